Source: an optimization exercise on an open RTL-to-GDS flow (aim: small area and a short achievable clock period). Production flows keep margins and buffers that such runs may drop.
Where RTL was checked, it was by simulation tests only, not by an equivalence proof against the original.
Order is by start time. A run may have started before the one above it ended, and the first run may already hold edits.
Not every run is shown, and edits may drop behaviour that the tests do not exercise.
The RTL of runs 2 to 7, 20, 24 to 26 and 31 was laid out without a check of its function.
Power is estimated from default activity; no workload was simulated.

==> flow/design.v <==
`timescale 1ns/1ns
module fifo(clock,reset,pin,sin,din,pout,dout, TM, SI, S0);
input clock,reset; 
input pin, sin; 
input [8:0] din;
output pout ; 
output [8:0] dout;
output S0;
input TM, SI; 
reg full,empty ;  
reg mem_write, mem_read; 
reg [4:0] full_w,memw,full_r,memr; 
reg pout;
assign S0 = memw[4] ; 
mem32x9 mem (.clock   (clock),
             .waddr (memw), 
             .wdata (din), 
             .write (mem_write),
             .raddr (memr), 
             .rdata (dout)
            );
always @ (*)
begin
  if((memw + 5'd1) == memr)
    full = 1'b1 ;
  else 
    full = 1'b0 ; 
  if(memw == memr)
    empty = 1'b1 ;
  else 
    empty = 1'b0 ; 
  mem_write = pin & !full ;
  mem_read = !sin & !empty;
  if(mem_write) 
    full_w = memw + 1'b1 ; else 
    full_w = memw  ;
  if(mem_read) 
    full_r = memr + 1'b1 ; else 
    full_r = memr  ;
  if(!empty)
    pout = 1'b1;
  else 
    pout = 1'b0;
end
always @ (posedge clock or posedge(reset))
begin
  if(reset) begin
    	memw <= 0;
  end else begin
 	memw <= ( (TM)? ({memw[3:0], memr[4]}): full_w );
  end
end
always @ (posedge clock or posedge(reset))
begin
  if(reset) begin
    	memr <= 0;
  end else begin
   	memr <= ( (TM)? ({memr[3:0], SI}): full_r );
  end
end
endmodule
`timescale 1ns/10ps
module mem32x9(input clock,input [4:0] waddr, 
    input [8:0] wdata, input write,
    input [4:0] raddr, output [8:0] rdata);
reg [8:0] mem[0:31];
reg [8:0] rdataf;
assign rdata = rdataf;
always @(*) begin
  rdataf = mem[raddr];
end
always @(posedge(clock)) begin
  if(write) begin
    mem[waddr]<=wdata;
  end
end
endmodule
==> flow/run.sh <==
#!/bin/bash
# synth_recipe.tcl (not shown) runs the flow's synth.tcl, then flattens the netlist and writes it again
# the make line also repeats each setting of config.mk as NAME=value (left out here)
make -C /OpenROAD-flow-scripts/flow DESIGN_CONFIG=/design/flow/config.mk WORK_HOME=/design/flow/orfs CLKGATE_MAP_FILE= SYNTH_SCRIPT=/design/flow/synth_recipe.tcl finish
==> flow/config.mk <==
export PLATFORM = sky130hd
export DESIGN_NAME = fifo
export DESIGN_NICKNAME = fifo
export VERILOG_FILES = /design/flow/design.v
export SDC_FILE = /design/flow/constraint.sdc
export NUM_CORES = 4
export LEC_CHECK = 0
export CAP_MARGIN = 20
export CORE_MARGIN = 2
export CORE_UTILIZATION = 40
export SETUP_SLACK_MARGIN = 1.0
export SLEW_MARGIN = 20
==> flow/constraint.sdc <==
create_clock -name core_clock -period 3.5 [get_ports {clock}]
set_input_delay 0.7000 -clock core_clock [delete_from_list [all_inputs] [get_ports {clock}]]
set_output_delay 0.7000 -clock core_clock [all_outputs]
set_load 0.01 [all_outputs]
==> results.py, run 1 <==
metrics = {
    "setup_path": {
        "rrSetupSlack_ps": 990,
        "timing.rr.start": "memr[0]$_DFFE_PP0P_",
        "crit_end": "dout[3]",
        "required_ps": 2800,
        "cp_max_fo": 7,
        "r2r-end": "mem.mem[3][5]$_DFFE_PP_",
        "crit_arrival_ps": 2750,
        "crit_path_start_kind": "flop",
        "crit_type": "reg -> out",
        "end_kind": "output port",
        "reg2regPathDepth": 9,
        "cp-startpoint": "memr[0]$_DFFE_PP0P_",
    },
    "detailed_routing": {
        "vias": 6019,
        "ant_nets": 0,
        "drt-total-wl_mm": 26.2,
        "drc": 0,
        "viasPerCell": 5.49,
        "wire_per_inst_um": 23.8,
        "drt_pass1_iterations": 5,
        "drtIter0Drc": 559,
    },
    "pwr": {
        "p_seq_frac": 0.427,
        "p_leak_nw": 4.68,
        "ir_drop_v": 0.000408,
        "clockPowerShare": 0.295,
        "swShare": 0.286,
        "p_int_mw": 7.34,
        "p_switching_mw": 2.94,
        "comb_power_share": 0.278,
        "p_per_area_nw_per_um2": 708,
    },
    "synthesis": {
        "synth_common_cells": "edfxtp_1 (288), mux4_2 (72), nor2_1 (36)",
        "synth.cell_area_um2": 12000,
        "yosys_warnings": 2,
        "yosys.area.top_type_share": 0.722,
        "yosysTopAreaCell": "edfxtp_1",
        "ys.flop_type": "edfxtp_1",
        "synth_edf_count": 288,
        "netlist_instances": 584,
        "synth_area_per_cell_um2": 20.5,
        "ys_ff_latch": 298,
        "yosys-top-cells-area": "edfxtp_1 (72%), mux4_2 (14%), dfrtp_1 (2.1%), mux2_2 (1.8%), mux2i_1 (1.8%)",
        "synthDistinctLibCells": 41,
        "yosysSeqAreaShare": 0.743,
        "async_flop_share": 0.0336,
        "yosysMostFrequentCell": "edfxtp_1",
    },
    "die": {
        "design.core.area_um2": 29600,
        "die_x_um": 177,
        "die_y_um": 177,
        "dieArea_um2": 31400,
        "initial_core_util": 0.405,
        "rows": 63,
        "ios": 26,
    },
    "placed_design": {
        "dp_cells": 1016,
        "globalplace.congestion": 0.780,
        "port_buffers": 25,
        "dp_hpwl_mm": 15.7,
    },
    "finish": {
        "finalNonFillerCells": 1097,
        "fillers": 2391,
        "syn_to_final_growth_pct": 21.2,
        "drive_gt1_frac": 0.371,
        "antenna_cells": 0,
        "regArea_um2": 8910,
        "fin_util": 0.491,
        "final_nets": 703,
        "multiInputGateArea_um2": 3120,
    },
    "grt": {
        "overflow": 0,
        "first_global_vias": 6214,
        "grt_max_degree": 47,
        "grt_usage": 0.168,
        "grt_pass1_wl_mm": 38.6,
        "antenna_found_initial": 0,
    },
    "cts": {
        "clockBufferDepth": 3,
        "htree_levels": 1,
        "cts_tree": "done",
        "clk_pin_slew_ps": 60,
        "clk_latency_ps": 540,
        "clock-sinks": 298,
        "cts-root-buf": "clkbuf_16",
        "numCtsBuffers": 30,
    },
    "timing": {
        "setup_viol": 0,
        "final-max-slew-violation-count": 0,
        "skew_ps": 12.5,
        "fin_crit_ps": 3450,
        "worst_pin_slew_ps": 652,
        "hold_ws_ps": 457,
        "max_freq_mhz": 290,
        "slew_headroom": 0.564,
        "period_share": 0.987,
        "rsz0062_at_grt": "true",
        "hold_violations": 0,
    },
    "status": {
        "status": "no timing/DRC/antenna violations",
    },
    "worst_hold_path": {
        "min_path_type": "in -> async",
    },
    "job": {
        "max_cap_viol_count": 0,
    },
}
[flip-flops by register name (all words and copies together) (netlist names)]
register	cells
mem.mem	288
memr	5
memw	5
[power groups by stage]
stage,combinational (mW),clock (mW),sequential [mW]
floorplan,1.69,0,4.29
global placement,2.37,0,4.44
detailed placement,2.40,0,4.45
CTS,2.74,3.09,4.37
global route,3.02,3.21,4.41
finish,2.86,3.03,4.38
[through the flow]
stage	setup WS (ps)	power [mW]	cell area (um^2)	TNS, ps
final	46.3	10.3	14500	0
after global routing	-19.9	10.6	14500	-19.9
after CTS	35.8	10.2	14400	0
after detailed placement	142	6.85	13000	0
after global placement	147	6.81	13000	0
after floorplan	1000	5.98	12000	0
[what timing repair did]
action	in CTS	in global routing
gates cloned	5	1
setup endpoints to repair	298	166
buffers inserted	14	5
pin swaps	7	6
gates resized for setup	91	14
hold buffers	0	0
[worst max-delay path, stage by stage (launching register included)]
cell and delay [ps]:
dfrtp_4 490, buf_12 160, buf_12 150, buf_16 150, mux4_2 460, mux2i_2 200, o22ai_2 130, a221o_1 320
buf_2 150
[area by class of cell]
cell class / instances / area share
clock buffers: 36 / 0.0547
clock inverters: 20 / 0.0103
inverters: 6 / 0.00155
multi-input cells: 246 / 0.215
flip-flops and latches: 298 / 0.614
well taps: 390 / 0.0336
repair buffers: 101 / 0.0706
[cells in the final DEF (no fill, tap or decap), types with 8 or more instances in the layout]
| master | count |
|---|---|
| clkbuf_16 | 31 |
| nor2_1 | 35 |
| nand2_1 | 14 |
| buf_4 | 57 |
| clkinv_1 | 8 |
| mux2_2 | 14 |
| mux4_2 | 72 |
| buf_2 | 11 |
| clkdlybuf4s50_1 | 14 |
| a221o_1 | 9 |
| mux2i_2 | 8 |
| edfxtp_1 | 288 |
| buf_12 | 8 |
| a21oi_1 | 8 |
[routing by layer]
metal	global-route usage	wire (um)	vias up
met5	0	0	-
met4	0.0355	507	0
met3	0.0262	1320	39
met2	0.291	13400	175
met1	0.226	11000	3187
li1	-	-	2618
[worst min path at each step]
stage                     slack [ps]                 from             endpoint
after floorplan                  540                reset  memr[0]$_DFFE_PP0P_
after global placement           670  memw[1]$_DFFE_PP0P_  memw[2]$_DFFE_PP0P_
after detailed placement         690  memw[1]$_DFFE_PP0P_  memw[2]$_DFFE_PP0P_
after CTS                        450                reset  memw[0]$_DFFE_PP0P_
after global routing             480                reset  memw[0]$_DFFE_PP0P_
final                            460                reset  memw[0]$_DFFE_PP0P_
[kinds of logic after synthesis]
kind of cell             Yosys count  synth area share
XOR/XNOR                           9           0.00658
flip-flops                       298             0.743
AO/OA/AOI/OAI                     43            0.0259
AND/OR/NAND/NOR                   76            0.0306
buffers and inverters             41            0.0182
adder cells (fa/ha/maj)            5           0.00522
multiplexers                     112             0.171
==> run 2, diff against run 1 <==
==> flow/design.v (replaced) <==
`timescale 1ns/1ns
module fifo(clock,reset,pin,sin,din,pout,dout, TM, SI, S0);
input clock,reset;
input pin, sin;
input [8:0] din;
output pout;
output [8:0] dout;
output S0;
input TM, SI;
reg [4:0] memw, memr;    
reg       ne;            
reg       full;          
reg [8:0] dq;            
reg [8:0] mem [0:31];
assign pout = ne;
assign S0   = memw[4];
assign dout = dq;
wire write = pin & ~full;
wire pop   = ~sin & ne;
wire [4:0] w1 = memw + 5'd1;
wire [4:0] r1 = memr + 5'd1;
wire [4:0] wt = {memw[3:0], memr[4]};       
wire one    = (memw == r1);                   
wire thirty = ((memw + 5'd2) == memr);        
wire tne0   = (wt != {memr[3:0], 1'b0});
wire tne1   = (wt != {memr[3:0], 1'b1});
wire tfu0   = ((wt + 5'd1) == {memr[3:0], 1'b0});
wire tfu1   = ((wt + 5'd1) == {memr[3:0], 1'b1});
wire tby0   = (memw == {memr[3:0], 1'b0});
wire tby1   = (memw == {memr[3:0], 1'b1});
wire [4:0] raddr = TM ? {memr[3:0], SI} : r1;
wire [8:0] rd = mem[raddr];
wire byp = write & (TM ? (SI ? tby1 : tby0) : (pop ? one : ~ne));
always @(posedge clock) begin
  if (write) mem[memw] <= din;
  dq <= byp ? din : ((TM | pop) ? rd : dq);
end
always @(posedge clock or posedge reset) begin
  if (reset) begin
    memw <= 5'd0;
    memr <= 5'd0;
    ne   <= 1'b0;
    full <= 1'b0;
  end else if (TM) begin
    memw <= wt;
    memr <= {memr[3:0], SI};
    ne   <= SI ? tne1 : tne0;
    full <= SI ? tfu1 : tfu0;
  end else begin
    memw <= memw + {4'd0, write};
    memr <= memr + {4'd0, pop};
    if (write & ~pop) begin
      ne   <= 1'b1;
      full <= thirty;
    end else if (pop & ~write) begin
      ne   <= ~one;
      full <= 1'b0;
    end
  end
end
endmodule
--- a/flow/config.mk
+++ b/flow/config.mk
@@ -7,6 +7,6 @@
 export LEC_CHECK = 0
 export CAP_MARGIN = 20
 export CORE_MARGIN = 2
-export CORE_UTILIZATION = 40
-export SETUP_SLACK_MARGIN = 1.0
+export CORE_UTILIZATION = 60
+export SETUP_SLACK_MARGIN = 1.7
 export SLEW_MARGIN = 20
==> results.py, run 2 <==
metrics = {
    "status": {
        "status": "no timing/DRC/antenna violations",
    },
    "synthesis": {
        "netlist_instances": 970,
        "yosysSeqAreaShare": 0.634,
        "yosys_warnings": 1,
        "yosysMostFrequentCell": "edfxtp_1",
        "synth_edf_count": 297,
        "synthDistinctLibCells": 70,
        "yosys.area.top_type_share": 0.613,
        "synth.cell_area_um2": 14500,
        "synth_area_per_cell_um2": 15.0,
        "yosysTopAreaCell": "edfxtp_1",
        "ys_ff_latch": 309,
        "synth_common_cells": "edfxtp_1 (297), mux2_2 (86), a22oi_1 (75)",
        "ys.flop_type": "edfxtp_1",
        "yosys-top-cells-area": "edfxtp_1 (61%), mux2_2 (6.7%), a22oi_1 (3.9%), mux4_2 (2.6%), a221oi_1 (2.2%)",
        "async_flop_share": 0.0388,
    },
    "setup_path": {
        "critPathMaxStageDelay_ps": 450,
        "rrSetupSlack_ps": 930,
        "reg2regPathDepth": 8,
        "required_ps": 3810,
        "path_cells": "ha_4 > and2b_4 > buf_8 > a22oi_2 > a21oi_2 > o22ai_2 > mux2_4 > a221oi_4",
        "cp_max_fo": 7,
        "slowest_stage": "dfrtp_2",
        "end_kind": "flop",
        "crit_arrival_ps": 2880,
        "crit_path_start_kind": "flop",
        "crit_type": "reg -> reg",
    },
    "cts": {
        "cts_tree": "done",
        "clk_pin_slew_ps": 60,
        "cts-root-buf": "clkbuf_16",
        "htree_levels": 2,
        "numCtsBuffers": 34,
        "clock-sinks": 309,
        "clk_latency_ps": 510,
        "clockBufferDepth": 3,
    },
    "pwr": {
        "p_leak_nw": 5.89,
        "ir_drop_v": 0.000641,
        "p_per_area_nw_per_um2": 784,
    },
    "worst_hold_path": {
        "whs_path_depth": 1,
        "min_path_type": "reg -> reg",
    },
    "finish": {
        "drive_gt1_frac": 0.354,
        "antenna_cells": 0,
        "top_regs": "mem: 288 flops, dq: 9 flops",
        "regArea_um2": 9240,
        "multiInputGateArea_um2": 5230,
        "largest_register_ff_count": 288,
        "fillers": 1414,
        "layout_commonest_cell": "edfxtp_1",
        "fin_util": 0.752,
        "top_register": "mem",
        "finalNonFillerCells": 1406,
        "layout.cells.most_common_list": "edfxtp_1 (297), mux2_2 (80), a22oi_1 (73), buf_4 (51), clkbuf_16 (41)",
        "syn_to_final_growth_pct": 22.0,
        "final_nets": 1084,
    },
    "placed_design": {
        "dp_hpwl_mm": 22.8,
        "port_buffers": 25,
        "dp_cells": 1276,
        "globalplace.congestion": 0.878,
    },
    "timing": {
        "max_freq_mhz": 390,
        "fin_crit_ps": 2570,
        "worst_pin_slew_ps": 1120,
        "rsz0062_at_grt": "true",
        "hold_ws_ps": 503,
        "hold_violations": 0,
        "setup_viol": 0,
        "period_share": 0.734,
        "slew_headroom": 0.255,
        "fin_setup_tns_ps": 0,
        "final-max-slew-violation-count": 0,
        "skew_ps": 11.4,
    },
    "job": {
        "max_cap_viol_count": 0,
    },
    "detailed_routing": {
        "wire_per_inst_um": 29.2,
        "ant_nets": 0,
        "vias": 9727,
        "viasPerCell": 6.92,
        "drt-total-wl_mm": 41.0,
        "drc": 0,
        "drtIter0Drc": 1295,
        "drt_pass1_iterations": 8,
    },
    "die": {
        "ios": 26,
        "initial_core_util": 0.616,
        "die_x_um": 160,
        "rows": 56,
        "design.core.area_um2": 23600,
        "die_y_um": 160,
        "dieArea_um2": 25500,
    },
    "grt": {
        "overflow": 0,
        "grt_pass1_wl_mm": 59.2,
        "grt_usage": 0.309,
        "grt_max_degree": 103,
        "first_global_vias": 9753,
        "antenna_found_initial": 0,
    },
}
[run 2: worst paths after layout]
kind	from	endpoint
worst max-delay path	memr[0]$_DFF_PP0_	dq[8]$_DFFE_PP_
worst min-delay path	full$_DFFE_PP0P_	full$_DFFE_PP0P_
worst max register to register	memr[0]$_DFF_PP0_	dq[8]$_DFFE_PP_
worst min register to register	full$_DFFE_PP0P_	full$_DFFE_PP0P_
max in group asynchronous	reset	memw[3]$_DFF_PP0_
min in group asynchronous	reset	full$_DFFE_PP0P_
[run 2: kinds of logic (layout without fill, tap and decap cells)]
kind of cell,after synthesis,in the layout,share of synthesized area
flip-flops,309,309,0.634
AO/OA/AOI/OAI,273,273,0.136
AND/OR/NAND/NOR,144,144,0.0471
multiplexers,122,123,0.119
buffers and inverters,91,207,0.0415
XOR/XNOR,24,24,0.0173
adder cells (fa/ha/maj),7,7,0.00602
[run 2: per-stage QoR]
step	power, mW	area (um^2)	setup WS, ps
3_5_place_dp	9.24	15300	492
5_1_grt	14.4	17700	923
6_report	13.9	17700	933
3_3_place_gp	9.15	15300	530
2_1_floorplan	7.92	14800	1120
4_1_cts	13.4	17300	1090
[run 2: what timing repair did]
item                                    CTS  global route
setup buffers                            43            14
cloned                                    4             8
hold buffers                              0             0
pin swaps                                27            26
resized for setup                       113            37
endpoints found under the setup margin  336           173
[run 2: final cells by class]
cell class | instances | area share
Sequential cell | 309 | 0.520
Multi-Input combinational cell | 571 | 0.295
Timing Repair Buffer | 136 | 0.0984
Inverter | 10 | 0.00254
Clock buffer | 40 | 0.0504
Tap cell | 319 | 0.0225
Clock inverter | 21 | 0.0112
[run 2: power breakdown]
part / leakage [nW] / switching (mW) / internal, mW
clock network: 0.534 / 1.40 / 2.12
registers: 2.82 / 0.339 / 4.44
logic: 2.54 / 3.17 / 2.44
total: 5.89 / 4.91 / 9.00
[run 2: layer usage]
metal | global-route usage | vias up | wire (um)
met5 | 0 | - | 0
met4 | 0.127 | 0 | 1520
met3 | 0.0535 | 111 | 3690
met2 | 0.509 | 587 | 20400
met1 | 0.411 | 4916 | 15400
li1 | - | 4113 | -
[run 2: critical path: cells and delay by family, from the launching register on]
| family | cells | cell delay [ps] |
|---|---|---|
| compound gates | 4 | 740 |
| fa+ha+maj | 1 | 360 |
| buf+inv | 1 | 170 |
| flops | 1 | 450 |
| mux | 1 | 340 |
| simple gates | 1 | 300 |
==> run 3, diff against run 2 <==
--- a/flow/config.mk
+++ b/flow/config.mk
@@ -7,6 +7,6 @@
 export LEC_CHECK = 0
 export CAP_MARGIN = 20
 export CORE_MARGIN = 2
-export CORE_UTILIZATION = 60
-export SETUP_SLACK_MARGIN = 1.7
+export CORE_UTILIZATION = 40
+export SETUP_SLACK_MARGIN = 1.0
 export SLEW_MARGIN = 20
==> results.py, run 3 <==
metrics = {
    "synthesis": {
        "yosys-top-cells-area": "edfxtp_1 (61%), mux2_2 (6.7%), a22oi_1 (3.9%), mux4_2 (2.6%), a221oi_1 (2.2%)",
        "yosys_warnings": 1,
        "synthDistinctLibCells": 70,
        "synth_edf_count": 297,
        "yosysSeqAreaShare": 0.634,
        "yosysMostFrequentCell": "edfxtp_1",
        "synth_area_per_cell_um2": 15.0,
        "synth_common_cells": "edfxtp_1 (297), mux2_2 (86), a22oi_1 (75)",
        "yosys.area.top_type_share": 0.613,
        "yosysTopAreaCell": "edfxtp_1",
        "async_flop_share": 0.0388,
        "ys.flop_type": "edfxtp_1",
        "netlist_instances": 970,
        "synth.cell_area_um2": 14500,
        "ys_ff_latch": 309,
    },
    "finish": {
        "fin_util": 0.481,
        "layout.cells.most_common_list": "edfxtp_1 (297), mux2_2 (81), buf_4 (79), a22oi_1 (75), nor2_1 (51)",
        "layout_commonest_cell": "edfxtp_1",
        "finalNonFillerCells": 1542,
        "top_register": "mem",
        "largest_register_ff_count": 288,
        "syn_to_final_growth_pct": 18.0,
        "top_regs": "mem: 288 flops, dq: 9 flops",
        "drive_gt1_frac": 0.284,
        "antenna_cells": 0,
        "final_nets": 1080,
    },
    "detailed_routing": {
        "ant_nets": 0,
        "drt_pass1_iterations": 7,
        "viasPerCell": 6.06,
        "wire_per_inst_um": 25.9,
        "drt-total-wl_mm": 39.9,
        "vias": 9338,
        "drtIter0Drc": 937,
        "drc": 0,
    },
    "die": {
        "dieArea_um2": 37900,
        "rows": 69,
        "die_y_um": 195,
        "die_x_um": 195,
        "ios": 26,
        "design.core.area_um2": 35700,
        "initial_core_util": 0.408,
    },
    "grt": {
        "grt_usage": 0.209,
        "grt.met2_usage": 0.342,
        "antenna_found_initial": 0,
        "globalRouteMet1Util": 0.289,
        "met3_usage": 0.0312,
        "busiest_layer": "met2",
        "overflow": 0,
        "grt_pass1_wl_mm": 59.5,
        "grt_max_degree": 74,
        "first_global_vias": 9235,
    },
    "setup_path": {
        "end_kind": "flop",
        "crit_type": "reg -> reg",
        "cp_max_fo": 7,
        "required_ps": 3760,
        "crit_path_start_kind": "flop",
        "rrSetupSlack_ps": 960,
        "crit_arrival_ps": 2800,
    },
    "timing": {
        "max_freq_mhz": 394,
        "worst_pin_slew_ps": 950,
        "rsz0062_at_grt": "true",
        "setup_viol": 0,
        "hold_violations": 0,
        "period_share": 0.725,
        "fin_crit_ps": 2540,
        "skew_ps": 19.6,
        "final-max-slew-violation-count": 0,
        "hold_ws_ps": 487,
        "fin_setup_tns_ps": 0,
        "slew_headroom": 0.365,
    },
    "cts": {
        "cts-root-buf": "clkbuf_16",
        "clock-sinks": 309,
        "cts_tree": "done",
        "clk_latency_ps": 540,
        "htree_levels": 2,
        "cts_hold_buf": 0,
        "clk_pin_slew_ps": 70,
        "clockBufferDepth": 3,
        "numCtsBuffers": 35,
    },
    "pwr": {
        "p_leak_nw": 5.71,
        "fin_total_pwr_mw": 13.4,
        "ir_drop_v": 0.000446,
        "p_per_area_nw_per_um2": 783,
    },
    "placed_design": {
        "port_buffers": 25,
        "dp_cells": 1449,
        "dp_hpwl_mm": 23.2,
        "globalplace.congestion": 0.813,
    },
    "worst_hold_path": {
        "min_path_type": "reg -> reg",
    },
    "status": {
        "status": "no timing/DRC/antenna violations",
    },
    "job": {
        "max_cap_viol_count": 0,
    },
}
-- run 3: cell counts after synthesis --
Identical to the previous run, type by type.
-- run 3: cells by family after synthesis --
| family | synth area share |
|---|---|
| compound gates | 0.136 |
| xor+xnor | 0.0173 |
| fa+ha+maj | 0.00602 |
| buf+inv | 0.0415 |
| flops | 0.634 |
| mux | 0.119 |
| simple gates | 0.0471 |
-- run 3: cell type report --
class	count	area, um^2
fillers	3051	18500
flip-flops and latches	309	9220
multi-input cells	571	4910
repair buffers	131	1370
clock buffers	44	910
well taps	461	577
clock inverters	16	136
inverters	10	37.5
-- run 3: what timing repair did --
item,4_1_cts,5_1_grt
endpoints found under the setup margin,9,9
pin swaps,16,15
gates resized for setup,32,27
gates cloned,5,3
setup buffers,13,12
-- run 3: layer usage --
layer	share of wire	vias up
met5	0	-
met1	0.42	4780
met3	0.070	70
li1	-	4106
met4	0.025	0
met2	0.48	382
-- run 3: metrics by stage --
step	worst slack [ps]	instance area [um^2]
6_report	963	17200
3_5_place_dp	418	15400
2_1_floorplan	1030	14500
5_1_grt	876	17200
4_1_cts	991	16900
3_3_place_gp	498	15400
-- run 3: worst paths after layout --
kind	startpoint	to	cells after the start
min	full$_DFFE_PP0P_	full$_DFFE_PP0P_	1
min reg2reg	full$_DFFE_PP0P_	full$_DFFE_PP0P_	1
max in group asynchronous	reset	memr[2]$_DFF_PP0_	2
max	memr[0]$_DFF_PP0_	dq[8]$_DFFE_PP_	9
min in group asynchronous	reset	memw[1]$_DFF_PP0_	2
max reg2reg	memr[0]$_DFF_PP0_	dq[8]$_DFFE_PP_	9
-- run 3: critical path, cell delays in order (launching register included) --
cell	delay [ps]
dfrtp_2	430
buf_12	140
nor2_1	70
a21oi_4	250
buf_12	150
clkbuf_16	150
mux4_1	550
a22o_1	260
nor2_2	190
a221oi_2	80
-- run 3: report_power, final --
group	internal, mW	switching (mW)	leakage [nW]
combinational	2.35	2.85	2.39
clock	1.99	1.45	0.501
sequential	4.43	0.376	2.82
==> run 4, diff against run 3 <==
--- a/flow/design.v
+++ b/flow/design.v
@@ -7,17 +7,16 @@
 output [8:0] dout;
 output S0;
 input TM, SI;
-reg [4:0] memw, memr;    
-reg       ne;            
-reg       full;          
-reg [8:0] dq;            
-reg [8:0] mem [0:31];
+reg [4:0]   memw, memr;    
+reg         ne;            
+reg         full;          
+reg [8:0]   dq;            
+reg [287:0] mem;           
 assign pout = ne;
 assign S0   = memw[4];
 assign dout = dq;
 wire write = pin & ~full;
 wire pop   = ~sin & ne;
-wire [4:0] w1 = memw + 5'd1;
 wire [4:0] r1 = memr + 5'd1;
 wire [4:0] wt = {memw[3:0], memr[4]};       
 wire one    = (memw == r1);                   
@@ -28,13 +27,38 @@
 wire tfu1   = ((wt + 5'd1) == {memr[3:0], 1'b1});
 wire tby0   = (memw == {memr[3:0], 1'b0});
 wire tby1   = (memw == {memr[3:0], 1'b1});
-wire [4:0] raddr = TM ? {memr[3:0], SI} : r1;
-wire [8:0] rd = mem[raddr];
+wire [31:0] wdec = 32'd1 << memw;
+integer i;
+always @(posedge clock)
+  for (i = 0; i < 32; i = i + 1)
+    if (write & wdec[i]) mem[9*i +: 9] <= din;
+wire [31:0] rdec  = 32'd1 << memr;
+wire [15:0] rdec4 = 16'd1 << memr[3:0];
+wire [31:0] sel;
+genvar e, b;
+generate
+  for (e = 0; e < 32; e = e + 1) begin : g_sel
+    assign sel[e] = TM ? (rdec4[e >> 1] & (e % 2 ? SI : ~SI)) : rdec[(e + 31) % 32];
+  end
+endgenerate
+wire [8:0] rd;
+generate
+  for (b = 0; b < 9; b = b + 1) begin : g_rd
+    wire [10:0] g;
+    for (e = 0; e < 10; e = e + 1) begin : g_grp
+      fifo_aoi222 u (.a1(sel[3*e]),   .a2(mem[9*(3*e)+b]),
+                     .b1(sel[3*e+1]), .b2(mem[9*(3*e+1)+b]),
+                     .c1(sel[3*e+2]), .c2(mem[9*(3*e+2)+b]),
+                     .y(g[e]));
+    end
+    fifo_aoi22 u10 (.a1(sel[30]), .a2(mem[9*30+b]),
+                    .b1(sel[31]), .b2(mem[9*31+b]), .y(g[10]));
+    assign rd[b] = ~&g;
+  end
+endgenerate
 wire byp = write & (TM ? (SI ? tby1 : tby0) : (pop ? one : ~ne));
-always @(posedge clock) begin
-  if (write) mem[memw] <= din;
-  dq <= byp ? din : ((TM | pop) ? rd : dq);
-end
+always @(posedge clock)
+  if (byp | TM | pop) dq <= byp ? din : rd;
 always @(posedge clock or posedge reset) begin
   if (reset) begin
     memw <= 5'd0;
@@ -59,3 +83,9 @@
   end
 end
 endmodule
+module fifo_aoi222(input a1, a2, b1, b2, c1, c2, output y);
+  assign y = ~((a1 & a2) | (b1 & b2) | (c1 & c2));
+endmodule
+module fifo_aoi22(input a1, a2, b1, b2, output y);
+  assign y = ~((a1 & a2) | (b1 & b2));
+endmodule
--- a/flow/config.mk
+++ b/flow/config.mk
@@ -10,3 +10,4 @@
 export CORE_UTILIZATION = 40
 export SETUP_SLACK_MARGIN = 1.0
 export SLEW_MARGIN = 20
+export SYNTH_HIERARCHICAL = 1
==> results.py, run 4 <==
metrics = {
    "finish": {
        "top_register": "mem",
        "syn_to_final_growth_pct": 27.8,
        "final_area_um2": 15400,
        "top_regs": "mem: 288 flops, dq: 9 flops",
        "antenna_cells": 0,
        "layout_commonest_cell": "edfxtp_1",
        "fin_util": 0.519,
        "final_nets": 916,
        "layout.cells.most_common_list": "edfxtp_1 (297), buf_4 (135), a222oi_1 (90), nor2_1 (46), clkbuf_16 (35)",
        "drive_gt1_frac": 0.317,
        "largest_register_ff_count": 288,
        "finalNonFillerCells": 1302,
    },
    "synthesis": {
        "ys_ff_latch": 309,
        "yosysSeqAreaShare": 0.766,
        "synth.cell_area_um2": 12000,
        "yosysMostFrequentCell": "edfxtp_1",
        "yosys.area.top_type_share": 0.741,
        "ys.flop_type": "edfxtp_1",
        "async_flop_share": 0.0388,
        "yosys_warnings": 7,
        "synth_area_per_cell_um2": 17.1,
        "yosys-top-cells-area": "edfxtp_1 (74%), a222oi_1 (7.5%), dfrtp_1 (2.5%), nor2_1 (1.7%), nand4_1 (1.6%)",
        "yosysTopAreaCell": "edfxtp_1",
        "synthDistinctLibCells": 49,
        "netlist_instances": 705,
        "synth_edf_count": 297,
        "synth_common_cells": "edfxtp_1 (297), a222oi_1 (90), nor2_1 (55)",
    },
    "timing": {
        "hold_ws_ps": 518,
        "max_freq_mhz": 357,
        "fin_ws_ps": 702,
        "setup_viol": 0,
        "fin_setup_tns_ps": 0,
        "worst_pin_slew_ps": 1020,
        "slew_headroom": 0.318,
        "period_share": 0.800,
        "skew_ps": 30.7,
        "hold_violations": 0,
        "rsz0062_at_grt": "true",
        "final-max-slew-violation-count": 0,
        "fin_crit_ps": 2800,
    },
    "setup_path": {
        "crit_path_start_kind": "flop",
        "end_kind": "flop",
        "cp_max_fo": 8,
        "required_ps": 3770,
        "crit_type": "reg -> reg",
        "crit_arrival_ps": 3070,
    },
    "placed_design": {
        "dp_hpwl_mm": 21.6,
        "globalplace.congestion": 0.903,
        "dp_cells": 1218,
        "port_buffers": 25,
        "placed_area_um2": 13700,
        "pre_cts_ws_ps": -226,
    },
    "die": {
        "rows": 63,
        "design.core.area_um2": 29600,
        "die_y_um": 177,
        "initial_core_util": 0.406,
        "die_x_um": 177,
        "ios": 26,
        "dieArea_um2": 31500,
    },
    "cts": {
        "clock-sinks": 309,
        "clk_latency_ps": 520,
        "clk_pin_slew_ps": 60,
        "numCtsBuffers": 34,
        "cts-root-buf": "clkbuf_16",
        "clockBufferDepth": 3,
        "cts_tree": "done",
        "htree_levels": 2,
    },
    "pwr": {
        "fin_total_pwr_mw": 11.0,
        "ir_drop_v": 0.000351,
        "p_switching_mw": 3.24,
        "clockPowerShare": 0.325,
        "p_seq_frac": 0.422,
        "swShare": 0.294,
        "p_per_area_nw_per_um2": 716,
        "p_int_mw": 7.78,
        "p_leak_nw": 5.12,
        "comb_power_share": 0.254,
    },
    "grt": {
        "first_global_vias": 7682,
        "grt_usage": 0.206,
        "overflow": 0,
        "grt_max_degree": 36,
        "grt_pass1_wl_mm": 48.1,
        "antenna_found_initial": 0,
    },
    "detailed_routing": {
        "drc": 0,
        "wire_per_inst_um": 24.8,
        "wl_met1_mm": 13.1,
        "routed.top_layer": "met4",
        "wl_met3_mm": 2.83,
        "drt-total-wl_mm": 32.3,
        "viasPerCell": 5.98,
        "ant_nets": 0,
        "vias": 7792,
        "wl_met2_mm": 15.4,
        "drt_pass1_iterations": 8,
        "drtIter0Drc": 1276,
    },
    "worst_hold_path": {
        "min_path_type": "in -> async",
    },
    "job": {
        "max_cap_viol_count": 0,
    },
    "status": {
        "status": "no timing/DRC/antenna violations",
    },
}
-- run 4: changes by cell type after synthesis, moves of 14 or more --
cell / previous run / this run
a22oi_1: 75 / 2
a221oi_1: 36 / 0
o21ai_0: 45 / 14
a21oi_1: 44 / 8
buf_4: 30 / 2
mux4_2: 17 / 0
buf_2: 18 / 1
a222oi_1: 0 / 90
mux2_2: 86 / 13
nand4_1: 5 / 30
a22o_1: 14 / 0
o22ai_1: 22 / 3
-- run 4: path summary, 6_finish.rpt --
path	slack (ps)	startpoint	cells after the start	endpoint
max	700	memr[2]$_DFF_PP0_	9	dq[1]$_DFFE_PP_
max in group asynchronous	2600	reset	2	memr[2]$_DFF_PP0_
min in group core_clock	660	full$_DFFE_PP0P_	2	full$_DFFE_PP0P_
min reg2reg	660	full$_DFFE_PP0P_	2	full$_DFFE_PP0P_
min	520	reset	2	memw[1]$_DFF_PP0_
max reg2reg	700	memr[2]$_DFF_PP0_	9	dq[1]$_DFFE_PP_
-- run 4: timing repair --
item                       4_1_cts  5_1_grt
setup endpoints to repair       18       19
gates resized for setup         69       26
hold endpoints to repair         0        0
cloned                           3        0
hold buffers                     0        0
pin swaps                       43       43
buffers inserted                14        8
-- run 4: area by class of cell --
class / count / area, um^2
fillers: 2422 / 14300
flip-flops and latches: 309 / 9220
multi-input cells: 363 / 3030
repair buffers: 176 / 1490
clock buffers: 39 / 891
well taps: 390 / 488
clock inverters: 20 / 244
inverters: 5 / 22.5
-- run 4: worst max-delay path, stage by stage, from the launching register on --
cell and delay [ps]:
dfrtp_2 450, clkinvlp_4 190, ha_4 230, buf_4 150, nand2_1 100, o21ai_2 90, buf_4 180, a222oi_1 700
nand4_1 170, mux2_4 300
-- run 4: kinds of logic after synthesis --
group	synth area share
and+or+nand+nor	0.0691
muxes	0.0130
xor gates and xnor gates	0.0181
adders and majority gates	0.0125
AOI/OAI and AO/OA	0.110
DFF	0.766
buffers and inverters	0.0121
-- run 4: power groups by stage --
stage               Combinational (mW)  Sequential (mW)  Clock, mW
finish                            2.79             4.65       3.58
global placement                  2.33             4.69          0
CTS                               2.59             4.64       3.63
global route                      2.97             4.67       3.79
floorplan                         1.45             4.61          0
detailed placement                2.36             4.70          0
-- run 4: per-module statistics from Yosys (local to each module, per instance) --
| module | cells inside | times used | area (um^2) |
|---|---|---|---|
| fifo_aoi222 | 1 | 90 | 10.0 |
| fifo | 606 | 1 | 11000 |
| fifo_aoi22 | 1 | 9 | 12.5 |
-- run 4: metal layers --
metal / track usage / up-vias
met2: 0.329 / 431
li1: - / 3369
met3: 0.0362 / 61
met5: 0 / -
met1: 0.288 / 3931
met4: 0.0683 / 0
==> run 5, diff against run 4 <==
--- a/flow/config.mk
+++ b/flow/config.mk
@@ -7,7 +7,8 @@
 export LEC_CHECK = 0
 export CAP_MARGIN = 20
 export CORE_MARGIN = 2
-export CORE_UTILIZATION = 40
-export SETUP_SLACK_MARGIN = 1.0
+export CORE_UTILIZATION = 55
+export CTS_BUF_LIST = sky130_fd_sc_hd__clkbuf_4 sky130_fd_sc_hd__clkbuf_8
+export SETUP_SLACK_MARGIN = 1.2
 export SLEW_MARGIN = 20
 export SYNTH_HIERARCHICAL = 1
==> results.py, run 5 <==
metrics = {
    "synthesis": {
        "yosysTopAreaCell": "edfxtp_1",
        "yosysSeqAreaShare": 0.766,
        "synth.cell_area_um2": 12000,
        "synth_edf_count": 297,
        "synth_area_per_cell_um2": 17.1,
        "synthDistinctLibCells": 49,
        "yosysMostFrequentCell": "edfxtp_1",
        "yosys-top-cells-area": "edfxtp_1 (74%), a222oi_1 (7.5%), dfrtp_1 (2.5%), nor2_1 (1.7%), nand4_1 (1.6%)",
        "yosys.area.top_type_share": 0.741,
        "netlist_instances": 705,
        "ys_ff_latch": 309,
        "async_flop_share": 0.0388,
        "synth_common_cells": "edfxtp_1 (297), a222oi_1 (90), nor2_1 (55)",
        "yosys_warnings": 7,
        "ys.flop_type": "edfxtp_1",
    },
    "cts": {
        "clockBufferDepth": 3,
        "htree_levels": 2,
        "clk_latency_ps": 570,
        "cts_tree": "done",
        "clk_pin_slew_ps": 60,
        "clock-sinks": 309,
        "cts_hold_buf": 0,
        "cts-root-buf": "clkbuf_8",
        "numCtsBuffers": 48,
    },
    "finish": {
        "final_area_um2": 14800,
        "layout_commonest_cell": "edfxtp_1",
        "fin_util": 0.686,
        "layout.cells.most_common_list": "edfxtp_1 (297), buf_4 (129), a222oi_1 (90), clkbuf_8 (50), nor2_1 (47)",
        "top_regs": "mem: 288 flops, dq: 9 flops",
        "antenna_cells": 0,
        "top_register": "mem",
        "fillers": 1460,
        "largest_register_ff_count": 288,
        "syn_to_final_growth_pct": 23.2,
        "final_nets": 915,
        "drive_gt1_frac": 0.307,
        "finalNonFillerCells": 1205,
    },
    "timing": {
        "worst_pin_slew_ps": 870,
        "final-max-slew-violation-count": 0,
        "fin_ws_ps": 607,
        "max_freq_mhz": 346,
        "fin_setup_tns_ps": 0,
        "hold_violations": 0,
        "period_share": 0.827,
        "skew_ps": 31.7,
        "slew_headroom": 0.418,
        "setup_viol": 0,
        "fin_crit_ps": 2890,
        "rsz0062_at_grt": "true",
    },
    "setup_path": {
        "rrSetupSlack_ps": 610,
        "required_ps": 3790,
        "cp_top_family": "compound AO/OA/AOI/OAI gates",
        "timing.rr.start": "memr[0]$_DFF_PP0_",
        "critPathMaxStageDelay_ps": 440,
        "reg2regPathDepth": 11,
        "slowest_stage": "dfrtp_2",
        "crit_arrival_ps": 3180,
        "cp_num_buf_inv": 3,
        "cp_max_fo": 8,
        "crit_path_start_kind": "flop",
        "path_cells": "buf_4 > ha_4 > a32oi_4 > nor2_4 > a222oi_1 > buf_4 > nand4_1 > buf_6 > nor2_4 > nand4_1 > mux2_4",
        "cp-startpoint": "memr[0]$_DFF_PP0_",
        "crit_type": "reg -> reg",
        "r2r-end": "dq[2]$_DFFE_PP_",
        "end_kind": "flop",
    },
    "pwr": {
        "swShare": 0.303,
        "comb_power_share": 0.268,
        "p_switching_mw": 3.12,
        "ir_drop_v": 0.000512,
        "p_int_mw": 7.17,
        "p_seq_frac": 0.451,
        "p_leak_nw": 4.99,
        "clockPowerShare": 0.281,
        "p_per_area_nw_per_um2": 694,
    },
    "placed_design": {
        "dp_cells": 1101,
        "port_buffers": 25,
        "dp_hpwl_mm": 20.1,
        "pre_cts_ws_ps": -297,
        "globalplace.congestion": 0.914,
        "placed_area_um2": 13500,
    },
    "status": {
        "status": "no timing/DRC/antenna violations",
    },
    "detailed_routing": {
        "vias": 7671,
        "wire_per_inst_um": 25.5,
        "viasPerCell": 6.37,
        "drt_pass1_iterations": 7,
        "drtIter0Drc": 1209,
        "drc": 0,
        "drt-total-wl_mm": 30.8,
        "ant_nets": 0,
    },
    "job": {
        "max_cap_viol_count": 0,
    },
    "die": {
        "design.core.area_um2": 21600,
        "initial_core_util": 0.557,
        "ios": 26,
        "die_x_um": 152,
        "dieArea_um2": 23100,
        "die_y_um": 152,
        "rows": 54,
    },
    "worst_hold_path": {
        "min_path_type": "in -> async",
    },
    "grt": {
        "grt_max_degree": 34,
        "grt_pass1_wl_mm": 46.9,
        "antenna_found_initial": 0,
        "first_global_vias": 7605,
        "overflow": 0,
        "grt_usage": 0.269,
    },
}
==> run 5: cell count changes in the layout (fill, tap and decap cells not counted), moves of 4 or more <==
cell,previous run,this run
buf_6,9,2
clkbuf_16,35,0
clkinv_1,5,15
clkbuf_1,4,0
clkbuf_4,0,15
clkbuf_8,0,50
buf_4,135,129
==> run 5: how the worst max path moves through the flow <==
stage,endpoint,slack [ps],depth (start not counted)
after floorplan,dq[0]$_DFFE_PP_,940,12
after CTS,dq[2]$_DFFE_PP_,620,11
final,dq[2]$_DFFE_PP_,610,11
after detailed placement,dq[2]$_DFFE_PP_,-300,12
after global routing,dq[2]$_DFFE_PP_,500,11
after global placement,dq[5]$_DFFE_PP_,-160,11
==> run 5: what timing repair did <==
item,4_1_cts,5_1_grt
endpoints found under the hold margin,0,0
cloned,2,0
pin swaps,28,16
setup endpoints to repair,19,18
gates resized for setup,53,12
buffers inserted,13,2
==> run 5: stage by stage <==
stage | hold slack (ps) | power [mW]
after global routing | 508 | 10.7
after global placement | 606 | 7.00
after floorplan | 565 | 6.06
after detailed placement | 638 | 7.05
after CTS | 463 | 10.2
final | 470 | 10.3
==> run 5: kinds of logic (layout without fill, tap and decap cells) <==
| logic type | after synthesis | in the layout | share of synthesized area |
|---|---|---|---|
| simple gates | 168 | 168 | 0.0691 |
| fa+ha+maj | 12 | 12 | 0.0125 |
| compound gates | 144 | 145 | 0.110 |
| buf+inv | 34 | 253 | 0.0121 |
| xor+xnor | 24 | 24 | 0.0181 |
| mux | 14 | 14 | 0.0130 |
| flops | 309 | 309 | 0.766 |
==> run 5: Yosys stat by module, one instance, submodules excluded <==
module,flip-flops and latches,cells,copies in the design,area [um^2]
fifo_aoi22,0,1,9,12.5
fifo,309,606,1,11000
fifo_aoi222,0,1,90,10.0
==> run 5: power by group through the flow <==
| stage | registers, mW | clock network [mW] | logic [mW] |
|---|---|---|---|
| global route | 4.67 | 3.10 | 2.94 |
| global placement | 4.69 | 0 | 2.31 |
| floorplan | 4.61 | 0 | 1.45 |
| CTS | 4.63 | 2.95 | 2.67 |
| finish | 4.64 | 2.89 | 2.76 |
| detailed placement | 4.70 | 0 | 2.35 |
==> run 5: metal layers <==
layer  wire length [um]  vias to the layer above  track usage
li1                   -                     3373            -
met1              13200                     3808        0.402
met2              13800                      421        0.405
met3               2650                       69       0.0482
met4               1090                        0       0.0921
met5                  0                        -            0
==> run 5: cell type report <==
class	count	area [um^2]	area share
sequential	309	9220	0.622
multi-input combinational	363	2990	0.202
timing repair buffer	161	1320	0.0890
clock buffer	65	801	0.0540
tap	280	350	0.0236
clock inverter	22	124	0.00835
inverter	5	18.8	0.00127
==> run 6, diff against run 5 <==
==> flow/design.v (replaced) <==
`timescale 1ns/1ns
module fifo(clock,reset,pin,sin,din,pout,dout, TM, SI, S0);
input clock,reset;
input pin, sin;
input [8:0] din;
output pout;
output [8:0] dout;
output S0;
input TM, SI;
reg [4:0]   memw, memr;    
reg         ne;            
reg [8:0]   dq;            
reg [287:0] mem;           
assign pout = ne;
assign S0   = memw[4];
assign dout = dq;
wire full  = ((memw + 5'd1) == memr);
wire write = pin & ~full;
wire pop   = ~sin & ne;
wire [4:0] r1 = memr + 5'd1;
wire [4:0] wt = {memw[3:0], memr[4]};       
wire one    = (memw == r1);                   
wire tne0   = (wt != {memr[3:0], 1'b0});
wire tne1   = (wt != {memr[3:0], 1'b1});
wire tby0   = (memw == {memr[3:0], 1'b0});
wire tby1   = (memw == {memr[3:0], 1'b1});
wire [31:0] wdec = 32'd1 << memw;
integer i;
always @(posedge clock)
  for (i = 0; i < 32; i = i + 1)
    if (write & wdec[i]) mem[9*i +: 9] <= din;
wire [7:0] hn, ht;                   
wire [3:0] ln, lt;                   
genvar e, b;
generate
  for (e = 0; e < 8; e = e + 1) begin : g_hi
    assign hn[e] = (memr[4:2] == e);
    assign ht[e] = (memr[3:1] == e);
  end
  for (e = 0; e < 4; e = e + 1) begin : g_lo
    assign ln[e] = ~TM & (memr[1:0] == e);
    assign lt[e] = TM & ({memr[0], SI} == e);
  end
endgenerate
wire [31:0] sel;
generate
  for (e = 0; e < 32; e = e + 1) begin : g_sel
    fifo_ao22 u (.a1(hn[((e + 31) % 32) / 4]), .a2(ln[(e + 31) % 4]),
                 .b1(ht[e / 4]),               .b2(lt[e % 4]),
                 .x(sel[e]));
  end
endgenerate
wire [8:0] rd;
generate
  for (b = 0; b < 9; b = b + 1) begin : g_rd
    wire [3:0] g;
    for (e = 0; e < 4; e = e + 1) begin : g_grp
      wire [7:0] m;
      genvar k;
      for (k = 0; k < 8; k = k + 1) begin : g_m
        assign m[k] = mem[9*(8*e+k)+b];
      end
      fifo_andor8 u (.s(sel[8*e +: 8]), .m(m), .y(g[e]));
    end
    assign rd[b] = |g;
  end
endgenerate
wire byp = write & (TM ? (SI ? tby1 : tby0) : (pop ? one : ~ne));
always @(posedge clock)
  if (byp | TM | pop) dq <= byp ? din : rd;
always @(posedge clock or posedge reset) begin
  if (reset) begin
    memw <= 5'd0;
    memr <= 5'd0;
    ne   <= 1'b0;
  end else if (TM) begin
    memw <= wt;
    memr <= {memr[3:0], SI};
    ne   <= SI ? tne1 : tne0;
  end else begin
    memw <= memw + {4'd0, write};
    memr <= memr + {4'd0, pop};
    if (write & ~pop)
      ne <= 1'b1;
    else if (pop & ~write)
      ne <= ~one;
  end
end
endmodule
module fifo_ao22(input a1, a2, b1, b2, output x);
  assign x = (a1 & a2) | (b1 & b2);
endmodule
module fifo_andor8(input [7:0] s, input [7:0] m, output y);
  assign y = |(s & m);
endmodule
--- a/flow/config.mk
+++ b/flow/config.mk
@@ -9,6 +9,6 @@
 export CORE_MARGIN = 2
 export CORE_UTILIZATION = 55
 export CTS_BUF_LIST = sky130_fd_sc_hd__clkbuf_4 sky130_fd_sc_hd__clkbuf_8
-export SETUP_SLACK_MARGIN = 1.2
+export SETUP_SLACK_MARGIN = 1.0
 export SLEW_MARGIN = 20
 export SYNTH_HIERARCHICAL = 1
==> results.py, run 6 <==
metrics = {
    "status": {
        "status": "no timing/DRC/antenna violations",
    },
    "setup_path": {
        "cp-startpoint": "memr[4]$_DFF_PP0_",
        "cp_max_fo": 10,
        "timing.rr.start": "memr[4]$_DFF_PP0_",
        "end_kind": "flop",
        "crit_path_start_kind": "flop",
        "crit_arrival_ps": 3200,
        "reg2regPathDepth": 7,
        "r2r-end": "dq[7]$_DFFE_PP_",
        "crit_type": "reg -> reg",
        "rrSetupSlack_ps": 630,
        "required_ps": 3830,
    },
    "synthesis": {
        "synth_common_cells": "edfxtp_1 (297), a22oi_1 (144), nand4_1 (38)",
        "yosysSeqAreaShare": 0.758,
        "yosysTopAreaCell": "edfxtp_1",
        "yosysMostFrequentCell": "edfxtp_1",
        "ys.flop_type": "edfxtp_1",
        "synthDistinctLibCells": 45,
        "ys_ff_latch": 308,
        "yosys-top-cells-area": "edfxtp_1 (74%), a22oi_1 (8.9%), a22o_1 (2.3%), dfrtp_1 (2.3%), nand4_1 (2.0%)",
        "synth_edf_count": 297,
        "async_flop_share": 0.0357,
        "synth_area_per_cell_um2": 16.7,
        "yosys.area.top_type_share": 0.735,
        "netlist_instances": 726,
        "yosys_warnings": 7,
        "synth.cell_area_um2": 12100,
    },
    "finish": {
        "finalNonFillerCells": 1210,
        "drive_gt1_frac": 0.394,
        "top_register": "mem",
        "final_nets": 926,
        "final_area_um2": 15800,
        "top_regs": "mem: 288 flops, dq: 9 flops",
        "fin_util": 0.727,
        "fillers": 1392,
        "layout_commonest_cell": "edfxtp_1",
        "syn_to_final_growth_pct": 30.3,
        "antenna_cells": 0,
        "largest_register_ff_count": 288,
        "layout.cells.most_common_list": "edfxtp_1 (297), a22oi_1 (89), a22oi_2 (55), buf_4 (51), clkbuf_8 (48)",
    },
    "grt": {
        "grt_max_degree": 33,
        "grt_pass1_wl_mm": 53.2,
        "first_global_vias": 7872,
        "overflow": 0,
        "grt_usage": 0.319,
        "antenna_found_initial": 1,
    },
    "detailed_routing": {
        "drt_pass1_iterations": 5,
        "viasPerCell": 6.78,
        "drtIter0Drc": 1162,
        "wire_per_inst_um": 31.3,
        "drt-total-wl_mm": 37.9,
        "vias": 8205,
        "ant_nets": 0,
        "drc": 0,
    },
    "placed_design": {
        "port_buffers": 25,
        "pre_cts_ws_ps": -269,
        "placed_area_um2": 13300,
        "globalplace.congestion": 0.969,
        "dp_cells": 1068,
        "dp_hpwl_mm": 23.5,
    },
    "die": {
        "die_x_um": 153,
        "rows": 54,
        "die_y_um": 153,
        "ios": 26,
        "initial_core_util": 0.558,
        "design.core.area_um2": 21800,
        "dieArea_um2": 23300,
    },
    "pwr": {
        "ir_drop_v": 0.000518,
        "p_int_mw": 7.31,
        "p_switching_mw": 3.46,
        "comb_power_share": 0.301,
        "p_leak_nw": 5.21,
        "p_per_area_nw_per_um2": 681,
        "clockPowerShare": 0.272,
        "p_seq_frac": 0.427,
        "swShare": 0.321,
        "fin_total_pwr_mw": 10.8,
    },
    "timing": {
        "slew_headroom": 0.161,
        "fin_ws_ps": 631,
        "hold_violations": 0,
        "fin_setup_tns_ps": 0,
        "fin_crit_ps": 2870,
        "worst_pin_slew_ps": 1250,
        "hold_ws_ps": 458,
        "setup_viol": 0,
        "final-max-slew-violation-count": 0,
        "max_freq_mhz": 349,
        "period_share": 0.820,
        "skew_ps": 16.2,
        "rsz0062_at_grt": "true",
    },
    "cts": {
        "clk_pin_slew_ps": 60,
        "htree_levels": 2,
        "clock-sinks": 308,
        "clockBufferDepth": 3,
        "numCtsBuffers": 48,
        "cts_tree": "done",
        "cts-root-buf": "clkbuf_8",
        "cts_hold_buf": 0,
        "clk_latency_ps": 580,
    },
    "worst_hold_path": {
        "min_path_type": "in -> async",
    },
    "job": {
        "max_cap_viol_count": 0,
    },
}
==> run 6: metal layers <==
layer,global-route usage,share of wire,vias up
met3,0.0939,0.12,106
met2,0.486,0.47,557
met5,0,0.00042,-
met1,0.441,0.37,4117
met4,0.126,0.041,2
li1,-,-,3423
==> run 6: critical path, stage by stage (launching register included) <==
cell     delay, ps
dfrtp_2        510
inv_1          200
nor2_1         170
a22o_2         420
a22oi_2        330
nand4_1        260
or4_1          450
mux2_2         270
==> run 6: area by class of cell <==
type | count | area, um^2 | area share
Sequential cell | 308 | 9200 | 0.582
Clock buffer | 63 | 773 | 0.0489
Tap cell | 280 | 350 | 0.0222
Clock inverter | 20 | 150 | 0.00950
Inverter | 14 | 62.6 | 0.00396
Timing Repair Buffer | 128 | 1320 | 0.0836
Multi-Input combinational cell | 397 | 3950 | 0.250
==> run 6: power groups by stage <==
stage	clock network, mW	registers [mW]	logic (mW)
detailed placement	0	4.67	2.29
floorplan	0	4.60	1.49
finish	2.93	4.60	3.24
global placement	0	4.67	2.25
global route	3.12	4.62	3.38
CTS	2.94	4.58	2.88
==> run 6: how the worst max path moves through the flow <==
stage                            endpoint  slack, ps  depth (start not counted)
after floorplan           dq[1]$_DFFE_PP_        800                          8
final                     dq[7]$_DFFE_PP_        630                          7
after global placement    dq[1]$_DFFE_PP_       -200                         10
after detailed placement  dq[3]$_DFFE_PP_       -270                         10
after CTS                 dq[3]$_DFFE_PP_        720                          9
after global routing      dq[7]$_DFFE_PP_        580                          7
==> run 6: logic make-up (layout without fill, tap and decap cells) <==
logic type | count (synthesis) | in the layout | share of synthesized area
XOR/XNOR | 20 | 20 | 0.0157
buffers and inverters | 33 | 225 | 0.0119
AND/OR/NAND/NOR | 141 | 143 | 0.0620
AO/OA/AOI/OAI | 195 | 205 | 0.125
multiplexers | 15 | 15 | 0.0136
flip-flops | 308 | 308 | 0.758
adder cells (fa/ha/maj) | 14 | 14 | 0.0144
==> run 6: repair_timing <==
item,4_1_cts,5_1_grt
gates resized for setup,158,85
cloned,16,11
pin swaps,45,25
buffers inserted,26,6
setup endpoints to repair,312,311
==> run 6: per-module statistics from Yosys (local to each module, per instance) <==
| module | flops+latches | cell area [um^2] | copies in the design |
|---|---|---|---|
| fifo | 308 | 10500 | 1 |
| fifo_andor8 | 0 | 36.3 | 36 |
| fifo_ao22 | 0 | 8.76 | 32 |
==> run 7, diff against run 6 <==
--- a/flow/design.v
+++ b/flow/design.v
@@ -9,19 +9,22 @@
 input TM, SI;
 reg [4:0]   memw, memr;    
 reg         ne;            
+reg         full;          
 reg [8:0]   dq;            
 reg [287:0] mem;           
 assign pout = ne;
 assign S0   = memw[4];
 assign dout = dq;
-wire full  = ((memw + 5'd1) == memr);
 wire write = pin & ~full;
 wire pop   = ~sin & ne;
 wire [4:0] r1 = memr + 5'd1;
 wire [4:0] wt = {memw[3:0], memr[4]};       
 wire one    = (memw == r1);                   
+wire thirty = ((memw + 5'd2) == memr);        
 wire tne0   = (wt != {memr[3:0], 1'b0});
 wire tne1   = (wt != {memr[3:0], 1'b1});
+wire tfu0   = ((wt + 5'd1) == {memr[3:0], 1'b0});
+wire tfu1   = ((wt + 5'd1) == {memr[3:0], 1'b1});
 wire tby0   = (memw == {memr[3:0], 1'b0});
 wire tby1   = (memw == {memr[3:0], 1'b1});
 wire [31:0] wdec = 32'd1 << memw;
@@ -73,17 +76,22 @@
     memw <= 5'd0;
     memr <= 5'd0;
     ne   <= 1'b0;
+    full <= 1'b0;
   end else if (TM) begin
     memw <= wt;
     memr <= {memr[3:0], SI};
     ne   <= SI ? tne1 : tne0;
+    full <= SI ? tfu1 : tfu0;
   end else begin
     memw <= memw + {4'd0, write};
     memr <= memr + {4'd0, pop};
-    if (write & ~pop)
-      ne <= 1'b1;
-    else if (pop & ~write)
-      ne <= ~one;
+    if (write & ~pop) begin
+      ne   <= 1'b1;
+      full <= thirty;
+    end else if (pop & ~write) begin
+      ne   <= ~one;
+      full <= 1'b0;
+    end
   end
 end
 endmodule
==> results.py, run 7 <==
metrics = {
    "status": {
        "status": "no timing/DRC/antenna violations",
    },
    "cts": {
        "numCtsBuffers": 49,
        "cts_tree": "done",
        "clk_latency_ps": 590,
        "clk_pin_slew_ps": 60,
        "htree_levels": 2,
        "cts-root-buf": "clkbuf_8",
        "clock-sinks": 309,
        "clockBufferDepth": 3,
    },
    "setup_path": {
        "end_kind": "flop",
        "cp_max_fo": 7,
        "crit_type": "reg -> reg",
        "crit_arrival_ps": 3240,
        "crit_path_start_kind": "flop",
        "required_ps": 3820,
    },
    "grt": {
        "overflow": 0,
        "antenna_found_initial": 2,
        "grt_pass1_wl_mm": 49.3,
        "grt_usage": 0.286,
        "first_global_vias": 7809,
        "grt_max_degree": 34,
    },
    "synthesis": {
        "async_flop_share": 0.0388,
        "ys.flop_type": "edfxtp_1",
        "yosys-top-cells-area": "edfxtp_1 (73%), a22oi_1 (8.9%), dfrtp_1 (2.5%), a22o_1 (2.4%), nand4_1 (2.0%)",
        "ys_ff_latch": 309,
        "synth_edf_count": 297,
        "synthDistinctLibCells": 46,
        "yosys_warnings": 7,
        "synth_common_cells": "edfxtp_1 (297), a22oi_1 (144), nor2_1 (49)",
        "synth.cell_area_um2": 12200,
        "yosysTopAreaCell": "edfxtp_1",
        "netlist_instances": 729,
        "synth_area_per_cell_um2": 16.7,
        "yosysMostFrequentCell": "edfxtp_1",
        "yosysSeqAreaShare": 0.757,
        "yosys.area.top_type_share": 0.732,
    },
    "finish": {
        "fin_util": 0.697,
        "layout.cells.most_common_list": "edfxtp_1 (297), a22oi_1 (103), buf_4 (95), clkbuf_8 (49), nor2_1 (46)",
        "top_register": "mem",
        "largest_register_ff_count": 288,
        "drive_gt1_frac": 0.326,
        "syn_to_final_growth_pct": 24.5,
        "layout_commonest_cell": "edfxtp_1",
        "final_nets": 928,
        "top_regs": "mem: 288 flops, dq: 9 flops",
    },
    "timing": {
        "hold_violations": 0,
        "max_freq_mhz": 343,
        "worst_pin_slew_ps": 1020,
        "skew_ps": 31.1,
        "fin_crit_ps": 2920,
        "rsz0062_at_grt": "true",
        "setup_viol": 0,
        "slew_headroom": 0.315,
        "fin_ws_ps": 583,
        "final-max-slew-violation-count": 0,
        "period_share": 0.833,
    },
    "detailed_routing": {
        "drt-total-wl_mm": 34.1,
        "drt_pass1_iterations": 6,
        "ant_nets": 0,
        "wire_per_inst_um": 27.9,
        "drc": 0,
        "viasPerCell": 6.43,
        "drtIter0Drc": 883,
        "vias": 7865,
    },
    "placed_design": {
        "globalplace.congestion": 0.903,
        "port_buffers": 25,
        "pre_cts_ws_ps": -163,
        "dp_hpwl_mm": 22.3,
    },
    "pwr": {
        "p_seq_frac": 0.467,
        "clockPowerShare": 0.294,
        "p_switching_mw": 2.97,
        "comb_power_share": 0.238,
        "p_leak_nw": 5.17,
        "swShare": 0.299,
        "p_per_area_nw_per_um2": 655,
        "p_int_mw": 6.97,
        "ir_drop_v": 0.000420,
    },
    "die": {
        "rows": 54,
        "die_y_um": 153,
        "design.core.area_um2": 21800,
        "ios": 26,
        "die_x_um": 153,
        "dieArea_um2": 23400,
        "initial_core_util": 0.560,
    },
    "job": {
        "max_cap_viol_count": 0,
    },
    "worst_hold_path": {
        "min_path_type": "in -> async",
    },
}
## run 7: cell count changes after synthesis, sizes merged, moves of 4 or more
| cell | previous run | this run |
|---|---|---|
| nor4 | 8 | 0 |
| inv | 13 | 8 |
| nor2b | 5 | 9 |
| ha | 14 | 10 |
| a21oi | 8 | 1 |
| nor3 | 17 | 4 |
| nand2 | 21 | 15 |
| nand3 | 5 | 10 |
| xnor2 | 13 | 17 |
| nor2 | 28 | 49 |
## run 7: repair_timing
| item | CTS | global route |
|---|---|---|
| gates cloned | 2 | 4 |
| resized for setup | 99 | 26 |
| setup endpoints to repair | 10 | 9 |
| hold buffers | 0 | 0 |
| pin swaps | 36 | 26 |
| setup buffers | 10 | 8 |
## run 7: power by group through the flow
stage               Sequential, mW  Clock, mW  Combinational, mW
global placement              4.69          0               2.02
finish                        4.65       2.93               2.37
CTS                           4.64       2.97               2.26
floorplan                     4.59          0               1.32
detailed placement            4.70          0               2.06
global route                  4.67       3.14               2.51
## run 7: worst paths after layout
check,startpoint,to,slack (ps),cells past startpoint
worst min register to register,full$_DFFE_PP0P_,full$_DFFE_PP0P_,550,1
worst min-delay path,reset,memr[1]$_DFF_PP0_,470,2
worst max-delay path,memr[1]$_DFF_PP0_,dq[4]$_DFFE_PP_,580,9
worst max register to register,memr[1]$_DFF_PP0_,dq[4]$_DFFE_PP_,580,9
max in group asynchronous,reset,memr[0]$_DFF_PP0_,2650,2
min in group core_clock,full$_DFFE_PP0P_,full$_DFFE_PP0P_,550,1
## run 7: kinds of logic after synthesis
logic type,after synthesis,share of synthesized area
AOI/OAI and AO/OA,198,0.127
xor gates and xnor gates,24,0.0194
adders and majority gates,10,0.0103
buffers and inverters,27,0.0110
DFF,309,0.757
muxes,12,0.0114
and+or+nand+nor,149,0.0642
## run 7: critical path, stage by stage (launching register included)
cell     delay, ps
dfrtp_2        500
ha_4           190
nor2b_4        150
buf_6          140
a22o_4         300
buf_6          130
a22oi_2        170
nand4_1        260
or4_1          570
mux2_2         270
## run 7: per-layer routing
layer / track usage / vias up / wire length [um]
met2: 0.463 / 398 / 16200
met5: 0 / - / 8
li1: - / 3411 / -
met1: 0.404 / 3991 / 13900
met4: 0.0842 / 2 / 883
met3: 0.0510 / 63 / 3090
## run 7: per-module statistics from Yosys, one instance, submodules excluded
module / cells inside / area, um^2 / flip-flops and latches
fifo: 517 / 10600 / 309
fifo_andor8: 5 / 36.3 / 0
fifo_ao22: 1 / 8.76 / 0
## run 7: cell type report
cell class,count,area [um^2]
repair buffers,136,1170
diodes,1,2.50
clock inverters,25,145
well taps,280,350
flip-flops and latches,309,9220
inverters,8,35.0
multi-input cells,399,3440
clock buffers,65,795
fillers,1461,6590
## run 7: metrics by stage
| step | hold slack (ps) | instance area (um^2) | cells | setup TNS (ps) | power, mW |
|---|---|---|---|---|---|
| finish | 469 | 15200 | 1223 | 0 | 9.94 |
| floorplan | 474 | 12300 | 729 | 0 | 5.90 |
| global placement | 530 | 13500 | 1108 | -646 | 6.71 |
| global route | 500 | 15200 | 1222 | 0 | 10.3 |
| detailed placement | 540 | 13500 | 1108 | -745 | 6.76 |
| CTS | 470 | 14900 | 1210 | 0 | 9.87 |
==> run 8, diff against run 7 <==
--- a/flow/design.v
+++ b/flow/design.v
@@ -32,17 +32,23 @@
 always @(posedge clock)
   for (i = 0; i < 32; i = i + 1)
     if (write & wdec[i]) mem[9*i +: 9] <= din;
+wire [4:0] rn = ~memr;
+wire       tn = ~TM, sn = ~SI;
 wire [7:0] hn, ht;                   
 wire [3:0] ln, lt;                   
-genvar e, b;
+genvar e, b, k;
 generate
   for (e = 0; e < 8; e = e + 1) begin : g_hi
-    assign hn[e] = (memr[4:2] == e);
-    assign ht[e] = (memr[3:1] == e);
+    fifo_and3 un (.a(e & 4 ? memr[4] : rn[4]), .b(e & 2 ? memr[3] : rn[3]),
+                  .c(e & 1 ? memr[2] : rn[2]), .x(hn[e]));
+    fifo_and3 ut (.a(e & 4 ? memr[3] : rn[3]), .b(e & 2 ? memr[2] : rn[2]),
+                  .c(e & 1 ? memr[1] : rn[1]), .x(ht[e]));
   end
   for (e = 0; e < 4; e = e + 1) begin : g_lo
-    assign ln[e] = ~TM & (memr[1:0] == e);
-    assign lt[e] = TM & ({memr[0], SI} == e);
+    fifo_and3 un (.a(tn), .b(e & 2 ? memr[1] : rn[1]),
+                  .c(e & 1 ? memr[0] : rn[0]), .x(ln[e]));
+    fifo_and3 ut (.a(TM), .b(e & 2 ? memr[0] : rn[0]),
+                  .c(e & 1 ? SI : sn), .x(lt[e]));
   end
 endgenerate
 wire [31:0] sel;
@@ -53,24 +59,29 @@
                  .x(sel[e]));
   end
 endgenerate
-wire [8:0] rd;
+wire byp = write & (TM ? (SI ? tby1 : tby0) : (pop ? one : ~ne));
+wire [8:0] dnext;
+wire nbyp = ~byp;
 generate
   for (b = 0; b < 9; b = b + 1) begin : g_rd
     wire [3:0] g;
+    wire [1:0] t;
+    wire       bd;
     for (e = 0; e < 4; e = e + 1) begin : g_grp
       wire [7:0] m;
-      genvar k;
       for (k = 0; k < 8; k = k + 1) begin : g_m
         assign m[k] = mem[9*(8*e+k)+b];
       end
       fifo_andor8 u (.s(sel[8*e +: 8]), .m(m), .y(g[e]));
     end
-    assign rd[b] = |g;
+    fifo_nor2  u0 (.a(g[0]), .b(g[1]), .y(t[0]));
+    fifo_nor2  u1 (.a(g[2]), .b(g[3]), .y(t[1]));
+    fifo_nor2  u2 (.a(nbyp), .b(din[b]), .y(bd));
+    fifo_a31oi u3 (.a1(nbyp), .a2(t[0]), .a3(t[1]), .b1(bd), .y(dnext[b]));
   end
 endgenerate
-wire byp = write & (TM ? (SI ? tby1 : tby0) : (pop ? one : ~ne));
 always @(posedge clock)
-  if (byp | TM | pop) dq <= byp ? din : rd;
+  if (byp | TM | pop) dq <= dnext;
 always @(posedge clock or posedge reset) begin
   if (reset) begin
     memw <= 5'd0;
@@ -95,6 +106,15 @@
   end
 end
 endmodule
+module fifo_and3(input a, b, c, output x);
+  assign x = a & b & c;
+endmodule
+module fifo_nor2(input a, b, output y);
+  assign y = ~(a | b);
+endmodule
+module fifo_a31oi(input a1, a2, a3, b1, output y);
+  assign y = ~((a1 & a2 & a3) | b1);
+endmodule
 module fifo_ao22(input a1, a2, b1, b2, output x);
   assign x = (a1 & a2) | (b1 & b2);
 endmodule
--- a/flow/config.mk
+++ b/flow/config.mk
@@ -9,6 +9,7 @@
 export CORE_MARGIN = 2
 export CORE_UTILIZATION = 55
 export CTS_BUF_LIST = sky130_fd_sc_hd__clkbuf_4 sky130_fd_sc_hd__clkbuf_8
+export GPL_TIMING_DRIVEN = 0
 export SETUP_SLACK_MARGIN = 1.0
 export SLEW_MARGIN = 20
 export SYNTH_HIERARCHICAL = 1
==> results.py, run 8 <==
metrics = {
    "status": {
        "status": "no timing/DRC/antenna violations",
    },
    "grt": {
        "globalRouteMet1Util": 0.378,
        "grt.met2_usage": 0.370,
        "grt_max_degree": 34,
        "antenna_found_initial": 0,
        "grt_usage": 0.250,
        "met3_usage": 0.0441,
        "overflow": 0,
        "first_global_vias": 7218,
        "grt_pass1_wl_mm": 43.4,
        "busiest_layer": "met1",
    },
    "finish": {
        "syn_to_final_growth_pct": 15.7,
        "layout_commonest_cell": "edfxtp_1",
        "drive_gt1_frac": 0.240,
        "fillers": 1558,
        "layout.cells.most_common_list": "edfxtp_1 (297), a22oi_1 (123), clkbuf_8 (49), nand4_1 (38), nor2_1 (29)",
        "regArea_um2": 9230,
        "top_regs": "mem: 288 flops, dq: 9 flops",
        "top_register": "mem",
        "finalNonFillerCells": 1139,
        "antenna_cells": 0,
        "largest_register_ff_count": 288,
        "multiInputGateArea_um2": 3220,
        "final_nets": 846,
    },
    "synthesis": {
        "yosys-top-cells-area": "edfxtp_1 (73%), a22oi_1 (8.9%), dfrtp_1 (2.5%), a22o_1 (2.3%), nand4_1 (2.0%)",
        "synthDistinctLibCells": 49,
        "synth_area_per_cell_um2": 16.4,
        "yosysMostFrequentCell": "edfxtp_1",
        "yosysSeqAreaShare": 0.758,
        "ys_ff_latch": 309,
        "yosys_warnings": 7,
        "synth.cell_area_um2": 12200,
        "synth_common_cells": "edfxtp_1 (297), a22oi_1 (144), nor2_1 (56)",
        "yosysTopAreaCell": "edfxtp_1",
        "ys.flop_type": "edfxtp_1",
        "netlist_instances": 743,
        "synth_edf_count": 297,
        "yosys.area.top_type_share": 0.733,
        "async_flop_share": 0.0388,
    },
    "pwr": {
        "p_per_area_nw_per_um2": 701,
        "ir_drop_v": 0.000366,
        "p_leak_nw": 4.52,
    },
    "setup_path": {
        "crit_arrival_ps": 2690,
        "slowest_stage": "nor2_1",
        "end_kind": "flop",
        "path_cells": "buf_4 > clkbuf_1 > nand3_1 > nor2_1",
        "crit_path_start_kind": "flop",
        "cp_max_fo": 10,
        "required_ps": 3690,
        "critPathMaxStageDelay_ps": 700,
        "crit_type": "reg -> reg",
    },
    "worst_hold_path": {
        "min_path_type": "in -> async",
    },
    "job": {
        "max_cap_viol_count": 0,
    },
    "detailed_routing": {
        "drt-total-wl_mm": 28.5,
        "ant_nets": 0,
        "vias": 7238,
        "drc": 0,
        "viasPerCell": 6.35,
        "drt_pass1_iterations": 5,
        "wire_per_inst_um": 25.1,
        "drtIter0Drc": 713,
    },
    "placed_design": {
        "dp_cells": 1048,
        "globalplace.congestion": 0.926,
        "port_buffers": 25,
        "dp_hpwl_mm": 18.9,
    },
    "die": {
        "initial_core_util": 0.559,
        "die_x_um": 153,
        "dieArea_um2": 23300,
        "rows": 54,
        "ios": 26,
        "design.core.area_um2": 21800,
        "die_y_um": 153,
    },
    "cts": {
        "cts_hold_buf": 0,
        "htree_levels": 2,
        "clock-sinks": 309,
        "clockBufferDepth": 3,
        "clk_pin_slew_ps": 70,
        "numCtsBuffers": 49,
        "cts_tree": "done",
        "cts-root-buf": "clkbuf_8",
        "clk_latency_ps": 560,
    },
    "timing": {
        "fin_crit_ps": 2500,
        "skew_ps": 22.1,
        "final-max-slew-violation-count": 0,
        "rsz0062_at_grt": "true",
        "max_freq_mhz": 401,
        "slew_headroom": 0.473,
        "setup_viol": 0,
        "period_share": 0.713,
        "hold_violations": 0,
        "hold_ws_ps": 471,
        "fin_setup_tns_ps": 0,
        "worst_pin_slew_ps": 787,
    },
}
-- run 8: cell types whose count changed in the layout (fill, tap and decap cells not counted), sizes merged, moves of 4 or more --
cell           change
clkdlybuf4s50      -9
nor3               +6
a31oi              +9
nand2b             +6
mux2               -8
and3              +22
nor2b             -10
a22o               -6
buf               -86
or4               -10
nor2               +7
clkinvlp           +4
-- run 8: modules after synthesis (local to each module, per instance) --
module       copies in the design  area (um^2)  flip-flops and latches  cells inside
fifo                            1        10300                     309           471
fifo_a31oi                      9         6.26                       0             1
fifo_and3                      24         6.26                       0             1
fifo_andor8                    36         36.3                       0             5
fifo_ao22                      32         8.76                       0             1
fifo_nor2                      27         3.75                       0             1
-- run 8: cell families after synthesis --
| group | synth area share |
|---|---|
| multiplexers | 0.00370 |
| buffers and inverters | 0.00966 |
| adder cells (fa/ha/maj) | 0.00720 |
| AO/OA/AOI/OAI | 0.132 |
| XOR/XNOR | 0.0190 |
| AND/OR/NAND/NOR | 0.0708 |
| flip-flops | 0.758 |
-- run 8: through the flow --
stage	power [mW]	setup WS, ps	utilization	cell area (um^2)
2_1_floorplan	6.03	1050	-	12200
3_3_place_gp	6.84	-637	0.587	12800
3_5_place_dp	6.91	-673	0.586	12800
4_1_cts	9.77	786	0.636	13800
5_1_grt	10.3	857	0.647	14100
6_report	9.86	1000	0.647	14100
-- run 8: final cells by class --
cell class	count	area share
Sequential cell	309	0.655
Multi-Input combinational cell	409	0.229
Clock buffer	63	0.0554
Tap cell	280	0.0249
Timing Repair Buffer	30	0.0182
Clock inverter	23	0.00765
Buffer	15	0.00693
Inverter	10	0.00293
-- run 8: path summary, 6_finish.rpt --
path | start | to | slack [ps] | cells after the start
min | reset | memr[0]$_DFF_PP0_ | 470 | 2
min in group core_clock | full$_DFFE_PP0P_ | full$_DFFE_PP0P_ | 560 | 2
max reg2reg | memw[3]$_DFF_PP0_ | mem[143]$_DFFE_PP_ | 1000 | 4
min reg2reg | full$_DFFE_PP0P_ | full$_DFFE_PP0P_ | 560 | 2
max | memw[3]$_DFF_PP0_ | mem[143]$_DFFE_PP_ | 1000 | 4
max in group asynchronous | reset | memr[4]$_DFF_PP0_ | 2630 | 2
-- run 8: worst max-delay path: cells and delay by family, from the launching register on --
family	cells	cell delay [ps]
flops	1	330
simple gates	2	1100
buf+inv	2	690
-- run 8: routing by layer --
layer | routed length, um | share of wire
met5 | 0 | 0
met4 | 835 | 0.029
met3 | 1910 | 0.067
met2 | 13000 | 0.45
met1 | 12800 | 0.45
-- run 8: power breakdown --
part           switching (mW)  internal, mW
combinational            1.63         0.921
clock                    1.31          1.45
sequential              0.135          4.41
-- run 8: what timing repair did --
action                                  CTS  global route
endpoints found under the setup margin  127           211
buffers inserted                          1             4
pin swaps                                 7            17
gates resized for setup                  66            55
hold endpoints to repair                  0             0
==> run 9, diff against run 8 <==
--- a/flow/config.mk
+++ b/flow/config.mk
@@ -9,7 +9,6 @@
 export CORE_MARGIN = 2
 export CORE_UTILIZATION = 55
 export CTS_BUF_LIST = sky130_fd_sc_hd__clkbuf_4 sky130_fd_sc_hd__clkbuf_8
-export GPL_TIMING_DRIVEN = 0
 export SETUP_SLACK_MARGIN = 1.0
 export SLEW_MARGIN = 20
 export SYNTH_HIERARCHICAL = 1
==> results.py, run 9 <==
metrics = {
    "synthesis": {
        "netlist_instances": 743,
        "yosysSeqAreaShare": 0.758,
        "yosys-top-cells-area": "edfxtp_1 (73%), a22oi_1 (8.9%), dfrtp_1 (2.5%), a22o_1 (2.3%), nand4_1 (2.0%)",
        "synth_common_cells": "edfxtp_1 (297), a22oi_1 (144), nor2_1 (56)",
        "synth.cell_area_um2": 12200,
        "async_flop_share": 0.0388,
        "synth_edf_count": 297,
        "yosys.area.top_type_share": 0.733,
        "ys_ff_latch": 309,
        "yosysTopAreaCell": "edfxtp_1",
        "ys.flop_type": "edfxtp_1",
        "yosysMostFrequentCell": "edfxtp_1",
        "synthDistinctLibCells": 49,
        "synth_area_per_cell_um2": 16.4,
        "yosys_warnings": 7,
    },
    "pwr": {
        "p_leak_nw": 4.72,
        "p_per_area_nw_per_um2": 697,
        "fin_total_pwr_mw": 9.95,
        "ir_drop_v": 0.000593,
    },
    "setup_path": {
        "path_cells": "buf_8 > ha_2 > xnor2_1 > o211ai_2 > a2111oi_4 > o311ai_2 > buf_4 > buf_6 > nor2_1 > a31oi_1",
        "crit_path_start_kind": "flop",
        "end_kind": "flop",
        "crit_arrival_ps": 2700,
        "cp_top_family": "compound AO/OA/AOI/OAI gates",
        "cp_max_fo": 10,
        "crit_type": "reg -> reg",
        "slowest_stage": "dfrtp_2",
        "cp_num_buf_inv": 3,
        "critPathMaxStageDelay_ps": 450,
        "required_ps": 3790,
    },
    "timing": {
        "fin_crit_ps": 2410,
        "final-max-slew-violation-count": 0,
        "slew_headroom": 0.279,
        "setup_viol": 0,
        "fin_setup_tns_ps": 0,
        "worst_pin_slew_ps": 1080,
        "period_share": 0.688,
        "fin_ws_ps": 1090,
        "max_freq_mhz": 415,
        "rsz0062_at_grt": "true",
        "hold_violations": 0,
        "skew_ps": 19.0,
    },
    "detailed_routing": {
        "ant_nets": 0,
        "drt-total-wl_mm": 31.3,
        "drc": 0,
        "drt_pass1_iterations": 5,
        "drtIter0Drc": 937,
        "viasPerCell": 6.49,
        "vias": 7603,
        "wire_per_inst_um": 26.7,
    },
    "worst_hold_path": {
        "min_path_type": "in -> async",
    },
    "grt": {
        "grt_max_degree": 27,
        "antenna_found_initial": 1,
        "grt_usage": 0.267,
        "first_global_vias": 7382,
        "overflow": 0,
        "grt_pass1_wl_mm": 46.1,
    },
    "placed_design": {
        "port_buffers": 25,
        "placed_area_um2": 13100,
        "globalplace.congestion": 0.886,
        "dp_hpwl_mm": 20.4,
        "pre_cts_ws_ps": 119,
    },
    "cts": {
        "clk_latency_ps": 570,
        "cts-root-buf": "clkbuf_8",
        "htree_levels": 2,
        "cts_tree": "done",
        "clk_pin_slew_ps": 60,
        "clock-sinks": 309,
        "numCtsBuffers": 47,
        "clockBufferDepth": 3,
    },
    "finish": {
        "top_register": "mem",
        "largest_register_ff_count": 288,
        "top_regs": "mem: 288 flops, dq: 9 flops",
        "drive_gt1_frac": 0.220,
        "final_area_um2": 14300,
        "layout.cells.most_common_list": "edfxtp_1 (297), a22oi_1 (134), buf_4 (51), nor2_1 (49), clkbuf_8 (49)",
        "layout_commonest_cell": "edfxtp_1",
        "syn_to_final_growth_pct": 17.3,
        "final_nets": 878,
    },
    "die": {
        "ios": 26,
        "die_y_um": 153,
        "design.core.area_um2": 21800,
        "dieArea_um2": 23300,
        "initial_core_util": 0.559,
        "die_x_um": 153,
        "rows": 54,
    },
    "status": {
        "status": "no timing/DRC/antenna violations",
    },
    "job": {
        "max_cap_viol_count": 0,
    },
}
-- run 9: cell counts after synthesis --
Identical to the previous run, type by type.
-- run 9: per-layer routing --
layer	wire length [um]	GRT usage
met1	13700	0.413
met2	14000	0.381
met3	2660	0.0549
met4	924	0.0922
met5	0	0
-- run 9: cell families (layout without fill, tap and decap cells) --
logic type      after synthesis  count (layout)  share of synthesized area
compound gates              209             209                      0.132
simple gates                166             166                     0.0708
fa+ha+maj                     7               7                    0.00720
flops                       309             309                      0.758
mux                           4               4                    0.00370
other cells                   0               2                          0
xor+xnor                     23              23                     0.0190
buf+inv                      25             172                    0.00966
-- run 9: power by group --
group | switching [mW] | internal (mW) | leakage [nW]
clock network | 1.30 | 1.52 | 0.470
logic | 1.49 | 0.937 | 1.42
registers | 0.295 | 4.41 | 2.83
total | 3.09 | 6.86 | 4.72
-- run 9: timing repair --
action / CTS / global route
endpoints found under the setup margin: 10 / 26
buffers inserted: 0 / 4
hold buffers: 0 / 0
gates cloned: 0 / 1
resized for setup: 50 / 36
pin swaps: 10 / 6
hold endpoints to repair: 0 / 0
-- run 9: cell type report --
class                           count  area, um^2
Inverter                           10        37.5
Antenna cell                        2        5.00
Fill cell                        1547        7480
Timing Repair Buffer               79         657
Clock inverter                     20         120
Tap cell                          280         350
Sequential cell                   309        9230
Multi-Input combinational cell    409        3100
Clock buffer                       63         779
-- run 9: per-module statistics from Yosys, one instance, submodules excluded --
module       cell area (um^2)  flip-flops and latches
fifo_a31oi               6.26                       0
fifo_nor2                3.75                       0
fifo_andor8              36.3                       0
fifo_and3                6.26                       0
fifo_ao22                8.76                       0
fifo                    10300                     309
-- run 9: metrics by stage --
step	instances	hold slack, ps	utilization
2_1_floorplan	743	503	-
3_3_place_gp	1082	543	0.601
3_5_place_dp	1082	545	0.600
4_1_cts	1165	483	0.648
5_1_grt	1170	515	0.656
6_report	1172	490	0.656
-- run 9: final timing paths --
| kind | startpoint | cells after the start | slack [ps] | to |
|---|---|---|---|---|
| worst min-delay path | reset | 2 | 490 | full$_DFFE_PP0P_ |
| max in group asynchronous | reset | 2 | 2620 | memr[1]$_DFF_PP0_ |
| worst max register to register | memr[1]$_DFF_PP0_ | 10 | 1090 | dq[6]$_DFFE_PP_ |
| worst max-delay path | memr[1]$_DFF_PP0_ | 10 | 1090 | dq[6]$_DFFE_PP_ |
| worst min register to register | full$_DFFE_PP0P_ | 2 | 560 | full$_DFFE_PP0P_ |
| min in group core_clock | full$_DFFE_PP0P_ | 2 | 560 | full$_DFFE_PP0P_ |
==> run 10, diff against run 9 <==
--- a/flow/design.v
+++ b/flow/design.v
@@ -10,6 +10,7 @@
 reg [4:0]   memw, memr;    
 reg         ne;            
 reg         full;          
+reg         one;           
 reg [8:0]   dq;            
 reg [287:0] mem;           
 assign pout = ne;
@@ -17,10 +18,13 @@
 assign dout = dq;
 wire write = pin & ~full;
 wire pop   = ~sin & ne;
+wire [4:0] w1 = memw + 5'd1;
 wire [4:0] r1 = memr + 5'd1;
 wire [4:0] wt = {memw[3:0], memr[4]};       
-wire one    = (memw == r1);                   
+wire two    = (memw == memr + 5'd2);          
 wire thirty = ((memw + 5'd2) == memr);        
+wire ton0   = (wt == {memr[3:0], 1'b1});
+wire ton1   = (wt == {r1[3:0], 1'b0});
 wire tne0   = (wt != {memr[3:0], 1'b0});
 wire tne1   = (wt != {memr[3:0], 1'b1});
 wire tfu0   = ((wt + 5'd1) == {memr[3:0], 1'b0});
@@ -88,20 +92,24 @@
     memr <= 5'd0;
     ne   <= 1'b0;
     full <= 1'b0;
+    one  <= 1'b0;
   end else if (TM) begin
     memw <= wt;
     memr <= {memr[3:0], SI};
     ne   <= SI ? tne1 : tne0;
     full <= SI ? tfu1 : tfu0;
+    one  <= SI ? ton1 : ton0;
   end else begin
-    memw <= memw + {4'd0, write};
-    memr <= memr + {4'd0, pop};
+    memw <= write ? w1 : memw;
+    memr <= pop ? r1 : memr;
     if (write & ~pop) begin
       ne   <= 1'b1;
       full <= thirty;
+      one  <= ~ne;
     end else if (pop & ~write) begin
       ne   <= ~one;
       full <= 1'b0;
+      one  <= two;
     end
   end
 end
==> flow/flow/run.sh (new file) <==
#!/bin/bash
# Layout flow: the standard ORFS flow (standard.sh), with two changes:
#  - the port buffers are plain buf_2 cells instead of the delay cells
#    buffer_ports picks by default;
#  - the clock tree uses larger sink clusters and no dummy loads.
# make's full output goes to flow.log in the work folder; ORFS keeps each
# step's own log under orfs/logs/.
set -euo pipefail
export BUFFER_PORTS_ARGS="-buffer_cell sky130_fd_sc_hd__buf_2"
export CTS_ARGS="-sink_clustering_enable -repair_clock_nets -dont_use_dummy_load -sink_clustering_size 30 -sink_clustering_max_diameter 80 -buf_list {sky130_fd_sc_hd__clkbuf_8 sky130_fd_sc_hd__clkbuf_16}"
bash standard.sh > flow.log 2>&1
==> flow/standard.sh (new file) <==
#!/bin/bash
# synth_recipe.tcl (not shown) runs the flow's synth.tcl, then flattens the netlist and writes it again
# the make line also repeats each setting of config.mk as NAME=value (left out here)
make -C /OpenROAD-flow-scripts/flow DESIGN_CONFIG=/design/flow/config.mk WORK_HOME=/design/flow/orfs CLKGATE_MAP_FILE= SYNTH_SCRIPT=/design/flow/synth_recipe.tcl "${@:-finish}"
--- a/flow/config.mk
+++ b/flow/config.mk
@@ -8,7 +8,6 @@
 export CAP_MARGIN = 20
 export CORE_MARGIN = 2
 export CORE_UTILIZATION = 55
-export CTS_BUF_LIST = sky130_fd_sc_hd__clkbuf_4 sky130_fd_sc_hd__clkbuf_8
-export SETUP_SLACK_MARGIN = 1.0
+export SETUP_SLACK_MARGIN = 1.6
 export SLEW_MARGIN = 20
 export SYNTH_HIERARCHICAL = 1
removed: flow/run.sh
==> results.py, run 10 <==
metrics = {
    "detailed_routing": {
        "viasPerCell": 6.78,
        "ant_nets": 0,
        "vias": 7531,
        "drc": 0,
        "drt_pass1_iterations": 5,
        "drtIter0Drc": 841,
        "drt-total-wl_mm": 32.3,
        "wire_per_inst_um": 29.1,
    },
    "job": {
        "max_cap_viol_count": 0,
    },
    "pwr": {
        "ir_drop_v": 0.000408,
        "p_per_area_nw_per_um2": 575,
        "p_leak_nw": 4.54,
    },
    "setup_path": {
        "required_ps": 3720,
        "r2r-end": "dq[4]$_DFFE_PP_",
        "crit_arrival_ps": 2460,
        "end_kind": "flop",
        "reg2regPathDepth": 7,
        "cp_max_fo": 5,
        "crit_path_start_kind": "flop",
        "crit_type": "reg -> reg",
        "rrSetupSlack_ps": 1270,
        "timing.rr.start": "memr[4]$_DFFE_PP0P_",
    },
    "timing": {
        "rsz0062_at_grt": "true",
        "fin_crit_ps": 2230,
        "skew_ps": 56.9,
        "fin_setup_tns_ps": 0,
        "setup_viol": 0,
        "hold_violations": 0,
        "worst_pin_slew_ps": 795,
        "fin_ws_ps": 1270,
        "slew_headroom": 0.470,
        "final-max-slew-violation-count": 0,
        "hold_ws_ps": 258,
        "period_share": 0.638,
        "max_freq_mhz": 448,
    },
    "die": {
        "rows": 54,
        "die_x_um": 153,
        "initial_core_util": 0.561,
        "die_y_um": 153,
        "ios": 26,
        "dieArea_um2": 23500,
        "design.core.area_um2": 21800,
    },
    "placed_design": {
        "globalplace.congestion": 0.885,
        "port_buffers": 25,
        "pre_cts_ws_ps": 590,
        "dp_hpwl_mm": 20.7,
        "placed_area_um2": 13000,
    },
    "synthesis": {
        "synth_simple_gate_area_frac": 0.0704,
        "synth_top_family_by_area": "compound AO/OA/AOI/OAI gates",
        "synthMuxAreaShare": 0.00163,
        "ys_ff_latch": 310,
        "synth_common_cells": "edfxtp_1 (297), a22oi_1 (144), nor2_1 (64)",
        "synthDistinctLibCells": 39,
        "async_flop_share": 0.0419,
        "ys.flop_type": "edfxtp_1",
        "yosysTopAreaCell": "edfxtp_1",
        "synthAdderAreaFrac": 0.0102,
        "yosys.area.top_type_share": 0.728,
        "yosysMostFrequentCell": "edfxtp_1",
        "synthXorXnorAreaFrac": 0.0199,
        "synth_edf_count": 297,
        "yosysSeqAreaShare": 0.755,
        "yosys-top-cells-area": "edfxtp_1 (73%), a22oi_1 (8.8%), dfrtp_1 (2.7%), a22o_1 (2.3%), nor2_1 (2.0%)",
        "synth_area_per_cell_um2": 15.9,
        "yosys_warnings": 7,
        "synth_compound_area_frac": 0.133,
        "synth.cell_area_um2": 12200,
        "netlist_instances": 768,
    },
    "finish": {
        "final_area_um2": 14400,
        "syn_to_final_growth_pct": 17.7,
        "top_regs": "mem: 288 flops, dq: 9 flops",
        "final_nets": 857,
        "layout.cells.most_common_list": "edfxtp_1 (297), a22oi_1 (99), a22oi_2 (46), nand4_1 (38), nor2_4 (32)",
        "layout_commonest_cell": "edfxtp_1",
        "antenna_cells": 0,
        "top_register": "mem",
        "fillers": 1491,
        "drive_gt1_frac": 0.284,
        "largest_register_ff_count": 288,
        "fin_util": 0.660,
    },
    "status": {
        "status": "no timing/DRC/antenna violations",
    },
    "grt": {
        "grt_max_degree": 34,
        "overflow": 0,
        "first_global_vias": 7405,
        "grt_usage": 0.275,
        "antenna_found_initial": 0,
        "grt_pass1_wl_mm": 47.2,
    },
    "cts": {
        "cts_hold_buf": 0,
        "clockBufferDepth": 3,
        "htree_levels": 1,
        "clk_latency_ps": 500,
        "cts_tree": "done",
        "numCtsBuffers": 15,
        "clock-sinks": 310,
        "clk_pin_slew_ps": 90,
        "cts-root-buf": "clkbuf_16",
    },
    "worst_hold_path": {
        "min_path_type": "in -> async",
    },
}
## run 10: cell types whose count changed after synthesis, moves of 4 or more
cell	change
nor2_1	+8
nand2_1	+6
mux2_2	-4
xor2_1	+7
a211oi_1	+4
nor3_1	-9
a21oi_1	+7
## run 10: area by class of cell
type                            instances  area (um^2)  share of cell area
Inverter                               13         51.3             0.00356
Sequential cell                       310         9250               0.642
Multi-Input combinational cell        436         3850               0.267
Clock buffer                           15          375              0.0261
Tap cell                              280          350              0.0243
Timing Repair Buffer                   56          524              0.0364
## run 10: timing repair
action | CTS | global route
setup endpoints to repair | 168 | 123
resized for setup | 136 | 16
gates cloned | 4 | 2
pin swaps | 47 | 22
buffers inserted | 17 | 7
endpoints found under the hold margin | 0 | 0
## run 10: metrics by stage
stage / cells / power [mW]
after floorplan: 768 / 5.61
final: 1110 / 8.28
after CTS: 1101 / 8.23
after detailed placement: 1065 / 6.21
after global placement: 1064 / 6.17
after global routing: 1110 / 8.59
## run 10: power by group
| group | switching [mW] | leakage (nW) | internal [mW] |
|---|---|---|---|
| registers | 0.176 | 2.84 | 4.35 |
| logic | 1.28 | 1.52 | 0.673 |
| clock network | 1.03 | 0.185 | 0.774 |
| total | 2.48 | 4.54 | 5.80 |
## run 10: worst max-delay path by stage
stage	start	end	slack [ps]
2_1_floorplan	SI	dq[0]$_DFFE_PP_	1510
3_3_place_gp	TM	dq[8]$_DFFE_PP_	620
3_5_place_dp	TM	dq[8]$_DFFE_PP_	590
4_1_cts	memr[0]$_DFFE_PP0P_	dq[8]$_DFFE_PP_	1370
5_1_grt	memr[4]$_DFFE_PP0P_	dq[4]$_DFFE_PP_	1290
6_report	memr[4]$_DFFE_PP0P_	dq[4]$_DFFE_PP_	1270
## run 10: cell families after synthesis
logic type               after synthesis
multiplexers                           2
XOR/XNOR                              27
buffers and inverters                 28
AO/OA/AOI/OAI                        219
flip-flops                           310
adder cells (fa/ha/maj)               10
AND/OR/NAND/NOR                      172
## run 10: critical path, stage by stage (launching register included)
cell,delay [ps]
dfrtp_2,440
buf_4,170
and3_4,210
a22o_4,310
a22oi_2,240
nand4_1,330
nor2_1,190
a31oi_1,80
## run 10: Yosys stat by module (local to each module, per instance)
module       times used  area (um^2)  cells
fifo                  1        10400    496
fifo_andor8          36         36.3      5
fifo_ao22            32         8.76      1
fifo_a31oi            9         6.26      1
fifo_and3            24         6.26      1
fifo_nor2            27         3.75      1
## run 10: layer usage
metal | vias up | share of wire | global-route usage
met2 | 362 | 0.50 | 0.450
met4 | 0 | 0.025 | 0.0798
met3 | 48 | 0.079 | 0.0417
met1 | 3831 | 0.40 | 0.389
met5 | - | 0 | 0
li1 | 3290 | - | -
==> run 11, diff against run 10 <==
--- a/flow/flow/run.sh
+++ b/flow/flow/run.sh
@@ -7,5 +7,5 @@
 # step's own log under orfs/logs/.
 set -euo pipefail
 export BUFFER_PORTS_ARGS="-buffer_cell sky130_fd_sc_hd__buf_2"
-export CTS_ARGS="-sink_clustering_enable -repair_clock_nets -dont_use_dummy_load -sink_clustering_size 30 -sink_clustering_max_diameter 80 -buf_list {sky130_fd_sc_hd__clkbuf_8 sky130_fd_sc_hd__clkbuf_16}"
+export CTS_ARGS="-sink_clustering_enable -repair_clock_nets -dont_use_dummy_load -sink_clustering_size 20 -sink_clustering_max_diameter 60 -buf_list {sky130_fd_sc_hd__clkbuf_8 sky130_fd_sc_hd__clkbuf_16}"
 bash standard.sh > flow.log 2>&1
--- a/flow/config.mk
+++ b/flow/config.mk
@@ -8,6 +8,6 @@
 export CAP_MARGIN = 20
 export CORE_MARGIN = 2
 export CORE_UTILIZATION = 55
-export SETUP_SLACK_MARGIN = 1.6
+export SETUP_SLACK_MARGIN = 1.8
 export SLEW_MARGIN = 20
 export SYNTH_HIERARCHICAL = 1
==> results.py, run 11 <==
metrics = {
    "synthesis": {
        "yosys_warnings": 7,
        "async_flop_share": 0.0419,
        "yosysMostFrequentCell": "edfxtp_1",
        "synth_edf_count": 297,
        "ys_ff_latch": 310,
        "synth_simple_gate_area_frac": 0.0704,
        "yosysSeqAreaShare": 0.755,
        "yosysTopAreaCell": "edfxtp_1",
        "synth.cell_area_um2": 12200,
        "yosys.area.top_type_share": 0.728,
        "synth_common_cells": "edfxtp_1 (297), a22oi_1 (144), nor2_1 (64)",
        "synthAdderAreaFrac": 0.0102,
        "ys.flop_type": "edfxtp_1",
        "netlist_instances": 768,
        "synth_area_per_cell_um2": 15.9,
        "synthXorXnorAreaFrac": 0.0199,
        "yosys-top-cells-area": "edfxtp_1 (73%), a22oi_1 (8.8%), dfrtp_1 (2.7%), a22o_1 (2.3%), nor2_1 (2.0%)",
        "synth_top_family_by_area": "compound AO/OA/AOI/OAI gates",
        "synth_compound_area_frac": 0.133,
        "synthMuxAreaShare": 0.00163,
        "synthDistinctLibCells": 39,
    },
    "finish": {
        "fillers": 1432,
        "drive_gt1_frac": 0.326,
        "antenna_cells": 0,
        "largest_register_ff_count": 288,
        "final_area_um2": 15100,
        "fin_util": 0.693,
        "layout.cells.most_common_list": "edfxtp_1 (297), a22oi_1 (110), nand4_1 (38), nor2_4 (35), a22oi_2 (35)",
        "top_regs": "mem: 288 flops, dq: 9 flops",
        "layout_commonest_cell": "edfxtp_1",
        "syn_to_final_growth_pct": 23.5,
        "finalNonFillerCells": 1151,
        "final_nets": 898,
        "top_register": "mem",
    },
    "timing": {
        "period_share": 0.652,
        "slew_headroom": 0.494,
        "fin_setup_tns_ps": 0,
        "max_freq_mhz": 438,
        "fin_ws_ps": 1220,
        "rsz0062_at_grt": "true",
        "final-max-slew-violation-count": 0,
        "hold_ws_ps": 236,
        "setup_viol": 0,
        "hold_violations": 0,
        "fin_crit_ps": 2280,
        "worst_pin_slew_ps": 759,
        "skew_ps": 54.3,
    },
    "setup_path": {
        "crit_type": "in -> reg",
        "required_ps": 3720,
        "cp-startpoint": "TM",
        "slowest_stage": "and3_4",
        "path_cells": "buf_2 > buf_4 > and3_4 > a22o_4 > a22oi_1 > nand4_1 > nor2_2 > a31oi_1",
        "crit_arrival_ps": 2500,
        "crit_path_start_kind": "primary input",
        "cp_max_fo": 26,
        "reg2regPathDepth": 7,
        "timing.rr.start": "memr[1]$_DFFE_PP0P_",
        "end_kind": "flop",
        "rrSetupSlack_ps": 1230,
        "critPathMaxStageDelay_ps": 290,
        "r2r-end": "dq[7]$_DFFE_PP_",
    },
    "cts": {
        "clock-sinks": 310,
        "clk_latency_ps": 540,
        "clk_pin_slew_ps": 80,
        "clockBufferDepth": 3,
        "numCtsBuffers": 22,
        "cts-root-buf": "clkbuf_16",
        "cts_tree": "done",
        "htree_levels": 1,
    },
    "grt": {
        "grt.met2_usage": 0.463,
        "overflow": 0,
        "grt_max_degree": 34,
        "globalRouteMet1Util": 0.409,
        "busiest_layer": "met2",
        "met3_usage": 0.0360,
        "grt_pass1_wl_mm": 49.6,
        "grt_usage": 0.285,
        "first_global_vias": 7680,
        "antenna_found_initial": 0,
    },
    "placed_design": {
        "dp_cells": 1063,
        "dp_hpwl_mm": 20.5,
        "port_buffers": 25,
        "placed_area_um2": 13100,
        "globalplace.congestion": 0.835,
        "pre_cts_ws_ps": 531,
    },
    "die": {
        "initial_core_util": 0.561,
        "ios": 26,
        "die_y_um": 153,
        "dieArea_um2": 23500,
        "design.core.area_um2": 21800,
        "die_x_um": 153,
        "rows": 54,
    },
    "pwr": {
        "fin_total_pwr_mw": 9.02,
        "p_leak_nw": 4.87,
        "ir_drop_v": 0.000535,
        "p_per_area_nw_per_um2": 596,
    },
    "detailed_routing": {
        "wire_per_inst_um": 29.2,
        "drtIter0Drc": 747,
        "drt_pass1_iterations": 5,
        "vias": 7793,
        "ant_nets": 0,
        "drc": 0,
        "drt-total-wl_mm": 33.6,
        "viasPerCell": 6.77,
    },
    "worst_hold_path": {
        "min_path_type": "in -> async",
    },
    "status": {
        "status": "no timing/DRC/antenna violations",
    },
    "job": {
        "max_cap_viol_count": 0,
    },
}
## run 11: cell types whose count changed in the layout (fill, tap and decap cells not counted), sizes merged
| cell | before | now |
|---|---|---|
| a22o | 36 | 38 |
| clkbuf | 15 | 22 |
| buf | 56 | 83 |
| nor2 | 64 | 69 |
## run 11: cells by family after synthesis
logic type | Yosys count
buffers and inverters | 28
adder cells (fa/ha/maj) | 10
AND/OR/NAND/NOR | 172
XOR/XNOR | 27
flip-flops | 310
multiplexers | 2
AO/OA/AOI/OAI | 219
## run 11: Yosys stat by module, one instance, submodules excluded
module | cell area, um^2 | cells | flops+latches
fifo | 10400 | 496 | 310
fifo_andor8 | 36.3 | 5 | 0
fifo_ao22 | 8.76 | 1 | 0
fifo_a31oi | 6.26 | 1 | 0
fifo_and3 | 6.26 | 1 | 0
fifo_nor2 | 3.75 | 1 | 0
## run 11: how the worst max path moves through the flow
stage,end,cells past startpoint
floorplan,dq[0]$_DFFE_PP_,8
global placement,dq[5]$_DFFE_PP_,8
detailed placement,dq[5]$_DFFE_PP_,8
CTS,dq[5]$_DFFE_PP_,8
global route,dq[3]$_DFFE_PP_,7
finish,dq[7]$_DFFE_PP_,8
## run 11: cell type report
cell class | instances | area, um^2 | area share
multi-input combinational | 443 | 3970 | 0.263
inverter | 13 | 56.3 | 0.00372
tap | 280 | 350 | 0.0232
clock buffer | 22 | 551 | 0.0364
sequential | 310 | 9250 | 0.612
timing repair buffer | 83 | 943 | 0.0624
## run 11: power by group
part	internal, mW	switching (mW)
registers	4.35	0.149
logic	0.868	1.42
clock network	1.11	1.12
## run 11: timing repair
item	in CTS	in global routing
hold buffers	0	0
buffers inserted	39	14
gates resized for setup	117	32
pin swaps	65	42
endpoints found under the setup margin	320	239
cloned	6	7
## run 11: layer usage
layer	vias up	part of all wire
met3	64	0.056
li1	3385	-
met2	288	0.49
met4	0	0.036
met5	-	0
met1	4056	0.42
## run 11: worst max-delay path, delay by kind of cell
kind	cells	cell delay, ps
and+or+nand+nor	3	800
buffers and inverters	2	370
AOI/OAI and AO/OA	3	620
==> run 12, diff against run 11 <==
--- a/flow/config.mk
+++ b/flow/config.mk
@@ -8,6 +8,6 @@
 export CAP_MARGIN = 20
 export CORE_MARGIN = 2
 export CORE_UTILIZATION = 55
-export SETUP_SLACK_MARGIN = 1.8
+export SETUP_SLACK_MARGIN = 1.4
 export SLEW_MARGIN = 20
 export SYNTH_HIERARCHICAL = 1
==> results.py, run 12 <==
metrics = {
    "detailed_routing": {
        "drt_pass1_iterations": 5,
        "drtIter0Drc": 937,
        "ant_nets": 0,
        "wire_per_inst_um": 30.0,
        "viasPerCell": 6.96,
        "drt-total-wl_mm": 34.7,
        "drc": 0,
        "vias": 8041,
    },
    "die": {
        "initial_core_util": 0.561,
        "ios": 26,
        "rows": 54,
        "die_y_um": 153,
        "die_x_um": 153,
        "dieArea_um2": 23500,
        "design.core.area_um2": 21800,
    },
    "setup_path": {
        "r2r-end": "dq[6]$_DFFE_PP_",
        "required_ps": 3710,
        "critPathMaxStageDelay_ps": 480,
        "crit_path_start_kind": "flop",
        "reg2regPathDepth": 7,
        "path_cells": "buf_6 > and3_4 > a22o_4 > a22oi_2 > nand4_1 > nor2_2 > a31oi_1",
        "rrSetupSlack_ps": 1170,
        "timing.rr.start": "memr[1]$_DFFE_PP0P_",
        "end_kind": "flop",
        "crit_arrival_ps": 2540,
        "slowest_stage": "dfrtp_2",
        "cp_max_fo": 6,
        "crit_type": "reg -> reg",
    },
    "synthesis": {
        "yosysTopAreaCell": "edfxtp_1",
        "yosysSeqAreaShare": 0.755,
        "yosysMostFrequentCell": "edfxtp_1",
        "yosys_warnings": 7,
        "synth_edf_count": 297,
        "yosys.area.top_type_share": 0.728,
        "netlist_instances": 768,
        "ys.flop_type": "edfxtp_1",
        "ys_ff_latch": 310,
        "async_flop_share": 0.0419,
        "synth.cell_area_um2": 12200,
        "yosys-top-cells-area": "edfxtp_1 (73%), a22oi_1 (8.8%), dfrtp_1 (2.7%), a22o_1 (2.3%), nor2_1 (2.0%)",
        "synthDistinctLibCells": 39,
        "synth_common_cells": "edfxtp_1 (297), a22oi_1 (144), nor2_1 (64)",
        "synth_area_per_cell_um2": 15.9,
    },
    "pwr": {
        "ir_drop_v": 0.000441,
        "p_per_area_nw_per_um2": 592,
        "p_leak_nw": 4.85,
    },
    "cts": {
        "htree_levels": 1,
        "cts-root-buf": "clkbuf_16",
        "clockBufferDepth": 3,
        "cts_hold_buf": 0,
        "clock-sinks": 310,
        "clk_pin_slew_ps": 80,
        "numCtsBuffers": 21,
        "clk_latency_ps": 520,
        "cts_tree": "done",
    },
    "grt": {
        "grt_pass1_wl_mm": 49.4,
        "grt_max_degree": 34,
        "overflow": 0,
        "grt_usage": 0.285,
        "first_global_vias": 7504,
        "antenna_found_initial": 0,
    },
    "timing": {
        "slew_headroom": 0.447,
        "max_freq_mhz": 429,
        "period_share": 0.666,
        "hold_violations": 0,
        "setup_viol": 0,
        "fin_setup_tns_ps": 0,
        "rsz0062_at_grt": "true",
        "fin_crit_ps": 2330,
        "final-max-slew-violation-count": 0,
        "skew_ps": 27.6,
        "worst_pin_slew_ps": 824,
    },
    "placed_design": {
        "globalplace.congestion": 0.917,
        "dp_hpwl_mm": 20.7,
        "placed_area_um2": 12700,
        "port_buffers": 25,
    },
    "finish": {
        "top_regs": "mem: 288 flops, dq: 9 flops",
        "layout.cells.most_common_list": "edfxtp_1 (297), a22oi_1 (85), a22oi_2 (60), nand4_1 (38), buf_4 (36)",
        "syn_to_final_growth_pct": 22.1,
        "final_area_um2": 14900,
        "top_register": "mem",
        "final_nets": 903,
        "drive_gt1_frac": 0.336,
        "antenna_cells": 0,
        "largest_register_ff_count": 288,
        "layout_commonest_cell": "edfxtp_1",
    },
    "status": {
        "status": "no timing/DRC/antenna violations",
    },
    "worst_hold_path": {
        "min_path_type": "in -> async",
    },
    "job": {
        "max_cap_viol_count": 0,
    },
}
run 12: timing repair:
action | CTS | global route
setup buffers | 29 | 22
pin swaps | 69 | 59
endpoints found under the setup margin | 265 | 226
cloned | 9 | 8
gates resized for setup | 203 | 57
run 12: how the worst max path moves through the flow:
stage                                    end  cells past startpoint           startpoint
final                        dq[6]$_DFFE_PP_                      7  memr[1]$_DFFE_PP0P_
after global routing      mem[109]$_DFFE_PP_                      4  memw[1]$_DFFE_PP0P_
after CTS                    dq[6]$_DFFE_PP_                      7  memr[1]$_DFFE_PP0P_
after detailed placement     dq[6]$_DFFE_PP_                      8                   TM
after global placement       dq[1]$_DFFE_PP_                      8                   SI
after floorplan           mem[180]$_DFFE_PP_                      4                  pin
run 12: per-module statistics from Yosys, one instance, submodules excluded:
module / flip-flops and latches / times used / area (um^2)
fifo: 310 / 1 / 10400
fifo_andor8: 0 / 36 / 36.3
fifo_ao22: 0 / 32 / 8.76
fifo_a31oi: 0 / 9 / 6.26
fifo_and3: 0 / 24 / 6.26
fifo_nor2: 0 / 27 / 3.75
run 12: cell type report:
class	instances	area (um^2)
Fill cell	1435	6880
Timing Repair Buffer	86	791
Clock buffer	21	526
Multi-Input combinational cell	446	3980
Sequential cell	310	9250
Inverter	13	56.3
Tap cell	280	350
run 12: kinds of logic (layout without fill, tap and decap cells):
kind of cell / after synthesis / count (layout) / synth area share
xor gates and xnor gates: 27 / 27 / 0.0199
AOI/OAI and AO/OA: 219 / 229 / 0.133
muxes: 2 / 2 / 0.00163
buffers and inverters: 28 / 120 / 0.0101
adders and majority gates: 10 / 10 / 0.0102
and+or+nand+nor: 172 / 178 / 0.0704
DFF: 310 / 310 / 0.755
run 12: layer usage:
metal / track usage / share of wire
met5: 0 / 0
met4: 0.0798 / 0.025
met3: 0.0576 / 0.10
met2: 0.404 / 0.44
met1: 0.453 / 0.43
run 12: metrics by stage:
| stage | setup WS [ps] | util | hold slack (ps) | cells | power [mW] |
|---|---|---|---|---|---|
| 4_1_cts | 1290 | 0.660 | 253 | 1126 | 8.59 |
| 3_5_place_dp | 506 | 0.583 | 514 | 1067 | 6.12 |
| 3_3_place_gp | 553 | 0.583 | 520 | 1066 | 6.09 |
| 2_1_floorplan | 1310 | - | 480 | 768 | 5.49 |
| 5_1_grt | 1130 | 0.685 | 279 | 1156 | 9.11 |
| 6_report | 1170 | 0.685 | 234 | 1156 | 8.85 |
run 12: where the power goes:
group          switching (mW)  total (mW)  leakage [nW]  internal [mW]
registers               0.224        4.58          2.84           4.35
logic                    1.33        2.09          1.75          0.760
clock network            1.12        2.18         0.259           1.06
run 12: worst max-delay path, delay by kind of cell (launching register included):
kind / cells / cell delay [ps]
compound gates: 3 / 670
flops: 1 / 480
simple gates: 3 / 740
buf+inv: 1 / 150
==> run 13, diff against run 12 <==
--- a/flow/flow/run.sh
+++ b/flow/flow/run.sh
@@ -7,5 +7,5 @@
 # step's own log under orfs/logs/.
 set -euo pipefail
 export BUFFER_PORTS_ARGS="-buffer_cell sky130_fd_sc_hd__buf_2"
-export CTS_ARGS="-sink_clustering_enable -repair_clock_nets -dont_use_dummy_load -sink_clustering_size 20 -sink_clustering_max_diameter 60 -buf_list {sky130_fd_sc_hd__clkbuf_8 sky130_fd_sc_hd__clkbuf_16}"
+export CTS_ARGS="-sink_clustering_enable -repair_clock_nets -dont_use_dummy_load -sink_clustering_size 30 -sink_clustering_max_diameter 80 -buf_list {sky130_fd_sc_hd__clkbuf_8 sky130_fd_sc_hd__clkbuf_16}"
 bash standard.sh > flow.log 2>&1
--- a/flow/config.mk
+++ b/flow/config.mk
@@ -8,6 +8,7 @@
 export CAP_MARGIN = 20
 export CORE_MARGIN = 2
 export CORE_UTILIZATION = 55
-export SETUP_SLACK_MARGIN = 1.4
+export SETUP_SLACK_MARGIN = 1.6
 export SLEW_MARGIN = 20
 export SYNTH_HIERARCHICAL = 1
+export TNS_END_PERCENT = 5
==> results.py, run 13 <==
metrics = {
    "die": {
        "ios": 26,
        "die_y_um": 153,
        "initial_core_util": 0.561,
        "die_x_um": 153,
        "design.core.area_um2": 21800,
        "dieArea_um2": 23500,
        "rows": 54,
    },
    "pwr": {
        "comb_power_share": 0.233,
        "p_seq_frac": 0.554,
        "p_leak_nw": 4.60,
        "clockPowerShare": 0.213,
        "p_switching_mw": 2.41,
        "fin_total_pwr_mw": 8.14,
        "swShare": 0.296,
        "ir_drop_v": 0.000399,
        "p_per_area_nw_per_um2": 573,
        "p_int_mw": 5.73,
    },
    "job": {
        "max_cap_viol_count": 0,
    },
    "synthesis": {
        "synth_area_per_cell_um2": 15.9,
        "yosys-top-cells-area": "edfxtp_1 (73%), a22oi_1 (8.8%), dfrtp_1 (2.7%), a22o_1 (2.3%), nor2_1 (2.0%)",
        "synthDistinctLibCells": 39,
        "yosys.area.top_type_share": 0.728,
        "async_flop_share": 0.0419,
        "synth_common_cells": "edfxtp_1 (297), a22oi_1 (144), nor2_1 (64)",
        "ys_ff_latch": 310,
        "synth.cell_area_um2": 12200,
        "yosysMostFrequentCell": "edfxtp_1",
        "ys.flop_type": "edfxtp_1",
        "yosysTopAreaCell": "edfxtp_1",
        "yosysSeqAreaShare": 0.755,
        "synth_edf_count": 297,
        "yosys_warnings": 7,
        "netlist_instances": 768,
    },
    "timing": {
        "hold_violations": 0,
        "period_share": 0.667,
        "worst_pin_slew_ps": 714,
        "max_freq_mhz": 428,
        "slew_headroom": 0.524,
        "setup_viol": 0,
        "fin_crit_ps": 2330,
        "rsz0062_at_grt": "true",
        "final-max-slew-violation-count": 0,
        "fin_setup_tns_ps": 0,
        "skew_ps": 42.2,
    },
    "finish": {
        "syn_to_final_growth_pct": 16.1,
        "top_regs": "mem: 288 flops, dq: 9 flops",
        "fillers": 1525,
        "top_register": "mem",
        "largest_register_ff_count": 288,
        "drive_gt1_frac": 0.265,
        "layout.cells.most_common_list": "edfxtp_1 (297), a22oi_1 (104), a22oi_2 (41), nand4_1 (38), nor2_1 (36)",
        "final_nets": 873,
        "layout_commonest_cell": "edfxtp_1",
        "antenna_cells": 0,
    },
    "setup_path": {
        "crit_type": "in -> reg",
        "crit_path_start_kind": "primary input",
        "rrSetupSlack_ps": 1170,
        "crit_arrival_ps": 2560,
        "cp_max_fo": 11,
        "required_ps": 3730,
        "end_kind": "flop",
    },
    "grt": {
        "first_global_vias": 7279,
        "grt_max_degree": 34,
        "grt_usage": 0.268,
        "grt_pass1_wl_mm": 46.8,
        "antenna_found_initial": 1,
        "overflow": 0,
    },
    "placed_design": {
        "globalplace.congestion": 0.837,
        "dp_hpwl_mm": 20.0,
        "port_buffers": 25,
    },
    "cts": {
        "clockBufferDepth": 3,
        "cts_hold_buf": 0,
        "clock-sinks": 310,
        "clk_latency_ps": 500,
        "htree_levels": 1,
        "numCtsBuffers": 14,
        "clk_pin_slew_ps": 110,
        "cts_tree": "done",
        "cts-root-buf": "clkbuf_16",
    },
    "worst_hold_path": {
        "min_path_type": "in -> async",
    },
    "detailed_routing": {
        "drt_pass1_iterations": 7,
        "drtIter0Drc": 785,
        "wire_per_inst_um": 28.4,
        "drc": 0,
        "ant_nets": 0,
        "viasPerCell": 6.71,
        "drt-total-wl_mm": 32.0,
        "vias": 7560,
    },
    "status": {
        "status": "no timing/DRC/antenna violations",
    },
}
-- run 13: logic make-up (layout without fill, tap and decap cells) --
| group | after synthesis | count (layout) | synth area share |
|---|---|---|---|
| muxes | 2 | 2 | 0.00163 |
| adders and majority gates | 10 | 10 | 0.0102 |
| buffers and inverters | 28 | 97 | 0.0101 |
| xor gates and xnor gates | 27 | 27 | 0.0199 |
| and+or+nand+nor | 172 | 173 | 0.0704 |
| DFF | 310 | 310 | 0.755 |
| AOI/OAI and AO/OA | 219 | 227 | 0.133 |
-- run 13: through the flow --
step	setup slack [ps]	hold slack, ps	std cells	area [um^2]	utilization
floorplan	1490	480	768	12600	-
finish	1170	248	1126	14200	0.651
global placement	494	517	1078	13100	0.601
detailed placement	478	529	1078	13100	0.601
global route	1170	286	1126	14200	0.651
CTS	1280	254	1111	13900	0.639
-- run 13: modules after synthesis, one instance, submodules excluded --
module,area (um^2),cells,flip-flops and latches
fifo_and3,6.26,1,0
fifo_ao22,8.76,1,0
fifo,10400,496,310
fifo_a31oi,6.26,1,0
fifo_nor2,3.75,1,0
fifo_andor8,36.3,5,0
-- run 13: worst paths after layout --
kind,startpoint,end,cells past startpoint
max in group asynchronous,reset,memr[1]$_DFFE_PP0P_,2
worst max register to register,memr[0]$_DFFE_PP0P_,dq[3]$_DFFE_PP_,7
worst max-delay path,SI,dq[3]$_DFFE_PP_,8
worst min-delay path,reset,memw[0]$_DFFE_PP0P_,2
worst min register to register,full$_DFFE_PP0P_,full$_DFFE_PP0P_,2
min in group core_clock,TM,memr[1]$_DFFE_PP0P_,2
-- run 13: layout make-up --
class / instances / area (um^2) / share of cell area
clock buffer: 14 / 350 / 0.0246
inverter: 13 / 51.3 / 0.00361
multi-input combinational: 439 / 3680 / 0.259
sequential: 310 / 9240 / 0.650
tap: 280 / 350 / 0.0246
timing repair buffer: 70 / 533 / 0.0375
-- run 13: worst max-delay path: stages --
cell	delay [ps]
buf_2	270
inv_4	70
and3_4	250
a22o_4	310
a22oi_2	170
nand4_1	330
nor2_2	320
a31oi_1	120
-- run 13: metal layers --
| layer | GRT usage | part of all wire | wire length (um) | vias up |
|---|---|---|---|---|
| li1 | - | - | - | 3330 |
| met1 | 0.378 | 0.40 | 13000 | 3855 |
| met2 | 0.438 | 0.48 | 15500 | 326 |
| met3 | 0.0471 | 0.083 | 2670 | 49 |
| met4 | 0.0736 | 0.029 | 913 | 0 |
| met5 | 0 | 0 | 0 | - |
-- run 13: timing repair --
item / CTS / global route
pin swaps: 41 / 42
endpoints found under the setup margin: 120 / 275
cloned: 5 / 4
buffers inserted: 14 / 11
gates resized for setup: 78 / 30
-- run 13: power by group through the flow --
stage	Clock (mW)	Combinational (mW)	Sequential [mW]
2_1_floorplan	0	1.06	4.54
3_3_place_gp	0	1.60	4.59
3_5_place_dp	0	1.63	4.58
4_1_cts	1.76	1.79	4.51
5_1_grt	1.89	2.02	4.54
6_report	1.74	1.89	4.51
==> run 14, diff against run 13 <==
--- a/flow/config.mk
+++ b/flow/config.mk
@@ -8,7 +8,6 @@
 export CAP_MARGIN = 20
 export CORE_MARGIN = 2
 export CORE_UTILIZATION = 55
-export SETUP_SLACK_MARGIN = 1.6
+export SETUP_SLACK_MARGIN = 1.3
 export SLEW_MARGIN = 20
 export SYNTH_HIERARCHICAL = 1
-export TNS_END_PERCENT = 5
==> results.py, run 14 <==
metrics = {
    "status": {
        "status": "no timing/DRC/antenna violations",
    },
    "setup_path": {
        "crit_type": "reg -> reg",
        "cp_num_buf_inv": 3,
        "r2r-end": "dq[4]$_DFFE_PP_",
        "reg2regPathDepth": 9,
        "cp_top_family": "simple AND/OR/NAND/NOR gates",
        "crit_path_start_kind": "flop",
        "end_kind": "flop",
        "timing.rr.start": "memr[1]$_DFFE_PP0P_",
        "cp_max_fo": 7,
        "rrSetupSlack_ps": 1130,
        "path_cells": "clkinvlp_4 > buf_6 > and3_4 > a22o_4 > buf_4 > a22oi_2 > nand4_1 > nor2_4 > a31oi_1",
        "crit_arrival_ps": 2560,
        "slowest_stage": "dfrtp_2",
        "required_ps": 3700,
        "critPathMaxStageDelay_ps": 430,
    },
    "die": {
        "die_x_um": 153,
        "rows": 54,
        "dieArea_um2": 23500,
        "initial_core_util": 0.561,
        "design.core.area_um2": 21800,
        "ios": 26,
        "die_y_um": 153,
    },
    "timing": {
        "skew_ps": 41.5,
        "rsz0062_at_grt": "true",
        "fin_crit_ps": 2370,
        "hold_violations": 0,
        "period_share": 0.676,
        "slew_headroom": 0.390,
        "final-max-slew-violation-count": 0,
        "fin_setup_tns_ps": 0,
        "setup_viol": 0,
        "worst_pin_slew_ps": 912,
        "max_freq_mhz": 423,
    },
    "pwr": {
        "fin_total_pwr_mw": 8.25,
        "ir_drop_v": 0.000331,
        "p_leak_nw": 4.50,
        "p_per_area_nw_per_um2": 582,
    },
    "cts": {
        "cts_hold_buf": 0,
        "clockBufferDepth": 3,
        "cts_tree": "done",
        "numCtsBuffers": 15,
        "clk_pin_slew_ps": 100,
        "htree_levels": 1,
        "cts-root-buf": "clkbuf_16",
        "clk_latency_ps": 500,
        "clock-sinks": 310,
    },
    "synthesis": {
        "ys.flop_type": "edfxtp_1",
        "synth_common_cells": "edfxtp_1 (297), a22oi_1 (144), nor2_1 (64)",
        "yosys_warnings": 7,
        "synth_area_per_cell_um2": 15.9,
        "netlist_instances": 768,
        "yosysMostFrequentCell": "edfxtp_1",
        "ys_ff_latch": 310,
        "yosysTopAreaCell": "edfxtp_1",
        "yosysSeqAreaShare": 0.755,
        "synth.cell_area_um2": 12200,
        "yosys.area.top_type_share": 0.728,
        "synth_edf_count": 297,
        "synthDistinctLibCells": 39,
        "yosys-top-cells-area": "edfxtp_1 (73%), a22oi_1 (8.8%), dfrtp_1 (2.7%), a22o_1 (2.3%), nor2_1 (2.0%)",
        "async_flop_share": 0.0419,
    },
    "detailed_routing": {
        "wire_per_inst_um": 30.4,
        "drt_pass1_iterations": 6,
        "drt-total-wl_mm": 33.8,
        "vias": 7837,
        "drtIter0Drc": 755,
        "ant_nets": 0,
        "viasPerCell": 7.05,
        "drc": 0,
    },
    "placed_design": {
        "port_buffers": 25,
        "dp_hpwl_mm": 20.3,
        "globalplace.congestion": 0.939,
    },
    "job": {
        "max_cap_viol_count": 0,
    },
    "finish": {
        "top_regs": "mem: 288 flops, dq: 9 flops",
        "layout.cells.most_common_list": "edfxtp_1 (297), a22oi_1 (84), a22oi_2 (61), nand4_1 (38), nor2_1 (34)",
        "layout_commonest_cell": "edfxtp_1",
        "largest_register_ff_count": 288,
        "fillers": 1535,
        "final_nets": 858,
        "drive_gt1_frac": 0.279,
        "antenna_cells": 0,
        "syn_to_final_growth_pct": 15.6,
        "top_register": "mem",
    },
    "grt": {
        "first_global_vias": 7244,
        "grt_pass1_wl_mm": 46.8,
        "antenna_found_initial": 1,
        "grt_usage": 0.270,
        "grt_max_degree": 34,
        "overflow": 0,
    },
    "worst_hold_path": {
        "min_path_type": "in -> async",
    },
}
run 14: cell types whose count changed in the layout (fill, tap and decap cells not counted), moves of 3 or more:
cell,before,now
nand3_2,3,0
a22oi_2,41,61
and3_4,13,20
and3_1,7,3
buf_12,3,0
nand3_1,7,10
buf_6,8,4
a22o_2,10,17
buf_4,35,18
a22oi_1,104,84
nor2_2,10,24
nor2_4,18,6
run 14: what timing repair did:
action                                  in CTS  in global routing
cloned                                       5                 12
setup buffers                                5                  7
gates resized for setup                     97                112
pin swaps                                   20                 62
endpoints found under the setup margin     117                227
run 14: worst max path at each step:
stage	startpoint	endpoint	cells past startpoint
after floorplan	pin	mem[180]$_DFFE_PP_	4
after global placement	TM	dq[0]$_DFFE_PP_	8
after detailed placement	TM	dq[0]$_DFFE_PP_	8
after CTS	memr[0]$_DFFE_PP0P_	dq[0]$_DFFE_PP_	7
after global routing	memr[1]$_DFFE_PP0P_	dq[4]$_DFFE_PP_	9
final	memr[1]$_DFFE_PP0P_	dq[4]$_DFFE_PP_	9
run 14: per-stage QoR:
step / util / cells / hold slack [ps] / setup slack (ps) / cell area [um^2]
after global placement: 0.583 / 1067 / 519 / 456 / 12700
after CTS: 0.618 / 1092 / 248 / 1240 / 13500
after detailed placement: 0.583 / 1067 / 510 / 452 / 12700
after global routing: 0.649 / 1111 / 265 / 1090 / 14200
after floorplan: - / 768 / 480 / 1310 / 12300
final: 0.649 / 1111 / 230 / 1130 / 14200
run 14: final cells by class:
| type | count | area, um^2 | area share |
|---|---|---|---|
| inverter | 13 | 52.6 | 0.00371 |
| timing repair buffer | 46 | 300 | 0.0212 |
| tap | 280 | 350 | 0.0247 |
| multi-input combinational | 447 | 3830 | 0.271 |
| sequential | 310 | 9250 | 0.653 |
| clock buffer | 15 | 375 | 0.0265 |
run 14: power by group:
part / switching, mW / internal [mW] / leakage (nW)
sequential: 0.197 / 4.35 / 2.84
clock: 1.04 / 0.774 / 0.185
combinational: 1.24 / 0.644 / 1.47
run 14: kinds of logic (layout without fill, tap and decap cells):
group / Yosys count / in the layout / share of synthesized area
flops: 310 / 310 / 0.755
compound gates: 219 / 234 / 0.133
fa+ha+maj: 10 / 10 / 0.0102
mux: 2 / 2 / 0.00163
simple gates: 172 / 174 / 0.0704
xor+xnor: 27 / 27 / 0.0199
buf+inv: 28 / 74 / 0.0101
run 14: Yosys stat by module (local to each module, per instance):
module	flops+latches	area, um^2
fifo	310	10400
fifo_a31oi	0	6.26
fifo_and3	0	6.26
fifo_andor8	0	36.3
fifo_ao22	0	8.76
fifo_nor2	0	3.75
run 14: layer usage:
metal | vias to the layer above | GRT usage | wire [um]
li1 | 3326 | - | -
met1 | 4019 | 0.433 | 14700
met2 | 412 | 0.381 | 14800
met3 | 78 | 0.0462 | 3160
met4 | 2 | 0.0802 | 1130
met5 | - | 0 | 13
==> run 15, diff against run 14 <==
--- a/flow/design.v
+++ b/flow/design.v
@@ -64,13 +64,15 @@
   end
 endgenerate
 wire byp = write & (TM ? (SI ? tby1 : tby0) : (pop ? one : ~ne));
+wire ld  = byp | TM | pop;        
+wire nbyp = ~byp;
+wire rdl = nbyp & (TM | pop);     
 wire [8:0] dnext;
-wire nbyp = ~byp;
 generate
   for (b = 0; b < 9; b = b + 1) begin : g_rd
     wire [3:0] g;
     wire [1:0] t;
-    wire       bd;
+    wire       h;
     for (e = 0; e < 4; e = e + 1) begin : g_grp
       wire [7:0] m;
       for (k = 0; k < 8; k = k + 1) begin : g_m
@@ -78,14 +80,14 @@
       end
       fifo_andor8 u (.s(sel[8*e +: 8]), .m(m), .y(g[e]));
     end
-    fifo_nor2  u0 (.a(g[0]), .b(g[1]), .y(t[0]));
-    fifo_nor2  u1 (.a(g[2]), .b(g[3]), .y(t[1]));
-    fifo_nor2  u2 (.a(nbyp), .b(din[b]), .y(bd));
-    fifo_a31oi u3 (.a1(nbyp), .a2(t[0]), .a3(t[1]), .b1(bd), .y(dnext[b]));
+    fifo_nor2   u0 (.a(g[0]), .b(g[1]), .y(t[0]));
+    fifo_nor2   u1 (.a(g[2]), .b(g[3]), .y(t[1]));
+    fifo_o22ai  u2 (.a1(ld), .a2(dq[b]), .b1(nbyp), .b2(din[b]), .y(h));
+    fifo_a31oi  u3 (.a1(rdl), .a2(t[0]), .a3(t[1]), .b1(h), .y(dnext[b]));
   end
 endgenerate
 always @(posedge clock)
-  if (byp | TM | pop) dq <= dnext;
+  dq <= dnext;
 always @(posedge clock or posedge reset) begin
   if (reset) begin
     memw <= 5'd0;
@@ -120,6 +122,9 @@
 module fifo_nor2(input a, b, output y);
   assign y = ~(a | b);
 endmodule
+module fifo_o22ai(input a1, a2, b1, b2, output y);
+  assign y = ~((a1 | a2) & (b1 | b2));
+endmodule
 module fifo_a31oi(input a1, a2, a3, b1, output y);
   assign y = ~((a1 & a2 & a3) | b1);
 endmodule
--- a/flow/config.mk
+++ b/flow/config.mk
@@ -8,6 +8,6 @@
 export CAP_MARGIN = 20
 export CORE_MARGIN = 2
 export CORE_UTILIZATION = 55
-export SETUP_SLACK_MARGIN = 1.3
+export SETUP_SLACK_MARGIN = 1.6
 export SLEW_MARGIN = 20
 export SYNTH_HIERARCHICAL = 1
==> results.py, run 15 <==
metrics = {
    "status": {
        "status": "no timing/DRC/antenna violations",
    },
    "synthesis": {
        "async_flop_share": 0.0419,
        "yosysMostFrequentCell": "edfxtp_1",
        "yosys-top-cells-area": "edfxtp_1 (71%), a22oi_1 (8.9%), dfrtp_1 (2.7%), a22o_1 (2.3%), nand4_1 (1.9%)",
        "synth_edf_count": 288,
        "ys_ff_latch": 310,
        "synth_common_cells": "edfxtp_1 (288), a22oi_1 (144), nor2_1 (57)",
        "yosys_warnings": 7,
        "synthDistinctLibCells": 43,
        "synth.cell_area_um2": 12200,
        "netlist_instances": 773,
        "yosysTopAreaCell": "edfxtp_1",
        "yosys.area.top_type_share": 0.708,
        "yosysSeqAreaShare": 0.750,
        "synth_area_per_cell_um2": 15.8,
        "ys.flop_type": "edfxtp_1",
    },
    "grt": {
        "grt_pass1_wl_mm": 48.8,
        "overflow": 0,
        "grt_max_degree": 34,
        "grt_usage": 0.280,
        "first_global_vias": 7626,
        "antenna_found_initial": 0,
    },
    "finish": {
        "top_regs": "mem: 288 flops, dq: 9 flops",
        "fillers": 1491,
        "layout.cells.most_common_list": "edfxtp_1 (288), a22oi_1 (91), a22oi_2 (53), nand4_1 (37)",
        "top_register": "mem",
        "largest_register_ff_count": 288,
        "final_nets": 878,
        "finalNonFillerCells": 1131,
        "syn_to_final_growth_pct": 19.9,
        "drive_gt1_frac": 0.327,
        "layout_commonest_cell": "edfxtp_1",
        "antenna_cells": 0,
    },
    "timing": {
        "fin_crit_ps": 2110,
        "max_freq_mhz": 474,
        "worst_pin_slew_ps": 708,
        "hold_ws_ps": 198,
        "final-max-slew-violation-count": 0,
        "rsz0062_at_grt": "true",
        "hold_violations": 0,
        "setup_viol": 0,
        "period_share": 0.603,
        "slew_headroom": 0.528,
        "skew_ps": 86.0,
        "fin_setup_tns_ps": 0,
    },
    "detailed_routing": {
        "drc": 0,
        "wire_per_inst_um": 29.6,
        "drt-total-wl_mm": 33.4,
        "vias": 7716,
        "ant_nets": 0,
        "drtIter0Drc": 759,
        "drt_pass1_iterations": 5,
        "viasPerCell": 6.82,
    },
    "cts": {
        "cts-root-buf": "clkbuf_16",
        "clk_pin_slew_ps": 110,
        "numCtsBuffers": 15,
        "cts_hold_buf": 0,
        "cts_tree": "done",
        "clockBufferDepth": 3,
        "clk_latency_ps": 520,
        "clock-sinks": 310,
        "htree_levels": 1,
    },
    "setup_path": {
        "path_cells": "buf_6 > buf_6 > and3_4 > a22o_4 > a22oi_2 > nand4_1 > nor2_2 > a31oi_1",
        "rrSetupSlack_ps": 1390,
        "crit_path_start_kind": "flop",
        "end_kind": "flop",
        "cp_top_family": "simple AND/OR/NAND/NOR gates",
        "cp_max_fo": 9,
        "reg2regPathDepth": 8,
        "critPathMaxStageDelay_ps": 450,
        "cp.depth": 8,
        "r2r-end": "dq[8]$_DFF_P_",
        "crit_arrival_ps": 2510,
        "slowest_stage": "dfrtp_2",
        "timing.rr.start": "memr[3]$_DFFE_PP0N_",
        "required_ps": 3900,
        "crit_top_cell": "buf_6",
        "cp_num_buf_inv": 2,
        "crit_type": "reg -> reg",
    },
    "pwr": {
        "p_seq_frac": 0.538,
        "swShare": 0.303,
        "ir_drop_v": 0.000626,
        "p_switching_mw": 2.53,
        "clockPowerShare": 0.216,
        "p_per_area_nw_per_um2": 570,
        "p_leak_nw": 4.61,
        "p_int_mw": 5.82,
        "comb_power_share": 0.246,
    },
    "die": {
        "initial_core_util": 0.560,
        "dieArea_um2": 23400,
        "ios": 26,
        "design.core.area_um2": 21800,
        "rows": 54,
        "die_y_um": 153,
        "die_x_um": 153,
    },
    "placed_design": {
        "dp_hpwl_mm": 20.7,
        "globalplace.congestion": 0.870,
        "port_buffers": 25,
        "dp_cells": 1070,
    },
    "job": {
        "max_cap_viol_count": 0,
    },
    "worst_hold_path": {
        "min_path_type": "in -> async",
    },
}
## run 15: cell types whose count changed after synthesis, sizes merged, moves of 3 or more
cell,delta
xor2,-4
dfxtp,+9
xnor2,+4
a211oi,-3
nand2,+6
o311ai,+3
o22ai,+8
nor2,-7
edfxtp,-9
## run 15: worst max path at each step
stage / from / end / slack (ps)
after global placement: TM / dq[3]$_DFF_P_ / 710
after floorplan: memw[2]$_DFFE_PP0P_ / mem[0]$_DFFE_PP_ / 1520
after global routing: memr[3]$_DFFE_PP0N_ / dq[6]$_DFF_P_ / 1390
after detailed placement: TM / dq[3]$_DFF_P_ / 620
final: memr[3]$_DFFE_PP0N_ / dq[8]$_DFF_P_ / 1390
after CTS: memr[2]$_DFFE_PP0N_ / dq[3]$_DFF_P_ / 1440
## run 15: per-module statistics from Yosys (local to each module, per instance)
module	cells	times used
fifo	501	1
fifo_a31oi	1	9
fifo_and3	1	24
fifo_andor8	5	36
fifo_ao22	1	32
fifo_nor2	1	18
fifo_o22ai	1	9
## run 15: kinds of logic (layout without fill, tap and decap cells)
kind of cell,count (synthesis),count (layout),share of synthesized area
fa+ha+maj,10,10,0.0102
xor+xnor,27,27,0.0221
flops,310,310,0.750
buf+inv,27,89,0.0101
compound gates,226,239,0.137
simple gates,173,176,0.0710
## run 15: routing by layer
metal	GRT usage	vias up	wire, um
met5	0	-	0
met4	0.0829	0	1090
met3	0.0303	69	2190
met2	0.487	356	16900
met1	0.378	3913	13300
li1	-	3378	-
## run 15: area by class of cell
class / count / area [um^2] / share of cell area
Timing Repair Buffer: 63 / 568 / 0.0388
Tap cell: 280 / 350 / 0.0239
Clock buffer: 15 / 375 / 0.0256
Sequential cell: 310 / 9160 / 0.626
Inverter: 11 / 50.0 / 0.00342
Multi-Input combinational cell: 452 / 4130 / 0.282
## run 15: per-stage QoR
step	util	setup slack [ps]	power [mW]	instance area, um^2
2_1_floorplan	-	1520	5.54	12500
3_3_place_gp	0.594	706	6.08	13000
3_5_place_dp	0.594	620	6.11	13000
4_1_cts	0.650	1440	8.18	14200
5_1_grt	0.671	1390	8.64	14600
6_report	0.671	1390	8.35	14600
## run 15: power by group through the flow
stage	registers, mW	logic (mW)	clock network, mW
floorplan	4.49	1.05	0
global placement	4.57	1.51	0
detailed placement	4.58	1.53	0
CTS	4.48	1.87	1.83
global route	4.51	2.18	1.96
finish	4.49	2.06	1.80
## run 15: worst reg2reg max path: stages (launching register included)
cell and delay (ps):
dfrtp_2 450, buf_6 140, buf_6 130, and3_4 210, a22o_4 280, a22oi_2 200
nand4_1 280, nor2_2 240, a31oi_1 100
## run 15: repair_timing
action | CTS | global route
buffers inserted | 16 | 13
pin swaps | 51 | 56
gates resized for setup | 149 | 50
endpoints found under the setup margin | 172 | 135
gates cloned | 14 | 3
==> run 16, diff against run 15 <==
--- a/flow/config.mk
+++ b/flow/config.mk
@@ -8,6 +8,6 @@
 export CAP_MARGIN = 20
 export CORE_MARGIN = 2
 export CORE_UTILIZATION = 55
-export SETUP_SLACK_MARGIN = 1.6
+export SETUP_SLACK_MARGIN = 1.5
 export SLEW_MARGIN = 20
 export SYNTH_HIERARCHICAL = 1
==> results.py, run 16 <==
metrics = {
    "cts": {
        "clock-sinks": 310,
        "htree_levels": 1,
        "cts_hold_buf": 0,
        "clk_pin_slew_ps": 120,
        "numCtsBuffers": 14,
        "cts_tree": "done",
        "cts-root-buf": "clkbuf_16",
        "clockBufferDepth": 3,
        "clk_latency_ps": 510,
    },
    "finish": {
        "top_regs": "mem: 288 flops, dq: 9 flops",
        "top_register": "mem",
        "layout.cells.most_common_list": "edfxtp_1 (288), a22oi_1 (96), a22oi_2 (48), nand4_1 (37), a22o_4 (34)",
        "drive_gt1_frac": 0.296,
        "syn_to_final_growth_pct": 18.1,
        "antenna_cells": 0,
        "final_nets": 878,
        "largest_register_ff_count": 288,
        "layout_commonest_cell": "edfxtp_1",
    },
    "timing": {
        "worst_pin_slew_ps": 794,
        "period_share": 0.598,
        "max_freq_mhz": 478,
        "fin_setup_tns_ps": 0,
        "slew_headroom": 0.469,
        "skew_ps": 44.8,
        "hold_violations": 0,
        "final-max-slew-violation-count": 0,
        "fin_crit_ps": 2090,
        "setup_viol": 0,
        "hold_ws_ps": 244,
        "rsz0062_at_grt": "true",
    },
    "job": {
        "max_cap_viol_count": 0,
    },
    "setup_path": {
        "critPathMaxStageDelay_ps": 450,
        "end_kind": "flop",
        "slowest_stage": "dfrtp_2",
        "rrSetupSlack_ps": 1410,
        "crit_arrival_ps": 2480,
        "crit_path_start_kind": "flop",
        "timing.rr.start": "memr[1]$_DFFE_PP0N_",
        "crit_type": "reg -> reg",
        "cp_max_fo": 6,
        "crit_top_cell": "buf_4",
        "required_ps": 3890,
        "path_cells": "buf_6 > buf_4 > buf_4 > ha_2 > a21boi_0 > nand4b_1 > o311ai_1 > o2111ai_1 > a21oi_1",
        "reg2regPathDepth": 9,
        "r2r-end": "one$_DFFE_PP0P_",
    },
    "detailed_routing": {
        "drt-total-wl_mm": 33.8,
        "viasPerCell": 6.85,
        "wire_per_inst_um": 29.9,
        "drc": 0,
        "ant_nets": 0,
        "drtIter0Drc": 840,
        "drt_pass1_iterations": 5,
        "vias": 7748,
    },
    "synthesis": {
        "yosys_warnings": 7,
        "yosys-top-cells-area": "edfxtp_1 (71%), a22oi_1 (8.9%), dfrtp_1 (2.7%), a22o_1 (2.3%), nand4_1 (1.9%)",
        "yosys.area.top_type_share": 0.708,
        "yosysSeqAreaShare": 0.750,
        "synth_common_cells": "edfxtp_1 (288), a22oi_1 (144), nor2_1 (57)",
        "synthDistinctLibCells": 43,
        "yosysMostFrequentCell": "edfxtp_1",
        "ys.flop_type": "edfxtp_1",
        "synth.cell_area_um2": 12200,
        "netlist_instances": 773,
        "async_flop_share": 0.0419,
        "yosysTopAreaCell": "edfxtp_1",
        "synth_area_per_cell_um2": 15.8,
        "ys_ff_latch": 310,
        "synth_edf_count": 288,
    },
    "placed_design": {
        "globalplace.congestion": 0.848,
        "dp_hpwl_mm": 20.9,
        "port_buffers": 25,
    },
    "grt": {
        "grt_max_degree": 34,
        "first_global_vias": 7544,
        "antenna_found_initial": 0,
        "overflow": 0,
        "grt_usage": 0.286,
        "grt_pass1_wl_mm": 49.5,
    },
    "pwr": {
        "p_per_area_nw_per_um2": 567,
        "p_leak_nw": 4.59,
        "ir_drop_v": 0.000475,
    },
    "die": {
        "rows": 54,
        "ios": 26,
        "dieArea_um2": 23400,
        "initial_core_util": 0.560,
        "design.core.area_um2": 21800,
        "die_y_um": 153,
        "die_x_um": 153,
    },
    "worst_hold_path": {
        "min_path_type": "in -> async",
    },
    "status": {
        "status": "no timing/DRC/antenna violations",
    },
}
==> run 16: cell types whose count changed in the layout (fill, tap and decap cells not counted), sizes merged <==
cell | previous run | this run
buf | 63 | 67
clkinvlp | 1 | 2
a22o | 45 | 39
nand2 | 25 | 24
and3 | 27 | 29
nor2 | 57 | 58
clkbuf | 15 | 14
==> run 16: worst max-delay path by stage <==
stage                              from                  to  slack, ps  cells past startpoint
floorplan                           pin  mem[171]$_DFFE_PP_       1380                      4
global placement                     TM       dq[4]$_DFF_P_        570                      7
detailed placement                   TM       dq[6]$_DFF_P_        590                      7
CTS                 memw[1]$_DFFE_PP0P_   mem[15]$_DFFE_PP_       1330                      4
global route        memr[3]$_DFFE_PP0N_       dq[8]$_DFF_P_       1350                      9
finish              memr[1]$_DFFE_PP0N_     one$_DFFE_PP0P_       1410                      9
==> run 16: area by class of cell <==
cell class,instances,area [um^2]
Fill cell,1494,7400
Inverter,11,47.5
Sequential cell,310,9160
Clock buffer,14,350
Timing Repair inverter,1,7.51
Timing Repair Buffer,67,609
Multi-Input combinational cell,448,3900
Tap cell,280,350
==> run 16: modules after synthesis, one instance, submodules excluded, a selection <==
module       flops+latches  times used
fifo_andor8              0          36
fifo_a31oi               0           9
fifo_ao22                0          32
fifo_and3                0          24
fifo_nor2                0          18
fifo_o22ai               0           9
==> run 16: layer usage <==
| metal | routed length, um | up-vias | track usage | share of wire |
|---|---|---|---|---|
| met5 | 0 | - | 0 | 0 |
| met4 | 1190 | 0 | 0.0807 | 0.035 |
| met3 | 2320 | 74 | 0.0377 | 0.068 |
| met2 | 16700 | 372 | 0.471 | 0.49 |
| met1 | 13700 | 3933 | 0.408 | 0.40 |
| li1 | - | 3369 | - | - |
==> run 16: repair_timing <==
| item | 4_1_cts | 5_1_grt |
|---|---|---|
| buffers inserted | 14 | 15 |
| endpoints found under the hold margin | 0 | 0 |
| endpoints found under the setup margin | 198 | 200 |
| gates cloned | 11 | 2 |
| gates resized for setup | 149 | 43 |
| pin swaps | 42 | 33 |
==> run 16: cells by family after synthesis <==
group,after synthesis,share of synthesized area
XOR/XNOR,27,0.0221
buffers and inverters,27,0.0101
AO/OA/AOI/OAI,226,0.137
AND/OR/NAND/NOR,173,0.0710
flip-flops,310,0.750
adder cells (fa/ha/maj),10,0.0102
==> run 16: through the flow <==
stage / instances / setup WS [ps] / util / power [mW] / cell area, um^2
after global routing: 1131 / 1350 / 0.661 / 8.44 / 14400
after global placement: 1075 / 573 / 0.589 / 6.04 / 12800
after detailed placement: 1075 / 593 / 0.589 / 6.07 / 12800
final: 1131 / 1410 / 0.661 / 8.17 / 14400
after CTS: 1114 / 1330 / 0.641 / 8.04 / 14000
after floorplan: 773 / 1380 / - / 5.48 / 12400
==> run 16: critical path: cells and delay by family (launching register included) <==
kind,cells,cell delay [ps]
compound gates,4,800
flops,1,450
buf+inv,3,430
fa+ha+maj,1,220
simple gates,1,120
==> run 16: report_power, final <==
group | internal (mW) | switching, mW
Clock | 0.726 | 1.03
Sequential | 4.29 | 0.197
Combinational | 0.699 | 1.23
Total | 5.71 | 2.46
==> run 17, diff against run 16 <==
--- a/flow/config.mk
+++ b/flow/config.mk
@@ -8,6 +8,7 @@
 export CAP_MARGIN = 20
 export CORE_MARGIN = 2
 export CORE_UTILIZATION = 55
+export GPL_TIMING_DRIVEN = 0
 export SETUP_SLACK_MARGIN = 1.5
 export SLEW_MARGIN = 20
 export SYNTH_HIERARCHICAL = 1
==> results.py, run 17 <==
metrics = {
    "synthesis": {
        "synthDistinctLibCells": 43,
        "yosysTopAreaCell": "edfxtp_1",
        "netlist_instances": 773,
        "yosys-top-cells-area": "edfxtp_1 (71%), a22oi_1 (8.9%), dfrtp_1 (2.7%), a22o_1 (2.3%), nand4_1 (1.9%)",
        "ys.flop_type": "edfxtp_1",
        "async_flop_share": 0.0419,
        "yosysMostFrequentCell": "edfxtp_1",
        "synth_common_cells": "edfxtp_1 (288), a22oi_1 (144), nor2_1 (57)",
        "synth_area_per_cell_um2": 15.8,
        "ys_ff_latch": 310,
        "yosysSeqAreaShare": 0.750,
        "yosys_warnings": 7,
        "synth.cell_area_um2": 12200,
        "yosys.area.top_type_share": 0.708,
        "synth_edf_count": 288,
    },
    "cts": {
        "cts_tree": "done",
        "cts-root-buf": "clkbuf_16",
        "clock-sinks": 310,
        "numCtsBuffers": 14,
        "clockBufferDepth": 3,
        "clk_pin_slew_ps": 110,
        "clk_latency_ps": 520,
        "htree_levels": 1,
        "cts_hold_buf": 0,
    },
    "timing": {
        "setup_viol": 0,
        "worst_pin_slew_ps": 687,
        "fin_crit_ps": 2220,
        "fin_setup_tns_ps": 0,
        "hold_violations": 0,
        "max_freq_mhz": 450,
        "slew_headroom": 0.542,
        "period_share": 0.635,
        "skew_ps": 50.6,
        "final-max-slew-violation-count": 0,
        "rsz0062_at_grt": "true",
    },
    "pwr": {
        "p_per_area_nw_per_um2": 557,
        "ir_drop_v": 0.000395,
        "p_leak_nw": 4.85,
        "fin_total_pwr_mw": 8.43,
    },
    "finish": {
        "drive_gt1_frac": 0.366,
        "final_nets": 929,
        "layout.cells.most_common_list": "edfxtp_1 (288), a22oi_1 (85), a22oi_2 (59), buf_4 (39)",
        "layout_commonest_cell": "edfxtp_1",
        "syn_to_final_growth_pct": 24.0,
        "fin_util": 0.694,
        "top_register": "mem",
        "largest_register_ff_count": 288,
        "final_area_um2": 15100,
        "antenna_cells": 0,
        "top_regs": "mem: 288 flops, dq: 9 flops",
        "fillers": 1411,
    },
    "grt": {
        "met3_usage": 0.0335,
        "overflow": 0,
        "grt.met2_usage": 0.448,
        "busiest_layer": "met2",
        "antenna_found_initial": 0,
        "grt_usage": 0.251,
        "grt_max_degree": 34,
        "globalRouteMet1Util": 0.315,
        "grt_pass1_wl_mm": 43.7,
        "first_global_vias": 7401,
    },
    "detailed_routing": {
        "viasPerCell": 6.88,
        "ant_nets": 0,
        "drt-total-wl_mm": 34.3,
        "vias": 8133,
        "drtIter0Drc": 684,
        "drt_pass1_iterations": 7,
        "wire_per_inst_um": 29.1,
        "drc": 0,
    },
    "setup_path": {
        "cp_max_fo": 7,
        "crit_arrival_ps": 2640,
        "required_ps": 3910,
        "crit_type": "reg -> reg",
        "crit_path_start_kind": "flop",
        "end_kind": "flop",
    },
    "die": {
        "die_x_um": 153,
        "rows": 54,
        "die_y_um": 153,
        "design.core.area_um2": 21800,
        "dieArea_um2": 23400,
        "ios": 26,
        "initial_core_util": 0.560,
    },
    "placed_design": {
        "port_buffers": 25,
        "placed_area_um2": 12800,
        "dp_hpwl_mm": 19.2,
        "globalplace.congestion": 0.909,
    },
    "worst_hold_path": {
        "min_path_type": "in -> async",
    },
    "job": {
        "max_cap_viol_count": 0,
    },
    "status": {
        "status": "no timing/DRC/antenna violations",
    },
}
==> run 17: cell counts after synthesis <==
No cell type changed its count.
==> run 17: stage by stage <==
step / instances / hold WS (ps) / setup WS (ps)
final: 1182 / 223 / 1280
after global routing: 1182 / 280 / 1260
after CTS: 1107 / 241 / 1250
after detailed placement: 1078 / 550 / 591
after global placement: 1078 / 525 / 617
after floorplan: 773 / 504 / 1380
==> run 17: cell families (layout without fill, tap and decap cells) <==
group,count (synthesis),after routing,synth area share
xor gates and xnor gates,27,27,0.0221
AOI/OAI and AO/OA,226,247,0.137
DFF,310,310,0.750
buffers and inverters,27,128,0.0101
and+or+nand+nor,173,180,0.0710
adders and majority gates,10,10,0.0102
==> run 17: cell type report <==
cell class,count,area (um^2),share of cell area
sequential,310,9160,0.605
inverter,11,58.8,0.00388
tap,280,350,0.0231
multi-input combinational,464,4260,0.281
clock buffer,14,350,0.0231
timing repair buffer,87,841,0.0555
buffer,16,121,0.00802
==> run 17: what timing repair did <==
action	CTS	global route
setup buffers	15	47
resized for setup	93	164
hold endpoints to repair	0	0
cloned	0	28
pin swaps	20	94
endpoints found under the setup margin	288	236
==> run 17: final timing paths <==
check                           cells past startpoint                 from  slack, ps                  end
worst max register to register                      8  memr[0]$_DFFE_PP0N_       1280        dq[6]$_DFF_P_
min in group core_clock                             2        dq[1]$_DFF_P_        570        dq[1]$_DFF_P_
worst min-delay path                                2                reset        220  memr[1]$_DFFE_PP0N_
worst min register to register                      2        dq[1]$_DFF_P_        570        dq[1]$_DFF_P_
max in group asynchronous                           2                reset       2820  memr[4]$_DFFE_PP0N_
worst max-delay path                                8  memr[0]$_DFFE_PP0N_       1280        dq[6]$_DFF_P_
==> run 17: where the power goes <==
group / internal, mW / switching [mW]
clock network: 0.725 / 1.03
logic: 0.838 / 1.43
registers: 4.29 / 0.119
==> run 17: critical path: stages, from the launching register on <==
cell	delay, ps
dfrtp_1	380
buf_6	140
clkinvlp_4	160
and3_4	280
a22o_4	300
a22oi_1	270
nand4_1	270
nor2_1	250
a31oi_1	100
==> run 17: metal layers <==
metal  up-vias  share of wire  wire, um
met5         -              0         0
met4         0          0.042      1430
met3        95          0.081      2790
met2       431           0.51     17600
met1      4080           0.37     12600
li1       3527              -         -
==> run 17: Yosys stat by module, one instance, submodules excluded <==
module       cell area [um^2]  flip-flops and latches  cells
fifo                    10300                     310    501
fifo_o22ai               6.26                       0      1
fifo_andor8              36.3                       0      5
fifo_and3                6.26                       0      1
fifo_a31oi               6.26                       0      1
fifo_nor2                3.75                       0      1
fifo_ao22                8.76                       0      1
==> run 18, diff against run 17 <==
--- a/flow/flow/run.sh
+++ b/flow/flow/run.sh
@@ -7,5 +7,5 @@
 # step's own log under orfs/logs/.
 set -euo pipefail
 export BUFFER_PORTS_ARGS="-buffer_cell sky130_fd_sc_hd__buf_2"
-export CTS_ARGS="-sink_clustering_enable -repair_clock_nets -dont_use_dummy_load -sink_clustering_size 30 -sink_clustering_max_diameter 80 -buf_list {sky130_fd_sc_hd__clkbuf_8 sky130_fd_sc_hd__clkbuf_16}"
+export CTS_ARGS="-sink_clustering_enable -repair_clock_nets -dont_use_dummy_load -sink_clustering_size 20 -sink_clustering_max_diameter 60 -buf_list {sky130_fd_sc_hd__clkbuf_8 sky130_fd_sc_hd__clkbuf_16}"
 bash standard.sh > flow.log 2>&1
--- a/flow/config.mk
+++ b/flow/config.mk
@@ -8,7 +8,6 @@
 export CAP_MARGIN = 20
 export CORE_MARGIN = 2
 export CORE_UTILIZATION = 55
-export GPL_TIMING_DRIVEN = 0
 export SETUP_SLACK_MARGIN = 1.5
 export SLEW_MARGIN = 20
 export SYNTH_HIERARCHICAL = 1
==> results.py, run 18 <==
metrics = {
    "status": {
        "status": "no timing/DRC/antenna violations",
    },
    "cts": {
        "clock-sinks": 310,
        "htree_levels": 1,
        "cts_tree": "done",
        "clk_pin_slew_ps": 80,
        "cts-root-buf": "clkbuf_16",
        "numCtsBuffers": 23,
        "clk_latency_ps": 520,
        "clockBufferDepth": 3,
    },
    "detailed_routing": {
        "drt_pass1_iterations": 5,
        "wire_per_inst_um": 30.3,
        "vias": 7896,
        "ant_nets": 0,
        "drc": 0,
        "drtIter0Drc": 904,
        "drt-total-wl_mm": 34.4,
        "viasPerCell": 6.96,
    },
    "timing": {
        "fin_crit_ps": 2100,
        "rsz0062_at_grt": "true",
        "worst_pin_slew_ps": 832,
        "max_freq_mhz": 477,
        "final-max-slew-violation-count": 0,
        "slew_headroom": 0.445,
        "setup_viol": 0,
        "hold_violations": 0,
        "fin_setup_tns_ps": 0,
        "period_share": 0.599,
        "skew_ps": 35.6,
        "hold_ws_ps": 238,
    },
    "synthesis": {
        "synthDistinctLibCells": 43,
        "yosys_warnings": 7,
        "ys.flop_type": "edfxtp_1",
        "synth_simple_gate_area_frac": 0.0710,
        "yosys-top-cells-area": "edfxtp_1 (71%), a22oi_1 (8.9%), dfrtp_1 (2.7%), a22o_1 (2.3%), nand4_1 (1.9%)",
        "synth_top_family_by_area": "compound AO/OA/AOI/OAI gates",
        "async_flop_share": 0.0419,
        "synthAdderAreaFrac": 0.0102,
        "yosys.area.top_type_share": 0.708,
        "synth_compound_area_frac": 0.137,
        "yosysMostFrequentCell": "edfxtp_1",
        "synth_area_per_cell_um2": 15.8,
        "netlist_instances": 773,
        "synthMuxAreaShare": 0,
        "ys_ff_latch": 310,
        "synth.cell_area_um2": 12200,
        "yosysTopAreaCell": "edfxtp_1",
        "synth_common_cells": "edfxtp_1 (288), a22oi_1 (144), nor2_1 (57)",
        "synth_edf_count": 288,
        "synthXorXnorAreaFrac": 0.0221,
        "yosysSeqAreaShare": 0.750,
    },
    "worst_hold_path": {
        "min_path_type": "in -> async",
    },
    "setup_path": {
        "required_ps": 3890,
        "crit_path_start_kind": "primary input",
        "crit_type": "in -> reg",
        "end_kind": "flop",
        "crit_arrival_ps": 2490,
        "cp_max_fo": 11,
    },
    "grt": {
        "first_global_vias": 7675,
        "grt_pass1_wl_mm": 50.4,
        "grt_usage": 0.292,
        "grt_max_degree": 34,
        "antenna_found_initial": 0,
        "overflow": 0,
    },
    "finish": {
        "layout.cells.most_common_list": "edfxtp_1 (288), a22oi_1 (85), a22oi_2 (59), nand4_1 (37), a22o_4 (35)",
        "fillers": 1465,
        "syn_to_final_growth_pct": 19.8,
        "layout_commonest_cell": "edfxtp_1",
        "largest_register_ff_count": 288,
        "top_regs": "mem: 288 flops, dq: 9 flops",
        "top_register": "mem",
        "drive_gt1_frac": 0.319,
        "final_nets": 881,
    },
    "die": {
        "die_x_um": 153,
        "die_y_um": 153,
        "design.core.area_um2": 21800,
        "rows": 54,
        "ios": 26,
        "initial_core_util": 0.560,
        "dieArea_um2": 23400,
    },
    "placed_design": {
        "port_buffers": 25,
        "dp_hpwl_mm": 20.9,
        "globalplace.congestion": 0.848,
    },
    "pwr": {
        "p_leak_nw": 4.67,
        "ir_drop_v": 0.000514,
        "p_per_area_nw_per_um2": 595,
    },
    "job": {
        "max_cap_viol_count": 0,
    },
}
[run 18: cell count changes in the layout (fill, tap and decap cells not counted), sizes merged]
cell | previous run | this run
buf | 98 | 62
a22o | 53 | 40
clkbuf | 19 | 23
and3 | 31 | 28
inv | 7 | 10
clkinvlp | 4 | 2
diode | 0 | 1
nor2 | 58 | 57
[run 18: per-stage QoR]
| stage | cells | util | instance area, um^2 | total power [mW] | setup WS, ps |
|---|---|---|---|---|---|
| 5_1_grt | 1134 | 0.670 | 14600 | 9.00 | 1340 |
| 3_5_place_dp | 1075 | 0.589 | 12800 | 6.07 | 593 |
| 6_report | 1135 | 0.670 | 14600 | 8.70 | 1400 |
| 2_1_floorplan | 773 | - | 12400 | 5.48 | 1380 |
| 3_3_place_gp | 1075 | 0.589 | 12800 | 6.04 | 573 |
| 4_1_cts | 1126 | 0.657 | 14300 | 8.62 | 1330 |
[run 18: per-module statistics from Yosys (local to each module, per instance)]
module / flops+latches / area (um^2) / times used
fifo_a31oi: 0 / 6.26 / 9
fifo_and3: 0 / 6.26 / 24
fifo_andor8: 0 / 36.3 / 36
fifo_nor2: 0 / 3.75 / 18
fifo: 310 / 10300 / 1
fifo_o22ai: 0 / 6.26 / 9
fifo_ao22: 0 / 8.76 / 32
[run 18: repair_timing]
item                       4_1_cts  5_1_grt
setup endpoints to repair      204      235
buffers inserted                16        8
resized for setup              169       36
pin swaps                       59       25
hold buffers                     0        0
cloned                          12        0
[run 18: cell type report]
class,count,area (um^2),share of cell area
antenna,1,2.50,0.000171
inverter,11,47.5,0.00325
tap,280,350,0.0240
multi-input combinational,447,3970,0.271
timing repair buffer,62,517,0.0353
clock buffer,23,576,0.0394
timing repair inverter,1,5.00,0.000342
sequential,310,9160,0.626
[run 18: worst paths after layout]
kind	endpoint	start	cells past startpoint	slack, ps
worst max-delay path	dq[4]$_DFF_P_	SI	8	1400
min in group core_clock	dq[3]$_DFF_P_	dq[3]$_DFF_P_	2	560
worst max register to register	dq[4]$_DFF_P_	memr[3]$_DFFE_PP0N_	8	1430
max in group asynchronous	memw[2]$_DFFE_PP0P_	reset	2	2790
worst min register to register	dq[3]$_DFF_P_	dq[3]$_DFF_P_	2	560
worst min-delay path	memr[4]$_DFFE_PP0N_	reset	2	240
[run 18: cell families (layout without fill, tap and decap cells)]
kind of cell | count (synthesis) | in the layout
AOI/OAI and AO/OA | 226 | 234
xor gates and xnor gates | 27 | 27
and+or+nand+nor | 173 | 176
other | 0 | 1
buffers and inverters | 27 | 97
adders and majority gates | 10 | 10
DFF | 310 | 310
[run 18: metal layers]
| metal | part of all wire | up-vias | routed length, um | GRT usage |
|---|---|---|---|---|
| met5 | 0 | - | 0 | 0 |
| met4 | 0.032 | 0 | 1110 | 0.0842 |
| li1 | - | 3382 | - | - |
| met1 | 0.40 | 4035 | 13700 | 0.419 |
| met3 | 0.080 | 79 | 2760 | 0.0374 |
| met2 | 0.49 | 400 | 16900 | 0.477 |
[run 18: critical path: stages]
cell and delay (ps):
buf_2 220, inv_1 170, and3_4 310, a22o_4 290, a22oi_2 210, nand4_1 250
nor2_4 210, a31oi_1 120
[run 18: report_power, final]
part           internal (mW)  switching, mW
logic                  0.697           1.23
registers               4.29          0.202
clock network           1.16           1.12
total                   6.15           2.55
==> run 19, diff against run 18 <==
--- a/flow/flow/run.sh
+++ b/flow/flow/run.sh
@@ -7,5 +7,5 @@
 # step's own log under orfs/logs/.
 set -euo pipefail
 export BUFFER_PORTS_ARGS="-buffer_cell sky130_fd_sc_hd__buf_2"
-export CTS_ARGS="-sink_clustering_enable -repair_clock_nets -dont_use_dummy_load -sink_clustering_size 20 -sink_clustering_max_diameter 60 -buf_list {sky130_fd_sc_hd__clkbuf_8 sky130_fd_sc_hd__clkbuf_16}"
+export CTS_ARGS="-sink_clustering_enable -repair_clock_nets -dont_use_dummy_load -sink_clustering_size 30 -sink_clustering_max_diameter 80 -buf_list {sky130_fd_sc_hd__clkbuf_8 sky130_fd_sc_hd__clkbuf_16}"
 bash standard.sh > flow.log 2>&1
--- a/flow/config.mk
+++ b/flow/config.mk
@@ -7,7 +7,7 @@
 export LEC_CHECK = 0
 export CAP_MARGIN = 20
 export CORE_MARGIN = 2
-export CORE_UTILIZATION = 55
+export CORE_UTILIZATION = 75
 export SETUP_SLACK_MARGIN = 1.5
 export SLEW_MARGIN = 20
 export SYNTH_HIERARCHICAL = 1
==> results.py, run 19 <==
metrics = {
    "detailed_routing": {
        "drtIter0Drc": 1552,
        "viasPerCell": 8.25,
        "drt-total-wl_mm": 37.7,
        "wire_per_inst_um": 35.8,
        "drt_pass1_iterations": 7,
        "vias": 8683,
        "drc": 0,
        "ant_nets": 0,
    },
    "synthesis": {
        "yosys-top-cells-area": "edfxtp_1 (71%), a22oi_1 (8.9%), dfrtp_1 (2.7%), a22o_1 (2.3%), nand4_1 (1.9%)",
        "synth.cell_area_um2": 12200,
        "netlist_instances": 773,
        "async_flop_share": 0.0419,
        "yosysTopAreaCell": "edfxtp_1",
        "yosys_warnings": 7,
        "synth_area_per_cell_um2": 15.8,
        "yosys.area.top_type_share": 0.708,
        "synth_edf_count": 288,
        "ys_ff_latch": 310,
        "synth_common_cells": "edfxtp_1 (288), a22oi_1 (144), nor2_1 (57)",
        "yosysMostFrequentCell": "edfxtp_1",
        "synthDistinctLibCells": 43,
        "ys.flop_type": "edfxtp_1",
        "yosysSeqAreaShare": 0.750,
    },
    "cts": {
        "numCtsBuffers": 14,
        "htree_levels": 1,
        "clk_pin_slew_ps": 120,
        "cts_tree": "done",
        "clk_latency_ps": 510,
        "cts-root-buf": "clkbuf_16",
        "clockBufferDepth": 3,
        "clock-sinks": 310,
    },
    "timing": {
        "skew_ps": 41.6,
        "fin_crit_ps": 2260,
        "setup_viol": 0,
        "fin_setup_tns_ps": 0,
        "hold_violations": 0,
        "final-max-slew-violation-count": 0,
        "worst_pin_slew_ps": 815,
        "rsz0062_at_grt": "true",
        "max_freq_mhz": 442,
        "period_share": 0.647,
        "fin_ws_ps": 1240,
        "slew_headroom": 0.457,
    },
    "finish": {
        "syn_to_final_growth_pct": 16.8,
        "top_register": "mem",
        "top_regs": "mem: 288 flops, dq: 9 flops",
        "multiInputGateArea_um2": 3930,
        "drive_gt1_frac": 0.301,
        "final_nets": 864,
        "fillers": 571,
        "antenna_cells": 0,
        "layout.cells.most_common_list": "edfxtp_1 (288), a22oi_1 (92), a22oi_2 (52), nand4_1 (37), a22o_4 (30)",
        "regArea_um2": 9170,
        "largest_register_ff_count": 288,
        "layout_commonest_cell": "edfxtp_1",
    },
    "placed_design": {
        "pre_cts_ws_ps": 506,
        "dp_hpwl_mm": 20.3,
        "port_buffers": 25,
        "globalplace.congestion": 0.944,
    },
    "setup_path": {
        "cp_max_fo": 10,
        "cp_top_family": "simple AND/OR/NAND/NOR gates",
        "crit_path_start_kind": "flop",
        "crit_type": "reg -> reg",
        "crit_arrival_ps": 2640,
        "reg2regPathDepth": 7,
        "cp-startpoint": "memr[2]$_DFFE_PP0N_",
        "critPathMaxStageDelay_ps": 440,
        "timing.rr.start": "memr[2]$_DFFE_PP0N_",
        "rrSetupSlack_ps": 1240,
        "end_kind": "flop",
        "required_ps": 3880,
        "cp_num_buf_inv": 1,
        "r2r-end": "dq[8]$_DFF_P_",
        "path_cells": "buf_12 > and3_4 > a22o_4 > a22oi_1 > nand4_1 > nor2_2 > a31oi_1",
        "cp.depth": 7,
        "crit_end": "dq[8]$_DFF_P_",
        "slowest_stage": "dfrtp_1",
    },
    "grt": {
        "grt_pass1_wl_mm": 51.4,
        "grt_max_degree": 34,
        "antenna_found_initial": 0,
        "grt_usage": 0.403,
        "first_global_vias": 8108,
        "overflow": 0,
    },
    "pwr": {
        "p_per_area_nw_per_um2": 581,
        "fin_total_pwr_mw": 8.29,
        "p_leak_nw": 4.49,
        "ir_drop_v": 0.000736,
    },
    "die": {
        "initial_core_util": 0.769,
        "dieArea_um2": 17300,
        "design.core.area_um2": 15900,
        "die_y_um": 132,
        "rows": 46,
        "ios": 26,
        "die_x_um": 132,
    },
    "worst_hold_path": {
        "min_path_type": "in -> async",
    },
    "job": {
        "max_cap_viol_count": 0,
    },
    "status": {
        "status": "no timing/DRC/antenna violations",
    },
}
## run 19: cell types whose count changed in the layout (fill, tap and decap cells not counted), moves of 3 or more
cell and delta:
a22o_2 +3, a22oi_1 +7, nor2_1 -3, a22o_4 -5, nor2_4 +11, clkbuf_16 -9, buf_4 -5, a22oi_2 -7
nor2_2 -7
## run 19: metal layers
metal / vias to the layer above / part of all wire / routed length [um] / track usage
met1: 4153 / 0.30 / 11300 / 0.538
li1: 3324 / - / - / -
met4: 0 / 0.080 / 3020 / 0.188
met5: - / 0 / 0 / 0
met2: 964 / 0.48 / 18200 / 0.662
met3: 242 / 0.14 / 5280 / 0.0648
## run 19: worst register-to-register path: cells and delay by family, from the launching register on
kind                   cells  cell delay (ps)
and+or+nand+nor            3              870
AOI/OAI and AO/OA          3              670
DFF                        1              440
buffers and inverters      1              160
## run 19: how the worst min path moves through the flow
stage                                from                   to  slack [ps]  depth (start not counted)
final                               reset  memw[1]$_DFFE_PP0P_         220                          2
after global routing                reset  memw[2]$_DFFE_PP0P_         280                          2
after CTS                           reset  memw[1]$_DFFE_PP0P_         240                          2
after detailed placement  one$_DFFE_PP0P_      one$_DFFE_PP0P_         550                          2
after global placement    one$_DFFE_PP0P_      one$_DFFE_PP0P_         540                          2
after floorplan           one$_DFFE_PP0P_      one$_DFFE_PP0P_         500                          2
## run 19: cell families after synthesis
logic type,synth area share
buffers and inverters,0.0101
DFF,0.750
adders and majority gates,0.0102
AOI/OAI and AO/OA,0.137
and+or+nand+nor,0.0710
xor gates and xnor gates,0.0221
## run 19: per-stage QoR
step                utilization  hold WS, ps  instances  area, um^2
detailed placement        0.802          548       1006       12700
floorplan                     -          504        773       12400
global placement          0.802          536       1006       12700
finish                    0.898          222       1053       14300
global route              0.898          281       1053       14300
CTS                       0.861          242       1033       13700
## run 19: what timing repair did
action	CTS	global route
hold buffers	0	0
buffers inserted	9	15
pin swaps	30	46
cloned	4	5
resized for setup	132	80
setup endpoints to repair	246	247
## run 19: layout make-up
class | count | share of cell area
clock buffers | 14 | 0.0246
well taps | 216 | 0.0189
inverters | 11 | 0.00333
multi-input cells | 445 | 0.276
flip-flops and latches | 310 | 0.643
repair buffers | 57 | 0.0347
## run 19: report_power, final
group          switching, mW  total [mW]  internal, mW
Clock                   1.05        1.78         0.726
Combinational           1.31        2.00         0.688
Sequential             0.225        4.52          4.29
## run 19: modules after synthesis (local to each module, per instance)
module / area, um^2 / flops+latches / cells / times used
fifo: 10300 / 310 / 501 / 1
fifo_nor2: 3.75 / 0 / 1 / 18
fifo_andor8: 36.3 / 0 / 5 / 36
fifo_a31oi: 6.26 / 0 / 1 / 9
fifo_ao22: 8.76 / 0 / 1 / 32
fifo_and3: 6.26 / 0 / 1 / 24
fifo_o22ai: 6.26 / 0 / 1 / 9
==> run 20, diff against run 19 <==
--- a/flow/design.v
+++ b/flow/design.v
@@ -21,16 +21,10 @@
 wire [4:0] w1 = memw + 5'd1;
 wire [4:0] r1 = memr + 5'd1;
 wire [4:0] wt = {memw[3:0], memr[4]};       
-wire two    = (memw == memr + 5'd2);          
-wire thirty = ((memw + 5'd2) == memr);        
-wire ton0   = (wt == {memr[3:0], 1'b1});
-wire ton1   = (wt == {r1[3:0], 1'b0});
-wire tne0   = (wt != {memr[3:0], 1'b0});
-wire tne1   = (wt != {memr[3:0], 1'b1});
-wire tfu0   = ((wt + 5'd1) == {memr[3:0], 1'b0});
-wire tfu1   = ((wt + 5'd1) == {memr[3:0], 1'b1});
 wire tby0   = (memw == {memr[3:0], 1'b0});
 wire tby1   = (memw == {memr[3:0], 1'b1});
+wire [4:0] w_nx = TM ? wt : (write ? w1 : memw);
+wire [4:0] r_nx = TM ? {memr[3:0], SI} : (pop ? r1 : memr);
 wire [31:0] wdec = 32'd1 << memw;
 integer i;
 always @(posedge clock)
@@ -95,24 +89,12 @@
     ne   <= 1'b0;
     full <= 1'b0;
     one  <= 1'b0;
-  end else if (TM) begin
-    memw <= wt;
-    memr <= {memr[3:0], SI};
-    ne   <= SI ? tne1 : tne0;
-    full <= SI ? tfu1 : tfu0;
-    one  <= SI ? ton1 : ton0;
   end else begin
-    memw <= write ? w1 : memw;
-    memr <= pop ? r1 : memr;
-    if (write & ~pop) begin
-      ne   <= 1'b1;
-      full <= thirty;
-      one  <= ~ne;
-    end else if (pop & ~write) begin
-      ne   <= ~one;
-      full <= 1'b0;
-      one  <= two;
-    end
+    memw <= w_nx;
+    memr <= r_nx;
+    ne   <= (w_nx != r_nx);
+    full <= (w_nx + 5'd1 == r_nx);
+    one  <= (w_nx == r_nx + 5'd1);
   end
 end
 endmodule
--- a/flow/config.mk
+++ b/flow/config.mk
@@ -7,7 +7,7 @@
 export LEC_CHECK = 0
 export CAP_MARGIN = 20
 export CORE_MARGIN = 2
-export CORE_UTILIZATION = 75
+export CORE_UTILIZATION = 65
 export SETUP_SLACK_MARGIN = 1.5
 export SLEW_MARGIN = 20
 export SYNTH_HIERARCHICAL = 1
==> results.py, run 20 <==
metrics = {
    "synthesis": {
        "ys_ff_latch": 310,
        "async_flop_share": 0.0419,
        "synth_edf_count": 288,
        "yosysTopAreaCell": "edfxtp_1",
        "yosys-top-cells-area": "edfxtp_1 (71%), a22oi_1 (9.0%), dfrtp_1 (2.7%), a22o_1 (2.3%), nand4_1 (2.0%)",
        "synth_area_per_cell_um2": 16.1,
        "synthDistinctLibCells": 48,
        "yosysMostFrequentCell": "edfxtp_1",
        "yosys_warnings": 7,
        "synth_common_cells": "edfxtp_1 (288), a22oi_1 (145), nor2_1 (53)",
        "netlist_instances": 753,
        "yosysSeqAreaShare": 0.753,
        "synth.cell_area_um2": 12200,
        "ys.flop_type": "edfxtp_1",
        "yosys.area.top_type_share": 0.711,
    },
    "cts": {
        "clk_latency_ps": 500,
        "cts-root-buf": "clkbuf_16",
        "numCtsBuffers": 14,
        "clock-sinks": 310,
        "clockBufferDepth": 3,
        "cts_tree": "done",
        "clk_pin_slew_ps": 110,
        "cts_hold_buf": 0,
        "htree_levels": 1,
    },
    "setup_path": {
        "reg2regPathDepth": 9,
        "crit_type": "reg -> reg",
        "end_kind": "flop",
        "cp_max_fo": 8,
        "crit_arrival_ps": 2580,
        "required_ps": 3870,
        "crit_path_start_kind": "flop",
    },
    "grt": {
        "first_global_vias": 7719,
        "grt_usage": 0.334,
        "antenna_found_initial": 0,
        "grt_max_degree": 34,
        "grt_pass1_wl_mm": 48.4,
        "overflow": 0,
    },
    "placed_design": {
        "globalplace.congestion": 0.879,
        "dp_hpwl_mm": 19.7,
        "pre_cts_ws_ps": 595,
        "placed_area_um2": 12700,
        "port_buffers": 25,
    },
    "die": {
        "ios": 26,
        "initial_core_util": 0.656,
        "rows": 50,
        "design.core.area_um2": 18500,
        "die_y_um": 141,
        "die_x_um": 141,
        "dieArea_um2": 19800,
    },
    "detailed_routing": {
        "drtIter0Drc": 1255,
        "wire_per_inst_um": 30.2,
        "drt_pass1_iterations": 5,
        "ant_nets": 0,
        "vias": 8149,
        "drc": 0,
        "drt-total-wl_mm": 33.5,
        "viasPerCell": 7.36,
    },
    "timing": {
        "hold_ws_ps": 261,
        "fin_ws_ps": 1290,
        "hold_violations": 0,
        "slew_headroom": 0.440,
        "worst_pin_slew_ps": 839,
        "period_share": 0.630,
        "fin_setup_tns_ps": 0,
        "rsz0062_at_grt": "true",
        "final-max-slew-violation-count": 0,
        "max_freq_mhz": 453,
        "setup_viol": 0,
        "skew_ps": 39.8,
        "fin_crit_ps": 2210,
    },
    "finish": {
        "layout.cells.most_common_list": "edfxtp_1 (288), a22oi_1 (91), buf_4 (67), a22oi_2 (54), nand4_1 (38)",
        "drive_gt1_frac": 0.345,
        "layout_commonest_cell": "edfxtp_1",
        "antenna_cells": 0,
        "top_register": "mem",
        "top_regs": "mem: 288 flops, dq: 9 flops",
        "final_nets": 899,
        "syn_to_final_growth_pct": 19.8,
        "final_area_um2": 14600,
        "largest_register_ff_count": 288,
    },
    "pwr": {
        "ir_drop_v": 0.000468,
        "fin_total_pwr_mw": 8.92,
        "p_leak_nw": 4.74,
        "p_per_area_nw_per_um2": 612,
    },
    "status": {
        "status": "no timing/DRC/antenna violations",
    },
    "worst_hold_path": {
        "min_path_type": "in -> async",
    },
    "job": {
        "max_cap_viol_count": 0,
    },
}
[run 20: cell types whose count changed in the layout (fill, tap and decap cells not counted), moves of 3 or more]
cell / delta
a22o_4: +3
o21ai_2: +4
nor2_4: -14
inv_1: +3
buf_4: +46
o21ai_0: -7
a22o_2: +4
a21oi_1: -5
ha_1: -4
buf_12: -6
nor2_1: +12
nor2_2: -3
nand2_1: -10
[run 20: path summary, 6_finish.rpt]
path,start,to,slack [ps]
worst max-delay path,memr[2]$_DFF_PP0_,dq[3]$_DFF_P_,1290
worst min-delay path,reset,memw[4]$_DFF_PP0_,260
worst max register to register,memr[2]$_DFF_PP0_,dq[3]$_DFF_P_,1290
worst min register to register,dq[0]$_DFF_P_,dq[0]$_DFF_P_,570
max in group asynchronous,reset,memr[0]$_DFF_PP0_,2830
min in group core_clock,dq[0]$_DFF_P_,dq[0]$_DFF_P_,570
[run 20: through the flow]
| step | utilization | cells |
|---|---|---|
| 2_1_floorplan | - | 753 |
| 3_3_place_gp | 0.687 | 1025 |
| 3_5_place_dp | 0.687 | 1025 |
| 4_1_cts | 0.771 | 1087 |
| 5_1_grt | 0.786 | 1107 |
| 6_report | 0.786 | 1107 |
[run 20: power by group]
group,leakage [nW],internal (mW),switching (mW)
clock network,0.173,0.725,1.01
registers,2.82,4.33,0.196
logic,1.75,1.04,1.62
[run 20: cell families after synthesis]
| kind of cell | Yosys count | synth area share |
|---|---|---|
| AO/OA/AOI/OAI | 221 | 0.138 |
| AND/OR/NAND/NOR | 162 | 0.0707 |
| flip-flops | 310 | 0.753 |
| XOR/XNOR | 23 | 0.0166 |
| multiplexers | 4 | 0.00350 |
| buffers and inverters | 24 | 0.00906 |
| adder cells (fa/ha/maj) | 9 | 0.00926 |
[run 20: what timing repair did]
| item | CTS | global route |
|---|---|---|
| cloned | 11 | 2 |
| pin swaps | 67 | 46 |
| setup endpoints to repair | 152 | 206 |
| gates resized for setup | 209 | 27 |
| setup buffers | 37 | 18 |
| endpoints found under the hold margin | 0 | 0 |
[run 20: area by class of cell]
cell class	count	area [um^2]
Sequential cell	310	9160
Fill cell	1002	3960
Multi-Input combinational cell	432	3930
Timing Repair Buffer	102	758
Clock buffer	14	350
Tap cell	234	293
Inverter	15	63.8
[run 20: critical path, cell delays in order, from the launching register on]
cell and delay (ps):
dfrtp_1 360, buf_8 140, clkinvlp_4 130, buf_4 160
and3_4 190, a22o_4 300, a22oi_2 170, nand4_1 240
nor2_2 270, a31oi_1 130
[run 20: modules after synthesis (local to each module, per instance)]
module / times used / area (um^2) / cells / flip-flops and latches
fifo_and3: 24 / 6.26 / 1 / 0
fifo_nor2: 18 / 3.75 / 1 / 0
fifo_andor8: 36 / 36.3 / 5 / 0
fifo: 1 / 10200 / 481 / 310
fifo_o22ai: 9 / 6.26 / 1 / 0
fifo_ao22: 32 / 8.76 / 1 / 0
fifo_a31oi: 9 / 6.26 / 1 / 0
[run 20: routing by layer]
layer	wire [um]	track usage	vias to the layer above
li1	-	-	3409
met1	13200	0.514	4033
met2	15300	0.510	643
met3	3950	0.0448	64
met4	1040	0.102	0
met5	0	0	-
==> run 21, diff against run 20 <==
--- a/flow/design.v
+++ b/flow/design.v
@@ -21,10 +21,16 @@
 wire [4:0] w1 = memw + 5'd1;
 wire [4:0] r1 = memr + 5'd1;
 wire [4:0] wt = {memw[3:0], memr[4]};       
+wire two    = (memw == memr + 5'd2);          
+wire thirty = ((memw + 5'd2) == memr);        
+wire ton0   = (wt == {memr[3:0], 1'b1});
+wire ton1   = (wt == {r1[3:0], 1'b0});
+wire tne0   = (wt != {memr[3:0], 1'b0});
+wire tne1   = (wt != {memr[3:0], 1'b1});
+wire tfu0   = ((wt + 5'd1) == {memr[3:0], 1'b0});
+wire tfu1   = ((wt + 5'd1) == {memr[3:0], 1'b1});
 wire tby0   = (memw == {memr[3:0], 1'b0});
 wire tby1   = (memw == {memr[3:0], 1'b1});
-wire [4:0] w_nx = TM ? wt : (write ? w1 : memw);
-wire [4:0] r_nx = TM ? {memr[3:0], SI} : (pop ? r1 : memr);
 wire [31:0] wdec = 32'd1 << memw;
 integer i;
 always @(posedge clock)
@@ -89,12 +95,24 @@
     ne   <= 1'b0;
     full <= 1'b0;
     one  <= 1'b0;
+  end else if (TM) begin
+    memw <= wt;
+    memr <= {memr[3:0], SI};
+    ne   <= SI ? tne1 : tne0;
+    full <= SI ? tfu1 : tfu0;
+    one  <= SI ? ton1 : ton0;
   end else begin
-    memw <= w_nx;
-    memr <= r_nx;
-    ne   <= (w_nx != r_nx);
-    full <= (w_nx + 5'd1 == r_nx);
-    one  <= (w_nx == r_nx + 5'd1);
+    memw <= write ? w1 : memw;
+    memr <= pop ? r1 : memr;
+    if (write & ~pop) begin
+      ne   <= 1'b1;
+      full <= thirty;
+      one  <= ~ne;
+    end else if (pop & ~write) begin
+      ne   <= ~one;
+      full <= 1'b0;
+      one  <= two;
+    end
   end
 end
 endmodule
==> results.py, run 21 <==
metrics = {
    "synthesis": {
        "synthXorXnorAreaFrac": 0.0221,
        "ys_ff_latch": 310,
        "synthDistinctLibCells": 43,
        "synth_top_family_by_area": "compound AO/OA/AOI/OAI gates",
        "synth.cell_area_um2": 12200,
        "yosysMostFrequentCell": "edfxtp_1",
        "synth_area_per_cell_um2": 15.8,
        "async_flop_share": 0.0419,
        "yosysSeqAreaShare": 0.750,
        "ys.flop_type": "edfxtp_1",
        "synthMuxAreaShare": 0,
        "synthAdderAreaFrac": 0.0102,
        "yosys-top-cells-area": "edfxtp_1 (71%), a22oi_1 (8.9%), dfrtp_1 (2.7%), a22o_1 (2.3%), nand4_1 (1.9%)",
        "synth_edf_count": 288,
        "yosysTopAreaCell": "edfxtp_1",
        "yosys_warnings": 7,
        "synth_compound_area_frac": 0.137,
        "yosys.area.top_type_share": 0.708,
        "synth_common_cells": "edfxtp_1 (288), a22oi_1 (144), nor2_1 (57)",
        "netlist_instances": 773,
        "synth_simple_gate_area_frac": 0.0710,
    },
    "timing": {
        "skew_ps": 58.4,
        "period_share": 0.587,
        "setup_viol": 0,
        "slew_headroom": 0.520,
        "max_freq_mhz": 487,
        "worst_pin_slew_ps": 720,
        "fin_crit_ps": 2050,
        "fin_setup_tns_ps": 0,
        "final-max-slew-violation-count": 0,
        "hold_violations": 0,
        "rsz0062_at_grt": "true",
    },
    "setup_path": {
        "rrSetupSlack_ps": 1450,
        "cp.depth": 7,
        "path_cells": "buf_12 > and3_2 > a22o_2 > a22oi_1 > nand4_1 > nor2_1 > a31oi_1",
        "r2r-end": "dq[2]$_DFF_P_",
        "crit_arrival_ps": 2450,
        "slowest_stage": "dfrtp_2",
        "end_kind": "flop",
        "crit_end": "dq[2]$_DFF_P_",
        "cp_max_fo": 14,
        "cp-startpoint": "memr[2]$_DFFE_PP0N_",
        "cp_num_buf_inv": 1,
        "crit_type": "reg -> reg",
        "cp_top_family": "simple AND/OR/NAND/NOR gates",
        "reg2regPathDepth": 7,
        "critPathMaxStageDelay_ps": 460,
        "crit_path_start_kind": "flop",
        "timing.rr.start": "memr[2]$_DFFE_PP0N_",
        "required_ps": 3900,
    },
    "grt": {
        "antenna_found_initial": 0,
        "grt_pass1_wl_mm": 45.9,
        "grt_usage": 0.314,
        "first_global_vias": 7405,
        "overflow": 0,
        "grt_max_degree": 34,
    },
    "finish": {
        "top_register": "mem",
        "layout.cells.most_common_list": "edfxtp_1 (288), a22oi_1 (92), a22oi_2 (52), nand4_1 (37), a22o_4 (31)",
        "syn_to_final_growth_pct": 17.3,
        "antenna_cells": 0,
        "top_regs": "mem: 288 flops, dq: 9 flops",
        "fillers": 1051,
        "drive_gt1_frac": 0.293,
        "layout_commonest_cell": "edfxtp_1",
        "final_nets": 868,
        "largest_register_ff_count": 288,
        "fin_util": 0.771,
    },
    "die": {
        "dieArea_um2": 19900,
        "initial_core_util": 0.657,
        "die_y_um": 141,
        "rows": 50,
        "ios": 26,
        "die_x_um": 141,
        "design.core.area_um2": 18600,
    },
    "worst_hold_path": {
        "min_path_type": "in -> async",
    },
    "cts": {
        "cts_tree": "done",
        "clk_pin_slew_ps": 110,
        "clock-sinks": 310,
        "numCtsBuffers": 14,
        "clk_latency_ps": 500,
        "clockBufferDepth": 3,
        "cts-root-buf": "clkbuf_16",
        "htree_levels": 1,
        "cts_hold_buf": 0,
    },
    "detailed_routing": {
        "drc": 0,
        "viasPerCell": 7.28,
        "drtIter0Drc": 929,
        "wire_per_inst_um": 30.2,
        "vias": 7826,
        "drt_pass1_iterations": 5,
        "ant_nets": 0,
        "drt-total-wl_mm": 32.5,
    },
    "placed_design": {
        "port_buffers": 25,
        "globalplace.congestion": 0.879,
        "dp_hpwl_mm": 19.8,
    },
    "pwr": {
        "p_leak_nw": 4.52,
        "p_per_area_nw_per_um2": 570,
        "fin_total_pwr_mw": 8.16,
        "ir_drop_v": 0.000526,
    },
    "status": {
        "status": "no timing/DRC/antenna violations",
    },
    "job": {
        "max_cap_viol_count": 0,
    },
}
run 21: cell families (layout without fill, tap and decap cells):
logic type                 Yosys count  count (layout)
DFF                                310             310
AOI/OAI and AO/OA                  226             237
and+or+nand+nor                    173             175
xor gates and xnor gates            27              27
buffers and inverters               27              82
adders and majority gates           10              10
run 21: metal layers:
layer	share of wire	wire, um	vias up	track usage
met5	0	0	-	0
met3	0.087	2820	90	0.0523
li1	-	-	3350	-
met4	0.041	1350	0	0.119
met1	0.37	11900	3943	0.413
met2	0.51	16400	443	0.534
run 21: report_power, final:
group | internal, mW | switching [mW] | total, mW | leakage, nW
Sequential | 4.29 | 0.187 | 4.48 | 2.82
Clock | 0.725 | 1.01 | 1.73 | 0.173
Combinational | 0.698 | 1.26 | 1.96 | 1.53
Total | 5.71 | 2.45 | 8.16 | 4.52
run 21: worst reg2reg max path: stages, from the launching register on:
cell	delay, ps
dfrtp_2	460
buf_12	170
and3_2	270
a22o_2	320
a22oi_1	220
nand4_1	260
nor2_1	160
a31oi_1	90
run 21: how the worst min path moves through the flow:
stage	slack (ps)	end	cells after the start
2_1_floorplan	500	one$_DFFE_PP0P_	2
3_5_place_dp	560	dq[7]$_DFF_P_	2
4_1_cts	270	memr[2]$_DFFE_PP0N_	2
3_3_place_gp	540	one$_DFFE_PP0P_	2
5_1_grt	280	memr[2]$_DFFE_PP0N_	2
6_report	240	memr[2]$_DFFE_PP0N_	2
run 21: per-module statistics from Yosys, one instance, submodules excluded:
module	flops+latches	cell area [um^2]	times used	cells inside
fifo	310	10300	1	501
fifo_a31oi	0	6.26	9	1
fifo_and3	0	6.26	24	1
fifo_andor8	0	36.3	36	5
fifo_ao22	0	8.76	32	1
fifo_nor2	0	3.75	18	1
fifo_o22ai	0	6.26	9	1
run 21: area by class of cell:
| cell class | instances | area [um^2] | area share |
|---|---|---|---|
| clock buffer | 14 | 350 | 0.0245 |
| timing repair buffer | 57 | 523 | 0.0365 |
| tap | 234 | 293 | 0.0204 |
| multi-input combinational | 449 | 3940 | 0.275 |
| sequential | 310 | 9160 | 0.640 |
| inverter | 11 | 47.5 | 0.00332 |
run 21: stage by stage:
step | hold slack (ps) | std cells | setup WS [ps] | cell area (um^2)
after floorplan | 504 | 773 | 1380 | 12400
after global placement | 535 | 1024 | 772 | 12800
after detailed placement | 555 | 1024 | 765 | 12800
after CTS | 266 | 1055 | 1320 | 13700
after global routing | 282 | 1075 | 1350 | 14300
final | 240 | 1075 | 1450 | 14300
run 21: what timing repair did:
item                       in CTS  in global routing
gates resized for setup       106                 86
gates cloned                    7                  6
pin swaps                      33                 63
setup buffers                  10                 14
setup endpoints to repair     235                229
==> run 22, diff against run 21 <==
--- a/flow/config.mk
+++ b/flow/config.mk
@@ -8,6 +8,6 @@
 export CAP_MARGIN = 20
 export CORE_MARGIN = 2
 export CORE_UTILIZATION = 65
-export SETUP_SLACK_MARGIN = 1.5
+export SETUP_SLACK_MARGIN = 1.6
 export SLEW_MARGIN = 20
 export SYNTH_HIERARCHICAL = 1
==> results.py, run 22 <==
metrics = {
    "cts": {
        "cts_hold_buf": 0,
        "clock-sinks": 310,
        "numCtsBuffers": 14,
        "cts_tree": "done",
        "clk_latency_ps": 510,
        "clockBufferDepth": 3,
        "clk_pin_slew_ps": 100,
        "cts-root-buf": "clkbuf_16",
        "htree_levels": 1,
    },
    "finish": {
        "largest_register_ff_count": 288,
        "layout_commonest_cell": "edfxtp_1",
        "syn_to_final_growth_pct": 19.2,
        "final_nets": 871,
        "fillers": 1026,
        "top_regs": "mem: 288 flops, dq: 9 flops",
        "regArea_um2": 9160,
        "fin_util": 0.783,
        "drive_gt1_frac": 0.327,
        "antenna_cells": 0,
        "layout.cells.most_common_list": "edfxtp_1 (288), a22oi_1 (85), a22oi_2 (59), nand4_1 (37), a22o_4 (37)",
        "top_register": "mem",
        "multiInputGateArea_um2": 4160,
    },
    "die": {
        "design.core.area_um2": 18600,
        "rows": 50,
        "initial_core_util": 0.657,
        "ios": 26,
        "die_y_um": 141,
        "dieArea_um2": 19900,
        "die_x_um": 141,
    },
    "timing": {
        "rsz0062_at_grt": "true",
        "final-max-slew-violation-count": 0,
        "worst_pin_slew_ps": 765,
        "fin_crit_ps": 2080,
        "fin_ws_ps": 1420,
        "setup_viol": 0,
        "hold_violations": 0,
        "slew_headroom": 0.490,
        "fin_setup_tns_ps": 0,
        "max_freq_mhz": 480,
        "period_share": 0.596,
        "skew_ps": 51.7,
    },
    "setup_path": {
        "crit_type": "reg -> reg",
        "critPathMaxStageDelay_ps": 370,
        "cp_max_fo": 11,
        "path_cells": "buf_12 > clkinvlp_4 > and3_4 > a22o_4 > a22oi_2 > nand4_1 > nor2_2 > a31oi_1",
        "end_kind": "flop",
        "rrSetupSlack_ps": 1420,
        "slowest_stage": "dfrtp_1",
        "crit_path_start_kind": "flop",
        "required_ps": 3890,
        "crit_arrival_ps": 2480,
    },
    "placed_design": {
        "pre_cts_ws_ps": 887,
        "port_buffers": 25,
        "globalplace.congestion": 0.877,
        "dp_hpwl_mm": 19.7,
    },
    "detailed_routing": {
        "vias": 8073,
        "drt_pass1_iterations": 6,
        "drc": 0,
        "drt-total-wl_mm": 33.8,
        "ant_nets": 0,
        "wire_per_inst_um": 31.3,
        "drtIter0Drc": 1080,
        "viasPerCell": 7.49,
    },
    "synthesis": {
        "synthDistinctLibCells": 43,
        "netlist_instances": 773,
        "yosysMostFrequentCell": "edfxtp_1",
        "ys.flop_type": "edfxtp_1",
        "synth_area_per_cell_um2": 15.8,
        "yosys-top-cells-area": "edfxtp_1 (71%), a22oi_1 (8.9%), dfrtp_1 (2.7%), a22o_1 (2.3%), nand4_1 (1.9%)",
        "synth.cell_area_um2": 12200,
        "synth_edf_count": 288,
        "yosysSeqAreaShare": 0.750,
        "ys_ff_latch": 310,
        "yosys_warnings": 7,
        "yosys.area.top_type_share": 0.708,
        "synth_common_cells": "edfxtp_1 (288), a22oi_1 (144), nor2_1 (57)",
        "yosysTopAreaCell": "edfxtp_1",
        "async_flop_share": 0.0419,
    },
    "grt": {
        "grt_max_degree": 34,
        "first_global_vias": 7700,
        "overflow": 0,
        "grt_pass1_wl_mm": 48.6,
        "grt_usage": 0.334,
        "antenna_found_initial": 0,
    },
    "pwr": {
        "p_per_area_nw_per_um2": 574,
        "ir_drop_v": 0.000564,
        "p_leak_nw": 4.57,
    },
    "status": {
        "status": "no timing/DRC/antenna violations",
    },
    "worst_hold_path": {
        "min_path_type": "in -> async",
    },
    "job": {
        "max_cap_viol_count": 0,
    },
}
-- run 22: changes by cell type in the layout (fill, tap and decap cells not counted), sizes merged --
cell | previous run | this run
a22o | 43 | 45
clkinvlp | 1 | 2
-- run 22: cell families after synthesis --
| kind of cell | count (synthesis) | synth area share |
|---|---|---|
| buffers and inverters | 27 | 0.0101 |
| XOR/XNOR | 27 | 0.0221 |
| AO/OA/AOI/OAI | 226 | 0.137 |
| flip-flops | 310 | 0.750 |
| AND/OR/NAND/NOR | 173 | 0.0710 |
| adder cells (fa/ha/maj) | 10 | 0.0102 |
-- run 22: worst paths after layout --
path                                     start                   to  depth (start not counted)
setup reg to reg           memr[3]$_DFFE_PP0N_        dq[2]$_DFF_P_                          8
setup / recovery           memr[3]$_DFFE_PP0N_        dq[2]$_DFF_P_                          8
hold reg to reg                  dq[5]$_DFF_P_        dq[5]$_DFF_P_                          2
hold / removal                           reset  memw[4]$_DFFE_PP0P_                          2
min in group core_clock          dq[5]$_DFF_P_        dq[5]$_DFF_P_                          2
max in group asynchronous                reset  memw[3]$_DFFE_PP0P_                          2
-- run 22: what timing repair did --
action,in CTS,in global routing
setup buffers,14,12
gates resized for setup,170,29
endpoints found under the setup margin,155,227
pin swaps,53,43
cloned,15,1
-- run 22: layout make-up --
| type | count | area share |
|---|---|---|
| Sequential cell | 310 | 0.629 |
| Clock buffer | 14 | 0.0241 |
| Multi-Input combinational cell | 451 | 0.286 |
| Inverter | 11 | 0.00327 |
| Timing Repair inverter | 1 | 0.000516 |
| Timing Repair Buffer | 57 | 0.0368 |
| Tap cell | 234 | 0.0201 |
-- run 22: power by group --
group	switching [mW]	total, mW	leakage, nW	internal [mW]
combinational	1.36	2.11	1.57	0.754
sequential	0.187	4.48	2.82	4.29
clock	1.03	1.76	0.173	0.726
total	2.58	8.35	4.57	5.77
-- run 22: critical path, delay by kind of cell, from the launching register on --
kind	cells	cell delay [ps]
AOI/OAI and AO/OA	3	640
buffers and inverters	2	310
DFF	1	370
and+or+nand+nor	3	680
-- run 22: routing by layer --
layer  GRT usage  up-vias  wire (um)  share of wire
met4      0.0979        0       1300          0.038
met3      0.0476      105       3620           0.11
met2       0.564      592      16700           0.49
met1       0.461     4015      12100           0.36
li1            -     3361          -              -
met5           0        -          0              0
-- run 22: metrics by stage --
step / instances / power (mW) / hold WS (ps) / area, um^2
2_1_floorplan: 773 / 5.54 / 504 / 12500
3_3_place_gp: 1022 / 6.05 / 538 / 12900
3_5_place_dp: 1022 / 6.09 / 540 / 12900
4_1_cts: 1065 / 8.14 / 237 / 14200
5_1_grt: 1078 / 8.57 / 279 / 14600
6_report: 1078 / 8.35 / 222 / 14600
-- run 22: per-module statistics from Yosys (local to each module, per instance) --
module,flip-flops and latches,times used,area [um^2]
fifo,310,1,10300
fifo_a31oi,0,9,6.26
fifo_nor2,0,18,3.75
fifo_and3,0,24,6.26
fifo_ao22,0,32,8.76
fifo_o22ai,0,9,6.26
fifo_andor8,0,36,36.3
==> run 23, diff against run 22 <==
--- a/flow/config.mk
+++ b/flow/config.mk
@@ -7,7 +7,7 @@
 export LEC_CHECK = 0
 export CAP_MARGIN = 20
 export CORE_MARGIN = 2
-export CORE_UTILIZATION = 65
-export SETUP_SLACK_MARGIN = 1.6
+export CORE_UTILIZATION = 60
+export SETUP_SLACK_MARGIN = 1.5
 export SLEW_MARGIN = 20
 export SYNTH_HIERARCHICAL = 1
==> results.py, run 23 <==
metrics = {
    "status": {
        "status": "no timing/DRC/antenna violations",
    },
    "timing": {
        "fin_setup_tns_ps": 0,
        "rsz0062_at_grt": "true",
        "slew_headroom": 0.470,
        "worst_pin_slew_ps": 793,
        "hold_violations": 0,
        "period_share": 0.615,
        "setup_viol": 0,
        "hold_ws_ps": 225,
        "fin_ws_ps": 1350,
        "final-max-slew-violation-count": 0,
        "skew_ps": 40.6,
        "max_freq_mhz": 464,
        "fin_crit_ps": 2150,
    },
    "pwr": {
        "p_leak_nw": 4.59,
        "p_int_mw": 5.80,
        "comb_power_share": 0.241,
        "p_switching_mw": 2.46,
        "clockPowerShare": 0.218,
        "ir_drop_v": 0.000566,
        "fin_total_pwr_mw": 8.26,
        "p_seq_frac": 0.541,
        "swShare": 0.298,
        "p_per_area_nw_per_um2": 570,
    },
    "finish": {
        "top_regs": "mem: 288 flops, dq: 9 flops",
        "antenna_cells": 0,
        "layout.cells.most_common_list": "edfxtp_1 (288), a22oi_1 (86), a22oi_2 (58), a22o_4 (40), nand4_1 (37)",
        "top_register": "mem",
        "multiInputGateArea_um2": 4080,
        "syn_to_final_growth_pct": 18.7,
        "layout_commonest_cell": "edfxtp_1",
        "drive_gt1_frac": 0.312,
        "largest_register_ff_count": 288,
        "regArea_um2": 9160,
        "fillers": 1262,
        "final_nets": 873,
    },
    "cts": {
        "clock-sinks": 310,
        "clk_pin_slew_ps": 100,
        "cts_hold_buf": 0,
        "numCtsBuffers": 15,
        "clk_latency_ps": 510,
        "cts-root-buf": "clkbuf_16",
        "htree_levels": 1,
        "cts_tree": "done",
        "clockBufferDepth": 3,
    },
    "die": {
        "die_x_um": 147,
        "initial_core_util": 0.607,
        "die_y_um": 147,
        "dieArea_um2": 21500,
        "design.core.area_um2": 20100,
        "rows": 52,
        "ios": 26,
    },
    "detailed_routing": {
        "ant_nets": 0,
        "vias": 7806,
        "wire_per_inst_um": 29.0,
        "drc": 0,
        "drtIter0Drc": 977,
        "drt-total-wl_mm": 32.4,
        "drt_pass1_iterations": 5,
        "viasPerCell": 6.99,
    },
    "placed_design": {
        "globalplace.congestion": 0.892,
        "dp_hpwl_mm": 19.7,
        "pre_cts_ws_ps": 727,
        "port_buffers": 25,
    },
    "grt": {
        "first_global_vias": 7346,
        "grt_usage": 0.292,
        "overflow": 0,
        "grt_pass1_wl_mm": 46.4,
        "antenna_found_initial": 0,
        "grt_max_degree": 34,
    },
    "synthesis": {
        "yosys-top-cells-area": "edfxtp_1 (71%), a22oi_1 (8.9%), dfrtp_1 (2.7%), a22o_1 (2.3%), nand4_1 (1.9%)",
        "synth_area_per_cell_um2": 15.8,
        "ys_ff_latch": 310,
        "synth_edf_count": 288,
        "yosysSeqAreaShare": 0.750,
        "synth.cell_area_um2": 12200,
        "ys.flop_type": "edfxtp_1",
        "yosys.area.top_type_share": 0.708,
        "async_flop_share": 0.0419,
        "synthDistinctLibCells": 43,
        "yosys_warnings": 7,
        "yosysTopAreaCell": "edfxtp_1",
        "synth_common_cells": "edfxtp_1 (288), a22oi_1 (144), nor2_1 (57)",
        "yosysMostFrequentCell": "edfxtp_1",
        "netlist_instances": 773,
    },
    "job": {
        "max_cap_viol_count": 0,
    },
    "setup_path": {
        "required_ps": 3850,
        "end_kind": "flop",
        "crit_arrival_ps": 2500,
        "crit_type": "reg -> reg",
        "cp_max_fo": 8,
        "crit_path_start_kind": "flop",
    },
    "worst_hold_path": {
        "min_path_type": "in -> async",
    },
}
## run 23: cell counts after synthesis
No cell type changed its count.
## run 23: through the flow
step           cell area, um^2   util  cells
2_1_floorplan            12400      -    773
3_3_place_gp             12800  0.636   1058
3_5_place_dp             12800  0.636   1058
4_1_cts                  13900  0.691   1091
5_1_grt                  14500  0.721   1116
6_report                 14500  0.721   1116
## run 23: final timing paths
check / start / end / slack [ps] / depth (start not counted)
min: reset / memr[2]$_DFFE_PP0N_ / 220 / 2
max reg2reg: memr[3]$_DFFE_PP0N_ / dq[5]$_DFF_P_ / 1350 / 8
max: memr[3]$_DFFE_PP0N_ / dq[5]$_DFF_P_ / 1350 / 8
min reg2reg: one$_DFFE_PP0P_ / one$_DFFE_PP0P_ / 570 / 2
max in group asynchronous: reset / memw[4]$_DFFE_PP0P_ / 2840 / 2
min in group core_clock: TM / memw[1]$_DFFE_PP0P_ / 500 / 2
## run 23: metal layers
layer	GRT usage	share of wire	wire [um]	vias to the layer above
met2	0.510	0.51	16600	401
met1	0.398	0.38	12400	3972
li1	-	-	-	3370
met4	0.0733	0.029	937	0
met5	0	0	0	-
met3	0.0338	0.077	2480	63
## run 23: layout make-up
class | count | area share
inverter | 11 | 0.00311
sequential | 310 | 0.632
timing repair buffer | 59 | 0.0345
multi-input combinational | 451 | 0.281
tap | 270 | 0.0233
clock buffer | 15 | 0.0259
## run 23: critical path, cell delays in order (launching register included)
cell and delay, ps:
dfrtp_2 410, clkinvlp_4 140, buf_6 150, and3_4 230, a22o_4 280, a22oi_1 220
nand4_1 200, nor2_2 230, a31oi_1 120
## run 23: logic make-up (layout without fill, tap and decap cells)
kind of cell,after synthesis,after routing,share of synthesized area
flops,310,310,0.750
xor+xnor,27,27,0.0221
buf+inv,27,85,0.0101
simple gates,173,176,0.0710
compound gates,226,238,0.137
fa+ha+maj,10,10,0.0102
## run 23: timing repair
action                                  CTS  global route
pin swaps                                46            47
gates cloned                              7             8
setup buffers                            11            17
endpoints found under the setup margin  280           271
gates resized for setup                 151            68
## run 23: per-module statistics from Yosys (local to each module, per instance)
module	cell area, um^2	flip-flops and latches	copies in the design
fifo	10300	310	1
fifo_andor8	36.3	0	36
fifo_ao22	8.76	0	32
fifo_a31oi	6.26	0	9
fifo_and3	6.26	0	24
fifo_o22ai	6.26	0	9
fifo_nor2	3.75	0	18
## run 23: power by group through the flow
stage / Combinational [mW] / Sequential, mW / Clock, mW
after global placement: 1.43 / 4.55 / 0
after floorplan: 0.992 / 4.49 / 0
final: 1.99 / 4.47 / 1.80
after CTS: 1.74 / 4.46 / 1.82
after global routing: 2.10 / 4.49 / 1.95
after detailed placement: 1.46 / 4.56 / 0
==> run 24, diff against run 23 <==
--- a/flow/design.v
+++ b/flow/design.v
@@ -23,14 +23,12 @@
 wire [4:0] wt = {memw[3:0], memr[4]};       
 wire two    = (memw == memr + 5'd2);          
 wire thirty = ((memw + 5'd2) == memr);        
-wire ton0   = (wt == {memr[3:0], 1'b1});
-wire ton1   = (wt == {r1[3:0], 1'b0});
-wire tne0   = (wt != {memr[3:0], 1'b0});
-wire tne1   = (wt != {memr[3:0], 1'b1});
-wire tfu0   = ((wt + 5'd1) == {memr[3:0], 1'b0});
-wire tfu1   = ((wt + 5'd1) == {memr[3:0], 1'b1});
-wire tby0   = (memw == {memr[3:0], 1'b0});
-wire tby1   = (memw == {memr[3:0], 1'b1});
+wire e0     = (memw[3:0] == memr[3:0]);
+wire e1     = (memw[3:0] == memr[3:0] + 4'd1);
+wire e15    = (memw[3:0] + 4'd1 == memr[3:0]);
+wire tbh    = (memw[4:1] == memr[3:0]);
+wire tby0   = tbh & ~memw[0];                 
+wire tby1   = tbh &  memw[0];                 
 wire [31:0] wdec = 32'd1 << memw;
 integer i;
 always @(posedge clock)
@@ -98,9 +96,9 @@
   end else if (TM) begin
     memw <= wt;
     memr <= {memr[3:0], SI};
-    ne   <= SI ? tne1 : tne0;
-    full <= SI ? tfu1 : tfu0;
-    one  <= SI ? ton1 : ton0;
+    ne   <= ~(e0 & (memr[4] == SI));
+    full <= SI ? (~memr[4] & e0) : (memr[4] & e15);
+    one  <= SI ? (~memr[4] & e1) : (memr[4] & e0);
   end else begin
     memw <= write ? w1 : memw;
     memr <= pop ? r1 : memr;
--- a/flow/config.mk
+++ b/flow/config.mk
@@ -7,7 +7,7 @@
 export LEC_CHECK = 0
 export CAP_MARGIN = 20
 export CORE_MARGIN = 2
-export CORE_UTILIZATION = 60
+export CORE_UTILIZATION = 65
 export SETUP_SLACK_MARGIN = 1.5
 export SLEW_MARGIN = 20
 export SYNTH_HIERARCHICAL = 1
==> results.py, run 24 <==
metrics = {
    "timing": {
        "period_share": 0.610,
        "slew_headroom": 0.448,
        "fin_setup_tns_ps": 0,
        "hold_ws_ps": 262,
        "skew_ps": 46.6,
        "final-max-slew-violation-count": 0,
        "fin_crit_ps": 2130,
        "max_freq_mhz": 469,
        "rsz0062_at_grt": "true",
        "setup_viol": 0,
        "hold_violations": 0,
        "worst_pin_slew_ps": 828,
    },
    "worst_hold_path": {
        "min_path_type": "in -> async",
    },
    "detailed_routing": {
        "drtIter0Drc": 1146,
        "drt_pass1_iterations": 6,
        "viasPerCell": 7.36,
        "ant_nets": 0,
        "drt-total-wl_mm": 31.6,
        "drc": 0,
        "vias": 7828,
        "wire_per_inst_um": 29.7,
    },
    "synthesis": {
        "yosysTopAreaCell": "edfxtp_1",
        "async_flop_share": 0.0419,
        "yosys_warnings": 7,
        "synth_edf_count": 288,
        "synthDistinctLibCells": 38,
        "synth_area_per_cell_um2": 15.9,
        "yosys.area.top_type_share": 0.711,
        "ys_ff_latch": 310,
        "netlist_instances": 764,
        "synth_common_cells": "edfxtp_1 (288), a22oi_1 (144), nor2_1 (58)",
        "yosysMostFrequentCell": "edfxtp_1",
        "yosys-top-cells-area": "edfxtp_1 (71%), a22oi_1 (8.9%), dfrtp_1 (2.7%), a22o_1 (2.4%), nand4_1 (1.9%)",
        "synth.cell_area_um2": 12200,
        "ys.flop_type": "edfxtp_1",
        "yosysSeqAreaShare": 0.752,
    },
    "setup_path": {
        "r2r-end": "dq[4]$_DFF_P_",
        "crit_type": "reg -> reg",
        "path_cells": "buf_12 > clkinvlp_4 > and3_4 > a22o_4 > a22oi_2 > nand4_1 > nor2_2 > a31oi_1",
        "crit_path_start_kind": "flop",
        "cp_num_buf_inv": 2,
        "timing.rr.start": "memr[3]$_DFFE_PP0N_",
        "required_ps": 3860,
        "slowest_stage": "dfrtp_1",
        "reg2regPathDepth": 8,
        "critPathMaxStageDelay_ps": 390,
        "end_kind": "flop",
        "rrSetupSlack_ps": 1370,
        "cp_max_fo": 11,
        "cp_top_family": "simple AND/OR/NAND/NOR gates",
        "crit_arrival_ps": 2490,
    },
    "cts": {
        "cts-root-buf": "clkbuf_16",
        "htree_levels": 1,
        "clock-sinks": 310,
        "clk_latency_ps": 510,
        "clk_pin_slew_ps": 110,
        "numCtsBuffers": 14,
        "clockBufferDepth": 3,
        "cts_tree": "done",
    },
    "finish": {
        "top_register": "mem",
        "finalNonFillerCells": 1063,
        "drive_gt1_frac": 0.267,
        "layout.cells.most_common_list": "edfxtp_1 (288), a22oi_1 (111), nand4_1 (37), a22oi_2 (33), nor2_4 (30)",
        "syn_to_final_growth_pct": 16.3,
        "layout_commonest_cell": "edfxtp_1",
        "fin_util": 0.764,
        "top_regs": "mem: 288 flops, dq: 9 flops",
        "largest_register_ff_count": 288,
        "final_nets": 855,
        "antenna_cells": 0,
    },
    "pwr": {
        "comb_power_share": 0.262,
        "clockPowerShare": 0.203,
        "p_switching_mw": 2.74,
        "p_leak_nw": 4.50,
        "p_int_mw": 5.90,
        "p_seq_frac": 0.535,
        "ir_drop_v": 0.000493,
        "p_per_area_nw_per_um2": 611,
        "swShare": 0.317,
    },
    "grt": {
        "met3_usage": 0.0530,
        "grt.met2_usage": 0.455,
        "first_global_vias": 7203,
        "antenna_found_initial": 0,
        "grt_max_degree": 34,
        "grt_pass1_wl_mm": 45.5,
        "grt_usage": 0.311,
        "overflow": 0,
        "busiest_layer": "met1",
        "globalRouteMet1Util": 0.493,
    },
    "placed_design": {
        "dp_hpwl_mm": 19.1,
        "dp_cells": 1015,
        "port_buffers": 25,
        "globalplace.congestion": 0.927,
    },
    "die": {
        "rows": 50,
        "design.core.area_um2": 18500,
        "ios": 26,
        "dieArea_um2": 19800,
        "initial_core_util": 0.657,
        "die_y_um": 141,
        "die_x_um": 141,
    },
    "job": {
        "max_cap_viol_count": 0,
    },
    "status": {
        "status": "no timing/DRC/antenna violations",
    },
}
## run 24: cell types whose count changed in the layout (fill, tap and decap cells not counted), moves of 4 or more
cell	previous run	this run
and3_4	24	17
and3_1	2	6
nor2_4	22	30
a22oi_2	58	33
a22o_4	40	25
buf_12	8	14
nand2_1	23	18
nor2b_1	1	5
a22oi_1	86	111
a22o_2	4	9
nor2_2	20	11
a22o_1	0	4
buf_4	25	20
## run 24: per-module statistics from Yosys (local to each module, per instance)
| module | flops+latches | cells inside | area [um^2] |
|---|---|---|---|
| fifo | 310 | 492 | 10200 |
| fifo_andor8 | 0 | 5 | 36.3 |
| fifo_ao22 | 0 | 1 | 8.76 |
| fifo_and3 | 0 | 1 | 6.26 |
| fifo_nor2 | 0 | 1 | 3.75 |
| fifo_o22ai | 0 | 1 | 6.26 |
| fifo_a31oi | 0 | 1 | 6.26 |
## run 24: cell families after synthesis
kind of cell / synth area share
AO/OA/AOI/OAI: 0.134
buffers and inverters: 0.00936
flip-flops: 0.752
AND/OR/NAND/NOR: 0.0696
multiplexers: 0.00165
adder cells (fa/ha/maj): 0.00926
XOR/XNOR: 0.0236
## run 24: worst max-delay path by stage
stage | end | slack (ps) | cells past startpoint | startpoint
2_1_floorplan | mem[27]$_DFFE_PP_ | 1460 | 4 | pin
3_3_place_gp | dq[4]$_DFF_P_ | 710 | 8 | TM
3_5_place_dp | dq[5]$_DFF_P_ | 680 | 8 | TM
4_1_cts | mem[254]$_DFFE_PP_ | 1330 | 2 | memw[3]$_DFFE_PP0P_
5_1_grt | dq[0]$_DFF_P_ | 1320 | 8 | memr[3]$_DFFE_PP0N_
6_report | dq[4]$_DFF_P_ | 1370 | 8 | memr[3]$_DFFE_PP0N_
## run 24: power groups by stage
stage	Sequential (mW)	Combinational, mW	Clock (mW)
6_report	4.62	2.27	1.75
5_1_grt	4.64	2.38	1.86
4_1_cts	4.60	2.00	1.75
3_5_place_dp	4.69	1.71	0
3_3_place_gp	4.69	1.68	0
2_1_floorplan	4.57	1.19	0
## run 24: area by class of cell
type / instances / area (um^2)
Sequential cell: 310 / 9160
Inverter: 11 / 45.0
Timing Repair inverter: 1 / 5.00
Clock buffer: 14 / 350
Tap cell: 234 / 293
Multi-Input combinational cell: 433 / 3720
Fill cell: 1091 / 4370
Timing Repair Buffer: 60 / 567
## run 24: routing by layer
| layer | routed length, um | vias to the layer above |
|---|---|---|
| li1 | - | 3278 |
| met2 | 14100 | 579 |
| met1 | 12600 | 3890 |
| met3 | 3910 | 81 |
| met4 | 1010 | 0 |
| met5 | 0 | - |
## run 24: what timing repair did
| item | 4_1_cts | 5_1_grt |
|---|---|---|
| pin swaps | 31 | 41 |
| cloned | 5 | 2 |
| gates resized for setup | 145 | 49 |
| setup endpoints to repair | 217 | 289 |
| buffers inserted | 11 | 16 |
| hold endpoints to repair | 0 | 0 |
| hold buffers | 0 | 0 |
## run 24: per-stage QoR
step	power, mW	worst slack (ps)	cell area [um^2]
after floorplan	5.76	1460	12200
after global placement	6.37	709	12600
after detailed placement	6.41	681	12600
after CTS	8.36	1330	13700
after global routing	8.89	1320	14100
final	8.64	1370	14100
==> run 25, diff against run 24 <==
--- a/flow/config.mk
+++ b/flow/config.mk
@@ -8,6 +8,6 @@
 export CAP_MARGIN = 20
 export CORE_MARGIN = 2
 export CORE_UTILIZATION = 65
-export SETUP_SLACK_MARGIN = 1.5
+export SETUP_SLACK_MARGIN = 1.6
 export SLEW_MARGIN = 20
 export SYNTH_HIERARCHICAL = 1
==> results.py, run 25 <==
metrics = {
    "timing": {
        "setup_viol": 0,
        "fin_crit_ps": 2150,
        "rsz0062_at_grt": "true",
        "fin_setup_tns_ps": 0,
        "hold_violations": 0,
        "slew_headroom": 0.461,
        "worst_pin_slew_ps": 808,
        "max_freq_mhz": 466,
        "period_share": 0.613,
        "final-max-slew-violation-count": 0,
        "skew_ps": 42.6,
    },
    "detailed_routing": {
        "wl_met3_mm": 3.47,
        "routed.top_layer": "met4",
        "vias": 7800,
        "drt_pass1_iterations": 5,
        "drtIter0Drc": 1106,
        "wire_per_inst_um": 30.8,
        "wl_met2_mm": 15.0,
        "viasPerCell": 7.32,
        "wl_met1_mm": 13.3,
        "drc": 0,
        "ant_nets": 0,
        "drt-total-wl_mm": 32.8,
    },
    "synthesis": {
        "yosysMostFrequentCell": "edfxtp_1",
        "yosys.area.top_type_share": 0.711,
        "ys_ff_latch": 310,
        "synth_edf_count": 288,
        "synth_area_per_cell_um2": 15.9,
        "yosys_warnings": 7,
        "async_flop_share": 0.0419,
        "yosysSeqAreaShare": 0.752,
        "synth_common_cells": "edfxtp_1 (288), a22oi_1 (144), nor2_1 (58)",
        "ys.flop_type": "edfxtp_1",
        "yosys-top-cells-area": "edfxtp_1 (71%), a22oi_1 (8.9%), dfrtp_1 (2.7%), a22o_1 (2.4%), nand4_1 (1.9%)",
        "netlist_instances": 764,
        "synth.cell_area_um2": 12200,
        "yosysTopAreaCell": "edfxtp_1",
        "synthDistinctLibCells": 38,
    },
    "setup_path": {
        "r2r-end": "dq[1]$_DFF_P_",
        "crit_arrival_ps": 2530,
        "cp_top_family": "simple AND/OR/NAND/NOR gates",
        "cp_num_buf_inv": 2,
        "critPathMaxStageDelay_ps": 390,
        "required_ps": 3890,
        "cp_max_fo": 11,
        "path_cells": "buf_12 > clkinvlp_4 > and3_4 > a22o_4 > a22oi_1 > nand4_1 > nor2_4 > a31oi_1",
        "slowest_stage": "dfrtp_1",
        "crit_path_start_kind": "flop",
        "rrSetupSlack_ps": 1350,
        "timing.rr.start": "memr[3]$_DFFE_PP0N_",
        "reg2regPathDepth": 8,
        "crit_type": "reg -> reg",
        "end_kind": "flop",
    },
    "placed_design": {
        "port_buffers": 25,
        "globalplace.congestion": 0.885,
        "dp_hpwl_mm": 19.9,
        "dp_cells": 1014,
    },
    "die": {
        "ios": 26,
        "design.core.area_um2": 18500,
        "rows": 50,
        "dieArea_um2": 19800,
        "die_x_um": 141,
        "die_y_um": 141,
        "initial_core_util": 0.657,
    },
    "finish": {
        "syn_to_final_growth_pct": 17.0,
        "top_register": "mem",
        "drive_gt1_frac": 0.285,
        "layout.cells.most_common_list": "edfxtp_1 (288), a22oi_1 (115), nand4_1 (37), nor2_4 (33), a22oi_2 (29)",
        "final_nets": 858,
        "finalNonFillerCells": 1066,
        "layout_commonest_cell": "edfxtp_1",
        "largest_register_ff_count": 288,
        "antenna_cells": 0,
        "fillers": 1079,
        "top_regs": "mem: 288 flops, dq: 9 flops",
    },
    "grt": {
        "antenna_found_initial": 0,
        "grt_usage": 0.337,
        "grt_pass1_wl_mm": 48.8,
        "first_global_vias": 7601,
        "grt_max_degree": 34,
        "overflow": 0,
    },
    "worst_hold_path": {
        "min_path_type": "in -> async",
    },
    "pwr": {
        "p_per_area_nw_per_um2": 621,
        "p_leak_nw": 4.52,
        "ir_drop_v": 0.000579,
        "fin_total_pwr_mw": 8.84,
    },
    "job": {
        "max_cap_viol_count": 0,
    },
    "cts": {
        "htree_levels": 1,
        "cts-root-buf": "clkbuf_16",
        "clk_pin_slew_ps": 110,
        "clk_latency_ps": 510,
        "cts_tree": "done",
        "clock-sinks": 310,
        "clockBufferDepth": 3,
        "numCtsBuffers": 14,
    },
    "status": {
        "status": "no timing/DRC/antenna violations",
    },
}
==> run 25: changes by cell type in the layout (fill, tap and decap cells not counted), moves of 2 or more <==
cell     before  now
a22o_1        4    1
a22oi_2      33   29
nor2_4       30   33
nor2_1       18   16
nand3_2       0    3
nor2_2       11    9
buf_4        20   25
nand3_1       8    5
a22oi_1     111  115
a22o_2        9   12
==> run 25: worst max-delay path by stage <==
stage          slack, ps                 from                  to  depth (start not counted)
2_1_floorplan       1480                  pin  mem[108]$_DFFE_PP_                          5
5_1_grt             1280  memr[3]$_DFFE_PP0N_       dq[3]$_DFF_P_                          8
3_5_place_dp         640                   TM       dq[1]$_DFF_P_                          8
4_1_cts             1470  memr[3]$_DFFE_PP0N_       dq[1]$_DFF_P_                          8
3_3_place_gp         700                   TM       dq[8]$_DFF_P_                          8
6_report            1350  memr[3]$_DFFE_PP0N_       dq[1]$_DFF_P_                          8
==> run 25: layout make-up <==
class	instances	area (um^2)	area share
flip-flops and latches	310	9160	0.644
inverters	11	45.0	0.00316
repair buffers	64	584	0.0411
repair inverters	1	7.51	0.000527
well taps	234	293	0.0206
multi-input cells	432	3790	0.266
clock buffers	14	350	0.0246
==> run 25: cell families after synthesis <==
family,share of synthesized area
AND/OR/NAND/NOR,0.0696
AO/OA/AOI/OAI,0.134
flip-flops,0.752
multiplexers,0.00165
buffers and inverters,0.00936
adder cells (fa/ha/maj),0.00926
XOR/XNOR,0.0236
==> run 25: timing repair <==
| action | 4_1_cts | 5_1_grt |
|---|---|---|
| setup buffers | 29 | 3 |
| resized for setup | 142 | 36 |
| hold buffers | 0 | 0 |
| gates cloned | 6 | 0 |
| pin swaps | 40 | 26 |
| endpoints found under the setup margin | 173 | 209 |
==> run 25: through the flow <==
stage,hold WS (ps),setup slack (ps),cell area [um^2],util
finish,225,1350,14200,0.769
global route,254,1280,14200,0.769
CTS,239,1470,14000,0.757
detailed placement,559,645,12700,0.688
global placement,555,697,12700,0.688
floorplan,558,1480,12300,-
==> run 25: modules after synthesis, one instance, submodules excluded <==
module       cells inside  copies in the design  area (um^2)  flip-flops and latches
fifo_andor8             5                    36         36.3                       0
fifo_and3               1                    24         6.26                       0
fifo_o22ai              1                     9         6.26                       0
fifo                  492                     1        10200                     310
fifo_a31oi              1                     9         6.26                       0
fifo_nor2               1                    18         3.75                       0
fifo_ao22               1                    32         8.76                       0
==> run 25: power by group <==
part / leakage [nW] / switching, mW / internal, mW
clock network: 0.173 / 1.02 / 0.725
registers: 2.82 / 0.214 / 4.36
logic: 1.52 / 1.60 / 0.918
total: 4.52 / 2.84 / 6.00
==> run 25: routing by layer <==
layer / vias to the layer above / GRT usage
met1: 3907 / 0.521
met4: 0 / 0.0858
li1: 3277 / -
met3: 87 / 0.0554
met5: - / 0
met2: 529 / 0.513
==> run 26, diff against run 25 <==
--- a/flow/config.mk
+++ b/flow/config.mk
@@ -8,6 +8,7 @@
 export CAP_MARGIN = 20
 export CORE_MARGIN = 2
 export CORE_UTILIZATION = 65
-export SETUP_SLACK_MARGIN = 1.6
+export SETUP_SLACK_MARGIN = 1.7
 export SLEW_MARGIN = 20
 export SYNTH_HIERARCHICAL = 1
+export TNS_END_PERCENT = 20
==> results.py, run 26 <==
metrics = {
    "status": {
        "status": "no timing/DRC/antenna violations",
    },
    "finish": {
        "fin_util": 0.776,
        "layout_commonest_cell": "edfxtp_1",
        "antenna_cells": 0,
        "syn_to_final_growth_pct": 18.1,
        "drive_gt1_frac": 0.306,
        "final_nets": 863,
        "fillers": 1039,
        "top_register": "mem",
        "top_regs": "mem: 288 flops, dq: 9 flops",
        "largest_register_ff_count": 288,
        "layout.cells.most_common_list": "edfxtp_1 (288), a22oi_1 (108), nand4_1 (37), a22oi_2 (36), nor2_4 (34)",
    },
    "synthesis": {
        "ys.flop_type": "edfxtp_1",
        "synth_edf_count": 288,
        "yosysTopAreaCell": "edfxtp_1",
        "synthDistinctLibCells": 38,
        "synthXorXnorAreaFrac": 0.0236,
        "synthMuxAreaShare": 0.00165,
        "synth.cell_area_um2": 12200,
        "yosysSeqAreaShare": 0.752,
        "synth_common_cells": "edfxtp_1 (288), a22oi_1 (144), nor2_1 (58)",
        "yosys_warnings": 7,
        "synthAdderAreaFrac": 0.00926,
        "yosys.area.top_type_share": 0.711,
        "synth_simple_gate_area_frac": 0.0696,
        "ys_ff_latch": 310,
        "yosysMostFrequentCell": "edfxtp_1",
        "synth_area_per_cell_um2": 15.9,
        "synth_top_family_by_area": "compound AO/OA/AOI/OAI gates",
        "synth_compound_area_frac": 0.134,
        "netlist_instances": 764,
        "async_flop_share": 0.0419,
        "yosys-top-cells-area": "edfxtp_1 (71%), a22oi_1 (8.9%), dfrtp_1 (2.7%), a22o_1 (2.4%), nand4_1 (1.9%)",
    },
    "setup_path": {
        "slowest_stage": "dfrtp_1",
        "crit_path_start_kind": "flop",
        "cp_max_fo": 9,
        "end_kind": "flop",
        "timing.rr.start": "memr[3]$_DFFE_PP0N_",
        "rrSetupSlack_ps": 1390,
        "cp-startpoint": "memr[3]$_DFFE_PP0N_",
        "path_cells": "buf_8 > clkinvlp_4 > and3_2 > a22o_4 > a22oi_1 > nand4_1 > nor2_1 > a31oi_1",
        "crit_type": "reg -> reg",
        "crit_arrival_ps": 2440,
        "required_ps": 3830,
        "critPathMaxStageDelay_ps": 360,
    },
    "die": {
        "die_y_um": 141,
        "rows": 50,
        "ios": 26,
        "dieArea_um2": 19800,
        "initial_core_util": 0.657,
        "design.core.area_um2": 18500,
        "die_x_um": 141,
    },
    "detailed_routing": {
        "drc": 0,
        "ant_nets": 0,
        "drtIter0Drc": 843,
        "viasPerCell": 7.20,
        "drt-total-wl_mm": 32.8,
        "vias": 7714,
        "wire_per_inst_um": 30.6,
        "drt_pass1_iterations": 6,
    },
    "timing": {
        "skew_ps": 50.4,
        "fin_setup_tns_ps": 0,
        "fin_crit_ps": 2110,
        "worst_pin_slew_ps": 783,
        "hold_violations": 0,
        "final-max-slew-violation-count": 0,
        "fin_ws_ps": 1390,
        "period_share": 0.603,
        "hold_ws_ps": 241,
        "rsz0062_at_grt": "true",
        "setup_viol": 0,
        "max_freq_mhz": 474,
        "slew_headroom": 0.477,
    },
    "grt": {
        "grt_max_degree": 34,
        "antenna_found_initial": 0,
        "grt_usage": 0.317,
        "overflow": 0,
        "first_global_vias": 7482,
        "grt_pass1_wl_mm": 45.8,
    },
    "job": {
        "max_cap_viol_count": 0,
    },
    "pwr": {
        "ir_drop_v": 0.000657,
        "p_per_area_nw_per_um2": 621,
        "p_leak_nw": 4.56,
    },
    "placed_design": {
        "dp_hpwl_mm": 19.9,
        "globalplace.congestion": 0.949,
        "pre_cts_ws_ps": 693,
        "port_buffers": 25,
    },
    "cts": {
        "clock-sinks": 310,
        "cts-root-buf": "clkbuf_16",
        "cts_tree": "done",
        "htree_levels": 1,
        "clk_latency_ps": 500,
        "clockBufferDepth": 3,
        "cts_hold_buf": 0,
        "clk_pin_slew_ps": 110,
        "numCtsBuffers": 14,
    },
    "worst_hold_path": {
        "min_path_type": "in -> async",
    },
}
## run 26: cell counts after synthesis
No cell type changed its count.
## run 26: final cells by class
cell class	count	area, um^2	share of cell area
clock buffers	14	350	0.0244
repair buffers	69	618	0.0430
flip-flops and latches	310	9160	0.638
multi-input cells	432	3880	0.270
well taps	234	293	0.0204
inverters	11	48.8	0.00340
repair inverters	1	7.51	0.000523
## run 26: logic make-up (layout without fill, tap and decap cells)
family	count (synthesis)	in the layout
buffers and inverters	27	95
muxes	2	2
AOI/OAI and AO/OA	220	223
and+or+nand+nor	167	169
DFF	310	310
xor gates and xnor gates	29	29
adders and majority gates	9	9
## run 26: critical path, delay by kind of cell, from the launching register on
family	cells	cell delay, ps
AO/OA/AOI/OAI	3	660
buffers and inverters	2	290
flip-flops	1	360
AND/OR/NAND/NOR	3	680
## run 26: report_power, final
part / internal [mW] / switching, mW / leakage (nW)
clock network: 0.725 / 1.01 / 0.173
registers: 4.36 / 0.294 / 2.82
logic: 0.936 / 1.59 / 1.56
## run 26: timing repair
action,CTS,global route
cloned,2,5
endpoints found under the setup margin,302,292
gates resized for setup,109,44
pin swaps,33,27
setup buffers,27,11
## run 26: layer usage
layer	up-vias	wire [um]	GRT usage
li1	3282	-	-
met1	3896	12200	0.429
met2	433	16300	0.531
met3	103	2580	0.0350
met4	0	1670	0.142
met5	-	0	0
## run 26: modules after synthesis, one instance, submodules excluded
| module | area [um^2] | flip-flops and latches |
|---|---|---|
| fifo_nor2 | 3.75 | 0 |
| fifo_o22ai | 6.26 | 0 |
| fifo_ao22 | 8.76 | 0 |
| fifo | 10200 | 310 |
| fifo_a31oi | 6.26 | 0 |
| fifo_and3 | 6.26 | 0 |
| fifo_andor8 | 36.3 | 0 |
## run 26: path summary, 6_finish.rpt
kind / end / depth (start not counted)
min reg2reg: dq[1]$_DFF_P_ / 2
max in group asynchronous: memw[4]$_DFFE_PP0P_ / 2
max reg2reg: dq[5]$_DFF_P_ / 8
min in group core_clock: dq[1]$_DFF_P_ / 2
min: one$_DFFE_PP0P_ / 2
max: dq[5]$_DFF_P_ / 8
## run 26: metrics by stage
stage | cells | instance area (um^2) | total power [mW]
6_report | 1071 | 14400 | 8.92
5_1_grt | 1071 | 14400 | 9.18
4_1_cts | 1055 | 14000 | 8.64
3_5_place_dp | 1012 | 12900 | 6.64
3_3_place_gp | 1012 | 12900 | 6.58
2_1_floorplan | 764 | 12600 | 5.96
==> run 27, diff against run 26 <==
--- a/flow/design.v
+++ b/flow/design.v
@@ -23,12 +23,14 @@
 wire [4:0] wt = {memw[3:0], memr[4]};       
 wire two    = (memw == memr + 5'd2);          
 wire thirty = ((memw + 5'd2) == memr);        
-wire e0     = (memw[3:0] == memr[3:0]);
-wire e1     = (memw[3:0] == memr[3:0] + 4'd1);
-wire e15    = (memw[3:0] + 4'd1 == memr[3:0]);
-wire tbh    = (memw[4:1] == memr[3:0]);
-wire tby0   = tbh & ~memw[0];                 
-wire tby1   = tbh &  memw[0];                 
+wire ton0   = (wt == {memr[3:0], 1'b1});
+wire ton1   = (wt == {r1[3:0], 1'b0});
+wire tne0   = (wt != {memr[3:0], 1'b0});
+wire tne1   = (wt != {memr[3:0], 1'b1});
+wire tfu0   = ((wt + 5'd1) == {memr[3:0], 1'b0});
+wire tfu1   = ((wt + 5'd1) == {memr[3:0], 1'b1});
+wire tby0   = (memw == {memr[3:0], 1'b0});
+wire tby1   = (memw == {memr[3:0], 1'b1});
 wire [31:0] wdec = 32'd1 << memw;
 integer i;
 always @(posedge clock)
@@ -96,9 +98,9 @@
   end else if (TM) begin
     memw <= wt;
     memr <= {memr[3:0], SI};
-    ne   <= ~(e0 & (memr[4] == SI));
-    full <= SI ? (~memr[4] & e0) : (memr[4] & e15);
-    one  <= SI ? (~memr[4] & e1) : (memr[4] & e0);
+    ne   <= SI ? tne1 : tne0;
+    full <= SI ? tfu1 : tfu0;
+    one  <= SI ? ton1 : ton0;
   end else begin
     memw <= write ? w1 : memw;
     memr <= pop ? r1 : memr;
--- a/flow/config.mk
+++ b/flow/config.mk
@@ -7,8 +7,7 @@
 export LEC_CHECK = 0
 export CAP_MARGIN = 20
 export CORE_MARGIN = 2
-export CORE_UTILIZATION = 65
-export SETUP_SLACK_MARGIN = 1.7
+export CORE_UTILIZATION = 68
+export SETUP_SLACK_MARGIN = 1.5
 export SLEW_MARGIN = 20
 export SYNTH_HIERARCHICAL = 1
-export TNS_END_PERCENT = 20
==> results.py, run 27 <==
metrics = {
    "status": {
        "status": "no timing/DRC/antenna violations",
    },
    "die": {
        "dieArea_um2": 19000,
        "rows": 49,
        "design.core.area_um2": 17800,
        "initial_core_util": 0.687,
        "die_y_um": 138,
        "ios": 26,
        "die_x_um": 138,
    },
    "cts": {
        "clk_latency_ps": 500,
        "cts-root-buf": "clkbuf_16",
        "clock-sinks": 310,
        "clockBufferDepth": 3,
        "cts_tree": "done",
        "htree_levels": 1,
        "clk_pin_slew_ps": 110,
        "numCtsBuffers": 14,
    },
    "job": {
        "max_cap_viol_count": 0,
    },
    "grt": {
        "grt_usage": 0.319,
        "globalRouteMet1Util": 0.429,
        "grt.met2_usage": 0.555,
        "first_global_vias": 7610,
        "antenna_found_initial": 0,
        "overflow": 0,
        "grt_pass1_wl_mm": 46.2,
        "met3_usage": 0.0367,
        "busiest_layer": "met2",
        "grt_max_degree": 34,
    },
    "timing": {
        "skew_ps": 50.1,
        "setup_viol": 0,
        "hold_violations": 0,
        "slew_headroom": 0.500,
        "final-max-slew-violation-count": 0,
        "fin_setup_tns_ps": 0,
        "rsz0062_at_grt": "true",
        "worst_pin_slew_ps": 749,
        "max_freq_mhz": 471,
        "period_share": 0.607,
        "fin_crit_ps": 2130,
    },
    "placed_design": {
        "dp_cells": 1020,
        "globalplace.congestion": 0.937,
        "port_buffers": 25,
        "dp_hpwl_mm": 19.0,
    },
    "detailed_routing": {
        "drt-total-wl_mm": 31.9,
        "drt_pass1_iterations": 5,
        "vias": 7925,
        "drc": 0,
        "wire_per_inst_um": 29.7,
        "drtIter0Drc": 959,
        "ant_nets": 0,
        "viasPerCell": 7.38,
    },
    "setup_path": {
        "crit_arrival_ps": 2530,
        "r2r-end": "dq[1]$_DFF_P_",
        "required_ps": 3900,
        "crit_end": "dq[1]$_DFF_P_",
        "timing.rr.start": "memr[3]$_DFFE_PP0N_",
        "rrSetupSlack_ps": 1370,
        "cp.depth": 7,
        "path_cells": "clkinvlp_4 > and3_4 > a22o_4 > a22oi_1 > nand4_1 > nor2_2 > a31oi_1",
        "crit_path_start_kind": "flop",
        "end_kind": "flop",
        "crit_type": "reg -> reg",
        "cp_num_buf_inv": 1,
        "cp-startpoint": "memr[3]$_DFFE_PP0N_",
        "reg2regPathDepth": 7,
        "slowest_stage": "dfrtp_2",
        "cp_max_fo": 9,
        "critPathMaxStageDelay_ps": 480,
        "cp_top_family": "simple AND/OR/NAND/NOR gates",
    },
    "finish": {
        "largest_register_ff_count": 288,
        "finalNonFillerCells": 1074,
        "top_register": "mem",
        "top_regs": "mem: 288 flops, dq: 9 flops",
        "syn_to_final_growth_pct": 17.2,
        "layout.cells.most_common_list": "edfxtp_1 (288), a22oi_1 (100), a22oi_2 (44), nand4_1 (37), a22o_4 (33)",
        "drive_gt1_frac": 0.298,
        "final_nets": 872,
        "layout_commonest_cell": "edfxtp_1",
        "antenna_cells": 0,
    },
    "synthesis": {
        "netlist_instances": 773,
        "yosys.area.top_type_share": 0.708,
        "synth_common_cells": "edfxtp_1 (288), a22oi_1 (144), nor2_1 (57)",
        "yosysTopAreaCell": "edfxtp_1",
        "ys_ff_latch": 310,
        "yosysSeqAreaShare": 0.750,
        "synth_edf_count": 288,
        "synth_area_per_cell_um2": 15.8,
        "synthDistinctLibCells": 43,
        "ys.flop_type": "edfxtp_1",
        "synth.cell_area_um2": 12200,
        "yosys_warnings": 7,
        "async_flop_share": 0.0419,
        "yosysMostFrequentCell": "edfxtp_1",
        "yosys-top-cells-area": "edfxtp_1 (71%), a22oi_1 (8.9%), dfrtp_1 (2.7%), a22o_1 (2.3%), nand4_1 (1.9%)",
    },
    "pwr": {
        "ir_drop_v": 0.000715,
        "p_leak_nw": 4.52,
        "p_per_area_nw_per_um2": 570,
    },
    "worst_hold_path": {
        "min_path_type": "in -> async",
    },
}
-- run 27: where the power goes --
group / switching [mW] / internal, mW
clock: 1.01 / 0.725
combinational: 1.24 / 0.703
sequential: 0.195 / 4.29
-- run 27: cells by family after synthesis --
kind of cell	count (synthesis)	synth area share
xor+xnor	27	0.0221
buf+inv	27	0.0101
fa+ha+maj	10	0.0102
simple gates	173	0.0710
flops	310	0.750
compound gates	226	0.137
-- run 27: what timing repair did --
| item | CTS | global route |
|---|---|---|
| setup buffers | 12 | 14 |
| setup endpoints to repair | 225 | 225 |
| resized for setup | 146 | 55 |
| pin swaps | 29 | 44 |
| hold buffers | 0 | 0 |
| cloned | 6 | 8 |
-- run 27: Yosys stat by module, one instance, submodules excluded --
module	flip-flops and latches	cells inside	times used
fifo_a31oi	0	1	9
fifo_and3	0	1	24
fifo_o22ai	0	1	9
fifo_ao22	0	1	32
fifo	310	501	1
fifo_andor8	0	5	36
fifo_nor2	0	1	18
-- run 27: how the worst min path moves through the flow --
stage,startpoint,end,slack [ps],depth (start not counted)
after CTS,reset,ne$_DFFE_PP0P_,230,2
after floorplan,one$_DFFE_PP0P_,one$_DFFE_PP0P_,500,2
after detailed placement,dq[7]$_DFF_P_,dq[7]$_DFF_P_,560,2
final,reset,ne$_DFFE_PP0P_,240,2
after global routing,reset,ne$_DFFE_PP0P_,270,2
after global placement,one$_DFFE_PP0P_,one$_DFFE_PP0P_,540,2
-- run 27: through the flow --
stage / worst slack, ps / hold slack [ps] / util / power, mW / area [um^2]
final: 1370 / 236 / 0.805 / 8.16 / 14300
after global routing: 1330 / 273 / 0.805 / 8.41 / 14300
after CTS: 1380 / 233 / 0.777 / 7.92 / 13800
after detailed placement: 853 / 562 / 0.717 / 6.00 / 12800
after global placement: 892 / 544 / 0.717 / 5.96 / 12800
after floorplan: 1380 / 504 / - / 5.48 / 12400
-- run 27: area by class of cell --
type                       instances  area, um^2
fill                             966        3470
sequential                       310        9160
tap                              229         287
inverter                          11        48.8
multi-input combinational        449        3960
clock buffer                      14         350
timing repair buffer              60         494
timing repair inverter             1        7.51
-- run 27: routing by layer --
| metal | vias up | part of all wire |
|---|---|---|
| li1 | 3362 | - |
| met2 | 517 | 0.51 |
| met4 | 0 | 0.036 |
| met3 | 76 | 0.094 |
| met5 | - | 0 |
| met1 | 3970 | 0.36 |
==> run 28, diff against run 27 <==
--- a/flow/config.mk
+++ b/flow/config.mk
@@ -7,7 +7,7 @@
 export LEC_CHECK = 0
 export CAP_MARGIN = 20
 export CORE_MARGIN = 2
-export CORE_UTILIZATION = 68
-export SETUP_SLACK_MARGIN = 1.5
+export CORE_UTILIZATION = 65
+export SETUP_SLACK_MARGIN = 1.45
 export SLEW_MARGIN = 20
 export SYNTH_HIERARCHICAL = 1
==> results.py, run 28 <==
metrics = {
    "synthesis": {
        "netlist_instances": 773,
        "synth_common_cells": "edfxtp_1 (288), a22oi_1 (144), nor2_1 (57)",
        "yosysTopAreaCell": "edfxtp_1",
        "ys_ff_latch": 310,
        "synthDistinctLibCells": 43,
        "synth_area_per_cell_um2": 15.8,
        "yosys-top-cells-area": "edfxtp_1 (71%), a22oi_1 (8.9%), dfrtp_1 (2.7%), a22o_1 (2.3%), nand4_1 (1.9%)",
        "yosysSeqAreaShare": 0.750,
        "async_flop_share": 0.0419,
        "synth.cell_area_um2": 12200,
        "ys.flop_type": "edfxtp_1",
        "yosys.area.top_type_share": 0.708,
        "yosys_warnings": 7,
        "yosysMostFrequentCell": "edfxtp_1",
        "synth_edf_count": 288,
    },
    "setup_path": {
        "required_ps": 3870,
        "crit_arrival_ps": 2550,
        "cp_max_fo": 9,
        "crit_type": "reg -> reg",
        "end_kind": "flop",
        "crit_path_start_kind": "flop",
    },
    "pwr": {
        "p_seq_frac": 0.559,
        "comb_power_share": 0.224,
        "ir_drop_v": 0.000569,
        "p_switching_mw": 2.34,
        "p_per_area_nw_per_um2": 577,
        "p_leak_nw": 4.35,
        "swShare": 0.293,
        "p_int_mw": 5.63,
        "clockPowerShare": 0.217,
    },
    "detailed_routing": {
        "drt-total-wl_mm": 31.4,
        "viasPerCell": 7.28,
        "wire_per_inst_um": 29.7,
        "ant_nets": 0,
        "vias": 7710,
        "drc": 0,
        "drt_pass1_iterations": 5,
        "drtIter0Drc": 1017,
    },
    "cts": {
        "cts-root-buf": "clkbuf_16",
        "numCtsBuffers": 14,
        "clk_pin_slew_ps": 110,
        "clk_latency_ps": 500,
        "clockBufferDepth": 3,
        "clock-sinks": 310,
        "cts_tree": "done",
        "htree_levels": 1,
    },
    "die": {
        "rows": 50,
        "ios": 26,
        "die_y_um": 141,
        "dieArea_um2": 19900,
        "die_x_um": 141,
        "design.core.area_um2": 18600,
        "initial_core_util": 0.657,
    },
    "finish": {
        "layout_commonest_cell": "edfxtp_1",
        "fillers": 1130,
        "drive_gt1_frac": 0.240,
        "antenna_cells": 0,
        "layout.cells.most_common_list": "edfxtp_1 (288), a22oi_1 (110), nand4_1 (37), a22oi_2 (34), buf_2 (25)",
        "syn_to_final_growth_pct": 13.1,
        "largest_register_ff_count": 288,
        "finalNonFillerCells": 1059,
        "top_register": "mem",
        "top_regs": "mem: 288 flops, dq: 9 flops",
        "multiInputGateArea_um2": 3690,
        "final_nets": 852,
        "regArea_um2": 9160,
    },
    "worst_hold_path": {
        "min_path_type": "in -> async",
    },
    "timing": {
        "rsz0062_at_grt": "true",
        "skew_ps": 36.0,
        "fin_ws_ps": 1310,
        "setup_viol": 0,
        "period_share": 0.625,
        "fin_setup_tns_ps": 0,
        "max_freq_mhz": 457,
        "hold_violations": 0,
        "fin_crit_ps": 2190,
        "slew_headroom": 0.457,
        "final-max-slew-violation-count": 0,
        "worst_pin_slew_ps": 811,
    },
    "placed_design": {
        "dp_hpwl_mm": 19.4,
        "port_buffers": 25,
        "pre_cts_ws_ps": 656,
        "globalplace.congestion": 0.954,
        "dp_cells": 1023,
    },
    "grt": {
        "grt_pass1_wl_mm": 46.3,
        "grt_max_degree": 34,
        "overflow": 0,
        "antenna_found_initial": 0,
        "grt_usage": 0.318,
        "first_global_vias": 7271,
    },
    "status": {
        "status": "no timing/DRC/antenna violations",
    },
    "job": {
        "max_cap_viol_count": 0,
    },
}
## run 28: changes by cell type in the layout (fill, tap and decap cells not counted), sizes merged
| cell | before | now |
|---|---|---|
| buf | 60 | 44 |
| a22o | 43 | 40 |
| clkinvlp | 3 | 1 |
| and3 | 26 | 27 |
| inv | 9 | 10 |
| nor2 | 58 | 57 |
## run 28: path summary, 6_finish.rpt
check / startpoint / to / slack, ps / depth (start not counted)
worst max-delay path: memr[0]$_DFFE_PP0N_ / dq[8]$_DFF_P_ / 1310 / 8
worst min-delay path: reset / memr[3]$_DFFE_PP0N_ / 250 / 2
worst max register to register: memr[0]$_DFFE_PP0N_ / dq[8]$_DFF_P_ / 1310 / 8
worst min register to register: dq[0]$_DFF_P_ / dq[0]$_DFF_P_ / 560 / 2
max in group asynchronous: reset / memr[1]$_DFFE_PP0N_ / 2780 / 2
min in group core_clock: dq[0]$_DFF_P_ / dq[0]$_DFF_P_ / 560 / 2
## run 28: through the flow
stage / total power, mW / cell area, um^2 / utilization / hold slack, ps
4_1_cts: 7.85 / 13600 / 0.730 / 264
5_1_grt: 8.23 / 13800 / 0.743 / 283
2_1_floorplan: 5.44 / 12200 / - / 504
3_3_place_gp: 5.94 / 12600 / 0.679 / 543
6_report: 7.97 / 13800 / 0.743 / 254
3_5_place_dp: 5.97 / 12600 / 0.679 / 547
## run 28: layer usage
metal / GRT usage / up-vias / share of wire
met5: 0 / - / 0
li1: - / 3308 / -
met1: 0.487 / 3843 / 0.40
met3: 0.0302 / 68 / 0.094
met4: 0.132 / 0 / 0.045
met2: 0.479 / 491 / 0.46
## run 28: timing repair
action | 4_1_cts | 5_1_grt
setup buffers | 11 | 1
hold buffers | 0 | 0
resized for setup | 135 | 47
pin swaps | 40 | 49
gates cloned | 6 | 4
endpoints found under the setup margin | 208 | 184
## run 28: logic make-up after synthesis
kind of cell | count (synthesis) | share of synthesized area
buf+inv | 27 | 0.0101
flops | 310 | 0.750
fa+ha+maj | 10 | 0.0102
xor+xnor | 27 | 0.0221
compound gates | 226 | 0.137
simple gates | 173 | 0.0710
## run 28: worst max-delay path: stages (launching register included)
cell     delay (ps)
dfrtp_1         390
buf_8           140
buf_4           140
and3_4          240
a22o_4          320
a22oi_1         210
nand4_1         250
nor2_2          270
a31oi_1         120
## run 28: Yosys stat by module, one instance, submodules excluded, a selection
module / cells / cell area (um^2) / flops+latches / times used
fifo_o22ai: 1 / 6.26 / 0 / 9
fifo_ao22: 1 / 8.76 / 0 / 32
fifo_a31oi: 1 / 6.26 / 0 / 9
fifo_and3: 1 / 6.26 / 0 / 24
fifo_andor8: 5 / 36.3 / 0 / 36
fifo_nor2: 1 / 3.75 / 0 / 18
## run 28: power by group through the flow
stage               Combinational, mW  Sequential [mW]  Clock, mW
finish                           1.78             4.45       1.73
global route                     1.90             4.48       1.85
CTS                              1.66             4.45       1.74
detailed placement               1.41             4.56          0
global placement                 1.39             4.55          0
floorplan                       0.954             4.49          0
## run 28: layout make-up
class                   instances  share of cell area
flip-flops and latches        310               0.663
multi-input cells             446               0.267
clock buffers                  14              0.0254
well taps                     234              0.0212
repair buffers                 44              0.0202
inverters                      11             0.00326
==> run 29, diff against run 28 <==
==> flow/flow/run.sh (replaced) <==
#!/bin/bash
# Layout flow: the standard ORFS flow (standard.sh), with two changes:
#  - the port buffers are plain buf_2 cells instead of the delay cells
#    buffer_ports picks by default;
#  - the clock tree uses larger sink clusters and no dummy loads;
#  - the floorplan step removes synthesis buffers instead of sizing gates
#    before placement.
# make's full output goes to flow.log in the work folder; ORFS keeps each
# step's own log under orfs/logs/.
set -euo pipefail
export REMOVE_ABC_BUFFERS=1
export BUFFER_PORTS_ARGS="-buffer_cell sky130_fd_sc_hd__buf_2"
export CTS_ARGS="-sink_clustering_enable -repair_clock_nets -dont_use_dummy_load -sink_clustering_size 30 -sink_clustering_max_diameter 80 -buf_list {sky130_fd_sc_hd__clkbuf_8 sky130_fd_sc_hd__clkbuf_16}"
bash standard.sh > flow.log 2>&1
--- a/flow/config.mk
+++ b/flow/config.mk
@@ -8,6 +8,6 @@
 export CAP_MARGIN = 20
 export CORE_MARGIN = 2
 export CORE_UTILIZATION = 65
-export SETUP_SLACK_MARGIN = 1.45
+export SETUP_SLACK_MARGIN = 1.5
 export SLEW_MARGIN = 20
 export SYNTH_HIERARCHICAL = 1
==> results.py, run 29 <==
metrics = {
    "status": {
        "status": "no timing/DRC/antenna violations",
    },
    "cts": {
        "clk_pin_slew_ps": 100,
        "clockBufferDepth": 3,
        "cts_tree": "done",
        "clk_latency_ps": 510,
        "cts_hold_buf": 0,
        "htree_levels": 1,
        "clock-sinks": 310,
        "numCtsBuffers": 14,
        "cts-root-buf": "clkbuf_16",
    },
    "synthesis": {
        "ys.flop_type": "edfxtp_1",
        "yosysMostFrequentCell": "edfxtp_1",
        "ys_ff_latch": 310,
        "synth_common_cells": "edfxtp_1 (288), a22oi_1 (144), nor2_1 (57)",
        "netlist_instances": 773,
        "synthDistinctLibCells": 43,
        "yosys-top-cells-area": "edfxtp_1 (71%), a22oi_1 (8.9%), dfrtp_1 (2.7%), a22o_1 (2.3%), nand4_1 (1.9%)",
        "synth_edf_count": 288,
        "yosys_warnings": 7,
        "async_flop_share": 0.0419,
        "yosysTopAreaCell": "edfxtp_1",
        "yosys.area.top_type_share": 0.708,
        "synth.cell_area_um2": 12200,
        "yosysSeqAreaShare": 0.750,
        "synth_area_per_cell_um2": 15.8,
    },
    "detailed_routing": {
        "ant_nets": 0,
        "drt_pass1_iterations": 5,
        "drt-total-wl_mm": 32.0,
        "vias": 7799,
        "drtIter0Drc": 1115,
        "viasPerCell": 7.25,
        "wire_per_inst_um": 29.7,
        "drc": 0,
    },
    "grt": {
        "overflow": 0,
        "first_global_vias": 7374,
        "grt_pass1_wl_mm": 46.9,
        "grt_max_degree": 34,
        "grt_usage": 0.323,
        "antenna_found_initial": 0,
    },
    "placed_design": {
        "dp_hpwl_mm": 19.8,
        "placed_area_um2": 12600,
        "port_buffers": 25,
        "globalplace.congestion": 0.956,
    },
    "die": {
        "die_y_um": 141,
        "die_x_um": 141,
        "ios": 26,
        "rows": 50,
        "dieArea_um2": 19900,
        "initial_core_util": 0.657,
        "design.core.area_um2": 18600,
    },
    "timing": {
        "fin_setup_tns_ps": 0,
        "period_share": 0.619,
        "rsz0062_at_grt": "true",
        "hold_violations": 0,
        "setup_viol": 0,
        "skew_ps": 35.3,
        "final-max-slew-violation-count": 0,
        "slew_headroom": 0.465,
        "max_freq_mhz": 461,
        "worst_pin_slew_ps": 800,
        "fin_crit_ps": 2170,
    },
    "setup_path": {
        "cp_max_fo": 8,
        "crit_arrival_ps": 2530,
        "end_kind": "flop",
        "required_ps": 3860,
        "crit_path_start_kind": "flop",
        "crit_type": "reg -> reg",
    },
    "finish": {
        "antenna_cells": 0,
        "syn_to_final_growth_pct": 14.8,
        "final_nets": 869,
        "final_area_um2": 14000,
        "layout_commonest_cell": "edfxtp_1",
        "fillers": 1066,
        "top_register": "mem",
        "largest_register_ff_count": 288,
        "multiInputGateArea_um2": 3720,
        "drive_gt1_frac": 0.267,
        "layout.cells.most_common_list": "edfxtp_1 (288), a22oi_1 (109), nand4_1 (37), a22oi_2 (35), buf_4 (35)",
        "top_regs": "mem: 288 flops, dq: 9 flops",
        "regArea_um2": 9160,
    },
    "pwr": {
        "p_leak_nw": 4.45,
        "p_per_area_nw_per_um2": 577,
        "ir_drop_v": 0.000568,
    },
    "job": {
        "max_cap_viol_count": 0,
    },
    "worst_hold_path": {
        "min_path_type": "in -> async",
    },
}
==> run 29: final cells by class <==
type / count / share of cell area
Tap cell: 234 / 0.0209
Timing Repair Buffer: 63 / 0.0319
Multi-Input combinational cell: 444 / 0.266
Inverter: 11 / 0.00321
Clock buffer: 14 / 0.0250
Sequential cell: 310 / 0.653
==> run 29: final timing paths <==
path	startpoint	slack [ps]	cells after the start	to
setup / recovery	memr[1]$_DFFE_PP0N_	1330	7	dq[6]$_DFF_P_
hold / removal	reset	230	2	memw[0]$_DFFE_PP0P_
setup reg to reg	memr[1]$_DFFE_PP0N_	1330	7	dq[6]$_DFF_P_
hold reg to reg	one$_DFFE_PP0P_	560	2	one$_DFFE_PP0P_
max in group asynchronous	reset	2820	2	memw[4]$_DFFE_PP0P_
min in group core_clock	SI	550	3	memr[0]$_DFFE_PP0N_
==> run 29: per-layer routing <==
| metal | global-route usage | share of wire |
|---|---|---|
| met1 | 0.499 | 0.41 |
| met5 | 0 | 0 |
| met2 | 0.474 | 0.45 |
| met4 | 0.103 | 0.033 |
| met3 | 0.0618 | 0.11 |
==> run 29: logic make-up after synthesis <==
kind of cell,synth area share
AOI/OAI and AO/OA,0.137
xor gates and xnor gates,0.0221
adders and majority gates,0.0102
buffers and inverters,0.0101
DFF,0.750
and+or+nand+nor,0.0710
==> run 29: critical path, cell delays in order, from the launching register on <==
cell        delay, ps
dfrtp_2           420
clkinvlp_4        180
and3_4            270
a22o_4            310
a22oi_1           210
nand4_1           300
nor2_4            250
a31oi_1           100
==> run 29: modules after synthesis, one instance, submodules excluded <==
module / times used / flip-flops and latches / area, um^2 / cells inside
fifo_nor2: 18 / 0 / 3.75 / 1
fifo_andor8: 36 / 0 / 36.3 / 5
fifo_o22ai: 9 / 0 / 6.26 / 1
fifo: 1 / 310 / 10300 / 501
fifo_ao22: 32 / 0 / 8.76 / 1
fifo_a31oi: 9 / 0 / 6.26 / 1
fifo_and3: 24 / 0 / 6.26 / 1
==> run 29: what timing repair did <==
action | in CTS | in global routing
cloned | 7 | 1
setup buffers | 20 | 6
gates resized for setup | 166 | 45
pin swaps | 32 | 16
endpoints found under the setup margin | 226 | 226
==> run 29: report_power, final <==
part / internal, mW / switching, mW / total (mW)
clock: 0.725 / 1.02 / 1.75
combinational: 0.666 / 1.20 / 1.87
sequential: 4.29 / 0.180 / 4.47
==> run 29: per-stage QoR <==
stage               hold WS [ps]  setup slack (ps)   util  instances  total power, mW
finish                       232              1330  0.755       1076             8.09
global route                 276              1330  0.755       1076             8.36
CTS                          248              1300  0.741       1069             7.94
detailed placement           548               580  0.680       1028             5.98
global placement             536               616  0.680       1028             5.95
floorplan                    503              1160      -        757             5.40
==> run 30, diff against run 29 <==
==> flow/flow/run.sh (replaced) <==
#!/bin/bash
# Layout flow: the standard ORFS flow (standard.sh), with two changes:
#  - the port buffers are plain buf_2 cells instead of the delay cells
#    buffer_ports picks by default;
#  - the clock tree uses larger sink clusters and no dummy loads.
# make's full output goes to flow.log in the work folder; ORFS keeps each
# step's own log under orfs/logs/.
set -euo pipefail
export BUFFER_PORTS_ARGS="-buffer_cell sky130_fd_sc_hd__buf_2"
export CTS_ARGS="-sink_clustering_enable -repair_clock_nets -dont_use_dummy_load -sink_clustering_size 25 -sink_clustering_max_diameter 70 -buf_list {sky130_fd_sc_hd__clkbuf_8 sky130_fd_sc_hd__clkbuf_16}"
bash standard.sh > flow.log 2>&1
==> results.py, run 30 <==
metrics = {
    "finish": {
        "fin_util": 0.765,
        "top_regs": "mem: 288 flops, dq: 9 flops",
        "antenna_cells": 0,
        "top_register": "mem",
        "layout.cells.most_common_list": "edfxtp_1 (288), a22oi_1 (106), a22oi_2 (38), nand4_1 (37), nor2_4 (26)",
        "syn_to_final_growth_pct": 16.3,
        "fillers": 1059,
        "finalNonFillerCells": 1075,
        "layout_commonest_cell": "edfxtp_1",
        "drive_gt1_frac": 0.275,
        "largest_register_ff_count": 288,
        "final_nets": 868,
    },
    "die": {
        "ios": 26,
        "initial_core_util": 0.657,
        "die_x_um": 141,
        "die_y_um": 141,
        "dieArea_um2": 19900,
        "design.core.area_um2": 18600,
        "rows": 50,
    },
    "synthesis": {
        "synth.cell_area_um2": 12200,
        "synth_common_cells": "edfxtp_1 (288), a22oi_1 (144), nor2_1 (57)",
        "netlist_instances": 773,
        "yosysTopAreaCell": "edfxtp_1",
        "yosys.area.top_type_share": 0.708,
        "yosysMostFrequentCell": "edfxtp_1",
        "ys.flop_type": "edfxtp_1",
        "synth_area_per_cell_um2": 15.8,
        "async_flop_share": 0.0419,
        "yosys_warnings": 7,
        "synth_edf_count": 288,
        "synthDistinctLibCells": 43,
        "yosys-top-cells-area": "edfxtp_1 (71%), a22oi_1 (8.9%), dfrtp_1 (2.7%), a22o_1 (2.3%), nand4_1 (1.9%)",
        "ys_ff_latch": 310,
        "yosysSeqAreaShare": 0.750,
    },
    "grt": {
        "grt_pass1_wl_mm": 46.8,
        "grt_max_degree": 34,
        "overflow": 0,
        "grt_usage": 0.321,
        "first_global_vias": 7551,
        "antenna_found_initial": 0,
    },
    "detailed_routing": {
        "drt_pass1_iterations": 6,
        "drtIter0Drc": 813,
        "viasPerCell": 7.31,
        "drc": 0,
        "wire_per_inst_um": 29.6,
        "vias": 7857,
        "ant_nets": 0,
        "drt-total-wl_mm": 31.8,
    },
    "timing": {
        "worst_pin_slew_ps": 717,
        "rsz0062_at_grt": "true",
        "period_share": 0.605,
        "setup_viol": 0,
        "final-max-slew-violation-count": 0,
        "fin_setup_tns_ps": 0,
        "slew_headroom": 0.522,
        "fin_crit_ps": 2120,
        "skew_ps": 30.3,
        "fin_ws_ps": 1380,
        "max_freq_mhz": 472,
        "hold_violations": 0,
    },
    "setup_path": {
        "required_ps": 3670,
        "crit_type": "reg -> reg",
        "crit_path_start_kind": "flop",
        "cp_max_fo": 7,
        "crit_arrival_ps": 2280,
        "end_kind": "flop",
    },
    "cts": {
        "clk_pin_slew_ps": 100,
        "cts_hold_buf": 0,
        "clockBufferDepth": 3,
        "htree_levels": 1,
        "clock-sinks": 310,
        "numCtsBuffers": 16,
        "cts_tree": "done",
        "clk_latency_ps": 500,
        "cts-root-buf": "clkbuf_16",
    },
    "placed_design": {
        "dp_hpwl_mm": 19.8,
        "dp_cells": 1024,
        "port_buffers": 25,
        "pre_cts_ws_ps": 765,
        "globalplace.congestion": 0.879,
    },
    "worst_hold_path": {
        "min_path_type": "in -> async",
    },
    "pwr": {
        "ir_drop_v": 0.000437,
        "p_per_area_nw_per_um2": 578,
        "p_leak_nw": 4.49,
    },
    "status": {
        "status": "no timing/DRC/antenna violations",
    },
    "job": {
        "max_cap_viol_count": 0,
    },
}
[run 30: cell counts after synthesis]
Identical to the previous run, type by type.
[run 30: layout make-up]
| class | count | area [um^2] | share of cell area |
|---|---|---|---|
| sequential | 310 | 9160 | 0.645 |
| multi-input combinational | 447 | 3780 | 0.266 |
| clock buffer | 16 | 400 | 0.0282 |
| timing repair buffer | 57 | 528 | 0.0372 |
| tap | 234 | 293 | 0.0206 |
| inverter | 11 | 43.8 | 0.00308 |
[run 30: metrics by stage]
| step | total power [mW] | instance area, um^2 | hold WS [ps] |
|---|---|---|---|
| 4_1_cts | 8.09 | 13900 | 265 |
| 6_report | 8.22 | 14200 | 236 |
| 3_5_place_dp | 6.04 | 12800 | 555 |
| 2_1_floorplan | 5.48 | 12400 | 504 |
| 3_3_place_gp | 6.00 | 12800 | 535 |
| 5_1_grt | 8.48 | 14200 | 284 |
[run 30: worst paths after layout]
| kind | start | to | slack (ps) | cells past startpoint |
|---|---|---|---|---|
| worst min register to register | one$_DFFE_PP0P_ | one$_DFFE_PP0P_ | 570 | 2 |
| min in group core_clock | TM | memr[2]$_DFFE_PP0N_ | 470 | 2 |
| worst max-delay path | memw[1]$_DFFE_PP0P_ | mem[188]$_DFFE_PP_ | 1380 | 4 |
| worst max register to register | memw[1]$_DFFE_PP0P_ | mem[188]$_DFFE_PP_ | 1380 | 4 |
| max in group asynchronous | reset | memr[1]$_DFFE_PP0N_ | 2830 | 2 |
| worst min-delay path | reset | memr[2]$_DFFE_PP0N_ | 240 | 2 |
[run 30: cells by family after synthesis]
logic type                 Yosys count  share of synthesized area
DFF                                310                      0.750
AOI/OAI and AO/OA                  226                      0.137
and+or+nand+nor                    173                     0.0710
xor gates and xnor gates            27                     0.0221
buffers and inverters               27                     0.0101
adders and majority gates           10                     0.0102
[run 30: repair_timing]
action,in CTS,in global routing
endpoints found under the setup margin,244,245
setup buffers,16,8
pin swaps,48,16
resized for setup,136,35
gates cloned,10,1
[run 30: worst max-delay path, cell delays in order (launching register included)]
cell and delay [ps]:
dfrtp_1 480, inv_1 240, ha_1 260, nand3_1 420
nor2_2 400
[run 30: modules after synthesis (local to each module, per instance)]
module,copies in the design,cells inside
fifo_nor2,18,1
fifo_andor8,36,5
fifo_ao22,32,1
fifo_and3,24,1
fifo_o22ai,9,1
fifo_a31oi,9,1
fifo,1,501
[run 30: metal layers]
| layer | global-route usage | wire length [um] | vias to the layer above |
|---|---|---|---|
| met5 | 0 | 0 | - |
| met4 | 0.127 | 1490 | 0 |
| met3 | 0.0639 | 2740 | 98 |
| met2 | 0.538 | 15900 | 452 |
| met1 | 0.421 | 11700 | 3960 |
| li1 | - | - | 3347 |
[run 30: where the power goes]
group	switching [mW]	leakage, nW	internal [mW]	total (mW)
Sequential	0.185	2.82	4.29	4.47
Combinational	1.23	1.48	0.674	1.90
Clock	1.02	0.197	0.822	1.84
==> run 31, diff against run 30 <==
--- a/flow/design.v
+++ b/flow/design.v
@@ -23,14 +23,12 @@
 wire [4:0] wt = {memw[3:0], memr[4]};       
 wire two    = (memw == memr + 5'd2);          
 wire thirty = ((memw + 5'd2) == memr);        
-wire ton0   = (wt == {memr[3:0], 1'b1});
-wire ton1   = (wt == {r1[3:0], 1'b0});
-wire tne0   = (wt != {memr[3:0], 1'b0});
-wire tne1   = (wt != {memr[3:0], 1'b1});
-wire tfu0   = ((wt + 5'd1) == {memr[3:0], 1'b0});
-wire tfu1   = ((wt + 5'd1) == {memr[3:0], 1'b1});
-wire tby0   = (memw == {memr[3:0], 1'b0});
-wire tby1   = (memw == {memr[3:0], 1'b1});
+wire e0     = (memw[3:0] == memr[3:0]);
+wire e1     = (memw[3:0] == memr[3:0] + 4'd1);
+wire e15    = (memw[3:0] + 4'd1 == memr[3:0]);
+wire tbh    = (memw[4:1] == memr[3:0]);
+wire tby0   = tbh & ~memw[0];                 
+wire tby1   = tbh &  memw[0];                 
 wire [31:0] wdec = 32'd1 << memw;
 integer i;
 always @(posedge clock)
@@ -98,9 +96,9 @@
   end else if (TM) begin
     memw <= wt;
     memr <= {memr[3:0], SI};
-    ne   <= SI ? tne1 : tne0;
-    full <= SI ? tfu1 : tfu0;
-    one  <= SI ? ton1 : ton0;
+    ne   <= ~(e0 & (memr[4] == SI));
+    full <= SI ? (~memr[4] & e0) : (memr[4] & e15);
+    one  <= SI ? (~memr[4] & e1) : (memr[4] & e0);
   end else begin
     memw <= write ? w1 : memw;
     memr <= pop ? r1 : memr;
--- a/flow/flow/run.sh
+++ b/flow/flow/run.sh
@@ -7,5 +7,5 @@
 # step's own log under orfs/logs/.
 set -euo pipefail
 export BUFFER_PORTS_ARGS="-buffer_cell sky130_fd_sc_hd__buf_2"
-export CTS_ARGS="-sink_clustering_enable -repair_clock_nets -dont_use_dummy_load -sink_clustering_size 25 -sink_clustering_max_diameter 70 -buf_list {sky130_fd_sc_hd__clkbuf_8 sky130_fd_sc_hd__clkbuf_16}"
+export CTS_ARGS="-sink_clustering_enable -repair_clock_nets -dont_use_dummy_load -sink_clustering_size 30 -sink_clustering_max_diameter 80 -buf_list {sky130_fd_sc_hd__clkbuf_8 sky130_fd_sc_hd__clkbuf_16}"
 bash standard.sh > flow.log 2>&1
--- a/flow/config.mk
+++ b/flow/config.mk
@@ -8,6 +8,6 @@
 export CAP_MARGIN = 20
 export CORE_MARGIN = 2
 export CORE_UTILIZATION = 65
-export SETUP_SLACK_MARGIN = 1.5
+export SETUP_SLACK_MARGIN = 1.45
 export SLEW_MARGIN = 20
 export SYNTH_HIERARCHICAL = 1
==> results.py, run 31 <==
metrics = {
    "status": {
        "status": "no timing/DRC/antenna violations",
    },
    "die": {
        "rows": 50,
        "initial_core_util": 0.657,
        "design.core.area_um2": 18500,
        "die_x_um": 141,
        "dieArea_um2": 19800,
        "die_y_um": 141,
        "ios": 26,
    },
    "detailed_routing": {
        "wire_per_inst_um": 30.4,
        "ant_nets": 0,
        "vias": 7863,
        "wl_met2_mm": 14.8,
        "wl_met1_mm": 13.0,
        "viasPerCell": 7.31,
        "drc": 0,
        "routed.top_layer": "met4",
        "drtIter0Drc": 1114,
        "wl_met3_mm": 3.90,
        "drt_pass1_iterations": 5,
        "drt-total-wl_mm": 32.7,
    },
    "synthesis": {
        "yosysMostFrequentCell": "edfxtp_1",
        "yosysSeqAreaShare": 0.752,
        "ys.flop_type": "edfxtp_1",
        "ys_ff_latch": 310,
        "yosys-top-cells-area": "edfxtp_1 (71%), a22oi_1 (8.9%), dfrtp_1 (2.7%), a22o_1 (2.4%), nand4_1 (1.9%)",
        "yosysTopAreaCell": "edfxtp_1",
        "synth_common_cells": "edfxtp_1 (288), a22oi_1 (144), nor2_1 (58)",
        "synth_edf_count": 288,
        "netlist_instances": 764,
        "yosys_warnings": 7,
        "synthDistinctLibCells": 38,
        "synth.cell_area_um2": 12200,
        "async_flop_share": 0.0419,
        "synth_area_per_cell_um2": 15.9,
        "yosys.area.top_type_share": 0.711,
    },
    "timing": {
        "final-max-slew-violation-count": 0,
        "period_share": 0.622,
        "max_freq_mhz": 459,
        "slew_headroom": 0.479,
        "hold_ws_ps": 240,
        "hold_violations": 0,
        "fin_crit_ps": 2180,
        "setup_viol": 0,
        "worst_pin_slew_ps": 781,
        "rsz0062_at_grt": "true",
        "skew_ps": 37.9,
        "fin_setup_tns_ps": 0,
    },
    "pwr": {
        "p_leak_nw": 4.57,
        "clockPowerShare": 0.203,
        "ir_drop_v": 0.000435,
        "p_switching_mw": 2.71,
        "p_seq_frac": 0.533,
        "p_int_mw": 5.92,
        "swShare": 0.314,
        "comb_power_share": 0.264,
        "p_per_area_nw_per_um2": 616,
    },
    "finish": {
        "final_nets": 868,
        "layout_commonest_cell": "edfxtp_1",
        "top_register": "mem",
        "largest_register_ff_count": 288,
        "layout.cells.most_common_list": "edfxtp_1 (288), a22oi_1 (116), buf_4 (40), nand4_1 (37), nor2_1 (34)",
        "antenna_cells": 0,
        "drive_gt1_frac": 0.261,
        "fillers": 1090,
        "top_regs": "mem: 288 flops, dq: 9 flops",
        "syn_to_final_growth_pct": 15.1,
    },
    "setup_path": {
        "end_kind": "flop",
        "timing.rr.start": "memr[1]$_DFFE_PP0N_",
        "crit_path_start_kind": "flop",
        "crit_type": "reg -> reg",
        "crit_arrival_ps": 2520,
        "required_ps": 3850,
        "cp-startpoint": "memr[1]$_DFFE_PP0N_",
        "cp_max_fo": 7,
        "reg2regPathDepth": 8,
        "critPathMaxStageDelay_ps": 430,
        "path_cells": "inv_1 > and3_4 > a22o_4 > buf_4 > a22oi_2 > nand4_1 > nor2_1 > a31oi_1",
        "slowest_stage": "dfrtp_2",
    },
    "grt": {
        "grt_pass1_wl_mm": 44.9,
        "overflow": 0,
        "first_global_vias": 7098,
        "grt_usage": 0.307,
        "grt_max_degree": 34,
        "antenna_found_initial": 0,
    },
    "cts": {
        "clk_pin_slew_ps": 110,
        "clock-sinks": 310,
        "htree_levels": 1,
        "clockBufferDepth": 3,
        "cts_tree": "done",
        "cts_hold_buf": 0,
        "cts-root-buf": "clkbuf_16",
        "clk_latency_ps": 500,
        "numCtsBuffers": 14,
    },
    "placed_design": {
        "port_buffers": 25,
        "globalplace.congestion": 0.968,
        "dp_hpwl_mm": 19.5,
    },
    "job": {
        "max_cap_viol_count": 0,
    },
    "worst_hold_path": {
        "min_path_type": "in -> async",
    },
}
run 31: cell count changes after synthesis, sizes merged, moves of 2 or more:
cell    previous run  this run
o311ai             3         0
nor2b              2         5
nand2             24        21
nor3               3         1
a21oi             10         8
xnor2             19        17
nand3             12         8
mux2i              0         2
o211ai             2         0
xor2               8        11
clkbuf             4         8
buf               12         8
run 31: modules after synthesis (local to each module, per instance), a selection:
module	area, um^2	cells	flops+latches
fifo_o22ai	6.26	1	0
fifo_andor8	36.3	5	0
fifo_a31oi	6.26	1	0
fifo	10200	492	310
fifo_ao22	8.76	1	0
fifo_and3	6.26	1	0
run 31: power groups by stage:
stage | Sequential [mW] | Clock [mW] | Combinational [mW]
floorplan | 4.57 | 0 | 1.17
global placement | 4.70 | 0 | 1.63
detailed placement | 4.71 | 0 | 1.66
CTS | 4.57 | 1.75 | 1.89
global route | 4.63 | 1.87 | 2.39
finish | 4.60 | 1.75 | 2.28
run 31: critical path, delay by kind of cell (launching register included):
kind	cells	cell delay, ps
and+or+nand+nor	3	750
AOI/OAI and AO/OA	3	550
DFF	1	430
buffers and inverters	2	330
run 31: worst paths after layout:
kind	slack [ps]	to
worst max-delay path	1320	dq[4]$_DFF_P_
worst min-delay path	240	memr[3]$_DFFE_PP0N_
worst max register to register	1320	dq[4]$_DFF_P_
worst min register to register	570	dq[6]$_DFF_P_
max in group asynchronous	2800	memr[0]$_DFFE_PP0N_
min in group core_clock	570	memr[0]$_DFFE_PP0N_
run 31: per-stage QoR:
step                setup WS [ps]  utilization  instance area (um^2)  std cells  power (mW)
CTS                          1270        0.720                 13300       1052        8.21
global route                 1290        0.756                 14000       1076        8.89
detailed placement            635        0.684                 12700       1027        6.37
finish                       1320        0.756                 14000       1076        8.63
global placement              647        0.684                 12700       1027        6.32
floorplan                    1340            -                 12200        764        5.74
run 31: final cells by class:
class                      instances  area [um^2]  area share
multi-input combinational        437         3670       0.262
inverter                          11         45.0     0.00322
tap                              234          293      0.0209
timing repair buffer              70          485      0.0347
clock buffer                      14          350      0.0250
sequential                       310         9160       0.654
run 31: routing by layer:
metal,up-vias,GRT usage
met5,-,0
met4,0,0.0774
met3,69,0.0404
met2,546,0.457
met1,3935,0.494
li1,3313,-
run 31: cells by family (layout without fill, tap and decap cells):
group,count (synthesis),in the layout,synth area share
compound gates,220,230,0.134
xor+xnor,29,29,0.0236
fa+ha+maj,9,9,0.00926
buf+inv,27,95,0.00936
flops,310,310,0.752
mux,2,2,0.00165
simple gates,167,167,0.0696
run 31: timing repair:
| action | CTS | global route |
|---|---|---|
| gates resized for setup | 77 | 117 |
| buffers inserted | 9 | 15 |
| setup endpoints to repair | 118 | 135 |
| pin swaps | 11 | 38 |
| endpoints found under the hold margin | 0 | 0 |
| gates cloned | 2 | 9 |
==> run 32, diff against run 31 <==
--- a/flow/design.v
+++ b/flow/design.v
@@ -23,12 +23,14 @@
 wire [4:0] wt = {memw[3:0], memr[4]};       
 wire two    = (memw == memr + 5'd2);          
 wire thirty = ((memw + 5'd2) == memr);        
-wire e0     = (memw[3:0] == memr[3:0]);
-wire e1     = (memw[3:0] == memr[3:0] + 4'd1);
-wire e15    = (memw[3:0] + 4'd1 == memr[3:0]);
-wire tbh    = (memw[4:1] == memr[3:0]);
-wire tby0   = tbh & ~memw[0];                 
-wire tby1   = tbh &  memw[0];                 
+wire ton0   = (wt == {memr[3:0], 1'b1});
+wire ton1   = (wt == {r1[3:0], 1'b0});
+wire tne0   = (wt != {memr[3:0], 1'b0});
+wire tne1   = (wt != {memr[3:0], 1'b1});
+wire tfu0   = ((wt + 5'd1) == {memr[3:0], 1'b0});
+wire tfu1   = ((wt + 5'd1) == {memr[3:0], 1'b1});
+wire tby0   = (memw == {memr[3:0], 1'b0});
+wire tby1   = (memw == {memr[3:0], 1'b1});
 wire [31:0] wdec = 32'd1 << memw;
 integer i;
 always @(posedge clock)
@@ -96,9 +98,9 @@
   end else if (TM) begin
     memw <= wt;
     memr <= {memr[3:0], SI};
-    ne   <= ~(e0 & (memr[4] == SI));
-    full <= SI ? (~memr[4] & e0) : (memr[4] & e15);
-    one  <= SI ? (~memr[4] & e1) : (memr[4] & e0);
+    ne   <= SI ? tne1 : tne0;
+    full <= SI ? tfu1 : tfu0;
+    one  <= SI ? ton1 : ton0;
   end else begin
     memw <= write ? w1 : memw;
     memr <= pop ? r1 : memr;
--- a/flow/config.mk
+++ b/flow/config.mk
@@ -8,6 +8,6 @@
 export CAP_MARGIN = 20
 export CORE_MARGIN = 2
 export CORE_UTILIZATION = 65
-export SETUP_SLACK_MARGIN = 1.45
+export SETUP_SLACK_MARGIN = 1.55
 export SLEW_MARGIN = 20
 export SYNTH_HIERARCHICAL = 1
==> results.py, run 32 <==
metrics = {
    "status": {
        "status": "no timing/DRC/antenna violations",
    },
    "synthesis": {
        "yosysMostFrequentCell": "edfxtp_1",
        "yosysTopAreaCell": "edfxtp_1",
        "synth.cell_area_um2": 12200,
        "synth_area_per_cell_um2": 15.8,
        "ys.flop_type": "edfxtp_1",
        "yosysSeqAreaShare": 0.750,
        "synth_edf_count": 288,
        "async_flop_share": 0.0419,
        "netlist_instances": 773,
        "ys_ff_latch": 310,
        "synth_common_cells": "edfxtp_1 (288), a22oi_1 (144), nor2_1 (57)",
        "yosys-top-cells-area": "edfxtp_1 (71%), a22oi_1 (8.9%), dfrtp_1 (2.7%), a22o_1 (2.3%), nand4_1 (1.9%)",
        "yosys_warnings": 7,
        "synthDistinctLibCells": 43,
        "yosys.area.top_type_share": 0.708,
    },
    "grt": {
        "grt_max_degree": 34,
        "antenna_found_initial": 0,
        "first_global_vias": 7652,
        "grt_pass1_wl_mm": 49.3,
        "grt_usage": 0.339,
        "overflow": 0,
    },
    "cts": {
        "cts_hold_buf": 0,
        "clk_pin_slew_ps": 110,
        "clockBufferDepth": 3,
        "htree_levels": 1,
        "clock-sinks": 310,
        "cts-root-buf": "clkbuf_16",
        "cts_tree": "done",
        "clk_latency_ps": 500,
        "numCtsBuffers": 14,
    },
    "placed_design": {
        "globalplace.congestion": 0.934,
        "pre_cts_ws_ps": 653,
        "placed_area_um2": 12900,
        "port_buffers": 25,
        "dp_hpwl_mm": 20.8,
    },
    "die": {
        "design.core.area_um2": 18600,
        "initial_core_util": 0.657,
        "die_y_um": 141,
        "die_x_um": 141,
        "ios": 26,
        "rows": 50,
        "dieArea_um2": 19900,
    },
    "timing": {
        "hold_violations": 0,
        "period_share": 0.616,
        "worst_pin_slew_ps": 801,
        "max_freq_mhz": 464,
        "fin_ws_ps": 1340,
        "setup_viol": 0,
        "fin_crit_ps": 2160,
        "fin_setup_tns_ps": 0,
        "rsz0062_at_grt": "true",
        "slew_headroom": 0.466,
        "skew_ps": 40.9,
        "final-max-slew-violation-count": 0,
    },
    "pwr": {
        "p_int_mw": 5.80,
        "p_leak_nw": 4.68,
        "ir_drop_v": 0.000604,
        "p_switching_mw": 2.63,
        "swShare": 0.312,
        "p_seq_frac": 0.533,
        "comb_power_share": 0.259,
        "fin_total_pwr_mw": 8.43,
        "p_per_area_nw_per_um2": 569,
        "clockPowerShare": 0.208,
    },
    "detailed_routing": {
        "vias": 8329,
        "drc": 0,
        "ant_nets": 0,
        "drt_pass1_iterations": 5,
        "wire_per_inst_um": 31.7,
        "drtIter0Drc": 1368,
        "drt-total-wl_mm": 34.9,
        "viasPerCell": 7.58,
    },
    "finish": {
        "layout.cells.most_common_list": "edfxtp_1 (288), a22oi_1 (80), a22oi_2 (64), nand4_1 (37), nor2_4 (36)",
        "top_regs": "mem: 288 flops, dq: 9 flops",
        "layout_commonest_cell": "edfxtp_1",
        "top_register": "mem",
        "antenna_cells": 0,
        "final_area_um2": 14800,
        "final_nets": 892,
        "largest_register_ff_count": 288,
        "fin_util": 0.797,
        "syn_to_final_growth_pct": 21.3,
        "drive_gt1_frac": 0.349,
    },
    "setup_path": {
        "cp_max_fo": 9,
        "crit_path_start_kind": "flop",
        "crit_type": "reg -> reg",
        "r2r-end": "dq[6]$_DFF_P_",
        "rrSetupSlack_ps": 1340,
        "end_kind": "flop",
        "timing.rr.start": "memr[0]$_DFFE_PP0N_",
        "cp-startpoint": "memr[0]$_DFFE_PP0N_",
        "crit_arrival_ps": 2560,
        "required_ps": 3910,
        "reg2regPathDepth": 8,
    },
    "worst_hold_path": {
        "min_path_type": "in -> async",
    },
    "job": {
        "max_cap_viol_count": 0,
    },
}
==> run 32: cell type report <==
class / count / area [um^2]
Sequential cell: 310 / 9170
Inverter: 11 / 45.0
Multi-Input combinational cell: 452 / 4120
Timing Repair Buffer: 78 / 845
Fill cell: 971 / 3760
Tap cell: 234 / 293
Clock buffer: 14 / 350
==> run 32: worst max path at each step <==
| stage | endpoint |
|---|---|
| 2_1_floorplan | mem[0]$_DFFE_PP_ |
| 3_3_place_gp | dq[7]$_DFF_P_ |
| 3_5_place_dp | dq[6]$_DFF_P_ |
| 4_1_cts | mem[54]$_DFFE_PP_ |
| 5_1_grt | dq[6]$_DFF_P_ |
| 6_report | dq[6]$_DFF_P_ |
==> run 32: power groups by stage <==
stage / Clock, mW / Sequential [mW] / Combinational, mW
floorplan: 0 / 4.49 / 1.04
global placement: 0 / 4.59 / 1.49
detailed placement: 0 / 4.60 / 1.53
CTS: 1.76 / 4.48 / 1.93
global route: 1.88 / 4.50 / 2.26
finish: 1.75 / 4.49 / 2.18
==> run 32: metrics by stage <==
step	instances	hold slack (ps)
6_report	1099	231
5_1_grt	1099	276
4_1_cts	1072	231
3_5_place_dp	1019	562
3_3_place_gp	1019	530
2_1_floorplan	773	504
==> run 32: what timing repair did <==
item / CTS / global route
gates cloned: 12 / 4
pin swaps: 54 / 49
buffers inserted: 27 / 23
endpoints found under the setup margin: 215 / 239
gates resized for setup: 170 / 33
==> run 32: worst max-delay path: stages (launching register included) <==
cell and delay [ps]:
dfrtp_2 430, inv_1 250, and3_4 280, buf_2 210
a22o_2 300, a22oi_1 120, nand4_1 180, nor2_1 80
a31oi_1 240
==> run 32: per-layer routing <==
metal | vias to the layer above | track usage | part of all wire
met5 | - | 0 | 0
met4 | 0 | 0.129 | 0.049
met3 | 114 | 0.0479 | 0.095
met2 | 596 | 0.546 | 0.48
met1 | 4224 | 0.480 | 0.37
li1 | 3395 | - | -
==> run 32: cells by family (layout without fill, tap and decap cells) <==
logic type / count (synthesis) / after routing / share of synthesized area
XOR/XNOR: 27 / 27 / 0.0221
AO/OA/AOI/OAI: 226 / 236 / 0.137
adder cells (fa/ha/maj): 10 / 10 / 0.0102
flip-flops: 310 / 310 / 0.750
buffers and inverters: 27 / 103 / 0.0101
AND/OR/NAND/NOR: 173 / 179 / 0.0710
==> run 32: per-module statistics from Yosys (local to each module, per instance) <==
module / cell area (um^2) / flip-flops and latches / copies in the design / cells inside
fifo: 10300 / 310 / 1 / 501
fifo_andor8: 36.3 / 0 / 36 / 5
fifo_ao22: 8.76 / 0 / 32 / 1
fifo_a31oi: 6.26 / 0 / 9 / 1
fifo_and3: 6.26 / 0 / 24 / 1
fifo_o22ai: 6.26 / 0 / 9 / 1
fifo_nor2: 3.75 / 0 / 18 / 1

[afterwards: timing with drivers on the ports]
The results above use ideal ports. As a check the final layouts listed here were re-extracted and re-timed, cells and wires unchanged.
Step 1 assumes that a clkbuf_16 drives the clock port and a buf_2 every other input.
Step 2, shift: input delay + t, output delay - t, t = (earliest + latest rising clock arrival at the registers) / 2. This alone moves slack from input paths to output paths.
Slacks: ideal / step 1 / step 2; pairs: ideal / step 1.
| run | t (ns) | setup slack, ns | hold slack, ns | latest minus earliest clock arrival (ns) |
|---|---|---|---|---|
| run 1 | 0.587 | 0.046 / -0.002 / 0.585 | 0.457 / 0.431 / 0.721 | 0.013 / 0.013 |
| run 2 | 0.552 | 0.933 / 0.933 / 0.476 | 0.503 / 0.503 / 0.503 | 0.015 / 0.015 |
| run 3 | 0.582 | 0.963 / 0.963 / 0.499 | 0.487 / 0.475 / 0.487 | 0.022 / 0.022 |
| run 4 | 0.556 | 0.702 / 0.702 / 0.180 | 0.518 / 0.487 / 0.663 | 0.032 / 0.031 |
| run 5 | 0.594 | 0.607 / 0.607 / 0.119 | 0.470 / 0.451 / 0.642 | 0.031 / 0.032 |
| run 6 | 0.619 | 0.631 / 0.631 / 0.083 | 0.458 / 0.436 / 0.761 | 0.019 / 0.019 |
| run 7 | 0.613 | 0.583 / 0.583 / 0.143 | 0.469 / 0.448 / 0.546 | 0.031 / 0.031 |
| run 8 | 0.599 | 1.003 / 1.003 / 0.436 | 0.471 / 0.446 / 0.558 | 0.026 / 0.027 |
| run 9 | 0.603 | 1.092 / 1.054 / 0.610 | 0.490 / 0.467 / 0.556 | 0.024 / 0.024 |
| run 10 | 0.521 | 1.266 / 1.266 / 0.785 | 0.258 / 0.225 / 0.562 | 0.057 / 0.058 |
| run 11 | 0.559 | 1.217 / 1.228 / 0.689 | 0.236 / 0.205 / 0.585 | 0.056 / 0.055 |
| run 12 | 0.552 | 1.168 / 1.168 / 0.717 | 0.234 / 0.203 / 0.543 | 0.028 / 0.028 |
| run 13 | 0.524 | 1.166 / 1.168 / 0.665 | 0.248 / 0.222 / 0.548 | 0.042 / 0.043 |
| run 14 | 0.531 | 1.134 / 1.134 / 0.708 | 0.230 / 0.203 / 0.540 | 0.042 / 0.042 |
| run 15 | 0.521 | 1.391 / 1.391 / 0.963 | 0.198 / 0.175 / 0.580 | 0.086 / 0.087 |
| run 16 | 0.533 | 1.407 / 1.407 / 0.959 | 0.244 / 0.220 / 0.567 | 0.046 / 0.046 |
| run 17 | 0.542 | 1.276 / 1.276 / 0.809 | 0.223 / 0.195 / 0.569 | 0.052 / 0.052 |
| run 18 | 0.552 | 1.402 / 1.428 / 0.878 | 0.238 / 0.213 / 0.557 | 0.036 / 0.036 |
| run 19 | 0.534 | 1.237 / 1.237 / 0.799 | 0.222 / 0.195 / 0.563 | 0.041 / 0.041 |
| run 20 | 0.524 | 1.294 / 1.294 / 0.851 | 0.261 / 0.235 / 0.575 | 0.041 / 0.041 |
| run 21 | 0.522 | 1.446 / 1.446 / 0.958 | 0.240 / 0.210 / 0.568 | 0.058 / 0.059 |
| run 22 | 0.532 | 1.416 / 1.416 / 0.970 | 0.222 / 0.195 / 0.588 | 0.051 / 0.052 |
| run 23 | 0.538 | 1.346 / 1.346 / 0.893 | 0.225 / 0.197 / 0.575 | 0.049 / 0.048 |
| run 24 | 0.528 | 1.367 / 1.367 / 0.907 | 0.262 / 0.233 / 0.625 | 0.049 / 0.048 |
| run 25 | 0.532 | 1.355 / 1.355 / 0.886 | 0.225 / 0.202 / 0.576 | 0.046 / 0.047 |
| run 26 | 0.518 | 1.389 / 1.389 / 0.922 | 0.241 / 0.213 / 0.587 | 0.051 / 0.051 |
| run 27 | 0.526 | 1.375 / 1.375 / 0.877 | 0.236 / 0.211 / 0.580 | 0.051 / 0.050 |
| run 28 | 0.528 | 1.313 / 1.313 / 0.867 | 0.254 / 0.225 / 0.561 | 0.036 / 0.037 |
| run 29 | 0.542 | 1.332 / 1.332 / 0.878 | 0.232 / 0.202 / 0.563 | 0.036 / 0.036 |
| run 30 | 0.530 | 1.382 / 1.382 / 0.942 | 0.236 / 0.210 / 0.565 | 0.035 / 0.035 |
| run 31 | 0.534 | 1.321 / 1.321 / 0.850 | 0.240 / 0.207 / 0.574 | 0.038 / 0.039 |
| run 32 | 0.530 | 1.345 / 1.345 / 0.896 | 0.231 / 0.206 / 0.579 | 0.041 / 0.041 |
After both steps every run listed still meets setup and hold. For run 8, which loses most, drivers alone change the setup slack by 0.000 ns; drivers and shift together by -0.567 ns.
